This is an optimization exercise on Yosys and OpenROAD, whose aim is small area, not a production implementation. Where RTL was checked, it was by simulation tests only, not by an equivalence proof against the original. Runs are listed by start time; runs that overlapped did not see each other's results, and the first one shown may already differ from the original design. Some runs may be left out. An edit can pass the tests and still lose a function that they never use. The RTL of runs 1, 2, 4 and 5 was laid out without a check of its function. The clock port is modelled as an ideal driver; clocking choices that lean on that would not hold on a real chip. No activity file was given, so power comes from the tool's default toggle rates.

==> design/flow/design.v <==
module spaceinvaders(
    input            CLOCK_50,       
    input            resetn,         
    input    [9:0]   SW,             
    output   [6:0]   HEX0,           
    output   [8:0]   VGA_X,          
    output   [8:0]   VGA_Y,          
    output   [2:0]   VGA_COLOUR,     
    output           VGA_PLOT        
    );
    wire [2:0] colour;
    wire [8:0] x;
    wire [8:0] y;
    wire writeEn;
    wire ld_player, ld_enemy, ld_enemy1, ld_enemy2, ld_enemy3, ld_enemy4, draw, draw_enemy, erase, move_l, move_r, init_bullet, shooting, ld_bullet, move_b, move_e, check;
	 wire endgame;
	 wire draw_board;
	 wire [2:0] score_out;
	 wire dead, dead1, dead2, dead3, dead4;
    assign VGA_X = x;
    assign VGA_Y = y;
    assign VGA_COLOUR = colour;
    assign VGA_PLOT = writeEn;
	 decoder hex(
					.VALUE(score_out),
					.HEX0(HEX0)
	);
    datapath d0(
            .clk(CLOCK_50),
            .resetn(resetn),
            .pos(SW[6:0]),
            .ld_player(ld_player),
            .ld_enemy(ld_enemy),
				.ld_enemy1(ld_enemy1),
				.ld_enemy2(ld_enemy2),
				.ld_enemy3(ld_enemy3),
				.ld_enemy4(ld_enemy4),
            .draw(draw),
				.draw_enemy(draw_enemy),
            .erase(erase),
				.init_bullet(init_bullet),
				.ld_bullet(ld_bullet),
            .out_x(x),
            .out_y(y),
            .out_color(colour),
				.move_l(move_l),
				.move_r(move_r),
				.move_b(move_b),
				.move_e(move_e),
				.check(check),
				.dead(dead),
				.dead1(dead1),
				.dead2(dead2),
				.dead3(dead3),
				.dead4(dead4),
				.endgame(endgame),
				.score_out(score_out),
				.draw_board(draw_board)
    );
    control c0(
        .clk(CLOCK_50),
        .resetn(resetn),
        .move_left(SW[1]),
        .move_right(SW[0]),
			.enable(SW[9]),
			.shoot(SW[2]),
        .ld_player(ld_player),
        .ld_enemy(ld_enemy),
		  .ld_enemy1(ld_enemy1),
		  .ld_enemy2(ld_enemy2),
		  .ld_enemy3(ld_enemy3),
		  .ld_enemy4(ld_enemy4),
        .draw(draw),
        .erase(erase),
        .writeEn(writeEn),
		  .move_l(move_l),
		  .move_r(move_r),
		  .init_bullet(init_bullet),
		  .ld_bullet(ld_bullet),
		  .move_b(move_b),
		  .move_e(move_e),
		  .check(check),
		  .draw_enemy(draw_enemy),
		  .endgame(endgame),
		  .dead(dead),
		  .dead1(dead1),
		  .dead2(dead2),
		  .dead3(dead3),
		  .dead4(dead4),
		  .draw_board(draw_board)
    );
endmodule
module datapath(
    input clk,
    input resetn,
    input [6:0] pos,
    input ld_player, ld_enemy,ld_enemy1, ld_enemy2, ld_enemy3, ld_enemy4, draw, draw_enemy, erase,move_l, move_r, init_bullet, ld_bullet, move_b, move_e, check,
	 input draw_board,
    output [8:0] out_x,
    output [8:0] out_y,
    output [2:0] out_color,
	 output shooting,
	 output dead, dead1, dead2, dead3, dead4,
	 output endgame,
	 output [2:0] score_out
     );
    reg [8:0] reg_x;
    reg [8:0] reg_y;
    reg [2:0] reg_color;
	 reg[8:0] player_x;
	 reg[8:0] player_y;
	 reg[2:0] player_color;
	 reg[8:0] enemy_x;
	 reg[8:0] enemy_y;
	 reg[2:0] enemy_color;
	 reg[1:0] enemy_direction;  
	 reg enemy_hit;
	 reg enemy_hit1;
	 reg enemy_hit2;
	 reg enemy_hit3;
	 reg enemy_hit4;
	 reg[8:0] bullet_x;
	 reg[8:0] bullet_y;
	 reg[2:0] bullet_color;
	 reg bullet_shooting;
	 reg[8:0] enemy_bullet_x;
	 reg[8:0] enemy_bullet_y;
	 reg[2:0] enemy_bullet_color;
	 reg enemy_bullet_shooting;
	 reg[7:0] board_counter_x;
	 reg[7:0] board_counter_y;
    reg [1:0] counter;  
	 reg [4:0] enemy_draw_counter;
    always @ (posedge clk) begin  
        if (!resetn) begin
            reg_x <= 8'd80;
            reg_y <= 8'b01110110;
            reg_color <= 3'b011;
				player_x <= 8'd80;
				player_y <= 8'b01110110;
				player_color <= 3'b011;
				enemy_x <= 8'd10;
				enemy_y <= 8'd10;
				enemy_color <= 3'b100;
				enemy_direction <= 2'b00;
				bullet_x <= 8'd80;
				bullet_y <= 8'b01110110;
				bullet_color <= 3'b111;
				bullet_shooting <= 1'b0;
				enemy_hit <= 1'b0;
				enemy_hit1 <= 1'b0;
				enemy_hit2 <= 1'b0;
				enemy_hit3 <= 1'b0;
				enemy_hit4 <= 1'b0;
				counter <= 2'b00;
				enemy_draw_counter <= 5'b00000;
				enemy_bullet_x <= 8'd0;
				enemy_bullet_y <= 8'd0;
				enemy_bullet_color <= 3'b100;
				enemy_bullet_shooting <= 1'b0;
				board_counter_x <= 8'd0;
				board_counter_y <= 8'd0;
				end
		  else begin
				if (ld_player) begin  
						reg_x <= player_x;
						reg_y <= player_y;
						reg_color <= player_color;
						end
				else begin
					if(ld_bullet && (bullet_shooting == 1'b1)) begin
						reg_x <= bullet_x;
						reg_y <= bullet_y;
						reg_color <= bullet_color;
						end
					else begin
						if(ld_enemy4) begin
							reg_x <= enemy_x+ 8'd120;
							reg_y <= enemy_y;
							reg_color <= enemy_color;
							end
						if(ld_enemy3) begin
							reg_x <= enemy_x+ 8'd90;
							reg_y <= enemy_y;
							reg_color <= enemy_color;
							end
						if(ld_enemy2) begin
							reg_x <= enemy_x+ 8'd60;
							reg_y <= enemy_y;
							reg_color <= enemy_color;
							end
						if(ld_enemy1) begin
							reg_x <= enemy_x + 8'd30;
							reg_y <= enemy_y;
							reg_color <= enemy_color;
							end
						if(ld_enemy) begin
							reg_x <= enemy_x;
							reg_y <= enemy_y;
							reg_color <= enemy_color;
							end
						end
					end
				if(init_bullet && (bullet_shooting == 1'b0)) begin  
						bullet_x <= player_x;
						bullet_y <= player_y - 2'b1;
						bullet_shooting <= 1'b1;
				end
					if(move_l && (player_x > 8'd9)) begin
						player_x <= player_x - 8'd3;
						end
					if(move_r && (player_x < 8'd151)) begin
						player_x <= player_x + 8'd3;
						end
					if((move_b && (bullet_y > 8'd0)) && (bullet_shooting == 1'b1)) begin
						bullet_y <= bullet_y - 8'd4;
					end
					if((move_b && (bullet_y <= 8'd10)) && (bullet_shooting == 1'b1)) begin
						bullet_shooting <= 1'b0;
						bullet_x <= player_x;
						bullet_y <= player_y;
					end
					if(move_e && (enemy_x == 8'd30) && (enemy_direction == 2'b00)) begin
						enemy_y <= enemy_y + 8'd2;
						enemy_direction <= 2'b01;
						end
					else begin
					if(move_e && ((enemy_x == 8'd10) && (enemy_direction == 2'b01))) begin
						enemy_y <= enemy_y + 1'b1;
						enemy_direction <= 2'b00;
					end
					else begin
						if(move_e && (enemy_direction == 2'b00)) begin
							enemy_x <= enemy_x + 1'b1;
							end
						else begin
							if(move_e && (enemy_direction == 2'b01))begin
								enemy_x <= enemy_x - 1'b1;
							end
							end
						end
					end
					if(draw) begin  
						if(counter == 2'b00) begin
						reg_x <= reg_x - 1'b1;
						reg_y <= reg_y + 1'b1;
						counter <= counter+1'b1;
						end
						else begin
						if(counter == 2'b11) begin
						reg_x <= reg_x + 1'b1;
						reg_y <= reg_y;
						counter <= 2'b00;
						end
						else begin
						reg_x<= reg_x +1'b1;
						counter<= counter+1'b1;
						end
						end
					end
					if(draw_enemy) begin
						if( (5'b01110 > enemy_draw_counter) &&   (enemy_draw_counter != 5'b00010) && (enemy_draw_counter != 5'b00111))begin
							reg_x <= reg_x +1'b1;
							enemy_draw_counter <= enemy_draw_counter + 1'b1;
						end
						else begin
							if(enemy_draw_counter == 5'b00010) begin
								reg_y <= reg_y + 1'b1;
								reg_x<= reg_x - 8'd3;
								enemy_draw_counter <= enemy_draw_counter + 1'b1;
							end
							if(enemy_draw_counter == 5'b00111) begin
								reg_y <= reg_y + 1'b1;
								reg_x <= reg_x - 8'd5;
								enemy_draw_counter <= enemy_draw_counter + 1'b1;
							end
							if(enemy_draw_counter == 5'b10000) begin
								reg_x <= reg_x - 8'd3;
								reg_y <= reg_y - 8'd3;
								enemy_draw_counter <= 5'b00000;
							end
							if(enemy_draw_counter == 5'b01111) begin
								reg_x <= reg_x + 8'd4;
								enemy_draw_counter <= enemy_draw_counter + 1'b1;
							end
							if(enemy_draw_counter == 5'b01110) begin
								reg_y <= reg_y + 1'b1;
								reg_x <= reg_x - 8'd5;
								enemy_draw_counter <= enemy_draw_counter + 1'b1;
							end
						end
					end
		if(check && (bullet_shooting == 1'b1)) begin
			if((bullet_x >= enemy_x - 8'd2) && (enemy_x + 8'd4 >= bullet_x) && (bullet_y >= enemy_y) && (enemy_y + 8'd3 >= bullet_y) && (enemy_hit == 1'b0)) begin
					enemy_hit <= 1'b1;
					bullet_shooting <= 1'b0;
			end
			if((bullet_x >= enemy_x + 8'd28) && (enemy_x + 8'd34 >= bullet_x) && (bullet_y >= enemy_y) && (enemy_y + 8'd3 >= bullet_y) && (enemy_hit1 == 1'b0)) begin
					enemy_hit1 <= 1'b1;
					bullet_shooting <= 1'b0;
			end
			if((bullet_x >= enemy_x + 8'd58) && (enemy_x + 8'd64 >= bullet_x) && (bullet_y >= enemy_y) && (enemy_y + 8'd3 >= bullet_y) && (enemy_hit2 == 1'b0)) begin
					enemy_hit2 <= 1'b1;
					bullet_shooting <= 1'b0;
			end
			if((bullet_x >= enemy_x + 8'd88) && (enemy_x + 8'd94 >= bullet_x) && (bullet_y >= enemy_y) && (enemy_y + 8'd3 >= bullet_y) && (enemy_hit3 == 1'b0)) begin
					enemy_hit3 <= 1'b1;
					bullet_shooting <= 1'b0;
			end
			if((bullet_x >= enemy_x + 8'd118) && (enemy_x + 8'd124 >= bullet_x) && (bullet_y >= enemy_y) && (enemy_y + 8'd3 >= bullet_y) && (enemy_hit4 == 1'b0)) begin
					enemy_hit4 <= 1'b1;
					bullet_shooting <= 1'b0;
			end
		end
		if(draw_board) begin
			if(8'd160 > board_counter_x) begin
				reg_x <= reg_x +1'b1;
				board_counter_x <= board_counter_x + 1'b1;
			end
			else begin
				reg_x <= 8'd0;
				reg_y <= reg_y + 1'b1;
				board_counter_x <= 8'd0;
			end
		end
		if (erase)
				reg_color <= 3'b000;
		end
		end
	 assign score_out = enemy_hit + enemy_hit1 + enemy_hit2 + enemy_hit3 + enemy_hit4;
	 assign dead = enemy_hit;
	 assign dead1 = enemy_hit1;
	 assign dead2 = enemy_hit2;
	 assign dead3 = enemy_hit3;
	 assign dead4 = enemy_hit4;
	 assign endgame = (enemy_hit && enemy_hit1 && enemy_hit2 && enemy_hit3 && enemy_hit4);
	 assign shooting = bullet_shooting;
    assign out_x = reg_x;
    assign out_y = reg_y;
    assign out_color = reg_color;
endmodule
module control(
		input clk,
		input resetn,
		input move_left,
		input move_right,
		input enable,
		input shoot,
		input shooting,
		input dead,
		input dead1,
		input dead2,
		input dead3,
		input dead4,
		input endgame,
		output reg ld_player, ld_enemy, ld_enemy1, ld_enemy2, ld_enemy3, ld_enemy4, draw, draw_enemy, erase, writeEn, move_l, move_r, init_bullet, ld_bullet, move_b, move_e, check,
		output reg draw_board
    );
	reg start_frame;
	reg reset_enemy, enable_enemy;
	reg enable_board;
	wire delay_out, frame_out, next, start;
	frame_counter f0(delay_out, clk, resetn, enable);
	enemy_counter e0(next, clk, reset_enemy, enable_enemy);
	board_counter b0(start, clk, resetn, enable_board);
    reg [6:0] current_state, next_state;
    localparam ERASE_BOARD = 7'd79,
					S_LOAD_INIT = 7'd0,
               S_DRAW_INIT = 7'd1,
					S_LOAD_ENEMY = 7'd24,
					S_DRAW_ENEMY = 7'd25,
					S_LOAD_ENEMY1 = 7'd34,
					S_DRAW_ENEMY1 = 7'd35,
					S_LOAD_ENEMY2 = 7'd36,
					S_DRAW_ENEMY2 = 7'd37,
					S_LOAD_ENEMY3 = 7'd38,
					S_DRAW_ENEMY3 = 7'd39,
					S_LOAD_ENEMY4 = 7'd40,
					S_DRAW_ENEMY4 = 7'd41,
					WAIT = 7'd2,   
					MOVE_L = 7'd3,
					MOVE_R = 7'd4,
					ERASE = 7'd5,
					DRAW_ERASE = 7'd6,
					LOAD_PLAYER = 7'd7,
					DRAW_PLAYER = 7'd8,
					S_DRAW_INIT1 = 7'd9,
					S_DRAW_INIT2 = 7'd10,
					S_DRAW_INIT3 = 7'd11,
					DRAW_ERASE1 = 7'd12,
					DRAW_ERASE2 = 7'd13,
					DRAW_ERASE3 = 7'd14,
					DRAW_PLAYER1 = 7'd15,
					DRAW_PLAYER2 = 7'd16,
					DRAW_PLAYER3 = 7'd17,
					INIT_BULLET = 7'd18,
					LOAD_BULLET = 7'd19,
					DRAW_BULLET = 7'd20,
					ERASE_BULLET = 7'd21,
					DRAW_ERASE_BULLET = 7'd22,
					MOVE_BULLET = 7'd23,
					ERASE_ENEMY = 7'd26,
					DRAW_ERASE_ENEMY = 7'd27,
					ERASE_ENEMY1 = 7'd42,
					DRAW_ERASE_ENEMY1 = 7'd43,
					ERASE_ENEMY2 = 7'd44,
					DRAW_ERASE_ENEMY2 = 7'd45,
					ERASE_ENEMY3 = 7'd46,
					DRAW_ERASE_ENEMY3 = 7'd47,
					ERASE_ENEMY4 = 7'd48,
					DRAW_ERASE_ENEMY4 = 6'd49,
					MOVE_ENEMY = 7'd28,
					LOAD_ENEMY = 7'd29,
					DRAW_ENEMY = 7'd30,
					LOAD_ENEMY1 = 7'd50,
					DRAW_ENEMY1 = 7'd51,
					LOAD_ENEMY2 = 7'd52,
					DRAW_ENEMY2 = 7'd53,
					LOAD_ENEMY3 = 7'd54,
					DRAW_ENEMY3 = 7'd55,
					LOAD_ENEMY4 = 7'd56,
					DRAW_ENEMY4 = 7'd57,
					CHECK = 7'd31,
					START = 7'd32,
					LOAD_ERASE_BULLET = 7'd33,
					ENDGAME = 7'd58,
					ERASE_ENEMY_BULLET = 7'd59,
					ERASE_DRAW_ENEMY_BULLET = 7'd60,
					ERASE_ENEMY_BULLET1 = 7'd61,
					ERASE_DRAW_ENEMY_BULLET1 = 7'd62,
					ERASE_ENEMY_BULLET2 = 7'd63,
					ERASE_DRAW_ENEMY_BULLET2 = 7'd64,
					ERASE_ENEMY_BULLET3 = 7'd65,
					ERASE_DRAW_ENEMY_BULLET3 = 7'd66,
					ERASE_ENEMY_BULLET4 = 7'd67,
					ERASE_DRAW_ENEMY_BULLET4 = 7'd68,
					LOAD_ENEMY_BULLET = 7'd69,
					DRAW_ENEMY_BULLET = 7'd70,
					LOAD_ENEMY_BULLET1 = 7'd71,
					DRAW_ENEMY_BULLET1 = 7'd72,
					LOAD_ENEMY_BULLET2 = 7'd73,
					DRAW_ENEMY_BULLET2 = 7'd74,
					LOAD_ENEMY_BULLET3 = 7'd75,
					DRAW_ENEMY_BULLET3 = 7'd76,
					LOAD_ENEMY_BULLET4 = 7'd77,
					DRAW_ENEMY_BULLET4 = 7'd78;
    always@(*)
    begin: state_table
            case (current_state)
				ERASE_BOARD: next_state = (start)?S_LOAD_INIT : ERASE_BOARD;
				START: next_state = S_LOAD_INIT;
				S_LOAD_INIT: next_state = S_DRAW_INIT;
				S_DRAW_INIT: next_state = S_DRAW_INIT1;
				S_DRAW_INIT1: next_state = S_DRAW_INIT2;
				S_DRAW_INIT2: next_state = S_DRAW_INIT3;
				S_DRAW_INIT3: next_state = S_LOAD_ENEMY;
				S_LOAD_ENEMY: next_state = S_DRAW_ENEMY;
				S_DRAW_ENEMY: next_state = (next)?S_LOAD_ENEMY1 : S_DRAW_ENEMY;
				S_LOAD_ENEMY1: next_state = S_DRAW_ENEMY1;
				S_DRAW_ENEMY1: next_state = (next)?S_LOAD_ENEMY2 : S_DRAW_ENEMY1;
				S_LOAD_ENEMY2: next_state = S_DRAW_ENEMY2;
				S_DRAW_ENEMY2: next_state = (next)?S_LOAD_ENEMY3: S_DRAW_ENEMY2;
				S_LOAD_ENEMY3: next_state = S_DRAW_ENEMY3;
				S_DRAW_ENEMY3: next_state = (next)?S_LOAD_ENEMY4 : S_DRAW_ENEMY3;
				S_LOAD_ENEMY4: next_state = S_DRAW_ENEMY4;
				S_DRAW_ENEMY4: next_state = (next)?WAIT: S_DRAW_ENEMY4;
				WAIT:next_state = ERASE;
				ERASE: next_state = (delay_out)? DRAW_ERASE : ERASE;
				DRAW_ERASE: next_state = DRAW_ERASE1;
				DRAW_ERASE1: next_state = DRAW_ERASE2;
				DRAW_ERASE2: next_state = DRAW_ERASE3;
				DRAW_ERASE3: begin
					next_state = LOAD_PLAYER;
					if(move_left)
						next_state = MOVE_L;
					else if(move_right)
						next_state = MOVE_R;
					else if(shoot)
						next_state = INIT_BULLET;
					end
				INIT_BULLET: next_state = LOAD_PLAYER;
				MOVE_L: next_state = LOAD_PLAYER;
				MOVE_R: next_state = LOAD_PLAYER;
				LOAD_PLAYER : next_state = DRAW_PLAYER;
				DRAW_PLAYER : next_state = DRAW_PLAYER1;
				DRAW_PLAYER1 : next_state = DRAW_PLAYER2;
				DRAW_PLAYER2 : next_state = DRAW_PLAYER3;
				DRAW_PLAYER3 : next_state = LOAD_ERASE_BULLET;
				LOAD_ERASE_BULLET : next_state = ERASE_BULLET;
				ERASE_BULLET:  next_state = DRAW_ERASE_BULLET;
				DRAW_ERASE_BULLET: next_state = MOVE_BULLET;
				MOVE_BULLET: next_state = LOAD_BULLET;
				LOAD_BULLET: next_state = DRAW_BULLET;
				DRAW_BULLET: next_state = ERASE_ENEMY;
				ERASE_ENEMY: next_state = DRAW_ERASE_ENEMY;
				DRAW_ERASE_ENEMY: next_state = (next)?ERASE_ENEMY1 : DRAW_ERASE_ENEMY;
				ERASE_ENEMY1: next_state = DRAW_ERASE_ENEMY1;
				DRAW_ERASE_ENEMY1: next_state = (next)?ERASE_ENEMY2 : DRAW_ERASE_ENEMY1;
				ERASE_ENEMY2: next_state = DRAW_ERASE_ENEMY2;
				DRAW_ERASE_ENEMY2: next_state = (next)?ERASE_ENEMY3 : DRAW_ERASE_ENEMY2;
				ERASE_ENEMY3: next_state = DRAW_ERASE_ENEMY3;
				DRAW_ERASE_ENEMY3: next_state = (next)?ERASE_ENEMY4 : DRAW_ERASE_ENEMY3;
				ERASE_ENEMY4: next_state = DRAW_ERASE_ENEMY4;
				DRAW_ERASE_ENEMY4: next_state = (next)?MOVE_ENEMY : DRAW_ERASE_ENEMY4;
				MOVE_ENEMY: next_state = LOAD_ENEMY;
				LOAD_ENEMY: next_state = (dead != 1'b1)?DRAW_ENEMY: LOAD_ENEMY1;
				DRAW_ENEMY: next_state = (next)?LOAD_ENEMY1 : DRAW_ENEMY;
				LOAD_ENEMY1: next_state = (dead1!= 1'b1)?DRAW_ENEMY1 : LOAD_ENEMY2;
				DRAW_ENEMY1: next_state = (next)?LOAD_ENEMY2 : DRAW_ENEMY1;
				LOAD_ENEMY2: next_state = (dead2 != 1'b1)?DRAW_ENEMY2 : LOAD_ENEMY3;
				DRAW_ENEMY2: next_state = (next)?LOAD_ENEMY3: DRAW_ENEMY2;
				LOAD_ENEMY3: next_state = (dead3 != 1'b1)?DRAW_ENEMY3 : LOAD_ENEMY4;
				DRAW_ENEMY3: next_state = (next)?LOAD_ENEMY4 : DRAW_ENEMY3;
				LOAD_ENEMY4: next_state = (dead4 != 1'b1)?DRAW_ENEMY4 : CHECK;
				DRAW_ENEMY4: next_state = (next)?CHECK: DRAW_ENEMY4;
				CHECK: next_state = (!endgame)?WAIT : ENDGAME;
				ENDGAME: next_state = ENDGAME;
				default: next_state = ERASE_BOARD;
				endcase
    end  
    always @(*)
    begin: enable_signals
        ld_player = 1'b0;
        ld_enemy = 1'b0;
		  ld_enemy1 = 1'b0;
		  ld_enemy2 = 1'b0;
		  ld_enemy3 = 1'b0;
		  ld_enemy4 = 1'b0;
        draw = 1'b0;  
		  draw_enemy = 1'b0;  
        erase = 1'b0;  
        writeEn  = 1'b0;  
		  move_l = 1'b0;
		  move_r = 1'b0;
		  start_frame = 1'b0;  
		  init_bullet = 1'b0;
		  ld_bullet = 1'b0;
		  move_b = 1'b0;
		  move_e = 1'b0;
		  reset_enemy = 1'b0;
		  enable_enemy = 1'b0;
		  check = 1'b0;
		  draw_board = 1'b0;
		  enable_board = 1'b0;
        case (current_state)
            S_LOAD_INIT: begin
					ld_player = 1'b1;
					end
            S_DRAW_INIT: begin
                draw = 1'b1;
                writeEn = 1'b1;
					end
				S_DRAW_INIT1: begin
                draw = 1'b1;
                writeEn = 1'b1;
					end
				S_DRAW_INIT2: begin
                draw = 1'b1;
                writeEn = 1'b1;
					end
				S_DRAW_INIT3: begin
                draw = 1'b1;
                writeEn = 1'b1;
					end
				S_LOAD_ENEMY: begin
					ld_enemy = 1'b1;
					reset_enemy = 1'b1;
					end
				S_DRAW_ENEMY: begin
					draw_enemy = 1'b1;
					writeEn = 1'b1;
					enable_enemy =1'b1;
					end
				S_LOAD_ENEMY1: begin
					ld_enemy1 = 1'b1;
					reset_enemy = 1'b1;
					end
				S_DRAW_ENEMY1: begin
					draw_enemy = 1'b1;
					writeEn = 1'b1;
					enable_enemy = 1'b1;
					end
				S_LOAD_ENEMY2: begin
					ld_enemy2 = 1'b1;
					reset_enemy = 1'b1;
					end
				S_DRAW_ENEMY2: begin
					draw_enemy = 1'b1;
					writeEn = 1'b1;
					enable_enemy = 1'b1;
					end
				S_LOAD_ENEMY3: begin
					ld_enemy3 = 1'b1;
					reset_enemy = 1'b1;
					end
				S_DRAW_ENEMY3: begin
					draw_enemy = 1'b1;
					writeEn = 1'b1;
					enable_enemy = 1'b1;
					end
				S_LOAD_ENEMY4: begin
					ld_enemy4 = 1'b1;
					reset_enemy = 1'b1;
					end
				S_DRAW_ENEMY4: begin
					draw_enemy = 1'b1;
					writeEn = 1'b1;
					enable_enemy = 1'b1;
					end
				ERASE: begin
					start_frame = 1'b1;
    				ld_player = 1'b1;
					erase = 1'b1;
					end
				DRAW_ERASE: begin
					draw = 1'b1;
					writeEn = 1'b1;
					end
				DRAW_ERASE1: begin
					draw = 1'b1;
					writeEn = 1'b1;
					end
				DRAW_ERASE2: begin
					draw = 1'b1;
					writeEn = 1'b1;
					end
				DRAW_ERASE3: begin
					draw = 1'b1;
					writeEn = 1'b1;
					end
				MOVE_L: begin
					move_l = 1'b1;
					end
				MOVE_R: begin
					move_r = 1'b1;
					end
				INIT_BULLET: begin
					init_bullet = 1'b1;
					end
				LOAD_PLAYER: begin
					ld_player = 1'b1;
					end
				DRAW_PLAYER: begin
					draw = 1'b1;
					writeEn = 1'b1;
					end
				DRAW_PLAYER1: begin
					draw = 1'b1;
					writeEn = 1'b1;
					end
				DRAW_PLAYER2: begin
					draw = 1'b1;
					writeEn = 1'b1;
					end
				DRAW_PLAYER3: begin
					draw = 1'b1;
					writeEn = 1'b1;
					end
				LOAD_ERASE_BULLET: begin
					ld_bullet = 1'b1;
					end
				ERASE_BULLET: begin
					ld_bullet = 1'b1;
					erase = 1'b1;
					end
				DRAW_ERASE_BULLET: begin
					writeEn = 1'b1;
					end
				MOVE_BULLET: begin
					move_b = 1'b1;
					end
				LOAD_BULLET: begin
					ld_bullet = 1'b1;
					end
				DRAW_BULLET: begin
					writeEn = 1'b1;
				end
				ERASE_ENEMY: begin
					ld_enemy = 1'b1;
					reset_enemy = 1'b1;
					erase = 1'b1;
					end
				DRAW_ERASE_ENEMY: begin
					writeEn = 1'b1;
					draw_enemy = 1'b1;
					enable_enemy = 1'b1;
					end
				ERASE_ENEMY1: begin
					ld_enemy1 = 1'b1;
					reset_enemy = 1'b1;
					erase = 1'b1;
					end
				DRAW_ERASE_ENEMY1: begin
					writeEn = 1'b1;
					draw_enemy = 1'b1;
					enable_enemy = 1'b1;
					end
				ERASE_ENEMY2: begin
					ld_enemy2 = 1'b1;
					reset_enemy = 1'b1;
					erase = 1'b1;
					end
				DRAW_ERASE_ENEMY2: begin
					writeEn = 1'b1;
					draw_enemy = 1'b1;
					enable_enemy = 1'b1;
					end
				ERASE_ENEMY3: begin
					ld_enemy3 = 1'b1;
					reset_enemy = 1'b1;
					erase = 1'b1;
					end
				DRAW_ERASE_ENEMY3: begin
					writeEn = 1'b1;
					draw_enemy = 1'b1;
					enable_enemy = 1'b1;
					end
				ERASE_ENEMY4: begin
					ld_enemy4 = 1'b1;
					reset_enemy = 1'b1;
					erase = 1'b1;
					end
				DRAW_ERASE_ENEMY4: begin
					writeEn = 1'b1;
					draw_enemy = 1'b1;
					enable_enemy = 1'b1;
					end
				MOVE_ENEMY: begin
					move_e = 1'b1;
					end
				LOAD_ENEMY: begin
					reset_enemy = 1'b1;
					ld_enemy = 1'b1;
					end
				DRAW_ENEMY: begin
					writeEn = 1'b1;
					draw_enemy = 1'b1;
					enable_enemy = 1'b1;
					end
				LOAD_ENEMY1: begin
					ld_enemy1 = 1'b1;
					reset_enemy = 1'b1;
					end
				DRAW_ENEMY1: begin
					draw_enemy = 1'b1;
					writeEn = 1'b1;
					enable_enemy = 1'b1;
					end
				LOAD_ENEMY2: begin
					ld_enemy2 = 1'b1;
					reset_enemy = 1'b1;
					end
				DRAW_ENEMY2: begin
					draw_enemy = 1'b1;
					writeEn = 1'b1;
					enable_enemy = 1'b1;
					end
				LOAD_ENEMY3: begin
					ld_enemy3 = 1'b1;
					reset_enemy = 1'b1;
					end
				DRAW_ENEMY3: begin
					draw_enemy = 1'b1;
					writeEn = 1'b1;
					enable_enemy = 1'b1;
					end
				LOAD_ENEMY4: begin
					ld_enemy4 = 1'b1;
					reset_enemy = 1'b1;
					end
				DRAW_ENEMY4: begin
					draw_enemy = 1'b1;
					writeEn = 1'b1;
					enable_enemy = 1'b1;
					end
				CHECK: begin
					check = 1'b1;
					end
				ERASE_BOARD: begin
					enable_board = 1'b1;
					draw_board = 1'b1;
					erase = 1'b1;
					writeEn = 1'b1;
					end
        endcase
    end  
    always@(posedge clk)
    begin: state_FFs
        if(!resetn)
            current_state <= ERASE_BOARD;
        else
            current_state <= next_state;
    end  
endmodule
module frame_counter(output out, input clk, input resetn, input enable);
 reg[22:0] q;
 always@(posedge clk)
  begin
    if(!resetn)
     q<= 23'd299;  
    else if(enable== 1'b1)
    begin
      if(q == 23'd0)
        q<= 23'd299;
      else
        q<= q-1'b1;
    end
  end
  assign out = (q== 23'b000000000000000000000000)? 1'b1 : 1'b0;
endmodule
module enemy_counter(output next, input clk, input resetn, input enable);
	reg[4:0] q;
	always @ (posedge clk) begin
		if(resetn) begin
			q<= 5'b00000;
		end
		else begin
			if(enable == 1'b1) begin
				q <= q +1'b1;
			end
		end
	end
	assign next = (q == 5'b10000)? 1'b1 : 1'b0;
endmodule
module board_counter(output start, input clk, input resetn, input enable);
	reg[14:0] q;
	always @ (posedge clk) begin
		if(!resetn) begin
			q<= 15'b0000000000000000;
		end
		else begin
			if(enable == 1'b1) begin
				q <= q +1'b1;
			end
		end
	end
	assign start = (q == 15'b110010000000000)? 1'b1 : 1'b0;
endmodule
module decoder(HEX0,VALUE);
    input [8:0] VALUE;
    output [6:0] HEX0;
    segment0 a(
    .c0(VALUE[0]),
    .c1(VALUE[1]),
    .c2(VALUE[2]),
    .c3(VALUE[3]),
    .h0(HEX0[0])
    );
    segment1 b(
    .c0(VALUE[0]),
    .c1(VALUE[1]),
    .c2(VALUE[2]),
    .c3(VALUE[3]),
    .h1(HEX0[1])
    );
    segment2 c(
    .c0(VALUE[0]),
    .c1(VALUE[1]),
    .c2(VALUE[2]),
    .c3(VALUE[3]),
    .h2(HEX0[2])
    );
    segment3 d(
    .c0(VALUE[0]),
    .c1(VALUE[1]),
    .c2(VALUE[2]),
    .c3(VALUE[3]),
    .h3(HEX0[3])
    );
    segment4 e(
    .c0(VALUE[0]),
    .c1(VALUE[1]),
    .c2(VALUE[2]),
    .c3(VALUE[3]),
    .h4(HEX0[4])
    );
    segment5 f(
    .c0(VALUE[0]),
    .c1(VALUE[1]),
    .c2(VALUE[2]),
    .c3(VALUE[3]),
    .h5(HEX0[5])
    );
    segment6 g(
    .c0(VALUE[0]),
    .c1(VALUE[1]),
    .c2(VALUE[2]),
    .c3(VALUE[3]),
    .h6(HEX0[6])
    );
endmodule
module segment0(c0, c1, c2, c3, h0);
    input c0;
    input c1;
    input c2;
    input c3;
    output h0;
    assign h0 = ~c1&c0&~c3&~c2|~c1&~c0&~c3&c2|~c1&c0&c3&c2|c1&c0&c3&~c2;
endmodule
module segment1(c0, c1, c2, c3, h1);
    input c0;
    input c1;
    input c2;
    input c3;
    output h1;
    assign h1 = ~c1&c0&~c3&c2|c1&~c0&c2|c1&c0&c3|~c0&c3&c2;
endmodule
module segment2(c0, c1, c2, c3, h2);
    input c0;
    input c1;
    input c2;
    input c3;
    output h2;
    assign h2 = c1&~c0&~c3&~c2|c1&c3&c2|~c0&c3&c2;
endmodule
module segment3(c0, c1, c2, c3, h3);
    input c0;
    input c1;
    input c2;
    input c3;
    output h3;
    assign h3 = ~c1&c0&~c2|c1&c0&c2|~c1&~c0&~c3&c2|~c0&c1&c3&~c2;
endmodule
module segment4(c0, c1, c2, c3, h4);
    input c0;
    input c1;
    input c2;
    input c3;
    output h4;
    assign h4 = ~c3&c2&~c1|~c3&c0&~c2|~c2&c0&~c1|c0&c1&~c3;
endmodule
module segment5(c0, c1, c2, c3, h5);
    input c0;
    input c1;
    input c2;
    input c3;
    output h5;
    assign h5 = c0&~c3&~c2|c1&~c3&~c2|c1&c0&~c3|c0&~c1&c3&c2;
endmodule
module segment6(c0, c1, c2, c3, h6);
    input c0;
    input c1;
    input c2;
    input c3;
    output h6;
    assign h6 = c3&c2&~c1&~c0|~c1&~c3&~c2|c1&c0&~c3&c2;
endmodule
==> design/flow/run.sh <==
#!/bin/bash
# synth_recipe.tcl (not shown) runs the flow's synth.tcl, then flattens the netlist and writes it again
# the make line also repeats each setting of config.mk as NAME=value (left out here)
make -C /OpenROAD-flow-scripts/flow DESIGN_CONFIG=/design/flow/config.mk WORK_HOME=/design/flow/orfs CLKGATE_MAP_FILE= SYNTH_SCRIPT=/design/flow/synth_recipe.tcl finish
==> design/flow/config.mk <==
export PLATFORM = sky130hd
export DESIGN_NAME = spaceinvaders
export DESIGN_NICKNAME = spaceinvaders
export VERILOG_FILES = /design/flow/design.v
export SDC_FILE = /design/flow/constraint.sdc
export NUM_CORES = 4
export LEC_CHECK = 0
export CAP_MARGIN = 20
export CORE_MARGIN = 2
export CORE_UTILIZATION = 40
export SLEW_MARGIN = 20
==> design/flow/constraint.sdc <==
create_clock -name core_clock -period 10.0 [get_ports {CLOCK_50}]
set_input_delay 2.0000 -clock core_clock [delete_from_list [all_inputs] [get_ports {CLOCK_50}]]
set_output_delay 2.0000 -clock core_clock [all_outputs]
set_load 0.01 [all_outputs]
==> reports/metrics.yaml, run 1 <==
outcome: "no timing/DRC/antenna violations"
drive_gt1_frac: 0.04424
yosysTopAreaCellShare: 0.2115
rsz0062_at_grt: "false"
max_cap_violations: 0
synth_cell_types: 87
clk_pin_slew_worst_paths_ns: 0.06
hold_start: "d0.board_counter_x[7]$_SDFFE_PN0P_"
synth_cells: 1985
ys_top_cells_by_area: "dfxtp_1 (21%), ha_1 (13%), xnor2_1 (6.0%)"
cts_resized: 0
post-route-period-util: 0.5467
drt-initial-drc-count: 1482
final_hold_viol_count: 0
hold_path.class: "register to register"
whs_path_depth: 2
fin_nets: 2098
crit_required_ns: 8.00
relSlewSlack: 0.2581
io_buffers: 34
postCtsSetupBuffers: 0
slowest_delay_ns: 0.64
fin_tns_setup_ns: 0
initial_core_util: 0.4043
cp.arrival_ns: 3.47
core_area_um2: 36520
synth_ff_type: "dfxtp_1"
dp_slack_ns: 4.856
start_kind: "register"
track_usage: 0.2320
critPathCaptureType: "primary output"
rr_startpoint: "c0.current_state[6]$_SDFF_PN1_"
synthArstFlopShare: 0
hold_end: "d0.board_counter_x[7]$_SDFFE_PN0P_"
antenna_cells: 0
clock_skew_ns: 0.02616
combPwrFrac: 0.418
intPower_mw: 1.469
via_per_inst: 6.002
yosys-top-cells-count: "nor2_1 (197), nand2_1 (173), dfxtp_1 (156), a21oi_1 (151), ha_1 (151)"
gp_congestion: 0.9289
min_period_ns: 5.467
crit_path_cell_trace: "ha_1 > inv_1 > fa_1 > inv_1 > ha_1 > fa_1 > xor2_1 > and2_1 > clkdlybuf4s50_1"
fp.dieW_um: 196.1
setup_violations: 0
fillers: 3686
syn_area_um2: 14770
finalWorstSetupSlack_ns: 4.533
r2r_cells: 9
grt_pass1_wl_um: 72520
vias: 14480
cts-htree-levels: 4
crit_type: "register to primary output"
seq_power_share: 0.304
tightest_slew_ns: 1.085
numCtsBuffers: 17
regToRegSetupSlack_ns: 5.95
yosys.cell_count.top_type: "nor2_1"
ios: 41
slew_viol_final: 0
syn_avg_cell_area_um2: 7.438
synth_nets: 2152
area_growth_pct: 7.839
drt_wl_total_um: 44960
synth-seq-cells: 156
first_pass_iters: 5
yosysSeqAreaShare: 0.2115
dp_hpwl_um: 32360
cts-root-buf: "clkbuf_16"
leakagePower_nw: 6.176
die_h_um: 196.1
cts_buffer_depth: 2
clock_latency_ns: 0.45
die_area_um2: 38470
pwr-share-clk: 0.278
synth_top_cell_by_area: "dfxtp_1"
cts_tree: "done"
grt_max_degree: 64
rows: 70
swShare: 0.4133
grt_pass1_vias: 13580
worstPathMaxFanout: 7
synth_warnings: 6
fmaxAchievable_ghz: 0.1829
post-route-util: 0.4360
r2r-end: "VGA_PLOT$_DFF_P_"
ir_drop_mv: 0.1139
cp_slowest_cell: "fa_1"
drtAntennaViolNets: 0
power_density_nw_per_um2: 157.3
grt_overflow: 0
synth_enable_flop_cells: 0
p_sw_mw: 1.035
wl_per_cell_um: 18.64
cts_hold_buf: 0
drcViolationCount: 0
antenna_found_initial: 0
cts_sinks: 156
==> layer usage <==
layer / vias up / track usage / part of all wire
met3: 95 / 0.03163 / 0.068
met5: - / 0 / 0
met2: 534 / 0.3759 / 0.45
met1: 6845 / 0.3147 / 0.45
met4: 0 / 0.08418 / 0.027
li1: 7003 / - / -
==> logic make-up after synthesis <==
logic type | after synthesis | share of synthesized area
mux | 24 | 0.01669
flops | 156 | 0.2115
xor+xnor | 161 | 0.09550
buf+inv | 240 | 0.06584
simple gates | 722 | 0.2455
fa+ha+maj | 155 | 0.1334
compound gates | 527 | 0.2316
==> worst max path at each step <==
stage                                     from                to  slack [ns]
floorplan           d0.enemy_hit1$_SDFFE_PN0P_           HEX0[1]        5.49
global placement                         SW[2]  VGA_PLOT$_DFF_P_        4.87
detailed placement                       SW[2]  VGA_PLOT$_DFF_P_        4.86
CTS                 d0.enemy_hit1$_SDFFE_PN0P_           HEX0[1]        4.50
global route        d0.enemy_hit1$_SDFFE_PN0P_           HEX0[1]        4.38
finish              d0.enemy_hit1$_SDFFE_PN0P_           HEX0[1]        4.53
==> cell usage in the layout, fill, tap and decap left out, types with 6 or more instances in the layout <==
cell type	count
nor2_1	197
nand2_1	173
dfxtp_1	156
a21oi_1	151
ha_1	151
o21ai_0	114
inv_1	106
xnor2_1	101
nand3_1	65
xor2_1	60
nor3_1	59
nand2b_1	34
clkdlybuf4s50_1	33
nor2b_1	28
a211oi_1	28
a21o_1	28
nor4_1	27
nand4_1	23
buf_4	23
or3_1	22
a31oi_1	20
mux2i_1	19
clkbuf_16	17
and2_1	16
o22ai_1	16
a2111oi_0	16
o211ai_1	16
and3_1	14
nor3b_1	13
o21a_1	13
o221ai_1	13
a22oi_1	11
o31ai_1	9
a221oi_1	9
nand3b_1	8
o21bai_1	8
a221o_1	8
nor4b_1	6
o2bb2ai_1	6
a32oi_1	6
==> sequential cells by signal, indices dropped and copies added (netlist names), 5 cells and up <==
signal	cells
c0.f0.q	23
c0.b0.q	15
d0.bullet_x	9
d0.bullet_y	9
d0.enemy_x	9
d0.enemy_y	9
d0.player_x	9
d0.reg_x	9
d0.reg_y	9
d0.board_counter_x	8
c0.current_state	7
c0.e0.q	5
d0.enemy_draw_counter	5
==> stage by stage <==
stage,total power [mW],cells,hold WS (ns),cell area [um^2]
global placement,1.790,2380,0.4435,15310
finish,2.505,2412,0.4722,15920
detailed placement,1.795,2380,0.4665,15310
CTS,2.496,2412,0.4795,15920
global route,2.644,2412,0.5048,15920
floorplan,1.526,1985,0.3931,14770
==> power groups by stage <==
stage	clock network [mW]	registers (mW)	logic, mW
2_1_floorplan	0	0.730	0.797
3_3_place_gp	0	0.773	1.02
3_5_place_dp	0	0.772	1.02
4_1_cts	0.712	0.759	1.03
5_1_grt	0.736	0.768	1.14
6_report	0.697	0.761	1.05
==> layout make-up <==
class                   instances  area (um^2)  area share
repair buffers                 57        508.0     0.03190
well taps                     468        585.6     0.03678
flip-flops and latches        156         3123      0.1961
multi-input cells            1589        10680      0.6705
inverters                     110        412.9     0.02593
clock inverters                11        156.4    0.009822
clock buffers                  21        460.4     0.02892
==> critical path, delay by kind of cell, from the launching register on <==
family | cells | cell delay (ns)
xor gates and xnor gates | 1 | 0.20
adders and majority gates | 4 | 1.68
buffers and inverters | 3 | 0.62
DFF | 1 | 0.39
and+or+nand+nor | 1 | 0.15
==> inputs of run 2 (changes only) <==
==> design/flow/design.v (replaced) <==
module spaceinvaders(
    input            CLOCK_50,
    input            resetn,
    input    [9:0]   SW,
    output   [6:0]   HEX0,
    output   [8:0]   VGA_X,
    output   [8:0]   VGA_Y,
    output   [2:0]   VGA_COLOUR,
    output           VGA_PLOT
    );
    localparam BF = 5'd0,  B0 = 5'd1,  BB = 5'd2,  PI = 5'd3,
               EI = 5'd4,  WT = 5'd5,  PE = 5'd6,  ML = 5'd7,
               MR = 5'd8,  FI = 5'd9,  PD = 5'd10, BU = 5'd11,
               EE = 5'd12, ME = 5'd13, ED = 5'd14, CK = 5'd15,
               EG = 5'd16;
    reg [4:0] st;
    reg [4:0] s;
    reg [2:0] k;
    reg [7:0] px;
    reg [8:0] ey;
    reg [4:0] ex;
    reg       dir;
    reg [7:0] bx;
    reg [4:0] byi;
    reg       shooting;
    reg       ended;
    reg [4:0] hit;
    reg [8:0] fc;
    wire [6:0] by = {byi, 2'b01};
    wire fz = (fc == 9'd0);
    wire s17 = (s == 5'd17);
    wire s4 = (s == 5'd4);
    wire k4 = (k == 3'd4);
    wire endgame = &hit;
    reg signed [3:0] dxe;
    reg [1:0] dye;
    always @(*) begin
        case (s)
            5'd1:  begin dxe = 0;  dye = 0; end
            5'd2:  begin dxe = 1;  dye = 0; end
            5'd3:  begin dxe = 2;  dye = 0; end
            5'd4:  begin dxe = -1; dye = 1; end
            5'd5:  begin dxe = 0;  dye = 1; end
            5'd6:  begin dxe = 1;  dye = 1; end
            5'd7:  begin dxe = 2;  dye = 1; end
            5'd8:  begin dxe = 3;  dye = 1; end
            5'd9:  begin dxe = -2; dye = 2; end
            5'd10: begin dxe = -1; dye = 2; end
            5'd11: begin dxe = 0;  dye = 2; end
            5'd12: begin dxe = 1;  dye = 2; end
            5'd13: begin dxe = 2;  dye = 2; end
            5'd14: begin dxe = 3;  dye = 2; end
            5'd15: begin dxe = 4;  dye = 2; end
            5'd16: begin dxe = -1; dye = 3; end
            5'd17: begin dxe = 3;  dye = 3; end
            default: begin dxe = 0; dye = 0; end
        endcase
    end
    reg [7:0] koff;
    always @(*) begin
        case (k)
            3'd0: koff = 8'd0;
            3'd1: koff = 8'd30;
            3'd2: koff = 8'd60;
            3'd3: koff = 8'd90;
            default: koff = 8'd120;
        endcase
    end
    wire [7:0] ex_k = {3'b000, ex} + koff + {{4{dxe[3]}}, dxe};
    wire [8:0] ey_k = ey + {7'd0, dye};
    reg signed [1:0] dxp;
    always @(*) begin
        case (s)
            5'd2: dxp = -1;
            5'd4: dxp = 1;
            default: dxp = 0;
        endcase
    end
    wire [7:0] px_d = px + {{6{dxp[1]}}, dxp};
    wire isP = (st == PI) || (st == PE) || (st == PD);
    wire isE = (st == EI) || (st == EE) || (st == ED);
    wire isB = (st == BF) || (st == B0) || (st == BB);
    wire bsel2 = shooting;
    wire bsel5 = shooting | ended;
    reg plot;
    reg [7:0] ox;
    reg [8:0] oy;
    reg [2:0] oc;
    always @(*) begin
        plot = 1'b0; ox = px; oy = ey; oc = 3'b000;
        if (isB) begin
            plot = 1'b1; ox = px; oy = ey; oc = (st == BF) ? 3'b011 : 3'b000;
        end else if (isP) begin
            plot = (s != 0); ox = px_d; oy = (s >= 5'd2) ? 9'd119 : 9'd118;
            oc = (st == PE) ? 3'b000 : 3'b011;
        end else if (isE) begin
            plot = (s != 0); ox = ex_k; oy = ey_k;
            oc = (st == EE) ? 3'b000 : 3'b100;
        end else if (st == BU) begin
            plot = (s == 5'd2) || (s == 5'd5);
            if ((s == 5'd2) ? bsel2 : bsel5) begin
                ox = bx; oy = {2'b00, by};
            end else begin
                ox = px + 8'd2; oy = 9'd119;
            end
            oc = (s == 5'd5 && shooting) ? 3'b111 : 3'b000;
        end
    end
    assign VGA_PLOT = plot;
    assign VGA_X = {1'b0, ox};
    assign VGA_Y = oy;
    assign VGA_COLOUR = oc;
    wire [8:0] dxb = {1'b0, bx} - {4'b0, ex};
    wire [8:0] dyb = {2'b00, by} - ey;
    wire yok = (dyb <= 9'd3);
    wire signed [9:0] dd = {dxb[8], dxb};
    wire [4:0] inwin;
    assign inwin[0] = (dd >= -2)  && (dd <= 4);
    assign inwin[1] = (dd >= 28)  && (dd <= 34);
    assign inwin[2] = (dd >= 58)  && (dd <= 64);
    assign inwin[3] = (dd >= 88)  && (dd <= 94);
    assign inwin[4] = (dd >= 118) && (dd <= 124);
    wire [4:0] newhit = inwin & ~hit & {5{yok}};
    always @(posedge CLOCK_50) begin
        if (!resetn) begin
            st <= BF; s <= 0; k <= 0;
            px <= 8'd80; ey <= 9'd118; ex <= 5'd10; dir <= 1'b0;
            bx <= 8'd0; byi <= 5'd0; shooting <= 1'b0; ended <= 1'b0;
            hit <= 5'd0;
        end else begin
            case (st)
                BF: begin px <= px + 1'b1; st <= B0; end
                B0: begin
                    if (px == 8'd240) begin px <= 8'd0; ey <= ey + 1'b1; st <= BB; end
                    else px <= px + 1'b1;
                end
                BB: begin
                    if (px == 8'd160) begin px <= 8'd0; ey <= ey + 1'b1; end
                    else if (px == 8'd1 && ey == 9'd277) begin
                        px <= 8'd80; ey <= 9'd10; st <= PI; s <= 0;
                    end else px <= px + 1'b1;
                end
                PI, PD: begin
                    if (s4) begin s <= 0; k <= 0; st <= (st == PI) ? EI : BU; end
                    else s <= s + 1'b1;
                end
                PE: begin
                    if (s == 0) begin if (fz) s <= 1; end
                    else if (s4) begin
                        s <= 0;
                        if (SW[1]) st <= ML;
                        else if (SW[0]) st <= MR;
                        else if (SW[2]) st <= FI;
                        else st <= PD;
                    end else s <= s + 1'b1;
                end
                ML: begin if (px > 8'd9) px <= px - 8'd3; st <= PD; end
                MR: begin if (px < 8'd151) px <= px + 8'd3; st <= PD; end
                FI: begin
                    if (!shooting) begin bx <= px; byi <= 5'd29; shooting <= 1'b1; end
                    st <= PD;
                end
                BU: begin
                    if (s == 5'd3) begin
                        ended <= shooting && (byi == 5'd2);
                        if (shooting) begin
                            if (byi == 5'd2) shooting <= 1'b0;
                            else byi <= byi - 1'b1;
                        end
                    end
                    if (s == 5'd5) begin s <= 0; k <= 0; st <= EE; end
                    else s <= s + 1'b1;
                end
                EI, EE, ED: begin
                    if (s == 0 && st == ED && hit[k]) begin
                        if (k4) st <= CK; else k <= k + 1'b1;
                    end else if (s17) begin
                        s <= 0;
                        if (k4) begin
                            k <= 0;
                            st <= (st == EI) ? WT : (st == EE) ? ME : CK;
                        end else k <= k + 1'b1;
                    end else s <= s + 1'b1;
                end
                WT: begin st <= PE; s <= 0; end
                ME: begin
                    if (!dir && ex == 5'd30) begin ey <= ey + 9'd2; dir <= 1'b1; end
                    else if (dir && ex == 5'd10) begin ey <= ey + 9'd1; dir <= 1'b0; end
                    else if (!dir) ex <= ex + 1'b1;
                    else ex <= ex - 1'b1;
                    st <= ED; s <= 0; k <= 0;
                end
                CK: begin
                    if (shooting && (newhit != 5'd0)) begin
                        hit <= hit | newhit;
                        shooting <= 1'b0;
                    end
                    st <= endgame ? EG : WT;
                end
                default: st <= EG;
            endcase
        end
    end
    always @(posedge CLOCK_50) begin
        if (!resetn) fc <= 9'd299;
        else if (SW[9]) fc <= fz ? 9'd299 : fc - 1'b1;
    end
    wire [2:0] score = hit[0] + hit[1] + hit[2] + hit[3] + hit[4];
    reg [6:0] hx;
    always @(*) begin
        case (score)
            3'd0: hx = 7'b1000000;
            3'd1: hx = 7'b1111001;
            3'd2: hx = 7'b0100100;
            3'd3: hx = 7'b0110000;
            3'd4: hx = 7'b0011001;
            3'd5: hx = 7'b0010010;
            3'd6: hx = 7'b0000010;
            default: hx = 7'b1111000;
        endcase
    end
    assign HEX0 = hx;
endmodule
==> run 2 against run 1 <==
Still clean on timing, DRC and antenna; routed wire length shrank 54%; cell area fell by 50%; clock skew fell by 0.019 ns; sequential share of layout area decreased by 1.8 points; count of clock-buffer cells in the layout shrank 8; first-iteration DRC count is 72% lower; cell count down 50%; die area down 50%; largest cell class unchanged; largest power group unchanged.
==> reports/metrics.yaml, run 2 <==
stdcell_count: 1195
tightest_slew_ns: 1.128
synth_warnings: 1
hold_start: "fc[2]$_SDFFE_PN0P_"
setup_violations: 0
vias: 6923
core_area_um2: 17900
synth_nets: 1058
grt_max_degree: 70
grt_pass1_vias: 6324
gp_congestion: 0.8749
cts_resized: 0
synth_compound_area_frac: 0.2579
cts_sinks: 71
synth-seq-cells: 71
swShare: 0.4062
cts_buffer_depth: 2
rows: 49
final_hold_viol_count: 0
postCtsSetupBuffers: 0
seq_power_share: 0.312
yosys.cell_count.top_type: "nand2_1"
dp_hpwl_um: 15530
drt_wl_total_um: 20480
via_per_inst: 5.793
intPower_mw: 0.7186
muxShareOfSynthArea: 0.01137
synth_enable_flop_cells: 0
synth_ff_type: "dfxtp_1"
clk_pin_slew_worst_paths_ns: 0.06
drcViolationCount: 0
ios: 41
critPathCaptureType: "primary output"
die_area_um2: 19250
max_cap_violations: 0
hold_path.class: "register to register"
fp.dieW_um: 138.8
power_density_nw_per_um2: 151.9
yosys-top-cells-count: "nand2_1 (85), nor2_1 (75), dfxtp_1 (71), ha_1 (66), o21ai_0 (61)"
cp.arrival_ns: 4.40
first_pass_iters: 6
io_buffers: 33
finalPower_mw: 1.210
track_usage: 0.2124
outcome: "no timing/DRC/antenna violations"
cts_tree: "done"
numCtsBuffers: 9
yosysSeqAreaShare: 0.1957
ys_top_cells_by_area: "dfxtp_1 (20%), ha_1 (11%), nand2_1 (4.4%)"
dp_cells: 1179
min_period_ns: 6.404
fin_nets: 1051
drive_gt1_frac: 0.04658
drt-initial-drc-count: 416
crit_required_ns: 8.00
wl_per_cell_um: 17.13
cts-root-buf: "clkbuf_16"
grt_overflow: 0
cts-htree-levels: 3
p_sw_mw: 0.4916
synth-simple-area-share: 0.2696
synth_cells: 968
pwr-share-clk: 0.273
rr_startpoint: "st[2]$_SDFFE_PN0P_"
relSlewSlack: 0.2479
crit_type: "register to primary output"
combPwrFrac: 0.415
slew_viol_final: 0
antenna_cells: 0
clock_latency_ns: 0.35
largest_registers: "ey (9), fc (9)"
post-route-period-util: 0.6404
area_growth_pct: 9.664
layout_common_cells: "nand2_1 (85), nor2_1 (75), dfxtp_1 (71), ha_1 (66), o21ai_0 (61)"
leakagePower_nw: 3.236
antenna_found_initial: 0
initial_core_util: 0.4057
yosysTopAreaCellShare: 0.1957
synth_top_family_by_area: "simple AND/OR/NAND/NOR gates"
die_h_um: 138.8
synthArstFlopShare: 0
syn_area_um2: 7263
rsz0062_at_grt: "false"
worstPathMaxFanout: 9
fin_tns_setup_ns: 0
synth_cell_types: 84
syn_avg_cell_area_um2: 7.503
synth-adder-area-share: 0.1481
synth_xor_area_frac: 0.05426
final_common_cell: "nand2_1"
drtAntennaViolNets: 0
synth_top_cell_by_area: "dfxtp_1"
grt_pass1_wl_um: 33270
crit_start: "k[2]$_SDFFE_PN0P_"
clock_skew_ns: 0.007142
cts_hold_buf: 0
start_kind: "register"
ir_drop_mv: 0.1199
fmaxAchievable_ghz: 0.1562
fillers: 1854
## run 2: final cells by class
cell class / instances / area (um^2) / share of cell area
multi-input cells: 783 / 5388 / 0.6764
repair buffers: 37 / 355.3 / 0.04461
clock buffers: 13 / 250.2 / 0.03142
inverters: 59 / 221.5 / 0.02780
flip-flops and latches: 71 / 1421 / 0.1784
well taps: 229 / 286.5 / 0.03597
clock inverters: 3 / 42.54 / 0.005341
## run 2: stage by stage
step	cell area (um^2)	hold slack, ns	utilization	setup slack [ns]
global route	7965	0.5070	0.4449	3.354
CTS	7965	0.4807	0.4449	3.593
floorplan	7263	0.4524	-	4.688
detailed placement	7672	0.4747	0.4286	3.980
global placement	7672	0.4746	0.4286	4.019
finish	7965	0.4797	0.4449	3.596
## run 2: kinds of logic after synthesis
kind of cell / count (synthesis)
AO/OA/AOI/OAI: 278
XOR/XNOR: 45
adder cells (fa/ha/maj): 79
buffers and inverters: 114
flip-flops: 71
multiplexers: 7
other: 1
AND/OR/NAND/NOR: 373
## run 2: worst paths after layout
kind | depth (start not counted) | endpoint | slack, ns
worst min-delay path | 2 | fc[2]$_SDFFE_PN0P_ | 0.48
worst min register to register | 2 | fc[2]$_SDFFE_PN0P_ | 0.48
worst max-delay path | 14 | VGA_X[7] | 3.60
worst max register to register | 13 | dxe[1]$_DFF_P_ | 5.71
## run 2: critical path, stage by stage (launching register included)
cell,delay [ns]
dfxtp_1,0.54
inv_1,0.14
ha_1,0.23
a21o_1,0.19
or3b_2,0.49
fa_1,0.45
ha_1,0.34
a21o_1,0.17
a21oi_1,0.22
o21bai_1,0.09
a21oi_1,0.17
xnor2_1,0.21
o211ai_1,0.13
o211ai_1,0.11
clkdlybuf4s50_1,0.56
## run 2: layer usage
metal | track usage | part of all wire
met3 | 0.02486 | 0.039
met5 | 0 | 0
met4 | 0.07283 | 0.024
met2 | 0.3369 | 0.45
met1 | 0.3002 | 0.49
## run 2: power by group through the flow
stage	logic, mW	registers (mW)	clock network (mW)
after floorplan	0.389	0.330	0
after global placement	0.493	0.382	0
after detailed placement	0.498	0.382	0
after CTS	0.500	0.376	0.335
after global routing	0.556	0.385	0.347
final	0.502	0.378	0.330
==> inputs of run 3 (changes only) <==
==> design/flow/design.v (replaced) <==
module spaceinvaders(
    input            CLOCK_50,
    input            resetn,
    input    [9:0]   SW,
    output   [6:0]   HEX0,
    output   [8:0]   VGA_X,
    output   [8:0]   VGA_Y,
    output   [2:0]   VGA_COLOUR,
    output           VGA_PLOT
    );
    localparam BD = 4'd0,  BU = 4'd1,  EG = 4'd3,
               PI = 4'd4,  PD = 4'd5,  PE = 4'd6,
               EI = 4'd8,  ED = 4'd9,  EE = 4'd10;
    reg [3:0] st;
    reg [4:0] s;
    reg [2:0] k;
    reg [7:0] px;
    reg [8:0] ey;
    reg [4:0] ex;
    reg       dir;
    reg [7:0] bx;
    reg [4:0] byi;
    reg       shooting;
    reg [4:0] hit;
    reg [8:0] fc;
    wire isP = (st[3:2] == 2'b01);
    wire isE = (st[3:2] == 2'b10);
    wire isB = (st == BD);
    wire isU = (st == BU);
    wire ers = st[1];
    wire s31 = (s == 5'd31);
    wire s30 = (s == 5'd30);
    wire ck  = (st == PE) && s30;
    wire sel = shooting || (s == 5'd7);
    reg [7:0] xa;
    reg [7:0] xb;
    reg signed [3:0] dxe;
    reg [1:0] dye;
    always @(*) begin
        case (s)
            5'd1:  begin dxe = 0;  dye = 0; end
            5'd2:  begin dxe = 1;  dye = 0; end
            5'd3:  begin dxe = 2;  dye = 0; end
            5'd4:  begin dxe = -1; dye = 1; end
            5'd5:  begin dxe = 0;  dye = 1; end
            5'd6:  begin dxe = 1;  dye = 1; end
            5'd7:  begin dxe = 2;  dye = 1; end
            5'd8:  begin dxe = 3;  dye = 1; end
            5'd9:  begin dxe = -2; dye = 2; end
            5'd10: begin dxe = -1; dye = 2; end
            5'd11: begin dxe = 0;  dye = 2; end
            5'd12: begin dxe = 1;  dye = 2; end
            5'd13: begin dxe = 2;  dye = 2; end
            5'd14: begin dxe = 3;  dye = 2; end
            5'd15: begin dxe = 4;  dye = 2; end
            5'd16: begin dxe = -1; dye = 3; end
            5'd17: begin dxe = 3;  dye = 3; end
            default: begin dxe = 0; dye = 0; end
        endcase
    end
    reg [7:0] koff;
    always @(*) begin
        case (k)
            3'd0: koff = 8'd0;
            3'd1: koff = 8'd30;
            3'd2: koff = 8'd60;
            3'd3: koff = 8'd90;
            default: koff = 8'd120;
        endcase
    end
    always @(*) begin
        xa = px; xb = 8'd0;
        if (isB) begin
            xb = 8'd1;
        end else if (isP) begin
            if (ck) begin
                xa = bx; xb = {3'b111, ~ex};
            end else if (s31) xb = (k == 3'd1) ? -8'd3 : 8'd3;
            else if (s == 5'd2) xb = -8'd1;
            else if (s == 5'd4) xb = 8'd1;
        end else if (isU) begin
            if (sel) xa = bx; else xb = 8'd2;
        end else begin
            xa = {3'b000, ex};
            if (s31) xb = dir ? -8'd1 : 8'd1;
            else xb = koff + {{4{dxe[3]}}, dxe};
        end
    end
    wire [7:0] X = xa + xb;
    reg [1:0] yb;
    always @(*) begin
        if (isB) yb = 2'd1;
        else if (isE) yb = s31 ? (dir ? 2'd1 : 2'd2) : dye;
        else yb = 2'd2;
    end
    wire [8:0] Y = ey + {7'd0, yb};
    reg plot;
    reg [8:0] oy;
    reg [2:0] oc;
    always @(*) begin
        plot = 1'b0; oy = Y; oc = 3'b000;
        if (isB) begin
            plot = 1'b1; oc = (s == 5'd0) ? 3'b011 : 3'b000;
        end else if (isP) begin
            plot = (s != 5'd0) && (s <= 5'd4);
            oy = {8'b00111011, s >= 5'd2};
            oc = ers ? 3'b000 : 3'b011;
        end else if (isE) begin
            plot = (s != 5'd0) && (s <= 5'd17);
            oc = ers ? 3'b000 : 3'b100;
        end else if (isU) begin
            plot = (s == 5'd2) || (s == 5'd5) || (s == 5'd7);
            oy = sel ? {2'b00, byi, 2'b01} : 9'd119;
            oc = (s == 5'd5 && shooting) ? 3'b111 : 3'b000;
        end
    end
    assign VGA_PLOT = plot;
    assign VGA_X = {1'b0, X};
    assign VGA_Y = oy;
    assign VGA_COLOUR = oc;
    wire [4:0] win;
    assign win[0] = (X >= 8'd253) || (X <= 8'd3);
    assign win[1] = (X >= 8'd27)  && (X <= 8'd33);
    assign win[2] = (X >= 8'd57)  && (X <= 8'd63);
    assign win[3] = (X >= 8'd87)  && (X <= 8'd93);
    assign win[4] = (X >= 8'd117) && (X <= 8'd123);
    wire yok = (Y[8:2] == {2'b00, byi});
    wire [4:0] newhit = win & ~hit & {5{yok}};
    wire fz = (fc == 9'd0);
    wire k4 = (k == 3'd4);
    always @(posedge CLOCK_50) begin
        if (!resetn) begin
            st <= BD; s <= 5'd0; k <= 3'd0;
            px <= 8'd79; ey <= 9'd117; ex <= 5'd10; dir <= 1'b0;
            shooting <= 1'b0; hit <= 5'd0;
        end else begin
            case (st)
                BD: begin
                    if (s == 5'd0) begin px <= X; s <= 5'd1; end
                    else if (s == 5'd1) begin
                        if (X == 8'd240) begin px <= 8'd255; ey <= Y; s <= 5'd2; end
                        else px <= X;
                    end else begin
                        if (X == 8'd160) begin px <= 8'd255; ey <= Y; end
                        else if (X == 8'd1 && Y == 9'd277) begin
                            px <= 8'd80; ey <= 9'd10; st <= PI; s <= 5'd0;
                        end else px <= X;
                    end
                end
                PI: begin
                    if (s == 5'd4) begin st <= EI; s <= 5'd0; k <= 3'd0; end
                    else s <= s + 1'b1;
                end
                PE: begin
                    if (s30) begin
                        if (shooting && (newhit != 5'd0)) begin
                            hit <= hit | newhit;
                            shooting <= 1'b0;
                        end
                        if (&hit) st <= EG; else s <= 5'd31;
                    end else if (s == 5'd0) begin
                        if (fz) s <= 5'd1;
                    end else if (s == 5'd4) begin
                        st <= PD;
                        if (SW[1]) begin s <= 5'd31; k <= 3'd1; end
                        else if (SW[0]) begin s <= 5'd31; k <= 3'd2; end
                        else if (SW[2]) begin s <= 5'd31; k <= 3'd3; end
                        else s <= 5'd0;
                    end else s <= s + 1'b1;
                end
                PD: begin
                    if (s31) begin
                        if (k == 3'd1) begin if (px != 8'd8) px <= X; end
                        else if (k == 3'd2) begin if (px != 8'd152) px <= X; end
                        else if (!shooting) begin bx <= px; byi <= 5'd29; shooting <= 1'b1; end
                        s <= 5'd0;
                    end else if (s == 5'd4) begin st <= BU; s <= 5'd0; end
                    else s <= s + 1'b1;
                end
                BU: begin
                    if (s == 5'd3) begin
                        if (shooting && byi == 5'd2) begin shooting <= 1'b0; s <= 5'd6; end
                        else begin
                            if (shooting) byi <= byi - 1'b1;
                            s <= 5'd4;
                        end
                    end else if (s == 5'd5 || s == 5'd7) begin st <= EE; s <= 5'd0; k <= 3'd0; end
                    else s <= s + 1'b1;
                end
                EI, EE, ED: begin
                    if (s31) begin
                        if (!dir && ex == 5'd30) begin ey <= Y; dir <= 1'b1; end
                        else if (dir && ex == 5'd10) begin ey <= Y; dir <= 1'b0; end
                        else ex <= X[4:0];
                        s <= 5'd0;
                    end else if (s == 5'd0 && st == ED && hit[k]) begin
                        if (k4) begin st <= PE; s <= 5'd30; k <= 3'd0; end
                        else k <= k + 1'b1;
                    end else if (s == 5'd17) begin
                        s <= 5'd0;
                        if (k4) begin
                            k <= 3'd0;
                            if (st == EI) begin st <= PE; s <= 5'd31; end
                            else if (st == EE) begin st <= ED; s <= 5'd31; end
                            else begin st <= PE; s <= 5'd30; end
                        end else k <= k + 1'b1;
                    end else s <= s + 1'b1;
                end
                default: st <= EG;
            endcase
        end
    end
    always @(posedge CLOCK_50) begin
        if (!resetn) fc <= 9'd299;
        else if (SW[9]) fc <= fz ? 9'd299 : fc - 1'b1;
    end
    wire [2:0] score = hit[0] + hit[1] + hit[2] + hit[3] + hit[4];
    reg [6:0] hx;
    always @(*) begin
        case (score)
            3'd0: hx = 7'b1000000;
            3'd1: hx = 7'b1111001;
            3'd2: hx = 7'b0100100;
            3'd3: hx = 7'b0110000;
            3'd4: hx = 7'b0011001;
            3'd5: hx = 7'b0010010;
            3'd6: hx = 7'b0000010;
            default: hx = 7'b1111000;
        endcase
    end
    assign HEX0 = hx;
endmodule
==> run 3 against run 2 <==
Flip-flop and latch count shrank 2; clock skew is essentially flat; critical endpoint unchanged; highest routed layer unchanged; largest cell class unchanged; global-route usage grew 3.2 points; clock power grew 6.7%; largest power group unchanged; routed wire length shrank 5.7%; non-clock buffer count grew 3; sequential power shrank 3%.
==> reports/metrics.yaml, run 3 <==
critPathCaptureType: "primary output"
dp_cells: 953
cts_hold_buf: 0
layout_common_cells: "nand2_1 (82), nor2_1 (79), a21oi_1 (60), dfxtp_1 (56), o21ai_0 (42)"
synth_ff_type: "dfxtp_1"
rsz0062_at_grt: "false"
cts-root-buf: "clkbuf_16"
crit_required_ns: 8.00
gp_congestion: 0.9648
synth-adder-area-share: 0.09352
synth_nets: 824
syn_area_um2: 5967
yosysSeqAreaShare: 0.2533
core_area_um2: 14530
rr_startpoint: "st[1]$_SDFFE_PN0P_"
first_pass_iters: 7
synth_enable_flop_cells: 13
fin_tns_setup_ns: 0
hold_path.class: "register to register"
fillers: 1484
numCtsBuffers: 9
grt_pass1_wl_um: 30730
syn_avg_cell_area_um2: 7.739
path_depth: 20
regArea_um2: 1511
antenna_cells: 0
clock_latency_ns: 0.35
cts_sinks: 69
slew_viol_final: 0
drtAntennaViolNets: 0
synth_top_family_by_area: "compound AO/OA/AOI/OAI gates"
synth_warnings: 1
stdcell_area_um2: 6740
cts_tree: "done"
wl_per_cell_um: 19.92
synth-simple-area-share: 0.2548
initial_core_util: 0.4106
vias: 6073
r2r-end: "dxe[1]$_DFF_P_"
worstPathMaxFanout: 13
stdcell_count: 969
final_common_cell: "nand2_1"
fin_nets: 833
synth_xor_area_frac: 0.05053
area_growth_pct: 12.96
crit_type: "register to primary output"
drt_wl_total_um: 19310
cp_slowest_cell: "xnor3_1"
postCtsSetupBuffers: 0
outcome: "no timing/DRC/antenna violations"
slowest_delay_ns: 0.81
synthArstFlopShare: 0
cts-htree-levels: 3
crit_start: "k[0]$_SDFFE_PN0P_"
io_buffers: 33
grt_pass1_vias: 5687
synth_top_cell_by_area: "dfxtp_1"
post-route-period-util: 0.7982
clk_pin_slew_worst_paths_ns: 0.06
yosys.cell_count.top_type: "nand2_1"
synth_compound_area_frac: 0.2745
largest_registers: "ey (9), fc (9)"
start_kind: "register"
crit_family: "compound AO/OA/AOI/OAI gates"
finalPower_mw: 1.385
drt-initial-drc-count: 679
clock_skew_ns: 0.007239
multi_input_comb_area_um2: 4154
tightest_slew_ns: 1.002
cts_buffer_depth: 2
ios: 41
final_hold_viol_count: 0
fmaxAchievable_ghz: 0.1253
power_density_nw_per_um2: 205.5
setup_violations: 0
muxShareOfSynthArea: 0.01908
synth-seq-cells: 69
drive_gt1_frac: 0.06624
drcViolationCount: 0
critPathCapture: "VGA_X[7]"
cp.arrival_ns: 5.98
leakagePower_nw: 2.574
max_cap_violations: 0
rows: 44
crit_path_cell_trace: "inv_1 > ha_1 > o21ai_0 > inv_1 > or3_1 > ha_1 > a21oi_1 > nand2_1 > a21oi_1 > xor2_1 > o21ai_0 > a21oi_1 > nor3_1 > ha_1 > o21a_1 > o31a_1 > nor2_1 > xnor3_1 > inv_1 > clkdlybuf4s50_1"
yosysTopAreaCellShare: 0.1879
regToRegSetupSlack_ns: 2.39
die_area_um2: 15910
post-route-util: 0.4638
grt_overflow: 0
track_usage: 0.2442
yosys-top-cells-count: "nand2_1 (82), nor2_1 (79), a21oi_1 (60), dfxtp_1 (56), o21ai_0 (42)"
via_per_inst: 6.267
min_period_ns: 7.982
synth_cell_types: 88
r2r_cells: 19
dp_hpwl_um: 14320
path_buf_inv: 4
cts_resized: 0
antenna_found_initial: 0
ys_top_cells_by_area: "dfxtp_1 (19%), ha_1 (7.3%), edfxtp_1 (6.5%)"
ir_drop_mv: 0.1145
relSlewSlack: 0.3226
detailed_place.area_um2: 6405
synth_cells: 771
die_h_um: 126.1
grt_max_degree: 27
fp.dieW_um: 126.1
## run 3: cell families (layout without fill, tap and decap cells)
family,after synthesis,in the layout
buffers and inverters,79,93
multiplexers,10,10
XOR/XNOR,32,32
other,1,1
AND/OR/NAND/NOR,300,300
AO/OA/AOI/OAI,239,239
adder cells (fa/ha/maj),41,41
flip-flops,69,69
## run 3: how the worst min path moves through the flow
stage                  startpoint         endpoint  slack (ns)  cells past startpoint
6_report       px[2]$_SDFFE_PN1P_  bx[2]$_DFFE_PP_        0.46                      0
4_1_cts        px[2]$_SDFFE_PN1P_  bx[2]$_DFFE_PP_        0.46                      0
2_1_floorplan  px[2]$_SDFFE_PN1P_  bx[2]$_DFFE_PP_        0.43                      0
3_5_place_dp   px[2]$_SDFFE_PN1P_  bx[2]$_DFFE_PP_        0.44                      0
3_3_place_gp   px[2]$_SDFFE_PN1P_  bx[2]$_DFFE_PP_        0.46                      0
5_1_grt        px[2]$_SDFFE_PN1P_  bx[2]$_DFFE_PP_        0.48                      0
## run 3: metrics by stage
stage                     worst slack [ns]  hold slack (ns)
after floorplan                      3.970           0.4305
after global placement               2.581           0.4586
after detailed placement             2.429           0.4425
after CTS                            2.049           0.4567
after global routing                 1.644           0.4839
final                                2.018           0.4559
## run 3: metal layers
metal	global-route usage	share of wire	routed length (um)
met5	0	0	0
met4	0.1015	0.035	667
met3	0.05098	0.069	1328
met2	0.3798	0.45	8682
met1	0.3299	0.45	8626
## run 3: final cells by class
type | count | share of cell area
inverters | 37 | 0.02061
clock buffers | 9 | 0.03341
well taps | 184 | 0.03416
clock inverters | 7 | 0.01448
repair buffers | 40 | 0.05680
flip-flops and latches | 69 | 0.2242
multi-input cells | 623 | 0.6163
## run 3: power breakdown
part,leakage (nW),switching (mW),total (mW),internal [mW]
clock,0.152,0.133,0.352,0.219
sequential,0.561,0.0473,0.367,0.320
combinational,1.86,0.399,0.666,0.267
total,2.57,0.579,1.39,0.806
==> inputs of run 4 (changes only) <==
==> design/flow/design.v (replaced) <==
module spaceinvaders(
    input            CLOCK_50,
    input            resetn,
    input    [9:0]   SW,
    output   [6:0]   HEX0,
    output   [8:0]   VGA_X,
    output   [8:0]   VGA_Y,
    output   [2:0]   VGA_COLOUR,
    output           VGA_PLOT
    );
    localparam BF = 4'd0,  B0 = 4'd1,  BB = 4'd2,  BU = 4'd3,
               PI = 4'd4,  PD = 4'd5,  PE = 4'd6,  CK = 4'd7,
               EI = 4'd8,  ED = 4'd9,  EE = 4'd10, ME = 4'd11,
               EG = 4'd12;
    reg [3:0] st;
    reg [1:0] dy;      
    reg [2:0] dx;      
    reg [2:0] k;       
    reg [7:0] px;
    reg [8:0] ey;
    reg [4:0] ex;
    reg       dir;
    reg [7:0] bx;
    reg [4:0] byi;
    reg       shooting;
    reg [4:0] hit;
    reg [8:0] fc;
    wire isP = (st == PI) || (st == PD) || (st == PE);
    wire isE = (st == EI) || (st == ED) || (st == EE);
    wire isB = (st == BF) || (st == B0) || (st == BB);
    wire isU = (st == BU);
    wire ld  = (dy == 2'd0) && (dx == 3'd1);
    wire sel = isU && (shooting || (k == 3'd7));
    reg [7:0] xa;
    reg [8:0] ya;
    always @(*) begin
        if (isE || st == ME) xa = {k, ex};
        else if (st == CK || sel) xa = bx;
        else xa = px;
        if (isP || (isU && !sel)) ya = 9'd118;
        else if (sel) ya = {2'b00, byi, 2'b01};
        else ya = ey;
    end
    wire [2:0] kk = isE ? k : ((st == PD && k == 3'd1) ? 3'd1 : 3'd0);
    wire [5:0] toff = {3'b000, dx} - 6'd2 - {2'b00, kk, 1'b0};
    wire [7:0] xb = (st == CK) ? {3'b111, ~ex} : sel ? 8'd0 : {{2{toff[5]}}, toff};
    wire [1:0] yb = sel ? 2'd0 : dy;
    wire [7:0] X = xa + xb;
    wire [8:0] Y = ya + {7'd0, yb};
    reg plot;
    reg [2:0] oc;
    always @(*) begin
        plot = 1'b0; oc = 3'b000;
        if (isB) begin
            plot = 1'b1; oc = (st == BF) ? 3'b011 : 3'b000;
        end else if (isP) begin
            plot = !ld && (dx[2] == 1'b0) && !(dy == 2'd0 && dx == 3'd0) && (k == 3'd0);
            oc = (st == PE) ? 3'b000 : 3'b011;
        end else if (isE) begin
            plot = !ld;
            oc = (st == EE) ? 3'b000 : 3'b100;
        end else if (isU) begin
            plot = (k == 3'd2) || (k == 3'd5) || (k == 3'd7);
            oc = (k == 3'd5 && shooting) ? 3'b111 : 3'b000;
        end
    end
    assign VGA_PLOT = plot;
    assign VGA_X = {1'b0, X};
    assign VGA_Y = Y;
    assign VGA_COLOUR = oc;
    reg [4:0] win;
    always @(*) begin
        case (X)
            8'd253, 8'd254, 8'd255, 8'd0, 8'd1, 8'd2, 8'd3: win = 5'b00001;
            8'd27, 8'd28, 8'd29, 8'd30, 8'd31, 8'd32, 8'd33: win = 5'b00010;
            8'd57, 8'd58, 8'd59, 8'd60, 8'd61, 8'd62, 8'd63: win = 5'b00100;
            8'd87, 8'd88, 8'd89, 8'd90, 8'd91, 8'd92, 8'd93: win = 5'b01000;
            8'd117, 8'd118, 8'd119, 8'd120, 8'd121, 8'd122, 8'd123: win = 5'b10000;
            default: win = 5'b00000;
        endcase
    end
    wire yok = (Y[8:2] == {2'b00, byi});
    wire [4:0] newhit = win & ~hit & {5{yok}};
    wire fz = (fc == 9'd0);
    wire k4 = (k == 3'd4);
    always @(posedge CLOCK_50) begin
        if (!resetn) begin
            st <= BF; dy <= 2'd1; dx <= 3'd3; k <= 3'd0;
            px <= 8'd79; ey <= 9'd117; ex <= 5'd10; dir <= 1'b0;
            shooting <= 1'b0; hit <= 5'd0;
        end else begin
            case (st)
                BF: begin px <= X; st <= B0; end
                B0: begin
                    if (X == 8'd240) begin px <= 8'd255; ey <= Y; st <= BB; end
                    else px <= X;
                end
                BB: begin
                    if (X == 8'd160) begin px <= 8'd255; ey <= Y; end
                    else if (X == 8'd1 && Y == 9'd277) begin
                        px <= 8'd80; ey <= 9'd10; st <= PI; dy <= 2'd0; dx <= 3'd1;
                    end else px <= X;
                end
                PI, PD, PE: begin
                    if (st == PD && k != 3'd0) begin
                        if (k == 3'd1) begin if (px != 8'd8) px <= X; end
                        else if (!shooting) begin bx <= px; byi <= 5'd29; shooting <= 1'b1; end
                        k <= 3'd0; dx <= 3'd1;
                    end else if (st == PD && dx == 3'd5) begin
                        if (px != 8'd152) px <= X;
                        dx <= 3'd1;
                    end else if (ld && st == PE && !fz) begin
                    end else if (dy == 2'd0 && dx == 3'd2) begin
                        dy <= 2'd1; dx <= 3'd1;
                    end else if (dy == 2'd1 && dx == 3'd3) begin
                        dy <= 2'd0; dx <= 3'd1;
                        if (st == PI) begin st <= EI; k <= 3'd0; end
                        else if (st == PD) begin st <= BU; k <= 3'd0; dy <= 2'd1; dx <= 3'd4; end
                        else begin
                            st <= PD;
                            if (SW[1]) k <= 3'd1;
                            else if (SW[0]) dx <= 3'd5;
                            else if (SW[2]) k <= 3'd2;
                        end
                    end else dx <= dx + 1'b1;
                end
                BU: begin
                    if (k == 3'd3) begin
                        if (shooting && byi == 5'd2) begin shooting <= 1'b0; k <= 3'd6; end
                        else begin
                            if (shooting) byi <= byi - 1'b1;
                            k <= 3'd4;
                        end
                    end else if (k == 3'd5 || k == 3'd7) begin
                        st <= EE; k <= 3'd0; dy <= 2'd0; dx <= 3'd1;
                    end else k <= k + 1'b1;
                end
                EI, EE, ED: begin
                    if (ld && st == ED && hit[k]) begin
                        if (k4) begin st <= CK; k <= 3'd0; dy <= 2'd2; end
                        else k <= k + 1'b1;
                    end else if (dy == 2'd3 && dx == 3'd5) begin
                        dy <= 2'd0; dx <= 3'd1;
                        if (k4) begin
                            k <= 3'd0;
                            if (st == EI) begin st <= PE; dx <= 3'd0; end
                            else if (st == EE) begin
                                st <= ME;
                                if (dir) begin dy <= 2'd1; dx <= 3'd1; end
                                else begin dy <= 2'd2; dx <= 3'd3; end
                            end else begin st <= CK; dy <= 2'd2; end
                        end else k <= k + 1'b1;
                    end else if (dy == 2'd3 && dx == 3'd1) begin
                        dx <= 3'd5;
                    end else if (dx == {1'b1, dy}) begin
                        dy <= dy + 1'b1; dx <= {2'b00, ~dy[0]};
                    end else dx <= dx + 1'b1;
                end
                ME: begin
                    if (!dir && ex == 5'd30) begin ey <= Y; dir <= 1'b1; end
                    else if (dir && ex == 5'd10) begin ey <= Y; dir <= 1'b0; end
                    else ex <= X[4:0];
                    st <= ED; dy <= 2'd0; dx <= 3'd1;
                end
                CK: begin
                    if (shooting && (newhit != 5'd0)) begin
                        hit <= hit | newhit;
                        shooting <= 1'b0;
                    end
                    if (&hit) st <= EG; else begin st <= PE; dy <= 2'd0; dx <= 3'd0; end
                end
                default: st <= EG;
            endcase
        end
    end
    always @(posedge CLOCK_50) begin
        if (!resetn) fc <= 9'd299;
        else if (SW[9]) fc <= fz ? 9'd299 : fc - 1'b1;
    end
    wire s1 = hit[0] ^ hit[1] ^ hit[2];
    wire c1 = (hit[0] & hit[1]) | (hit[2] & (hit[0] ^ hit[1]));
    wire p0 = s1 ^ hit[3] ^ hit[4];
    wire c2 = (hit[3] & hit[4]) | (s1 & (hit[3] ^ hit[4]));
    wire p1 = c1 ^ c2;
    wire p2 = c1 & c2;
    wire [6:0] hx;
    assign hx[6] = ~p2 & ~p1;
    assign hx[5] = ~p2 & (p1 | p0);
    assign hx[4] = p2 | p0;
    assign hx[3] = ~p1 & (p0 ^ p2);
    assign hx[2] = p1 & ~p0;
    assign hx[1] = p2 & p0;
    assign hx[0] = ~p1 & (p0 ^ p2);
    assign HEX0 = hx;
endmodule
==> design/flow/flow/run.sh (new file) <==
#!/bin/bash
# Own layout flow: the standard synthesis, then an area-oriented re-mapping
# of the combinational logic (registers kept as synthesized), then the standard flow's
# standard layout steps. Each tool's output goes to a log file in this folder.
set -euo pipefail
R=orfs/results/$FLOW_PLATFORM/spaceinvaders/base
bash standard.sh synth > 1_synth.log 2>&1
cp $R/1_2_yosys.v $R/1_2_yosys_std.v
RS_LIB=$FLOW_HOME/platforms/$FLOW_PLATFORM/lib/sky130_fd_sc_hd__tt_025C_1v80.lib \
RS_IN=$R/1_2_yosys_std.v RS_OUT=$R/1_2_yosys.v RS_ABC=$PWD/flow/area.abc \
  yosys -c flow/resynth.tcl > 2_resynth.log 2>&1
EXTRA=()
if [[ -f flow/extra.args ]]; then mapfile -t EXTRA < flow/extra.args; fi
bash standard.sh "${EXTRA[@]}" finish > 3_layout.log 2>&1
==> design/flow/flow/area.abc (new file) <==
strash
balance -l
resub -K 6 -l
rewrite -l
resub -K 6 -N 2 -l
refactor -l
resub -K 8 -l
balance -l
resub -K 8 -N 2 -l
rewrite -l
resub -K 10 -l
rewrite -z -l
resub -K 10 -N 2 -l
balance -l
resub -K 12 -l
refactor -z -l
resub -K 12 -N 2 -l
rewrite -z -l
balance -l
balance -l
resub -K 6 -l
rewrite -l
resub -K 6 -N 2 -l
refactor -l
resub -K 8 -l
balance -l
resub -K 8 -N 2 -l
rewrite -l
resub -K 10 -l
rewrite -z -l
resub -K 10 -N 2 -l
balance -l
resub -K 12 -l
refactor -z -l
resub -K 12 -N 2 -l
rewrite -z -l
balance -l
dch -f
map -a
mfs2
strash
dch -f
map -a
topo
==> design/flow/flow/resynth.tcl (new file) <==
# Re-map the combinational logic of the standard synthesis netlist for area.
# Registers (and their instance names and cell types) are kept as they are.
yosys -import
set lib $::env(RS_LIB)
set in  $::env(RS_IN)
set out $::env(RS_OUT)
set script $::env(RS_ABC)
read_liberty -ignore_miss_func $lib
read_verilog $in
hierarchy -top spaceinvaders
set seq {}
foreach c [list dfxtp_1 dfxtp_2 dfxtp_4 edfxtp_1 dfrtp_1 dfstp_1 dfbbp_1 dfrbp_1 dfsbp_1 dfxbp_1 edfxbp_1 sdfxtp_1 conb_1 dlxtp_1] {
  lappend seq sky130_fd_sc_hd__$c
}
foreach m $seq { catch { setattr -mod -set keep_hierarchy 1 $m } }
flatten
opt -purge
set du {}
foreach p {*probe* *lpflow* *clkdly* *dlygate* *dlymetal* *clkbuf* *clkinv* *buf_16 *buf_12 *buf_8 *buf_6 *inv_16 *inv_12 *inv_8 *inv_6 *bufinv* *bufbuf* *conb*} { lappend du -dont_use $p }
abc -liberty $lib {*}$du -script $script
opt_clean -purge
hilomap -singleton -hicell sky130_fd_sc_hd__conb_1 HI -locell sky130_fd_sc_hd__conb_1 LO
foreach m $seq { catch { blackbox $m } }
# left out here: clear keep_hierarchy, clean up
stat -liberty $lib
write_verilog -noattr -nohex -nodec $out
==> design/flow/standard.sh (new file) <==
#!/bin/bash
# synth_recipe.tcl (not shown) runs the flow's synth.tcl, then flattens the netlist and writes it again
# the make line also repeats each setting of config.mk as NAME=value (left out here)
make -C /OpenROAD-flow-scripts/flow DESIGN_CONFIG=/design/flow/config.mk WORK_HOME=/design/flow/orfs CLKGATE_MAP_FILE= SYNTH_SCRIPT=/design/flow/synth_recipe.tcl "${@:-finish}"
removed: design/flow/run.sh
==> run 4 against run 3 <==
Still clean on timing, DRC and antenna; die area down 27%; routed wire length down 29%; area after synthesis down 28%; sequential power down 5%; non-clock buffer count down 6; critical endpoint unchanged.
==> reports/metrics.yaml, run 4 <==
setup_violations: 0
relSlewSlack: 0.3760
met2_usage: 0.3958
drt-initial-drc-count: 436
cts_resized: 0
busiest_layer: "met2"
cts-htree-levels: 3
rsz0062_at_grt: "false"
dp_hpwl_um: 10590
crit_required_ns: 8.00
synth_nets: 691
fin_tns_setup_ns: 0
clock_skew_ns: 0.007979
area_growth_pct: 16.41
cpMostUsedCell: "nor2_1"
layout_common_cells: "nor2_1 (132), inv_1 (118), nand2_1 (105), a21oi_1 (71), dfxtp_1 (50)"
via_per_inst: 5.568
ir_drop_mv: 0.1959
cts_sinks: 63
grt_overflow: 0
drtAntennaViolNets: 0
ios: 41
fmaxAchievable_ghz: 0.1205
met3_usage: 0.04116
syn_avg_cell_area_um2: 6.322
clock_latency_ns: 0.35
worstPathMaxFanout: 15
antenna_cells: 0
rows: 37
fillers: 1084
fp.dieW_um: 107.6
grt_pass1_wl_um: 22250
multi_input_comb_area_um2: 2464
vias: 4816
post-route-period-util: 0.8300
regArea_um2: 1391
fin_nets: 736
final_hold_viol_count: 0
cts_buffer_depth: 2
wl_per_cell_um: 15.89
hold_path.class: "register to register"
cts_hold_buf: 0
final_common_cell: "nor2_1"
synth_cells: 679
synth_warnings: 1
grt_pass1_vias: 4484
track_usage: 0.2468
tightest_slew_ns: 0.9310
antenna_found_initial: 0
slowest_delay_ns: 0.52
clk_pin_slew_worst_paths_ns: 0.07
core_area_um2: 10370
die_h_um: 107.6
cp.arrival_ns: 6.30
min_period_ns: 8.300
initial_core_util: 0.4140
slew_viol_final: 0
cts_tree: "done"
first_pass_iters: 8
largest_registers: "ey (9), fc (9)"
numCtsBuffers: 9
drive_gt1_frac: 0.05075
critPathCaptureType: "primary output"
gp_congestion: 0.9389
start_kind: "register"
max_cap_violations: 0
io_buffers: 33
power_density_nw_per_um2: 326.7
cts-root-buf: "clkbuf_8"
leakagePower_nw: 2.056
detailed_place.area_um2: 4806
outcome: "no timing/DRC/antenna violations"
die_area_um2: 11580
stdcell_area_um2: 4997
crit_type: "register to primary output"
cp_slowest_cell: "nor2_1"
syn_area_um2: 4293
drcViolationCount: 0
grt_max_degree: 26
postCtsSetupBuffers: 0
drt_wl_total_um: 13750
grt.met1_usage: 0.3326
==> run 4: cell count changes in the layout (fill, tap and decap cells not counted), sizes merged, moves of 8 or more <==
cell    delta
nor2      +53
ha        -35
a211oi    -12
xnor2     -13
a21oi     +11
mux2i      -8
and3      -10
o21a      -10
nand2     +23
nor3      -12
inv       +81
nor2b      -8
nand2b    -14
==> run 4: path summary, 6_finish.rpt <==
kind	cells past startpoint	start	to	slack, ns
worst max-delay path	25	st[1]$_SDFFE_PN0P_	VGA_X[7]	1.70
worst min-delay path	0	px[2]$_SDFFE_PN1P_	bx[2]$_DFFE_PP_	0.43
worst max register to register	32	st[1]$_SDFFE_PN0P_	ey[2]$_SDFFE_PN1P_	2.74
worst min register to register	0	px[2]$_SDFFE_PN1P_	bx[2]$_DFFE_PP_	0.43
==> run 4: where the power goes <==
part	switching [mW]	leakage, nW	total (mW)	internal (mW)
Clock	0.105	0.101	0.215	0.110
Sequential	0.0503	0.521	0.349	0.299
Combinational	0.676	1.43	1.07	0.392
Total	0.831	2.06	1.63	0.801
==> run 4: per-layer routing <==
layer / up-vias / share of wire
li1: 2389 / -
met1: 2198 / 0.46
met2: 201 / 0.45
met3: 28 / 0.069
met4: 0 / 0.026
met5: - / 0
==> run 4: final cells by class <==
class	count	area share
multi-input combinational	498	0.4930
sequential	63	0.2784
inverter	118	0.08863
timing repair buffer	34	0.06760
tap	136	0.03405
clock buffer	11	0.03255
clock inverter	5	0.005759
==> run 4: worst max-delay path: cells and delay by family, from the launching register on <==
family / cells / cell delay, ns
flip-flops: 1 / 0.50
buffers and inverters: 6 / 1.69
XOR/XNOR: 2 / 0.55
AND/OR/NAND/NOR: 13 / 2.23
AO/OA/AOI/OAI: 4 / 0.98
==> run 4: through the flow <==
stage	util	power, mW	setup WS (ns)	hold slack (ns)	instances
after floorplan	-	1.032	4.143	0.4082	679
after detailed placement	0.4634	1.397	2.233	0.4155	849
after CTS	0.4819	1.617	1.801	0.4334	865
after global routing	0.4819	1.761	1.172	0.4537	865
after global placement	0.4634	1.392	2.312	0.4103	849
final	0.4819	1.632	1.700	0.4345	865
==> inputs of run 5 (changes only) <==
==> design/flow/flow/extra.args (new file) <==
CTS_ARGS=-sink_clustering_enable -repair_clock_nets -dont_use_dummy_load -buf_list sky130_fd_sc_hd__clkbuf_4 -root_buf sky130_fd_sc_hd__clkbuf_4 -sink_clustering_size 16
BUFFER_PORTS_ARGS=-buffer_cell sky130_fd_sc_hd__buf_1
==> run 5 against run 4 <==
Cell count is 0.69% lower; sequential share of layout area up 1.9 points; routed wire length increased by 0.78%; clock skew grew 0.0096 ns; critical endpoint unchanged; highest routed layer unchanged.
==> reports/metrics.yaml, run 5 <==
first_pass_iters: 6
finalWorstSetupSlack_ns: 1.976
critPathCaptureType: "primary output"
rsz0062_at_grt: "false"
synth_cells: 679
antenna_found_initial: 0
p_sw_mw: 0.8204
cts-htree-levels: 3
outcome: "no timing/DRC/antenna violations"
grt_max_degree: 26
cp_slowest_cell: "dfxtp_1"
cts_buffer_depth: 2
post-route-util: 0.4508
clock_skew_ns: 0.01762
syn_area_um2: 4293
grt_pass1_vias: 4503
power_density_nw_per_um2: 311.4
setup_violations: 0
fin_hold_ws_ns: 0.4408
vias: 4839
fmaxAchievable_ghz: 0.1246
synth_nets: 691
fin_tns_setup_ns: 0
syn_avg_cell_area_um2: 6.322
drt_wl_total_um: 13850
worstPathMaxFanout: 15
clock_latency_ns: 0.44
min_period_ns: 8.024
numCtsBuffers: 9
largest_registers: "ey (9), fc (9)"
ios: 41
met2_usage: 0.3994
met3_usage: 0.04600
max_cap_violations: 0
slowest_delay_ns: 0.51
cts_tree: "done"
pwr-share-clk: 0.088
cts_sinks: 63
slew_viol_final: 0
grt.met1_usage: 0.3233
drcViolationCount: 0
combPwrFrac: 0.672
area_growth_pct: 8.889
path_buf_inv: 6
gp_congestion: 0.9471
cts_hold_buf: 0
cts-root-buf: "clkbuf_4"
via_per_inst: 5.633
tightest_slew_ns: 0.9040
crit_required_ns: 8.00
relSlewSlack: 0.3941
leakagePower_nw: 1.914
antenna_cells: 0
initial_core_util: 0.4140
cpMostUsedCell: "nor2_1"
layout_common_cells: "nor2_1 (132), inv_1 (118), nand2_1 (105), a21oi_1 (71), dfxtp_1 (50)"
io_buffers: 33
swShare: 0.5636
grt_pass1_wl_um: 22220
dp_slack_ns: 2.628
dp_hpwl_um: 10640
rows: 37
hold_path.class: "register to register"
ir_drop_mv: 0.1416
stdcell_count: 859
cts_resized: 0
cp.arrival_ns: 6.02
dp_cells: 850
postCtsSetupBuffers: 0
track_usage: 0.2463
fp.dieW_um: 107.6
start_kind: "register"
busiest_layer: "met2"
fin_nets: 737
clk_pin_slew_worst_paths_ns: 0.11
intPower_mw: 0.6352
die_area_um2: 11580
final_common_cell: "nor2_1"
crit_family: "simple AND/OR/NAND/NOR gates"
post-route-period-util: 0.8024
synth_warnings: 1
die_h_um: 107.6
seq_power_share: 0.239
grt_overflow: 0
drt-initial-drc-count: 427
wl_per_cell_um: 16.13
drtAntennaViolNets: 0
crit_type: "register to primary output"
final_hold_viol_count: 0
drive_gt1_frac: 0.04288
core_area_um2: 10370
[run 5: path summary, 6_finish.rpt]
path,start,end,slack [ns],cells after the start
setup / recovery,st[1]$_SDFFE_PN0P_,VGA_X[7],1.98,25
hold reg to reg,px[2]$_SDFFE_PN1P_,bx[2]$_DFFE_PP_,0.44,0
setup reg to reg,st[1]$_SDFFE_PN0P_,ey[2]$_SDFFE_PN1P_,2.62,32
hold / removal,px[2]$_SDFFE_PN1P_,bx[2]$_DFFE_PP_,0.44,0
[run 5: final cells by class]
cell class / count / area [um^2]
Sequential cell: 63 / 1391
Fill cell: 1111 / 5695
Clock buffer: 9 / 67.56
Multi-Input combinational cell: 498 / 2464
Tap cell: 136 / 170.2
Inverter: 118 / 442.9
Timing Repair Buffer: 35 / 138.9
[run 5: worst reg2reg max path, delay by kind of cell, from the launching register on]
kind | cells | cell delay (ns)
AO/OA/AOI/OAI | 4 | 1.14
flip-flops | 1 | 0.51
buffers and inverters | 8 | 1.41
AND/OR/NAND/NOR | 18 | 3.61
XOR/XNOR | 2 | 0.59
[run 5: metal layers]
layer | vias up | routed length, um
met5 | - | 0
met4 | 0 | 393
met3 | 37 | 856
met2 | 205 | 6276
met1 | 2225 | 6325
li1 | 2372 | -
[run 5: stage by stage]
| stage | cell area, um^2 | total power, mW |
|---|---|---|
| after detailed placement | 4607 | 1.304 |
| after CTS | 4674 | 1.434 |
| after floorplan | 4293 | 1.032 |
| final | 4674 | 1.456 |
| after global routing | 4674 | 1.576 |
| after global placement | 4607 | 1.291 |
[run 5: power by group through the flow]
stage                     Sequential (mW)  Combinational [mW]  Clock (mW)
after floorplan                     0.336               0.696           0
after global placement              0.352               0.939           0
after detailed placement            0.353               0.951           0
after CTS                           0.347               0.955       0.132
after global routing                0.355                1.08       0.143
final                               0.348               0.978       0.129
==> inputs of run 6 (changes only) <==
--- a/design/flow/design.v
+++ b/design/flow/design.v
@@ -82,5 +82,5 @@
     wire yok = (Y[8:2] == {2'b00, byi});
     wire [4:0] newhit = win & ~hit & {5{yok}};
-    wire fz = (fc == 9'd0);
+    wire fz = ~fc[8] & ~fc[7] & fc[6] & fc[2] & ~fc[1] & ~fc[0];
     wire k4 = (k == 3'd4);
     always @(posedge CLOCK_50) begin
@@ -93,10 +93,10 @@
                 BF: begin px <= X; st <= B0; end
                 B0: begin
-                    if (X == 8'd240) begin px <= 8'd255; ey <= Y; st <= BB; end
+                    if (X[7] & X[6] & X[5] & X[4]) begin px <= 8'd255; ey <= Y; st <= BB; end
                     else px <= X;
                 end
                 BB: begin
-                    if (X == 8'd160) begin px <= 8'd255; ey <= Y; end
-                    else if (X == 8'd1 && Y == 9'd277) begin
+                    if (X[7] & X[5]) begin px <= 8'd255; ey <= Y; end
+                    else if (X[0] & Y[8] & Y[4] & Y[2] & Y[0]) begin
                         px <= 8'd80; ey <= 9'd10; st <= PI; dy <= 2'd0; dx <= 3'd1;
                     end else px <= X;
@@ -175,6 +175,6 @@
     end
     always @(posedge CLOCK_50) begin
-        if (!resetn) fc <= 9'd299;
-        else if (SW[9]) fc <= fz ? 9'd299 : fc - 1'b1;
+        if (!resetn) fc <= 9'd1;
+        else if (SW[9]) fc <= fz ? 9'd1 : {fc[7:0], fc[8] ^ fc[4]};
     end
     wire s1 = hit[0] ^ hit[1] ^ hit[2];
==> design/flow/flow/run.sh (replaced) <==
#!/bin/bash
# Own layout flow:
#  1. the standard synthesis (standard.sh synth), unchanged;
#  2. the combinational logic between the registers is re-mapped for area by
#     ABC with a few scripts (flow/*.abc); the smallest netlist is kept. The
#     registers keep their instances, names and cell types;
#  3. the standard layout (standard.sh finish) with one-size port buffers
#     and a clock tree of clkbuf_4 without dummy loads.
# Each tool writes its full output to a log file in this folder.
set -euo pipefail
R=orfs/results/$FLOW_PLATFORM/spaceinvaders/base
LIB=$FLOW_HOME/platforms/$FLOW_PLATFORM/lib/sky130_fd_sc_hd__tt_025C_1v80.lib
bash standard.sh synth > 1_synth.log 2>&1
cp $R/1_2_yosys.v $R/1_2_yosys_std.v
best=""; bestA=""
for s in flow/*.abc; do
  n=$(basename $s .abc)
  RS_LIB=$LIB RS_IN=$R/1_2_yosys_std.v RS_OUT=$R/rs_$n.v RS_ABC=$PWD/$s \
    yosys -c flow/resynth.tcl > 2_resynth_$n.log 2>&1 &
done
wait
for s in flow/*.abc; do
  n=$(basename $s .abc)
  a=$(grep "Chip area" 2_resynth_$n.log | tail -1 | awk '{print $NF}')
  echo "$n $a" >> 2_resynth_areas.log
  if [[ -n "$a" ]] && { [[ -z "$bestA" ]] || awk "BEGIN{exit !($a < $bestA)}"; }; then best=$n; bestA=$a; fi
done
echo "best $best $bestA" >> 2_resynth_areas.log
cp $R/rs_$best.v $R/1_2_yosys.v
bash standard.sh \
  "CTS_ARGS=-sink_clustering_enable -repair_clock_nets -dont_use_dummy_load -buf_list sky130_fd_sc_hd__clkbuf_4 -root_buf sky130_fd_sc_hd__clkbuf_4" \
  "BUFFER_PORTS_ARGS=-buffer_cell sky130_fd_sc_hd__buf_1" \
  finish > 3_layout.log 2>&1
==> design/flow/flow/c3.abc (new file) <==
strash
balance -l
resub -K 6 -l
rewrite -l
resub -K 6 -N 2 -l
refactor -l
resub -K 8 -l
balance -l
resub -K 8 -N 2 -l
rewrite -l
resub -K 10 -l
rewrite -z -l
resub -K 10 -N 2 -l
balance -l
resub -K 12 -l
refactor -z -l
resub -K 12 -N 2 -l
rewrite -z -l
balance -l
balance -l
resub -K 6 -l
rewrite -l
resub -K 6 -N 2 -l
refactor -l
resub -K 8 -l
balance -l
resub -K 8 -N 2 -l
rewrite -l
resub -K 10 -l
rewrite -z -l
resub -K 10 -N 2 -l
balance -l
resub -K 12 -l
refactor -z -l
resub -K 12 -N 2 -l
rewrite -z -l
balance -l
&get -n
&st
&dch -f
&nf -p -a -F 8 -A 4 -R 1000
&put
mfs2
strash
&get -n
&st
&dch -f
&nf -p -a -R 1000
&put
topo
==> design/flow/flow/d1.abc (new file) <==
strash
balance -l
resub -K 6 -l
rewrite -l
resub -K 6 -N 2 -l
refactor -l
resub -K 8 -l
balance -l
resub -K 8 -N 2 -l
rewrite -l
resub -K 10 -l
rewrite -z -l
resub -K 10 -N 2 -l
balance -l
resub -K 12 -l
refactor -z -l
resub -K 12 -N 2 -l
rewrite -z -l
balance -l
balance -l
resub -K 6 -l
rewrite -l
resub -K 6 -N 2 -l
refactor -l
resub -K 8 -l
balance -l
resub -K 8 -N 2 -l
rewrite -l
resub -K 10 -l
rewrite -z -l
resub -K 10 -N 2 -l
balance -l
resub -K 12 -l
refactor -z -l
resub -K 12 -N 2 -l
rewrite -z -l
balance -l
&get -n
&st
&dch -f
&nf -p -a -F 8 -A 4 -C 32 -R 1000
&put
mfs2
strash
&get -n
&st
&dch -f
&nf -p -a -F 8 -A 4 -C 32 -R 1000
&put
mfs2
strash
&get -n
&st
&dch -f
&nf -p -a -F 8 -A 4 -C 32 -R 1000
&put
topo
==> design/flow/flow/d2.abc (new file) <==
strash
balance -l
resub -K 6 -l
rewrite -l
resub -K 6 -N 2 -l
refactor -l
resub -K 8 -l
balance -l
resub -K 8 -N 2 -l
rewrite -l
resub -K 10 -l
rewrite -z -l
resub -K 10 -N 2 -l
balance -l
resub -K 12 -l
refactor -z -l
resub -K 12 -N 2 -l
rewrite -z -l
balance -l
balance -l
resub -K 6 -l
rewrite -l
resub -K 6 -N 2 -l
refactor -l
resub -K 8 -l
balance -l
resub -K 8 -N 2 -l
rewrite -l
resub -K 10 -l
rewrite -z -l
resub -K 10 -N 2 -l
balance -l
resub -K 12 -l
refactor -z -l
resub -K 12 -N 2 -l
rewrite -z -l
balance -l
&get -n
&st
&synch2
&nf -p -a -F 8 -A 4 -C 32 -R 1000
&put
mfs2
strash
&get -n
&st
&dch -f
&nf -p -a -F 8 -A 4 -C 32 -R 1000
&put
topo
==> design/flow/flow/d6.abc (new file) <==
strash
balance -l
resub -K 6 -l
rewrite -l
resub -K 6 -N 2 -l
refactor -l
resub -K 8 -l
balance -l
resub -K 8 -N 2 -l
rewrite -l
resub -K 10 -l
rewrite -z -l
resub -K 10 -N 2 -l
balance -l
resub -K 12 -l
refactor -z -l
resub -K 12 -N 2 -l
rewrite -z -l
balance -l
balance -l
resub -K 6 -l
rewrite -l
resub -K 6 -N 2 -l
refactor -l
resub -K 8 -l
balance -l
resub -K 8 -N 2 -l
rewrite -l
resub -K 10 -l
rewrite -z -l
resub -K 10 -N 2 -l
balance -l
resub -K 12 -l
refactor -z -l
resub -K 12 -N 2 -l
rewrite -z -l
balance -l
&get -n
&st
&dch -f
&nf -p -a -F 8 -A 4 -C 32 -R 1000
&put
mfs2
strash
&get -n
&st
&dch -f
&nf -p -a -F 8 -A 4 -C 32 -R 1000
&put
mfs2
strash
&get -n
&st
&dch -f
&nf -p -a -F 8 -A 4 -C 32 -R 1000
&put
mfs2
strash
&get -n
&st
&dch -f
&nf -p -a -F 8 -A 4 -C 32 -R 1000
&put
mfs2
strash
&get -n
&st
&dch -f
&nf -p -a -F 8 -A 4 -C 32 -R 1000
&put
topo
--- a/design/flow/flow/resynth.tcl
+++ b/design/flow/flow/resynth.tcl
@@ -1,4 +1,5 @@
 # Re-map the combinational logic of the standard synthesis netlist for area.
-# Registers (and their instance names and cell types) are kept as they are.
+# The registers keep their instances, names and cell types; only the logic
+# between them is re-mapped by ABC with the script named in RS_ABC.
 yosys -import
 set lib $::env(RS_LIB)
@@ -15,4 +16,5 @@
 foreach m $seq { catch { setattr -mod -set keep_hierarchy 1 $m } }
 flatten
+foreach m $seq { catch { blackbox $m } }
 opt -purge
 set du {}
@@ -21,5 +23,6 @@
 opt_clean -purge
 hilomap -singleton -hicell sky130_fd_sc_hd__conb_1 HI -locell sky130_fd_sc_hd__conb_1 LO
-foreach m $seq { catch { blackbox $m } }
+yosys rename -enumerate -pattern tie_% t:sky130_fd_sc_hd__conb_1
+yosys rename -hide w:*.*
 # left out here: clear keep_hierarchy, clean up
 stat -liberty $lib
removed: design/flow/flow/area.abc
removed: design/flow/flow/extra.args
==> run 6 against run 5 <==
Via count shrank 10%; synthesized cell count is 21% lower; critical path depth fell by 9; die area decreased by 6.5%.
==> reports/metrics.yaml, run 6 <==
syn_avg_cell_area_um2: 7.481
layout_common_cells: "nor2_1 (77), nand2_1 (64), o21ai_0 (56), a21oi_1 (56), dfxtp_1 (50)"
grt_pass1_wl_um: 20420
drcViolationCount: 0
max_cap_violations: 0
synth_cells: 535
cp.arrival_ns: 5.72
post-route-period-util: 0.7719
fin_nets: 597
fp.dieW_um: 104.0
cts_hold_buf: 0
grt_pass1_vias: 4054
cts-root-buf: "clkbuf_4"
tightest_slew_ns: 1.055
r2r_cells: 20
rsz0062_at_grt: "false"
clock_latency_ns: 0.41
cts_resized: 0
via_per_inst: 6.052
r2r-end: "ey[0]$_SDFFE_PN1P_"
io_buffers: 33
cts_tree: "done"
crit_start: "st[1]$_SDFFE_PN0P_"
start_kind: "register"
drive_gt1_frac: 0.02573
cts_buffer_depth: 2
min_period_ns: 7.719
rr_startpoint: "st[1]$_SDFFE_PN0P_"
relSlewSlack: 0.2895
postCtsSetupBuffers: 0
rows: 36
largest_registers: "ey (9), fc (9)"
worstPathMaxFanout: 21
fin_tns_setup_ns: 0
area_growth_pct: 10.00
drt-initial-drc-count: 430
fillers: 1003
cts_sinks: 63
syn_area_um2: 4003
initial_core_util: 0.4114
slew_viol_final: 0
die_area_um2: 10820
critPathCaptureType: "primary output"
ios: 41
cts-htree-levels: 3
hold_path.class: "register to register"
track_usage: 0.2338
wl_per_cell_um: 17.68
numCtsBuffers: 9
vias: 4333
grt_max_degree: 33
antenna_found_initial: 0
fmaxAchievable_ghz: 0.1295
crit_type: "register to primary output"
setup_violations: 0
die_h_um: 104.0
clk_pin_slew_worst_paths_ns: 0.09
clock_skew_ns: 0.02474
crit_required_ns: 8.00
synth_nets: 547
final_common_cell: "nor2_1"
critPathCapture: "VGA_X[7]"
dp_hpwl_um: 9021
first_pass_iters: 7
final_hold_viol_count: 0
drt_wl_total_um: 12660
grt_overflow: 0
drtAntennaViolNets: 0
regToRegSetupSlack_ns: 3.12
outcome: "no timing/DRC/antenna violations"
core_area_um2: 9729
gp_congestion: 0.9225
synth_warnings: 1
antenna_cells: 0
run 6: worst max-delay path, stage by stage (launching register included):
cell and delay [ns]:
dfxtp_1 0.79, nand2_1 0.19, nor3_1 0.54, o21ai_0 0.30, nand2_1 0.56, mux2i_1 0.25
a21oi_1 0.12, xnor2_1 0.41, a32o_1 0.28, maj3_1 0.18, or2_0 0.16, o21ai_0 0.17
a21oi_1 0.34, nor3b_1 0.31, mux2i_1 0.15, xnor2_1 0.37, buf_1 0.20
run 6: area by class of cell:
| class | instances | area (um^2) | share of cell area |
|---|---|---|---|
| multi-input combinational | 455 | 2547 | 0.5786 |
| sequential | 63 | 1391 | 0.3160 |
| timing repair buffer | 39 | 166.4 | 0.03779 |
| tap | 133 | 166.4 | 0.03779 |
| clock buffer | 9 | 67.56 | 0.01535 |
| inverter | 17 | 63.81 | 0.01449 |
run 6: per-layer routing:
metal | track usage | wire (um) | up-vias
met5 | 0 | 0 | -
met4 | 0.1081 | 392 | 0
met3 | 0.04073 | 955 | 33
met2 | 0.3600 | 5643 | 193
met1 | 0.3184 | 5666 | 2038
li1 | - | - | 2069
run 6: how the worst min path moves through the flow:
stage | startpoint | to | cells past startpoint
2_1_floorplan | ey[1]$_SDFFE_PN0P_ | ey[1]$_SDFFE_PN0P_ | 2
3_3_place_gp | ey[1]$_SDFFE_PN0P_ | ey[1]$_SDFFE_PN0P_ | 2
3_5_place_dp | fc[3]$_SDFFE_PN0P_ | fc[4]$_SDFFE_PN0P_ | 1
4_1_cts | ey[1]$_SDFFE_PN0P_ | ey[1]$_SDFFE_PN0P_ | 2
5_1_grt | px[3]$_SDFFE_PN1P_ | bx[3]$_DFFE_PP_ | 0
6_report | ey[1]$_SDFFE_PN0P_ | ey[1]$_SDFFE_PN0P_ | 2
run 6: through the flow:
step	setup WS [ns]	utilization	cell area [um^2]	hold slack, ns	instances
6_report	2.281	0.4525	4403	0.4660	716
5_1_grt	1.727	0.4525	4403	0.4952	716
4_1_cts	1.975	0.4520	4398	0.4706	715
3_5_place_dp	2.436	0.4451	4330	0.4517	706
3_3_place_gp	2.536	0.4451	4330	0.4423	706
2_1_floorplan	3.393	-	4003	0.4286	535
Power of run 6 is not shown: the default activity estimate is doubtful for this run.
==> inputs of run 7 (changes only) <==
==> design/flow/design.v (replaced) <==
module spaceinvaders(
    input            CLOCK_50,
    input            resetn,
    input    [9:0]   SW,
    output   [6:0]   HEX0,
    output   [8:0]   VGA_X,
    output   [8:0]   VGA_Y,
    output   [2:0]   VGA_COLOUR,
    output           VGA_PLOT
    );
    localparam ME = 5'd0,  BF = 5'd1,  B0 = 5'd2,  BB = 5'd3,
               PI = 5'd4,  PD = 5'd5,  PE = 5'd6,  BU = 5'd7,
               CK = 5'd13, EG = 5'd14;
    localparam [1:0] GI = 2'd1, GD = 2'd2, GE = 2'd3;
    reg [4:0] cs;
    reg [1:0] dy;      
    reg [2:0] dx;      
    reg [7:0] px;      
    reg [8:0] ey;      
    reg [4:0] ex;      
    reg       dir;
    reg [7:0] bx;      
    reg [4:0] byi;     
    reg [4:0] hit;
    reg [8:0] fc;
    wire [1:0] grp = cs[4:3];
    wire [2:0] k = cs[2:0];
    wire isE = (grp != 2'd0) && !(k[2] && (k[1] || k[0]));
    wire isP = (cs == PI) || (cs == PD) || (cs == PE);
    wire isB = (cs == BF) || (cs == B0) || (cs == BB);
    wire isU = (cs == BU);
    wire shooting = (byi != 5'd0);
    wire ld  = (dy == 2'd0) && (dx == 3'd1);
    wire sel = isU && (shooting || (dx == 3'd7));
    wire mvl = (cs == PD) && (dy == 2'd3) && (dx == 3'd1);
    reg [7:0] xa;
    reg [8:0] ya;
    always @(*) begin
        if (isE || cs == ME) xa = {k, ex};
        else if (cs == CK || sel) xa = bx;
        else xa = px;
        if (isP || (isU && !sel)) ya = 9'd118;
        else if (sel) ya = {2'b00, byi, 2'b01};
        else ya = ey;
    end
    wire [2:0] kk = isE ? k : 3'd0;
    wire [5:0] toff = {3'b000, dx} - 6'd2 - {2'b00, kk, 1'b0};
    wire [7:0] xb = (cs == CK) ? {3'b111, ~ex} : mvl ? 8'd253 : isU ? {6'd0, ~sel, 1'b0} : {{2{toff[5]}}, toff};
    wire [1:0] yb = isU ? {1'b0, ~sel} : dy;
    wire [7:0] X = xa + xb;
    wire [8:0] Y = ya + {7'd0, yb};
    reg plot;
    reg [2:0] oc;
    always @(*) begin
        plot = 1'b0; oc = 3'b000;
        if (isB) begin
            plot = 1'b1; oc = (cs == BF) ? 3'b011 : 3'b000;
        end else if (isP) begin
            plot = (dy == 2'd0 && dx == 3'd2) || (dy == 2'd1 && dx != 3'd0 && !dx[2]);
            oc = (cs == PE) ? 3'b000 : 3'b011;
        end else if (isE) begin
            plot = !ld;
            oc = (grp == GE) ? 3'b000 : 3'b100;
        end else if (isU) begin
            plot = (dx == 3'd2) || (dx == 3'd5) || (dx == 3'd7);
            oc = (dx == 3'd5 && shooting) ? 3'b111 : 3'b000;
        end
    end
    assign VGA_PLOT = plot;
    assign VGA_X = {1'b0, X};
    assign VGA_Y = Y;
    assign VGA_COLOUR = oc;
    reg [4:0] win;
    always @(*) begin
        case (X)
            8'd253, 8'd254, 8'd255, 8'd0, 8'd1, 8'd2, 8'd3: win = 5'b00001;
            8'd27, 8'd28, 8'd29, 8'd30, 8'd31, 8'd32, 8'd33: win = 5'b00010;
            8'd57, 8'd58, 8'd59, 8'd60, 8'd61, 8'd62, 8'd63: win = 5'b00100;
            8'd87, 8'd88, 8'd89, 8'd90, 8'd91, 8'd92, 8'd93: win = 5'b01000;
            8'd117, 8'd118, 8'd119, 8'd120, 8'd121, 8'd122, 8'd123: win = 5'b10000;
            default: win = 5'b00000;
        endcase
    end
    wire yok = (Y[8:2] == {2'b00, byi});
    wire [4:0] newhit = win & ~hit & {5{yok}};
    wire fz = ~fc[8] & ~fc[7] & fc[6] & fc[2] & ~fc[1] & ~fc[0];
    wire k4 = k[2];
    always @(posedge CLOCK_50) begin
        if (!resetn) begin
            cs <= BF; dy <= 2'd1; dx <= 3'd3;
            px <= 8'd79; ey <= 9'd117; ex <= 5'd10; dir <= 1'b0;
            byi <= 5'd0; hit <= 5'd0;
        end else if (isE) begin
            if (ld && grp == GD && hit[k]) begin
                if (k4) begin cs <= CK; dy <= 2'd2; end
                else cs <= cs + 1'b1;
            end else if (dy == 2'd3 && dx == 3'd5) begin
                dy <= 2'd0; dx <= 3'd1;
                if (k4) begin
                    if (grp == GI) begin cs <= PE; dx <= 3'd0; end
                    else if (grp == GE) begin
                        cs <= ME;
                        if (dir) begin dy <= 2'd1; dx <= 3'd1; end
                        else begin dy <= 2'd2; dx <= 3'd3; end
                    end else begin cs <= CK; dy <= 2'd2; end
                end else cs <= cs + 1'b1;
            end else if (dy == 2'd3 && dx == 3'd1) begin
                dx <= 3'd5;
            end else if (dx == {1'b1, dy}) begin
                dy <= dy + 1'b1; dx <= {2'b00, ~dy[0]};
            end else dx <= dx + 1'b1;
        end else begin
            case (cs)
                BF: begin px <= X; cs <= B0; end
                B0: begin
                    if (X[7] & X[6] & X[5] & X[4]) begin px <= 8'd255; ey <= Y; cs <= BB; end
                    else px <= X;
                end
                BB: begin
                    if (X[7] & X[5]) begin px <= 8'd255; ey <= Y; end
                    else if (X[0] & Y[8] & Y[4] & Y[2] & Y[0]) begin
                        px <= 8'd80; ey <= 9'd10; cs <= PI; dy <= 2'd0; dx <= 3'd1;
                    end else px <= X;
                end
                PI, PD, PE: begin
                    if (dy == 2'd3) begin
                        if (dx == 3'd1) begin if (px != 8'd8) px <= X; end
                        else if (dx == 3'd5) begin if (px != 8'd152) px <= X; end
                        else if (!shooting) begin bx <= px; byi <= 5'd29; end
                        dy <= 2'd0; dx <= 3'd1;
                    end else if (ld && cs == PE && !fz) begin
                    end else if (dy == 2'd0 && dx == 3'd2) begin
                        dy <= 2'd1; dx <= 3'd1;
                    end else if (dy == 2'd1 && dx == 3'd3) begin
                        if (cs == PI) begin cs <= {GI, 3'd0}; dy <= 2'd0; dx <= 3'd1; end
                        else if (cs == PD) begin cs <= BU; dx <= 3'd0; end
                        else begin
                            cs <= PD;
                            if (SW[1]) begin dy <= 2'd3; dx <= 3'd1; end
                            else if (SW[0]) begin dy <= 2'd3; dx <= 3'd5; end
                            else if (SW[2]) begin dy <= 2'd3; dx <= 3'd2; end
                            else begin dy <= 2'd0; dx <= 3'd1; end
                        end
                    end else dx <= dx + 1'b1;
                end
                BU: begin
                    if (dx == 3'd3) begin
                        if (byi == 5'd2) dx <= 3'd6;
                        else begin
                            if (shooting) byi <= byi - 1'b1;
                            dx <= 3'd4;
                        end
                    end else if (dx == 3'd5 || dx == 3'd7) begin
                        if (dx[1]) byi <= 5'd0;
                        cs <= {GE, 3'd0}; dy <= 2'd0; dx <= 3'd1;
                    end else dx <= dx + 1'b1;
                end
                ME: begin
                    if (!dir && ex == 5'd30) begin ey <= Y; dir <= 1'b1; end
                    else if (dir && ex == 5'd10) begin ey <= Y; dir <= 1'b0; end
                    else ex <= X[4:0];
                    cs <= {GD, 3'd0}; dy <= 2'd0; dx <= 3'd1;
                end
                CK: begin
                    if (shooting && yok) hit <= hit | win;
                    if (shooting && (newhit != 5'd0)) byi <= 5'd0;
                    if (&hit) cs <= EG; else begin cs <= PE; dy <= 2'd0; dx <= 3'd0; end
                end
                default: cs <= EG;
            endcase
        end
    end
    always @(posedge CLOCK_50) begin
        if (!resetn) fc <= 9'd1;
        else if (SW[9]) fc <= fz ? 9'd1 : {fc[7:0], fc[8] ^ fc[4]};
    end
    wire s1 = hit[0] ^ hit[1] ^ hit[2];
    wire c1 = (hit[0] & hit[1]) | (hit[2] & (hit[0] ^ hit[1]));
    wire p0 = s1 ^ hit[3] ^ hit[4];
    wire c2 = (hit[3] & hit[4]) | (s1 & (hit[3] ^ hit[4]));
    wire p1 = c1 ^ c2;
    wire p2 = c1 & c2;
    assign HEX0[6] = ~p2 & ~p1;
    assign HEX0[5] = ~p2 & (p1 | p0);
    assign HEX0[4] = p2 | p0;
    assign HEX0[3] = ~p1 & (p0 ^ p2);
    assign HEX0[2] = p1 & ~p0;
    assign HEX0[1] = p2 & p0;
    assign HEX0[0] = ~p1 & (p0 ^ p2);
endmodule
--- a/design/flow/flow/run.sh
+++ b/design/flow/flow/run.sh
@@ -31,3 +31,4 @@
   "CTS_ARGS=-sink_clustering_enable -repair_clock_nets -dont_use_dummy_load -buf_list sky130_fd_sc_hd__clkbuf_4 -root_buf sky130_fd_sc_hd__clkbuf_4" \
   "BUFFER_PORTS_ARGS=-buffer_cell sky130_fd_sc_hd__buf_1" \
+  GPL_TIMING_DRIVEN=0 \
   finish > 3_layout.log 2>&1
==> run 7 against run 6 <==
Fmax shrank 6.0%; core utilization grew 0.27 points; sequential share of layout area shrank 1.3 points; area after synthesis shrank 4.3%; synthesized cell count shrank 4.3%; critical path depth grew 3; critical path type unchanged; critical endpoint unchanged; largest cell class unchanged.
==> reports/metrics.yaml, run 7 <==
die_h_um: 101.9
multi_input_comb_area_um2: 2481
first_pass_iters: 7
fillers: 983
synth_warnings: 1
tightest_slew_ns: 1.016
cpMostUsedCell: "nand2_1"
critPathCaptureType: "primary output"
layout_common_cells: "nand2_1 (74), nor2_1 (52), dfxtp_1 (52), o21ai_0 (41), a21oi_1 (38)"
initial_core_util: 0.4128
dp_cells: 676
core_area_um2: 9284
fin_tns_setup_ns: 0
io_buffers: 33
dp_hpwl_um: 8938
syn_area_um2: 3832
area_growth_pct: 10.28
final_hold_viol_count: 0
clk_pin_slew_worst_paths_ns: 0.11
postCtsSetupBuffers: 0
via_per_inst: 6.045
rows: 35
crit_required_ns: 8.00
vias: 4141
fmaxAchievable_ghz: 0.1218
crit_type: "register to primary output"
fin_hold_ws_ns: 0.4554
final_common_cell: "nand2_1"
fin_nets: 570
synth_nets: 524
syn_avg_cell_area_um2: 7.485
drt_wl_total_um: 12030
crit_path_cell_trace: "nand2_1 > nor2_1 > o21ai_0 > nand2_1 > nor2_1 > nand2_1 > nand2_1 > and2_0 > nor2_1 > o21ai_0 > maj3_1 > maj3_1 > inv_1 > maj3_1 > nor3b_1 > mux2i_1 > xor2_1 > inv_1 > buf_1"
cts-htree-levels: 3
numCtsBuffers: 9
hold_path.class: "register to register"
die_area_um2: 10380
max_cap_violations: 0
r2r_cells: 25
min_period_ns: 8.210
gp_congestion: 0.9762
cp.arrival_ns: 6.21
setup_violations: 0
antenna_cells: 0
grt_pass1_wl_um: 19150
grt_pass1_vias: 3636
antenna_found_initial: 0
post-route-period-util: 0.8210
cts_resized: 0
relSlewSlack: 0.3173
cts_tree: "done"
wl_per_cell_um: 17.56
cts-root-buf: "clkbuf_4"
synth_cells: 512
rsz0062_at_grt: "false"
drive_gt1_frac: 0.02338
cts_hold_buf: 0
post-route-util: 0.4553
cp_slowest_cell: "dfxtp_1"
worstPathMaxFanout: 14
cts_buffer_depth: 2
grt_max_degree: 28
regArea_um2: 1281
largest_registers: "ey (9), fc (9)"
drcViolationCount: 0
track_usage: 0.2370
drt-initial-drc-count: 349
fp.dieW_um: 101.9
stdcell_count: 685
clock_skew_ns: 0.02891
whs_path_depth: 2
outcome: "no timing/DRC/antenna violations"
slowest_delay_ns: 0.65
slew_viol_final: 0
drtAntennaViolNets: 0
start_kind: "register"
clock_latency_ns: 0.42
cts_sinks: 60
ios: 41
grt_overflow: 0
==> run 7: area by class of cell <==
cell class / instances / area share
tap: 129 / 0.03819
clock buffer: 9 / 0.01599
sequential: 60 / 0.3031
timing repair buffer: 35 / 0.03789
multi-input combinational: 432 / 0.5870
inverter: 20 / 0.01776
==> run 7: final timing paths <==
check                startpoint                  to  slack [ns]
max          cs[2]$_SDFFE_PN0P_            VGA_X[7]        1.79
min          ey[3]$_SDFFE_PN0P_  ey[3]$_SDFFE_PN0P_        0.46
max reg2reg  cs[2]$_SDFFE_PN0P_  ey[0]$_SDFFE_PN1P_        2.24
min reg2reg  ey[3]$_SDFFE_PN0P_  ey[3]$_SDFFE_PN0P_        0.46
==> run 7: critical path, delay by kind of cell (launching register included) <==
family	cells	cell delay (ns)
AO/OA/AOI/OAI	2	0.66
XOR/XNOR	1	0.47
adder cells (fa/ha/maj)	3	1.00
buffers and inverters	3	0.39
flip-flops	1	0.65
multiplexers	1	0.12
AND/OR/NAND/NOR	9	2.51
==> run 7: metrics by stage <==
| step | area [um^2] | setup WS, ns |
|---|---|---|
| 5_1_grt | 4227 | 1.426 |
| 3_5_place_dp | 4159 | 2.356 |
| 6_report | 4227 | 1.790 |
| 2_1_floorplan | 3832 | 3.638 |
| 4_1_cts | 4227 | 1.897 |
| 3_3_place_gp | 4118 | 2.276 |
==> run 7: layer usage <==
layer / GRT usage / vias up / share of wire
met5: 0 / - / 0
met4: 0.06667 / 0 / 0.021
met3: 0.05062 / 22 / 0.057
met2: 0.3618 / 161 / 0.44
met1: 0.3388 / 1950 / 0.48
li1: - / 2008 / -
Power of run 7 is not shown: the default activity estimate is doubtful for this run.
==> inputs of run 8 (changes only) <==
--- a/design/flow/flow/run.sh
+++ b/design/flow/flow/run.sh
@@ -31,4 +31,3 @@
   "CTS_ARGS=-sink_clustering_enable -repair_clock_nets -dont_use_dummy_load -buf_list sky130_fd_sc_hd__clkbuf_4 -root_buf sky130_fd_sc_hd__clkbuf_4" \
   "BUFFER_PORTS_ARGS=-buffer_cell sky130_fd_sc_hd__buf_1" \
-  GPL_TIMING_DRIVEN=0 \
   finish > 3_layout.log 2>&1
==> run 8 against run 7 <==
Non-clock buffer count is 2 higher; die area stayed put; routed wire length is 0.37% lower; area after synthesis stayed put; clock skew is 0.015 ns higher; first-iteration DRC count is 31% higher; count of clock-buffer cells in the layout stayed put; hold slack better by 0.0054 ns.
==> reports/metrics.yaml, run 8 <==
slew_viol_final: 0
cts_tree: "done"
crit_required_ns: 8.00
area_growth_pct: 10.02
via_per_inst: 6.028
clock_skew_ns: 0.04352
setup_violations: 0
relSlewSlack: 0.3920
antenna_found_initial: 0
final_hold_viol_count: 0
clk_pin_slew_worst_paths_ns: 0.11
die_h_um: 101.9
cts_sinks: 60
syn_area_um2: 3832
fp.dieW_um: 101.9
fin_nets: 572
rows: 35
cp_slowest_cell: "dfxtp_1"
synth_warnings: 1
final_common_cell: "nand2_1"
vias: 4141
tightest_slew_ns: 0.9120
rsz0062_at_grt: "false"
outcome: "no timing/DRC/antenna violations"
cp.arrival_ns: 6.20
numCtsBuffers: 9
grt_max_degree: 46
hold_path.class: "register to register"
initial_core_util: 0.4128
synth_nets: 524
rr_startpoint: "byi[2]$_SDFFE_PN0P_"
crit_type: "register to primary output"
postCtsSetupBuffers: 0
track_usage: 0.2396
cts_hold_buf: 0
ios: 41
gp_congestion: 1.035
layout_common_cells: "nand2_1 (74), nor2_1 (52), dfxtp_1 (52), o21ai_0 (41), a21oi_1 (38)"
fmaxAchievable_ghz: 0.1220
cts-root-buf: "clkbuf_4"
crit_path_cell_trace: "nand2_1 > nor2_1 > o21ai_0 > nand2_1 > nor2_1 > nand2_1 > nand2_1 > and2_0 > nor2_1 > o21ai_0 > maj3_1 > maj3_1 > inv_1 > maj3_1 > nor3b_1 > mux2i_1 > xor2_1 > inv_1 > buf_1"
max_cap_violations: 0
grt_pass1_wl_um: 19200
fin_tns_setup_ns: 0
worstPathMaxFanout: 14
clock_latency_ns: 0.42
cts_resized: 0
drive_gt1_frac: 0.02509
dp_hpwl_um: 8663
wl_per_cell_um: 17.45
largest_registers: "ey (9), fc (9)"
die_area_um2: 10380
drcViolationCount: 0
antenna_cells: 0
drt_wl_total_um: 11990
cpMostUsedCell: "nand2_1"
cts-htree-levels: 3
grt_pass1_vias: 3673
critPathCaptureType: "primary output"
fillers: 967
core_area_um2: 9284
syn_avg_cell_area_um2: 7.485
post-route-period-util: 0.8199
grt_overflow: 0
start_kind: "register"
synth_cells: 512
drt-initial-drc-count: 457
post-route-util: 0.4542
hold_start: "ey[3]$_SDFFE_PN0P_"
io_buffers: 33
first_pass_iters: 5
cts_buffer_depth: 2
drtAntennaViolNets: 0
crit_start: "cs[2]$_SDFFE_PN0P_"
min_period_ns: 8.199
slowest_delay_ns: 0.65
run 8: final timing paths:
path	endpoint	depth (start not counted)	slack [ns]
setup reg to reg	ey[0]$_SDFFE_PN1P_	24	2.28
hold reg to reg	ey[3]$_SDFFE_PN0P_	2	0.46
setup / recovery	VGA_X[7]	19	1.80
hold / removal	ey[3]$_SDFFE_PN0P_	2	0.46
run 8: routing by layer:
| metal | routed length (um) | share of wire | up-vias | GRT usage |
|---|---|---|---|---|
| met5 | 0 | 0 | - | 0 |
| met2 | 5216 | 0.44 | 194 | 0.3568 |
| met4 | 295 | 0.025 | 0 | 0.08410 |
| li1 | - | - | 2006 | - |
| met3 | 1016 | 0.085 | 38 | 0.05198 |
| met1 | 5457 | 0.46 | 1903 | 0.3429 |
run 8: critical path: cells and delay by family, from the launching register on:
| family | cells | cell delay (ns) |
|---|---|---|
| adders and majority gates | 3 | 1.02 |
| muxes | 1 | 0.13 |
| AOI/OAI and AO/OA | 2 | 0.64 |
| DFF | 1 | 0.65 |
| and+or+nand+nor | 9 | 2.49 |
| buffers and inverters | 3 | 0.39 |
| xor gates and xnor gates | 1 | 0.45 |
run 8: final cells by class:
type | instances | area [um^2] | area share
multi-input combinational | 432 | 2476 | 0.5872
sequential | 60 | 1281 | 0.3039
clock buffer | 9 | 67.56 | 0.01602
tap | 129 | 161.4 | 0.03828
inverter | 20 | 75.07 | 0.01780
timing repair buffer | 37 | 155.1 | 0.03680
run 8: metrics by stage:
step | instances | hold WS, ns | instance area, um^2 | worst slack [ns]
global route | 687 | 0.4880 | 4217 | 1.399
finish | 687 | 0.4608 | 4217 | 1.801
global placement | 678 | 0.4372 | 4149 | 2.444
floorplan | 512 | 0.4233 | 3832 | 3.638
CTS | 687 | 0.4608 | 4217 | 1.847
detailed placement | 678 | 0.4449 | 4149 | 2.343
Power of run 8 is left out: the tool's default activity adds up to more than one toggle a clock period on the data nets, which glitch-free logic cannot reach.
==> inputs of run 9 (changes only) <==
--- a/design/flow/flow/run.sh
+++ b/design/flow/flow/run.sh
@@ -31,3 +31,4 @@
   "CTS_ARGS=-sink_clustering_enable -repair_clock_nets -dont_use_dummy_load -buf_list sky130_fd_sc_hd__clkbuf_4 -root_buf sky130_fd_sc_hd__clkbuf_4" \
   "BUFFER_PORTS_ARGS=-buffer_cell sky130_fd_sc_hd__buf_1" \
+  CORE_UTILIZATION=70 \
   finish > 3_layout.log 2>&1
==> run 9 against run 8 <==
Hold slack improved by 0.011 ns; clock skew fell by 0.014 ns; global-route usage rose by 14 points; still clean; cell count fell by 8.7%; non-clock buffer count fell by 1; sequential share of layout area rose by 0.61 points; register-to-register slack improved by 0.11 ns; first-iteration DRC count rose by 37%; die area fell by 41%; count of clock-buffer cells in the layout did not move; worst setup slack got worse by 0.055 ns; core utilization rose by 34 points.
==> reports/metrics.yaml, run 9 <==
fin_nets: 571
fillers: 388
crit_type: "register to primary output"
finalWorstSetupSlack_ns: 1.746
synth_cells: 512
path_buf_inv: 3
cts_sinks: 60
cts_buffer_depth: 2
syn_area_um2: 3832
drtAntennaViolNets: 0
postCtsSetupBuffers: 0
dp_hpwl_um: 8104
slew_viol_final: 0
area_growth_pct: 7.868
die_area_um2: 6082
layout_common_cells: "nand2_1 (74), nor2_1 (52), dfxtp_1 (52), o21ai_0 (41), a21oi_1 (38)"
crit_required_ns: 8.00
antenna_cells: 0
start_kind: "register"
tightest_slew_ns: 0.9042
cts-htree-levels: 3
clock_skew_ns: 0.02965
via_per_inst: 6.863
largest_registers: "ey (9), fc (9)"
fp.dieW_um: 77.99
cp.arrival_ns: 6.25
dp_slack_ns: 2.523
crit_family: "simple AND/OR/NAND/NOR gates"
worstPathMaxFanout: 10
cts_hold_buf: 0
fin_tns_setup_ns: 0
grt_overflow: 0
core_area_um2: 5205
cp_slowest_cell: "o21ai_0"
wl_per_cell_um: 17.85
synth_nets: 524
rsz0062_at_grt: "false"
cts-root-buf: "clkbuf_4"
fmaxAchievable_ghz: 0.1212
drt-initial-drc-count: 627
rows: 26
clock_latency_ns: 0.42
antenna_found_initial: 0
initial_core_util: 0.7363
synth_warnings: 1
die_h_um: 77.99
drt_wl_total_um: 11200
syn_avg_cell_area_um2: 7.485
clk_pin_slew_worst_paths_ns: 0.10
drive_gt1_frac: 0.02154
first_pass_iters: 9
drcViolationCount: 0
max_cap_violations: 0
relSlewSlack: 0.3908
io_buffers: 33
ios: 41
grt_max_degree: 46
track_usage: 0.3761
final_common_cell: "nand2_1"
regToRegSetupSlack_ns: 2.39
gp_congestion: 1.040
cts_resized: 0
final_hold_viol_count: 0
critPathCaptureType: "primary output"
min_period_ns: 8.254
hold_path.class: "register to register"
setup_violations: 0
post-route-period-util: 0.8254
cts_tree: "done"
outcome: "no timing/DRC/antenna violations"
grt_pass1_vias: 3856
slowest_delay_ns: 0.74
grt_pass1_wl_um: 18240
vias: 4303
crit_path_cell_trace: "or4_1 > nand2b_1 > o21ai_0 > nand2_1 > nor2_1 > nand2_1 > nand2_1 > and2_0 > nor2_1 > o21ai_0 > maj3_1 > maj3_1 > inv_1 > maj3_1 > nor3b_1 > mux2i_1 > xor2_1 > inv_1 > buf_1"
numCtsBuffers: 9
-- run 9: cell count changes in the layout (fill, tap and decap cells not counted), sizes merged --
cell | previous run | this run
clkbuf | 10 | 9
-- run 9: worst paths after layout --
path / endpoint / cells past startpoint / startpoint
worst min register to register: bx[6]$_DFFE_PP_ / 0 / px[6]$_SDFFE_PN1P_
worst min-delay path: bx[6]$_DFFE_PP_ / 0 / px[6]$_SDFFE_PN1P_
worst max-delay path: VGA_X[7] / 19 / byi[0]$_SDFFE_PN0P_
worst max register to register: ey[2]$_SDFFE_PN1P_ / 24 / byi[0]$_SDFFE_PN0P_
-- run 9: routing by layer --
layer | share of wire | global-route usage
met1 | 0.39 | 0.4731
met2 | 0.45 | 0.5991
met3 | 0.11 | 0.09302
met4 | 0.052 | 0.1912
met5 | 0 | 0
-- run 9: area by class of cell --
type	instances	area [um^2]	share of cell area
Multi-Input combinational cell	432	2476	0.5990
Sequential cell	60	1281	0.3099
Timing Repair Buffer	36	146.4	0.03541
Tap cell	70	87.58	0.02119
Inverter	20	75.07	0.01816
Clock buffer	9	67.56	0.01634
-- run 9: metrics by stage --
stage	hold WS [ns]	util	area (um^2)	cells
6_report	0.4721	0.7942	4134	627
5_1_grt	0.4963	0.7942	4134	627
4_1_cts	0.4691	0.7942	4134	627
3_5_place_dp	0.4682	0.7813	4066	618
3_3_place_gp	0.4360	0.7813	4066	618
2_1_floorplan	0.4233	-	3832	512
Power of run 9 is left out for the same reason.
==> inputs of run 10 (changes only) <==
--- a/design/flow/flow/run.sh
+++ b/design/flow/flow/run.sh
@@ -31,4 +31,4 @@
   "CTS_ARGS=-sink_clustering_enable -repair_clock_nets -dont_use_dummy_load -buf_list sky130_fd_sc_hd__clkbuf_4 -root_buf sky130_fd_sc_hd__clkbuf_4" \
   "BUFFER_PORTS_ARGS=-buffer_cell sky130_fd_sc_hd__buf_1" \
-  CORE_UTILIZATION=70 \
+  "PRE_CTS_TCL=$PWD/flow/pre_cts.tcl" \
   finish > 3_layout.log 2>&1
==> design/flow/flow/pre_cts.tcl (new file) <==
# Clock tree by hand, run before ORFS's CTS step: the clock port drives four
# clkbuf_8 leaf buffers, each driving the registers of one quarter of the
# placed registers (split at the median x, then the median y). ORFS's
# clock_tree_synthesis is then told to skip these nets.
set cell sky130_fd_sc_hd__clkbuf_8
set block [ord::get_db_block]
set net [$block findNet CLOCK_50]
set sinks {}
foreach it [$net getITerms] {
  if {[$it isInputSignal]} {
    set inst [$it getInst]
    set loc [$inst getLocation]
    lappend sinks [list [lindex $loc 0] [lindex $loc 1] "[$inst getName]/[[$it getMTerm] getName]"]
  }
}
proc split2 {lst idx} {
  set s [lsort -integer -index $idx $lst]
  set h [expr {[llength $s] / 2}]
  return [list [lrange $s 0 [expr {$h - 1}]] [lrange $s $h end]]
}
set groups {}
foreach half [split2 $sinks 0] {
  foreach q [split2 $half 1] { lappend groups $q }
}
set i 0
foreach g $groups {
  set pins {}; set sx 0; set sy 0
  foreach s $g {
    lappend pins [get_pins [lindex $s 2]]
    set sx [expr {$sx + [lindex $s 0]}]; set sy [expr {$sy + [lindex $s 1]}]
  }
  set n [llength $g]
  set x [expr {$sx / $n / 1000.0}]; set y [expr {$sy / $n / 1000.0}]
  insert_buffer -buffer_cell $cell -net CLOCK_50 -load_pins $pins -location [list $x $y] \
    -buffer_name clkleaf_$i -net_name clknet_leaf_$i
  incr i
}
set skip [list CLOCK_50]
foreach it [[$block findNet CLOCK_50] getITerms] {
  foreach o [[$it getInst] getITerms] {
    if {[$o isOutputSignal]} {
      [$o getNet] setSigType CLOCK
      lappend skip [[$o getNet] getName]
    }
  }
}
puts "Hand-built clock tree: [llength $groups] leaf buffers; CTS skips $skip"
set_cts_config -skip_nets $skip
==> run 10 against run 9 <==
Fmax grew 4.5%; global-route usage down 15 points; register-to-register slack worse by 0.02 ns; still clean; cell area up 1.7%; first-iteration DRC count decreased by 39%; via count decreased by 4.3%; core utilization fell by 34 points; critical endpoint unchanged; worst setup slack improved by 0.36 ns; hold slack got worse by 0.014 ns; cell count is 8.8% higher; clock skew fell by 0.017 ns.
==> reports/metrics.yaml, run 10 <==
synth_nets: 524
slew_viol_final: 0
outcome: "no timing/DRC/antenna violations"
drt-initial-drc-count: 385
cts_resized: 0
area_growth_pct: 9.696
io_buffers: 33
drt_wl_total_um: 11790
synth_cells: 512
grt_max_degree: 46
crit_required_ns: 8.00
grt_pass1_vias: 3654
whs_path_depth: 2
critPathCaptureType: "primary output"
via_per_inst: 6.037
track_usage: 0.2266
post-route-period-util: 0.7897
fin_nets: 567
fin_hold_ws_ns: 0.4582
cts_hold_buf: 0
relSlewSlack: 0.3994
start_kind: "register"
stdcell_count: 682
dp_slack_ns: 2.343
grt_pass1_wl_um: 19020
grt_overflow: 0
initial_core_util: 0.4128
crit_type: "register to primary output"
wl_per_cell_um: 17.29
vias: 4117
postCtsSetupBuffers: 0
worstPathMaxFanout: 14
final_hold_viol_count: 0
ios: 41
largest_registers: "ey (9), fc (9)"
first_pass_iters: 7
die_area_um2: 10380
syn_area_um2: 3832
fp.dieW_um: 101.9
rows: 35
fin_tns_setup_ns: 0
final_common_cell: "nand2_1"
fmaxAchievable_ghz: 0.1266
antenna_cells: 0
dp_hpwl_um: 8663
min_period_ns: 7.897
die_h_um: 101.9
tightest_slew_ns: 0.9009
drive_gt1_frac: 0.01627
clk_pin_slew_worst_paths_ns: 0.10
rsz0062_at_grt: "false"
r2r_cells: 24
synth_warnings: 1
drcViolationCount: 0
clock_skew_ns: 0.01294
clock_latency_ns: 0.16
cp.arrival_ns: 5.90
finalWorstSetupSlack_ns: 2.103
max_cap_violations: 0
drtAntennaViolNets: 0
gp_congestion: 1.035
core_area_um2: 9284
antenna_found_initial: 0
setup_violations: 0
dp_cells: 678
layout_common_cells: "nand2_1 (74), nor2_1 (52), dfxtp_1 (52), o21ai_0 (41), a21oi_1 (38)"
hold_path.class: "register to register"
syn_avg_cell_area_um2: 7.485
[run 10: per-layer routing]
layer / global-route usage / routed length (um)
met5: 0 / 0
met4: 0.04615 / 248
met3: 0.01915 / 853
met2: 0.3578 / 5267
met1: 0.3395 / 5422
[run 10: layout make-up, clock buffers not listed]
| class | instances | area, um^2 |
|---|---|---|
| well taps | 129 | 161.4 |
| repair buffers | 37 | 155.1 |
| flip-flops and latches | 60 | 1281 |
| inverters | 20 | 75.07 |
| multi-input cells | 432 | 2476 |
| fillers | 966 | 5080 |
[run 10: worst paths after layout]
path | start | to | slack, ns
max reg2reg | byi[2]$_SDFFE_PN0P_ | ey[2]$_SDFFE_PN1P_ | 2.37
max | cs[2]$_SDFFE_PN0P_ | VGA_X[7] | 2.10
min reg2reg | ey[3]$_SDFFE_PN0P_ | ey[3]$_SDFFE_PN0P_ | 0.46
min | ey[3]$_SDFFE_PN0P_ | ey[3]$_SDFFE_PN0P_ | 0.46
[run 10: worst max-delay path, cell delays in order, from the launching register on]
cell	delay, ns
dfxtp_1	0.65
nand2_1	0.39
nor2_1	0.57
o21ai_0	0.49
nand2_1	0.52
nor2_1	0.20
nand2_1	0.12
nand2_1	0.06
and2_0	0.22
nor2_1	0.10
o21ai_0	0.13
maj3_1	0.43
maj3_1	0.40
inv_1	0.09
maj3_1	0.19
nor3b_1	0.27
mux2i_1	0.13
xor2_1	0.45
inv_1	0.14
buf_1	0.16
[run 10: through the flow]
| step | util | area [um^2] |
|---|---|---|
| after floorplan | - | 3832 |
| after global placement | 0.4469 | 4149 |
| after detailed placement | 0.4469 | 4149 |
| after CTS | 0.4528 | 4204 |
| after global routing | 0.4528 | 4204 |
| final | 0.4528 | 4204 |
Power of run 10 is left out for the same reason.
==> inputs of run 11 (changes only) <==
--- a/design/flow/flow/run.sh
+++ b/design/flow/flow/run.sh
@@ -32,3 +32,4 @@
   "BUFFER_PORTS_ARGS=-buffer_cell sky130_fd_sc_hd__buf_1" \
   "PRE_CTS_TCL=$PWD/flow/pre_cts.tcl" \
+  MATCH_CELL_FOOTPRINT=0 \
   finish > 3_layout.log 2>&1
==> run 11 against run 10 <==
Still clean; via count stayed put; die area stayed put; sequential share of layout area stayed put; critical path type unchanged; largest cell class unchanged.
==> reports/metrics.yaml, run 11 <==
grt_overflow: 0
die_h_um: 101.9
drt-initial-drc-count: 385
path_buf_inv: 3
finalWorstSetupSlack_ns: 2.103
max_cap_violations: 0
drtAntennaViolNets: 0
stdcell_area_um2: 4204
ios: 41
slowest_delay_ns: 0.65
antenna_cells: 0
rows: 35
cpMostUsedCell: "nand2_1"
worstPathMaxFanout: 14
via_per_inst: 6.037
initial_core_util: 0.4128
core_area_um2: 9284
rsz0062_at_grt: "false"
hold_path.class: "register to register"
synth_nets: 524
die_area_um2: 10380
layout_common_cells: "nand2_1 (74), nor2_1 (52), dfxtp_1 (52), o21ai_0 (41), a21oi_1 (38)"
grt_max_degree: 46
drive_gt1_frac: 0.01627
fillers: 966
setup_violations: 0
final_hold_viol_count: 0
critPathCaptureType: "primary output"
crit_type: "register to primary output"
largest_registers: "ey (9), fc (9)"
syn_avg_cell_area_um2: 7.485
cp_slowest_cell: "dfxtp_1"
io_buffers: 33
wl_per_cell_um: 17.29
clock_skew_ns: 0.01294
detailed_place.area_um2: 4149
postCtsSetupBuffers: 0
fin_nets: 567
cp.arrival_ns: 5.90
clk_pin_slew_worst_paths_ns: 0.10
grt_pass1_vias: 3654
area_growth_pct: 9.696
syn_area_um2: 3832
drt_wl_total_um: 11790
crit_family: "simple AND/OR/NAND/NOR gates"
crit_required_ns: 8.00
fmaxAchievable_ghz: 0.1266
grt_pass1_wl_um: 19020
crit_path_cell_trace: "nand2_1 > nor2_1 > o21ai_0 > nand2_1 > nor2_1 > nand2_1 > nand2_1 > and2_0 > nor2_1 > o21ai_0 > maj3_1 > maj3_1 > inv_1 > maj3_1 > nor3b_1 > mux2i_1 > xor2_1 > inv_1 > buf_1"
start_kind: "register"
vias: 4117
cts_hold_buf: 0
post-route-period-util: 0.7897
final_common_cell: "nand2_1"
min_period_ns: 7.897
antenna_found_initial: 0
slew_viol_final: 0
dp_hpwl_um: 8663
fin_tns_setup_ns: 0
clock_latency_ns: 0.16
dp_slack_ns: 2.343
tightest_slew_ns: 0.9009
drcViolationCount: 0
track_usage: 0.2266
cts_resized: 0
first_pass_iters: 7
synth_warnings: 1
fp.dieW_um: 101.9
outcome: "no timing/DRC/antenna violations"
gp_congestion: 1.035
synth_cells: 512
relSlewSlack: 0.3994
-- run 11: layout make-up, clock buffers not listed --
class / count / area [um^2] / share of cell area
Sequential cell: 60 / 1281 / 0.3048
Tap cell: 129 / 161.4 / 0.03839
Inverter: 20 / 75.07 / 0.01786
Timing Repair Buffer: 37 / 155.1 / 0.03690
Multi-Input combinational cell: 432 / 2476 / 0.5890
-- run 11: routing by layer --
metal	GRT usage	vias to the layer above	wire length (um)
met3	0.01915	22	853
met5	0	-	0
met2	0.3578	197	5267
li1	-	2000	-
met1	0.3395	1898	5422
met4	0.04615	0	248
-- run 11: path summary, 6_finish.rpt --
check                       from                 end  slack, ns  cells past startpoint
max           cs[2]$_SDFFE_PN0P_            VGA_X[7]       2.10                     19
min           ey[3]$_SDFFE_PN0P_  ey[3]$_SDFFE_PN0P_       0.46                      2
max reg2reg  byi[2]$_SDFFE_PN0P_  ey[2]$_SDFFE_PN1P_       2.37                     24
min reg2reg   ey[3]$_SDFFE_PN0P_  ey[3]$_SDFFE_PN0P_       0.46                      2
-- run 11: stage by stage --
stage	util	cells	hold slack, ns
2_1_floorplan	-	512	0.4233
3_3_place_gp	0.4469	678	0.4372
3_5_place_dp	0.4469	678	0.4449
4_1_cts	0.4528	682	0.4459
5_1_grt	0.4528	682	0.4879
6_report	0.4528	682	0.4582
-- run 11: tightest hold or removal path, stage by stage (launching register included) --
cell and delay (ns):
dfxtp_1 0.33, inv_1 0.05, a21oi_1 0.05
Power of run 11 is left out for the same reason.
==> inputs of run 12 (changes only) <==
==> design/flow/flow/run.sh (replaced) <==
#!/bin/bash
# Own layout flow:
#  1. the standard synthesis (standard.sh synth), unchanged;
#  2. the combinational logic between the registers is re-mapped for area by
#     ABC (flow/resynth.tcl) with the scripts flow/*.abc; each round starts
#     from the smallest netlist so far, until a round finds nothing smaller.
#     The registers keep their instances, names and cell types;
#  3. the standard layout (standard.sh finish) with buf_1 port buffers,
#     70% core utilisation and a hand-built clock tree (flow/pre_cts.tcl):
#     the clock port drives four clkbuf_8, each driving a quarter of the
#     registers.
# Each tool writes its full output to a log file in this folder.
set -euo pipefail
R=orfs/results/$FLOW_PLATFORM/spaceinvaders/base
LIB=$FLOW_HOME/platforms/$FLOW_PLATFORM/lib/sky130_fd_sc_hd__tt_025C_1v80.lib
bash standard.sh synth > 1_synth.log 2>&1
cp $R/1_2_yosys.v $R/rs_best.v
bestA=999999999
for round in 1 2 3 4 5 6; do
  for s in flow/*.abc; do
    n=$(basename $s .abc)
    RS_LIB=$LIB RS_IN=$R/rs_best.v RS_OUT=$R/rs_${round}_$n.v RS_ABC=$PWD/$s \
      yosys -c flow/resynth.tcl > 2_resynth_${round}_$n.log 2>&1 &
  done
  wait || true
  improved=0
  for s in flow/*.abc; do
    n=$(basename $s .abc)
    a=$(grep "Chip area" 2_resynth_${round}_$n.log | tail -1 | awk '{print $NF}' || true)
    echo "round $round $n ${a:-failed}" >> 2_resynth_areas.log
    if [[ -n "$a" ]] && awk "BEGIN{exit !($a < $bestA)}"; then
      bestA=$a; cp $R/rs_${round}_$n.v $R/rs_next.v; improved=1
    fi
  done
  if [[ $improved == 1 ]]; then mv $R/rs_next.v $R/rs_best.v; else break; fi
done
echo "kept $bestA" >> 2_resynth_areas.log
cp $R/rs_best.v $R/1_2_yosys.v
bash standard.sh \
  "CTS_ARGS=-sink_clustering_enable -repair_clock_nets -dont_use_dummy_load -buf_list sky130_fd_sc_hd__clkbuf_4 -root_buf sky130_fd_sc_hd__clkbuf_4" \
  "BUFFER_PORTS_ARGS=-buffer_cell sky130_fd_sc_hd__buf_1" \
  "PRE_CTS_TCL=$PWD/flow/pre_cts.tcl" \
  CORE_UTILIZATION=70 \
  finish > 3_layout.log 2>&1
==> design/flow/flow/e3.abc (new file) <==
strash
balance -l
resub -K 6 -l
rewrite -l
resub -K 6 -N 2 -l
refactor -l
resub -K 8 -l
balance -l
resub -K 8 -N 2 -l
rewrite -l
resub -K 10 -l
rewrite -z -l
resub -K 10 -N 2 -l
balance -l
resub -K 12 -l
refactor -z -l
resub -K 12 -N 2 -l
rewrite -z -l
balance -l
balance -l
resub -K 6 -l
rewrite -l
resub -K 6 -N 2 -l
refactor -l
resub -K 8 -l
balance -l
resub -K 8 -N 2 -l
rewrite -l
resub -K 10 -l
rewrite -z -l
resub -K 10 -N 2 -l
balance -l
resub -K 12 -l
refactor -z -l
resub -K 12 -N 2 -l
rewrite -z -l
balance -l
&get -n
&st
&dch -f
&nf -p -a -F 8 -A 4 -C 32 -R 1000
&put
mfs2
strash
&get -n
&st
&dch -f
&nf -p -a -F 8 -A 4 -C 32 -R 1000
&put
mfs2
strash
&get -n
&st
&dch -f
&nf -p -a -F 8 -A 4 -C 32 -R 1000
&put
mfs2
strash
&get -n
&st
&dch -f
&nf -p -a -F 8 -A 4 -C 32 -R 1000
&put
mfs2
strash
&get -n
&st
&dch -f
&nf -p -a -F 8 -A 4 -C 32 -R 1000
&put
mfs2
strash
&get -n
&st
&dch -f
&nf -p -a -F 8 -A 4 -C 32 -R 1000
&put
mfs2
strash
&get -n
&st
&dch -f
&nf -p -a -F 8 -A 4 -C 32 -R 1000
&put
topo
removed: design/flow/flow/d2.abc
==> run 12 against run 11 <==
Via count rose by 2.9%; cell count fell by 9.4%; first-iteration DRC count rose by 52%; still clean on timing, DRC and antenna; register-to-register slack improved by 0.37 ns; critical path type unchanged; routed wire length fell by 7.3%; fmax fell by 1.2%; hold slack improved by 0.035 ns; worst setup slack got worse by 0.098 ns; die area fell by 42%; flip-flop and latch count did not move; sequential share of layout area rose by 0.80 points.
==> reports/metrics.yaml, run 12 <==
gp_congestion: 0.9738
rr_startpoint: "cs[3]$_SDFFE_PN0P_"
hold_path.class: "register to register"
fillers: 385
fmaxAchievable_ghz: 0.1251
antenna_cells: 0
outcome: "no timing/DRC/antenna violations"
rows: 26
fp.dieW_um: 77.83
drcViolationCount: 0
min_period_ns: 7.995
regToRegSetupSlack_ns: 2.74
multi_input_comb_area_um2: 2485
post-route-period-util: 0.7995
grt_max_degree: 44
clk_pin_slew_worst_paths_ns: 0.10
hold_end: "ey[4]$_SDFFE_PN1P_"
final_common_cell: "nand2_1"
cp.arrival_ns: 6.00
wl_per_cell_um: 17.70
area_growth_pct: 7.379
antenna_found_initial: 0
rsz0062_at_grt: "false"
whs_path_depth: 2
cpMostUsedCell: "nor2_1"
slew_viol_final: 0
first_pass_iters: 5
worstPathMaxFanout: 11
crit_family: "simple AND/OR/NAND/NOR gates"
die_h_um: 77.83
synth_nets: 521
die_area_um2: 6057
regArea_um2: 1281
crit_path_cell_trace: "nor2_1 > nand2_1 > nor2_1 > o21ai_0 > nand2_1 > nor2_1 > a22oi_1 > nand2_1 > nand2_1 > o21ai_0 > inv_1 > maj3_1 > nor2_1 > nor2_1 > nor2_1 > maj3_1 > nor3_1 > mux2i_1 > xnor2_1 > buf_1"
relSlewSlack: 0.2745
slowest_delay_ns: 0.68
io_buffers: 33
hold_start: "ey[4]$_SDFFE_PN1P_"
setup_violations: 0
critPathCaptureType: "primary output"
postCtsSetupBuffers: 0
ios: 41
r2r-end: "byi[0]$_SDFFE_PN0P_"
crit_required_ns: 8.00
final_hold_viol_count: 0
crit_type: "register to primary output"
cts_resized: 0
largest_registers: "ey (9), fc (9)"
layout_common_cells: "nand2_1 (81), nor2_1 (54), dfxtp_1 (52), o21ai_0 (46), a21oi_1 (35)"
core_area_um2: 5172
cts_hold_buf: 0
syn_avg_cell_area_um2: 7.495
fin_nets: 562
drt-initial-drc-count: 586
track_usage: 0.3650
clock_skew_ns: 0.01447
grt_overflow: 0
syn_area_um2: 3815
drt_wl_total_um: 10940
synth_cells: 509
start_kind: "register"
tightest_slew_ns: 1.077
drive_gt1_frac: 0.01095
max_cap_violations: 0
path_buf_inv: 2
drtAntennaViolNets: 0
initial_core_util: 0.7375
clock_latency_ns: 0.16
dp_hpwl_um: 8102
vias: 4236
cp_slowest_cell: "nor2_1"
grt_pass1_vias: 3928
synth_warnings: 1
fin_tns_setup_ns: 0
via_per_inst: 6.854
r2r_cells: 27
grt_pass1_wl_um: 18240
[run 12: final cells by class, clock buffers not listed]
cell class | count | area share
Timing Repair Buffer | 35 | 0.03390
Tap cell | 70 | 0.02138
Sequential cell | 60 | 0.3128
Inverter | 13 | 0.01191
Multi-Input combinational cell | 436 | 0.6066
[run 12: per-stage QoR]
step	hold WS (ns)	util	instance area (um^2)	cells	worst slack, ns
after global routing	0.5101	0.7920	4096	618	1.609
after CTS	0.4730	0.7920	4096	618	2.433
after floorplan	0.4428	-	3815	509	3.934
after global placement	0.4543	0.7813	4041	614	2.631
final	0.4935	0.7920	4096	618	2.005
after detailed placement	0.4616	0.7813	4041	614	2.481
[run 12: how the worst max path moves through the flow]
stage / start / to / slack, ns / cells past startpoint
after floorplan: byi[1]$_SDFFE_PN0P_ / VGA_X[7] / 3.93 / 16
after global placement: cs[3]$_SDFFE_PN0P_ / VGA_X[7] / 2.63 / 19
final: cs[3]$_SDFFE_PN0P_ / VGA_X[7] / 2.00 / 20
after global routing: cs[3]$_SDFFE_PN0P_ / VGA_X[7] / 1.61 / 20
after detailed placement: cs[3]$_SDFFE_PN0P_ / VGA_X[7] / 2.48 / 20
after CTS: cs[3]$_SDFFE_PN0P_ / VGA_X[7] / 2.43 / 20
[run 12: routing by layer]
metal | track usage | vias up | part of all wire | wire (um)
met5 | 0 | - | 0 | 0
met4 | 0.1429 | 0 | 0.044 | 484
met3 | 0.04651 | 60 | 0.10 | 1107
met2 | 0.5897 | 264 | 0.44 | 4832
met1 | 0.4963 | 1934 | 0.41 | 4512
li1 | - | 1978 | - | -
[run 12: worst min-delay path, stage by stage, from the launching register on]
cell	delay (ns)
dfxtp_1	0.35
a22oi_1	0.07
nand2_1	0.06
Power of run 12 is not shown: the default activity estimate is doubtful for this run.
==> inputs of run 13 (changes only) <==
--- a/design/flow/flow/run.sh
+++ b/design/flow/flow/run.sh
@@ -41,4 +41,4 @@
   "BUFFER_PORTS_ARGS=-buffer_cell sky130_fd_sc_hd__buf_1" \
   "PRE_CTS_TCL=$PWD/flow/pre_cts.tcl" \
-  CORE_UTILIZATION=70 \
+  CORE_UTILIZATION=70 CAP_MARGIN=5 SLEW_MARGIN=5 \
   finish > 3_layout.log 2>&1
==> run 13 against run 12 <==
Cell area stayed put; die area stayed put; register-to-register slack hardly changed; critical path depth stayed put; first-iteration DRC count stayed put; flip-flop and latch count stayed put; core utilization stayed put; highest routed layer unchanged; worst setup slack stayed put; fmax stayed put.
==> reports/metrics.yaml, run 13 <==
postCtsSetupBuffers: 0
tightest_slew_ns: 1.077
slowest_delay_ns: 0.68
track_usage: 0.3650
synth_cells: 509
start_kind: "register"
syn_avg_cell_area_um2: 7.495
dp_hpwl_um: 8102
clk_pin_slew_worst_paths_ns: 0.10
ios: 41
fp.dieW_um: 77.83
layout_common_cells: "nand2_1 (81), nor2_1 (54), dfxtp_1 (52), o21ai_0 (46), a21oi_1 (35)"
post-route-period-util: 0.7995
drive_gt1_frac: 0.01095
clock_latency_ns: 0.16
hold_path.class: "register to register"
crit_path_cell_trace: "nor2_1 > nand2_1 > nor2_1 > o21ai_0 > nand2_1 > nor2_1 > a22oi_1 > nand2_1 > nand2_1 > o21ai_0 > inv_1 > maj3_1 > nor2_1 > nor2_1 > nor2_1 > maj3_1 > nor3_1 > mux2i_1 > xnor2_1 > buf_1"
grt_max_degree: 44
antenna_found_initial: 0
stdcell_area_um2: 4096
cp_slowest_cell: "nor2_1"
cpMostUsedCell: "nor2_1"
grt_pass1_wl_um: 18240
grt_pass1_vias: 3928
fin_nets: 562
cts_resized: 0
cts_hold_buf: 0
dp_slack_ns: 2.481
clock_skew_ns: 0.01447
via_per_inst: 6.854
die_h_um: 77.83
cp.arrival_ns: 6.00
initial_core_util: 0.7375
syn_area_um2: 3815
finalWorstSetupSlack_ns: 2.005
core_area_um2: 5172
fmaxAchievable_ghz: 0.1251
first_pass_iters: 5
largest_registers: "ey (9), fc (9)"
worstPathMaxFanout: 11
fin_tns_setup_ns: 0
synth_warnings: 1
final_common_cell: "nand2_1"
drtAntennaViolNets: 0
slew_viol_final: 0
min_period_ns: 7.995
regToRegSetupSlack_ns: 2.74
antenna_cells: 0
io_buffers: 33
path_buf_inv: 2
setup_violations: 0
crit_required_ns: 8.00
drt-initial-drc-count: 586
fillers: 385
final_hold_viol_count: 0
die_area_um2: 6057
relSlewSlack: 0.2745
critPathCaptureType: "primary output"
outcome: "no timing/DRC/antenna violations"
drcViolationCount: 0
area_growth_pct: 7.379
vias: 4236
rows: 26
rsz0062_at_grt: "false"
gp_congestion: 0.9738
post-route-util: 0.7920
max_cap_violations: 0
synth_nets: 521
detailed_place.area_um2: 4041
wl_per_cell_um: 17.70
drt_wl_total_um: 10940
grt_overflow: 0
crit_type: "register to primary output"
crit_family: "simple AND/OR/NAND/NOR gates"
==> run 13: final timing paths <==
path                            cells past startpoint               start                   to
worst max-delay path                               20  cs[3]$_SDFFE_PN0P_             VGA_X[7]
worst min-delay path                                2  ey[4]$_SDFFE_PN1P_   ey[4]$_SDFFE_PN1P_
worst max register to register                     27  cs[3]$_SDFFE_PN0P_  byi[0]$_SDFFE_PN0P_
worst min register to register                      2  ey[4]$_SDFFE_PN1P_   ey[4]$_SDFFE_PN1P_
==> run 13: final cells by class, clock buffers not listed <==
| class | instances | area [um^2] | area share |
|---|---|---|---|
| multi-input cells | 436 | 2485 | 0.6066 |
| flip-flops and latches | 60 | 1281 | 0.3128 |
| repair buffers | 35 | 138.9 | 0.03390 |
| well taps | 70 | 87.58 | 0.02138 |
| inverters | 13 | 48.80 | 0.01191 |
==> run 13: tightest hold or removal path, cell delays in order (launching register included) <==
cell	delay, ns
dfxtp_1	0.35
a22oi_1	0.07
nand2_1	0.06
==> run 13: through the flow <==
step	hold slack, ns	std cells
after floorplan	0.4428	509
after global placement	0.4543	614
after detailed placement	0.4616	614
after CTS	0.4730	618
after global routing	0.5101	618
final	0.4935	618
==> run 13: routing by layer <==
layer,track usage,share of wire,vias up
li1,-,-,1978
met1,0.4963,0.41,1934
met2,0.5897,0.44,264
met3,0.04651,0.10,60
met4,0.1429,0.044,0
met5,0,0,-
Power of run 13 is not shown: the default activity estimate is doubtful for this run.
==> inputs of run 14 (changes only) <==
==> design/flow/flow/run.sh (replaced) <==
#!/bin/bash
# Own layout flow:
#  1. the standard synthesis (standard.sh synth), unchanged;
#  2. the combinational logic between the registers is re-mapped for area by
#     ABC (flow/resynth.tcl) with the scripts flow/*.abc, in rounds that start
#     from the smallest netlists so far; the smallest netlist is kept.
#     The registers keep their instances, names and cell types;
#  3. the standard layout (standard.sh finish) with buf_1 port buffers,
#     70% core utilisation and a hand-built clock tree (flow/pre_cts.tcl):
#     the clock port drives four clkbuf_8, each driving a quarter of the
#     registers.
# Each tool writes its full output to a log file in this folder.
set -euo pipefail
R=orfs/results/$FLOW_PLATFORM/spaceinvaders/base
LIB=$FLOW_HOME/platforms/$FLOW_PLATFORM/lib/sky130_fd_sc_hd__tt_025C_1v80.lib
bash standard.sh synth > 1_synth.log 2>&1
# Beam search over re-mapped netlists: each round re-maps the BEAM smallest
# netlists so far with every script; it stops when a round finds nothing
# smaller. Four re-mappings run at a time.
BEAM=3
cp $R/1_2_yosys.v $R/rs_0.v
echo "999999999 $R/rs_0.v" > 2_resynth_pool.log
best=999999999
for round in 1 2 3 4 5 6; do
  head -n $BEAM 2_resynth_pool.log | awk '{print $2}' > 2_resynth_starts.log
  i=0
  while read -r start; do
    for s in flow/*.abc; do
      i=$((i+1))
      n=$(basename $s .abc)
      out=$R/rs_${round}_$i.v
      log=2_resynth_${round}_${i}_$n.log
      ( RS_LIB=$LIB RS_IN=$start RS_OUT=$out RS_ABC=$PWD/$s \
          yosys -c flow/resynth.tcl > $log 2>&1 || true
        a=$(grep "Chip area" $log | tail -1 | awk '{print $NF}' || true)
        if [[ -n "$a" && -s $out ]]; then echo "$a $out" >> 2_resynth_pool.log; fi ) &
      if (( i % 4 == 0 )); then wait; fi
    done
  done < 2_resynth_starts.log
  wait
  sort -n -u 2_resynth_pool.log -o 2_resynth_pool.log
  nb=$(head -n 1 2_resynth_pool.log | awk '{print $1}')
  echo "round $round best $nb" >> 2_resynth_areas.log
  if awk "BEGIN{exit !($nb >= $best)}"; then break; fi
  best=$nb
done
cp "$(head -n 1 2_resynth_pool.log | awk '{print $2}')" $R/rs_best.v
echo "kept $(head -n 1 2_resynth_pool.log)" >> 2_resynth_areas.log
cp $R/rs_best.v $R/1_2_yosys.v
bash standard.sh \
  "CTS_ARGS=-sink_clustering_enable -repair_clock_nets -dont_use_dummy_load -buf_list sky130_fd_sc_hd__clkbuf_4 -root_buf sky130_fd_sc_hd__clkbuf_4" \
  "BUFFER_PORTS_ARGS=-buffer_cell sky130_fd_sc_hd__buf_1" \
  "PRE_CTS_TCL=$PWD/flow/pre_cts.tcl" \
  CORE_UTILIZATION=70 \
  finish > 3_layout.log 2>&1
==> run 14 against run 13 <==
Sequential share of layout area unchanged; fmax unchanged; die area unchanged; via count unchanged; area after synthesis unchanged; hold slack unchanged; critical path type unchanged; worst setup slack unchanged; clock skew unchanged; synthesized cell count unchanged; critical path depth unchanged; global-route usage unchanged.
==> reports/metrics.yaml, run 14 <==
initial_core_util: 0.7375
fin_tns_setup_ns: 0
rsz0062_at_grt: "false"
slew_viol_final: 0
post-route-period-util: 0.7995
io_buffers: 33
layout_common_cells: "nand2_1 (81), nor2_1 (54), dfxtp_1 (52), o21ai_0 (46), a21oi_1 (35)"
cts_hold_buf: 0
postCtsSetupBuffers: 0
cp.arrival_ns: 6.00
max_cap_violations: 0
drtAntennaViolNets: 0
final_common_cell: "nand2_1"
start_kind: "register"
tightest_slew_ns: 1.077
drcViolationCount: 0
cts_resized: 0
grt_pass1_vias: 3928
fp.dieW_um: 77.83
hold_path.class: "register to register"
synth_cells: 509
ios: 41
fmaxAchievable_ghz: 0.1251
track_usage: 0.3650
clk_pin_slew_worst_paths_ns: 0.10
rows: 26
core_area_um2: 5172
drt_wl_total_um: 10940
crit_required_ns: 8.00
relSlewSlack: 0.2745
vias: 4236
grt_pass1_wl_um: 18240
drt-initial-drc-count: 586
fillers: 385
first_pass_iters: 5
syn_area_um2: 3815
drive_gt1_frac: 0.01095
synth_warnings: 1
critPathCaptureType: "primary output"
area_growth_pct: 7.379
final_hold_viol_count: 0
min_period_ns: 7.995
clock_skew_ns: 0.01447
worstPathMaxFanout: 11
die_area_um2: 6057
die_h_um: 77.83
syn_avg_cell_area_um2: 7.495
largest_registers: "ey (9), fc (9)"
crit_type: "register to primary output"
gp_congestion: 0.9738
clock_latency_ns: 0.16
setup_violations: 0
dp_hpwl_um: 8102
antenna_found_initial: 0
outcome: "no timing/DRC/antenna violations"
grt_max_degree: 44
grt_overflow: 0
synth_nets: 521
via_per_inst: 6.854
antenna_cells: 0
fin_nets: 562
wl_per_cell_um: 17.70
[run 14: critical path, stage by stage, from the launching register on]
cell	delay [ns]
dfxtp_1	0.42
nor2_1	0.27
nand2_1	0.33
nor2_1	0.68
o21ai_0	0.61
nand2_1	0.54
nor2_1	0.18
a22oi_1	0.23
nand2_1	0.13
nand2_1	0.11
o21ai_0	0.14
inv_1	0.11
maj3_1	0.19
nor2_1	0.06
nor2_1	0.11
nor2_1	0.08
maj3_1	0.39
nor3_1	0.24
mux2i_1	0.12
xnor2_1	0.68
buf_1	0.22
[run 14: per-stage QoR]
stage	cell area, um^2	std cells	setup slack, ns	hold WS, ns	utilization
after floorplan	3815	509	3.934	0.4428	-
after global placement	4041	614	2.631	0.4543	0.7813
after detailed placement	4041	614	2.481	0.4616	0.7813
after CTS	4096	618	2.433	0.4730	0.7920
after global routing	4096	618	1.609	0.5101	0.7920
final	4096	618	2.005	0.4935	0.7920
[run 14: layer usage]
layer  track usage  vias to the layer above  share of wire
li1              -                     1978              -
met1        0.4963                     1934           0.41
met2        0.5897                      264           0.44
met3       0.04651                       60           0.10
met4        0.1429                        0          0.044
met5             0                        -              0
[run 14: layout make-up, clock buffers not listed]
class	instances	area, um^2	area share
inverters	13	48.80	0.01191
multi-input cells	436	2485	0.6066
flip-flops and latches	60	1281	0.3128
well taps	70	87.58	0.02138
repair buffers	35	138.9	0.03390
[run 14: worst paths after layout]
check,start,end,slack (ns),cells past startpoint
worst max-delay path,cs[3]$_SDFFE_PN0P_,VGA_X[7],2.00,20
worst min-delay path,ey[4]$_SDFFE_PN1P_,ey[4]$_SDFFE_PN1P_,0.49,2
worst max register to register,cs[3]$_SDFFE_PN0P_,byi[0]$_SDFFE_PN0P_,2.74,27
worst min register to register,ey[4]$_SDFFE_PN1P_,ey[4]$_SDFFE_PN1P_,0.49,2
Power of run 14 is not shown: the default activity estimate is doubtful for this run.
==> inputs of run 15 (changes only) <==
--- a/design/flow/design.v
+++ b/design/flow/design.v
@@ -45,5 +45,5 @@
     end
     wire [2:0] kk = isE ? k : 3'd0;
-    wire [5:0] toff = {3'b000, dx} - 6'd2 - {2'b00, kk, 1'b0};
+    wire [5:0] toff = {3'b000, dx} + {2'b11, ~kk, 1'b0};    
     wire [7:0] xb = (cs == CK) ? {3'b111, ~ex} : mvl ? 8'd253 : isU ? {6'd0, ~sel, 1'b0} : {{2{toff[5]}}, toff};
     wire [1:0] yb = isU ? {1'b0, ~sel} : dy;
--- a/design/flow/flow/run.sh
+++ b/design/flow/flow/run.sh
@@ -16,12 +16,14 @@
 bash standard.sh synth > 1_synth.log 2>&1
 # Beam search over re-mapped netlists: each round re-maps the BEAM smallest
-# netlists so far with every script; it stops when a round finds nothing
-# smaller. Four re-mappings run at a time.
-BEAM=3
+# netlists so far with every script (after a round without progress, the
+# next-best ones); it stops after two rounds in a row find nothing smaller. Four re-mappings run at a time.
+BEAM=4
+STALL=0
 cp $R/1_2_yosys.v $R/rs_0.v
 echo "999999999 $R/rs_0.v" > 2_resynth_pool.log
 best=999999999
-for round in 1 2 3 4 5 6; do
-  head -n $BEAM 2_resynth_pool.log | awk '{print $2}' > 2_resynth_starts.log
+for round in 1 2 3 4 5 6 7 8 9 10 11 12; do
+  # after a round without progress, start from the next-best netlists instead
+  tail -n +$((STALL * BEAM + 1)) 2_resynth_pool.log | head -n $BEAM | awk '{print $2}' > 2_resynth_starts.log
   i=0
   while read -r start; do
@@ -42,6 +44,9 @@
   nb=$(head -n 1 2_resynth_pool.log | awk '{print $1}')
   echo "round $round best $nb" >> 2_resynth_areas.log
-  if awk "BEGIN{exit !($nb >= $best)}"; then break; fi
-  best=$nb
+  if awk "BEGIN{exit !($nb >= $best)}"; then
+    STALL=$((STALL+1)); if (( STALL >= 2 )); then break; fi
+  else
+    STALL=0; best=$nb
+  fi
 done
 cp "$(head -n 1 2_resynth_pool.log | awk '{print $2}')" $R/rs_best.v
==> design/flow/flow/b1.abc (new file) <==
strash
balance -l
resub -K 6 -l
rewrite -l
resub -K 6 -N 2 -l
refactor -l
resub -K 8 -l
balance -l
resub -K 8 -N 2 -l
rewrite -l
resub -K 10 -l
rewrite -z -l
resub -K 10 -N 2 -l
balance -l
resub -K 12 -l
refactor -z -l
resub -K 12 -N 2 -l
rewrite -z -l
balance -l
balance -l
resub -K 6 -l
rewrite -l
resub -K 6 -N 2 -l
refactor -l
resub -K 8 -l
balance -l
resub -K 8 -N 2 -l
rewrite -l
resub -K 10 -l
rewrite -z -l
resub -K 10 -N 2 -l
balance -l
resub -K 12 -l
refactor -z -l
resub -K 12 -N 2 -l
rewrite -z -l
balance -l
dch -f
map -a
mfs2
strash
dch -f
map -a
topo
==> design/flow/flow/d2.abc (new file) <==
strash
balance -l
resub -K 6 -l
rewrite -l
resub -K 6 -N 2 -l
refactor -l
resub -K 8 -l
balance -l
resub -K 8 -N 2 -l
rewrite -l
resub -K 10 -l
rewrite -z -l
resub -K 10 -N 2 -l
balance -l
resub -K 12 -l
refactor -z -l
resub -K 12 -N 2 -l
rewrite -z -l
balance -l
balance -l
resub -K 6 -l
rewrite -l
resub -K 6 -N 2 -l
refactor -l
resub -K 8 -l
balance -l
resub -K 8 -N 2 -l
rewrite -l
resub -K 10 -l
rewrite -z -l
resub -K 10 -N 2 -l
balance -l
resub -K 12 -l
refactor -z -l
resub -K 12 -N 2 -l
rewrite -z -l
balance -l
&get -n
&st
&synch2
&nf -p -a -F 8 -A 4 -C 32 -R 1000
&put
mfs2
strash
&get -n
&st
&dch -f
&nf -p -a -F 8 -A 4 -C 32 -R 1000
&put
topo
==> design/flow/flow/e4.abc (new file) <==
strash
balance -l
resub -K 6 -l
rewrite -l
resub -K 6 -N 2 -l
refactor -l
resub -K 8 -l
balance -l
resub -K 8 -N 2 -l
rewrite -l
resub -K 10 -l
rewrite -z -l
resub -K 10 -N 2 -l
balance -l
resub -K 12 -l
refactor -z -l
resub -K 12 -N 2 -l
rewrite -z -l
balance -l
balance -l
resub -K 6 -l
rewrite -l
resub -K 6 -N 2 -l
refactor -l
resub -K 8 -l
balance -l
resub -K 8 -N 2 -l
rewrite -l
resub -K 10 -l
rewrite -z -l
resub -K 10 -N 2 -l
balance -l
resub -K 12 -l
refactor -z -l
resub -K 12 -N 2 -l
rewrite -z -l
balance -l
&get -n
&st
&synch2
&nf -p -a -F 8 -A 4 -C 32 -R 1000
&put
mfs2
strash
&get -n
&st
&synch2
&nf -p -a -F 8 -A 4 -C 32 -R 1000
&put
mfs2
strash
&get -n
&st
&dch -f
&nf -p -a -F 8 -A 4 -C 32 -R 1000
&put
topo
==> design/flow/flow/f2.abc (new file) <==
strash
balance -l
resub -K 6 -l
rewrite -l
resub -K 6 -N 2 -l
refactor -l
resub -K 8 -l
balance -l
resub -K 8 -N 2 -l
rewrite -l
resub -K 10 -l
rewrite -z -l
resub -K 10 -N 2 -l
balance -l
resub -K 12 -l
refactor -z -l
resub -K 12 -N 2 -l
rewrite -z -l
balance -l
balance -l
resub -K 6 -l
rewrite -l
resub -K 6 -N 2 -l
refactor -l
resub -K 8 -l
balance -l
resub -K 8 -N 2 -l
rewrite -l
resub -K 10 -l
rewrite -z -l
resub -K 10 -N 2 -l
balance -l
resub -K 12 -l
refactor -z -l
resub -K 12 -N 2 -l
rewrite -z -l
balance -l
dc2
&get -n
&st
&dc2
&put
&get -n
&st
&dch -f
&nf -p -a -F 8 -A 4 -C 32 -R 1000
&put
mfs2
strash
&get -n
&st
&dch -f
&nf -p -a -F 8 -A 4 -C 32 -R 1000
&put
topo
==> run 15 against run 14 <==
Critical endpoint unchanged; area after synthesis is 3.0% lower; worst setup slack better by 0.12 ns; critical path depth is 1 higher; via count is 1.3% higher; hold slack worse by 0.013 ns; critical path type unchanged; flip-flop and latch count stayed put; routed wire length is 2.3% higher; fmax is 1.5% higher; synthesized cell count is 0.79% lower.
==> reports/metrics.yaml, run 15 <==
outcome: "no timing/DRC/antenna violations"
post-route-util: 0.7837
first_pass_iters: 5
clock_skew_ns: 0.02065
track_usage: 0.3671
fp.dieW_um: 76.70
regArea_um2: 1281
dp_hpwl_um: 8098
fin_nets: 561
fillers: 386
tightest_slew_ns: 0.8935
grt_max_degree: 26
postCtsSetupBuffers: 0
die_area_um2: 5883
syn_area_um2: 3700
cp.arrival_ns: 5.88
drt-initial-drc-count: 597
via_per_inst: 6.951
drtAntennaViolNets: 0
die_h_um: 76.70
grt_overflow: 0
max_cap_violations: 0
setup_violations: 0
grt_pass1_vias: 3786
clk_pin_slew_worst_paths_ns: 0.11
gp_congestion: 1.042
dp_cells: 612
antenna_found_initial: 0
post-route-period-util: 0.7876
hold_path.class: "register to register"
core_area_um2: 5107
rsz0062_at_grt: "false"
syn_avg_cell_area_um2: 7.326
rows: 26
critPathCaptureType: "primary output"
crit_type: "register to primary output"
clock_latency_ns: 0.16
grt_pass1_wl_um: 18000
synth_nets: 517
antenna_cells: 0
slew_viol_final: 0
fmaxAchievable_ghz: 0.1270
cpMostUsedCell: "nor2_1"
area_growth_pct: 8.184
synth_warnings: 1
final_hold_viol_count: 0
initial_core_util: 0.7244
crit_required_ns: 8.00
cts_hold_buf: 0
drive_gt1_frac: 0.01645
multi_input_comb_area_um2: 2349
ios: 41
start_kind: "register"
cts_resized: 0
stdcell_count: 617
slowest_delay_ns: 0.54
fin_tns_setup_ns: 0
vias: 4289
synth_cells: 505
min_period_ns: 7.876
crit_path_cell_trace: "inv_1 > nor3_1 > buf_4 > and3_1 > nand2_1 > nand2_1 > nor2_1 > a22oi_1 > a21oi_1 > maj3_1 > nor2_1 > nor2_1 > a21oi_1 > nor2_1 > o21ai_0 > mux2i_1 > mux2i_1 > xnor2_1 > xor2_1 > inv_1 > buf_1"
layout_common_cells: "nand2_1 (75), nor2_1 (66), o21ai_0 (52), dfxtp_1 (52), a21oi_1 (44)"
io_buffers: 33
largest_registers: "ey (9), fc (9)"
fin_hold_ws_ns: 0.4806
final_common_cell: "nand2_1"
worstPathMaxFanout: 12
wl_per_cell_um: 18.14
cp_slowest_cell: "dfxtp_1"
drcViolationCount: 0
drt_wl_total_um: 11190
relSlewSlack: 0.3981
run 15: final timing paths:
kind	depth (start not counted)	to	slack, ns	start
hold / removal	1	fc[6]$_SDFFE_PN0P_	0.48	fc[5]$_SDFFE_PN0P_
setup / recovery	21	VGA_X[7]	2.12	cs[2]$_SDFFE_PN0P_
hold reg to reg	1	fc[6]$_SDFFE_PN0P_	0.48	fc[5]$_SDFFE_PN0P_
setup reg to reg	32	byi[4]$_SDFFE_PN0P_	2.40	cs[2]$_SDFFE_PN0P_
run 15: final cells by class, clock buffers not listed:
| type | instances | area share |
|---|---|---|
| Multi-Input combinational cell | 426 | 0.5867 |
| Sequential cell | 60 | 0.3201 |
| Timing Repair Buffer | 38 | 0.03970 |
| Tap cell | 70 | 0.02188 |
| Inverter | 19 | 0.01782 |
run 15: critical path: cells and delay by family, from the launching register on:
family | cells | cell delay (ns)
adders and majority gates | 1 | 0.40
and+or+nand+nor | 8 | 1.89
buffers and inverters | 4 | 0.66
xor gates and xnor gates | 2 | 0.62
DFF | 1 | 0.54
AOI/OAI and AO/OA | 4 | 0.97
muxes | 2 | 0.63
run 15: stage by stage:
step                instance area (um^2)  worst slack (ns)
global placement                    3941             2.795
finish                              4003             2.124
detailed placement                  3941             2.576
floorplan                           3700             3.546
CTS                                 3996             2.565
global route                        4003             1.754
run 15: metal layers:
layer	GRT usage	vias up	wire length, um
met3	0.02941	63	1278
li1	-	1947	-
met2	0.6211	347	5125
met5	0	-	0
met1	0.4864	1932	4259
met4	0.1491	0	529
Power of run 15 is not shown: the default activity estimate is doubtful for this run.
==> inputs of run 16 (changes only) <==
--- a/design/flow/flow/run.sh
+++ b/design/flow/flow/run.sh
@@ -7,5 +7,5 @@
 #     The registers keep their instances, names and cell types;
 #  3. the standard layout (standard.sh finish) with buf_1 port buffers,
-#     70% core utilisation and a hand-built clock tree (flow/pre_cts.tcl):
+#     85% core utilisation and a hand-built clock tree (flow/pre_cts.tcl):
 #     the clock port drives four clkbuf_8, each driving a quarter of the
 #     registers.
@@ -57,4 +57,4 @@
   "BUFFER_PORTS_ARGS=-buffer_cell sky130_fd_sc_hd__buf_1" \
   "PRE_CTS_TCL=$PWD/flow/pre_cts.tcl" \
-  CORE_UTILIZATION=70 \
+  CORE_UTILIZATION=85 \
   finish > 3_layout.log 2>&1
==> run 16 against run 15 <==
Synthesized cell count is the same; the run now fails in global placement without I/O (3_1_place_gp_skip_io); area after synthesis is the same.
==> reports/metrics.yaml, run 16 <==
initial_core_util: 0.9054
synth_nets: 517
rows: 23
error: "[ERROR GPL-0301] Utilization 106.474 % exceeds 100%."
outcome: "aborted with a tool error"
synth_warnings: 1
syn_avg_cell_area_um2: 7.326
synth_cells: 505
syn_area_um2: 3700
fp.dieW_um: 69.98
die_h_um: 69.98
haltStage: "global placement without I/O (3_1_place_gp_skip_io)"
==> inputs of run 17 (changes only) <==
--- a/design/flow/flow/run.sh
+++ b/design/flow/flow/run.sh
@@ -5,7 +5,8 @@
 #     ABC (flow/resynth.tcl) with the scripts flow/*.abc, in rounds that start
 #     from the smallest netlists so far; the smallest netlist is kept.
-#     The registers keep their instances, names and cell types;
+#     The registers keep their instances, names and cell types; weak gates
+#     driving six or more loads get a stronger cell (flow/upsize.py);
 #  3. the standard layout (standard.sh finish) with buf_1 port buffers,
-#     85% core utilisation and a hand-built clock tree (flow/pre_cts.tcl):
+#     70% core utilisation and a hand-built clock tree (flow/pre_cts.tcl):
 #     the clock port drives four clkbuf_8, each driving a quarter of the
 #     registers.
@@ -52,9 +53,9 @@
 cp "$(head -n 1 2_resynth_pool.log | awk '{print $2}')" $R/rs_best.v
 echo "kept $(head -n 1 2_resynth_pool.log)" >> 2_resynth_areas.log
-cp $R/rs_best.v $R/1_2_yosys.v
+python3 flow/upsize.py $R/rs_best.v $R/1_2_yosys.v > 2_upsize.log 2>&1
 bash standard.sh \
   "CTS_ARGS=-sink_clustering_enable -repair_clock_nets -dont_use_dummy_load -buf_list sky130_fd_sc_hd__clkbuf_4 -root_buf sky130_fd_sc_hd__clkbuf_4" \
   "BUFFER_PORTS_ARGS=-buffer_cell sky130_fd_sc_hd__buf_1" \
   "PRE_CTS_TCL=$PWD/flow/pre_cts.tcl" \
-  CORE_UTILIZATION=85 \
+  CORE_UTILIZATION=70 \
   finish > 3_layout.log 2>&1
==> design/flow/flow/upsize.py (new file) <==
#!/usr/bin/env python3
"""Give weak gates that drive many loads a stronger cell of the same function.

Reads a gate-level Verilog netlist (argv[1]) and writes it to argv[2] with
the cell type of every instance whose output net has at least MIN_FANOUT
loads changed by SWAP (registers and other cells are left as they are).
"""
import re, sys, collections

MIN_FANOUT = 6
SWAP = {
    'sky130_fd_sc_hd__o21ai_0': 'sky130_fd_sc_hd__o21ai_1',
    'sky130_fd_sc_hd__a2111oi_0': 'sky130_fd_sc_hd__a2111oi_1',
    'sky130_fd_sc_hd__o311ai_0': 'sky130_fd_sc_hd__o311ai_1',
    'sky130_fd_sc_hd__nor3_1': 'sky130_fd_sc_hd__nor3_2',
    'sky130_fd_sc_hd__nor4_1': 'sky130_fd_sc_hd__nor4_2',
}
OUT_PINS = {'X', 'Y', 'Q', 'Q_N', 'HI', 'LO', 'SUM', 'COUT'}

text = open(sys.argv[1]).read()
inst_re = re.compile(r'^(\s*)(sky130_fd_sc_hd__\w+)(\s+\S+\s*\()(.*?)\);', re.S | re.M)
pin_re = re.compile(r'\.(\w+)\(([^()]*)\)')
fanout = collections.Counter()
for m in inst_re.finditer(text):
    for pin, net in pin_re.findall(m.group(4)):
        if pin not in OUT_PINS:
            fanout[net.strip()] += 1
# output ports count as loads too
for m in re.finditer(r'^\s*assign\s+\S+\s*=\s*([^;]+);', text, re.M):
    fanout[m.group(1).strip()] += 1
swapped = 0
def repl(m):
    global swapped
    cell = m.group(2)
    if cell in SWAP:
        outs = [net.strip() for pin, net in pin_re.findall(m.group(4)) if pin in OUT_PINS]
        if outs and fanout[outs[0]] >= MIN_FANOUT:
            swapped += 1
            return m.group(1) + SWAP[cell] + m.group(3) + m.group(4) + ');'
    return m.group(0)
text = inst_re.sub(repl, text)
open(sys.argv[2], 'w').write(text)
print('upsized %d cells' % swapped)
==> run 17 against run 16 <==
The run now finishes clean; area after synthesis up 0.27%; synthesized cell count unchanged.
==> reports/metrics.yaml, run 17 <==
syn_avg_cell_area_um2: 7.346
wl_met1_um: 4404
wl_per_cell_um: 17.81
rr_startpoint: "cs[2]$_SDFFE_PN0P_"
clock_latency_ns: 0.17
vias: 4139
antenna_cells: 0
fmaxAchievable_ghz: 0.1276
die_h_um: 76.80
outcome: "no timing/DRC/antenna violations"
fp.dieW_um: 76.80
synth_cells: 505
hold_start: "fc[5]$_SDFFE_PN0P_"
grt_max_degree: 26
final_hold_viol_count: 0
rows: 26
max_cap_violations: 0
worstPathMaxFanout: 12
synth_nets: 517
tightest_slew_ns: 0.8591
dp_hpwl_um: 8059
largest_registers: "ey (9), fc (9)"
drt-initial-drc-count: 401
layout_common_cells: "nand2_1 (75), nor2_1 (66), dfxtp_1 (52), o21ai_0 (50), a21oi_1 (44)"
cts_hold_buf: 0
crit_required_ns: 8.00
setup_violations: 0
slew_viol_final: 0
wl_met2_um: 5016
ios: 41
top_layer: "met4"
r2r_cells: 30
core_area_um2: 5107
whs_path_depth: 1
relSlewSlack: 0.4246
drtAntennaViolNets: 0
crit_type: "register to primary output"
hold_end: "fc[6]$_SDFFE_PN0P_"
cp.arrival_ns: 5.84
drt_wl_total_um: 10940
first_pass_iters: 6
regToRegSetupSlack_ns: 2.38
via_per_inst: 6.741
hold_path.class: "register to register"
postCtsSetupBuffers: 0
fin_tns_setup_ns: 0
grt_pass1_vias: 3811
clock_skew_ns: 0.02313
clk_pin_slew_worst_paths_ns: 0.11
io_buffers: 33
fin_nets: 558
crit_path_cell_trace: "inv_1 > nor3_2 > and3_1 > nand2_1 > nand2_1 > nor2_1 > a22oi_1 > a21oi_1 > maj3_1 > nor2_1 > nor2_1 > a21oi_1 > nor2_1 > o21ai_0 > mux2i_1 > mux2i_1 > xnor2_1 > xor2_1 > inv_1 > buf_1"
wl_met3_um: 1117
cpMostUsedCell: "nor2_1"
start_kind: "register"
post-route-period-util: 0.7837
min_period_ns: 7.837
final_common_cell: "nand2_1"
drive_gt1_frac: 0.01471
cts_resized: 0
initial_core_util: 0.7264
antenna_found_initial: 0
r2r-end: "byi[4]$_SDFFE_PN0P_"
grt_pass1_wl_um: 17860
crit_family: "simple AND/OR/NAND/NOR gates"
critPathCaptureType: "primary output"
syn_area_um2: 3710
area_growth_pct: 7.622
synth_warnings: 1
grt_overflow: 0
gp_congestion: 1.016
track_usage: 0.3648
rsz0062_at_grt: "false"
die_area_um2: 5898
drcViolationCount: 0
slowest_delay_ns: 0.56
path_buf_inv: 3
cp_slowest_cell: "and3_1"
run 17: metrics by stage:
| step | util | worst slack (ns) | std cells | hold WS (ns) | cell area [um^2] |
|---|---|---|---|---|---|
| floorplan | - | 3.677 | 505 | 0.4393 | 3710 |
| finish | 0.7817 | 2.163 | 614 | 0.4835 | 3993 |
| CTS | 0.7815 | 2.535 | 614 | 0.4664 | 3991 |
| global placement | 0.7707 | 2.638 | 610 | 0.4527 | 3936 |
| global route | 0.7817 | 1.544 | 614 | 0.5082 | 3993 |
| detailed placement | 0.7707 | 2.546 | 610 | 0.4616 | 3936 |
run 17: area by class of cell, clock buffers not listed:
| cell class | count | area [um^2] |
|---|---|---|
| inverter | 19 | 71.32 |
| fill | 444 | 1115 |
| multi-input combinational | 426 | 2359 |
| sequential | 60 | 1281 |
| timing repair buffer | 35 | 138.9 |
| tap | 70 | 87.58 |
run 17: how the worst max path moves through the flow:
stage	cells past startpoint	from	end
floorplan	19	cs[2]$_SDFFE_PN0P_	VGA_X[7]
global placement	20	cs[2]$_SDFFE_PN0P_	VGA_X[7]
detailed placement	20	cs[2]$_SDFFE_PN0P_	VGA_X[7]
CTS	20	cs[2]$_SDFFE_PN0P_	VGA_X[7]
global route	20	cs[2]$_SDFFE_PN0P_	VGA_X[7]
finish	20	cs[2]$_SDFFE_PN0P_	VGA_X[7]
run 17: per-layer routing:
metal,up-vias,GRT usage
met3,45,0.06235
met4,0,0.1091
met5,-,0
li1,1945,-
met2,270,0.6202
met1,1879,0.4746
Power of run 17 is not shown: the default activity estimate is doubtful for this run.

what the ideal ports hide:
How much do the figures lean on ideal ports? The routed layouts below were timed once more, with nothing changed but the port constraints. Step 1, drivers: a clkbuf_16 drives CLOCK_50 and a buf_2 each remaining input, both assumed. Step 2 also shifts input and output timing later by t, the mid clock arrival at the registers, as if the neighbouring blocks saw the same clock. a / b / c = no drivers / after step 1 / after step 2; a / b = the first two.
run | shift t [ns] | slack for setup (ns) | hold WS [ns]
run 1 | 0.487 | 4.533 / 4.482 / 4.761 | 0.472 / 0.472 / 0.472
run 2 | 0.393 | 3.596 / 3.551 / 3.944 | 0.480 / 0.480 / 0.480
run 3 | 0.389 | 2.018 / 1.976 / 2.364 | 0.456 / 0.456 / 0.456
run 4 | 0.385 | 1.700 / 1.666 / 2.051 | 0.434 / 0.434 / 0.434
run 5 | 0.458 | 1.976 / 1.944 / 2.402 | 0.441 / 0.441 / 0.441
run 6 | 0.430 | 2.281 / 2.249 / 2.680 | 0.466 / 0.466 / 0.466
run 7 | 0.432 | 1.790 / 1.760 / 2.192 | 0.455 / 0.455 / 0.455
run 8 | 0.431 | 1.801 / 1.770 / 2.201 | 0.461 / 0.461 / 0.461
run 9 | 0.435 | 1.746 / 1.717 / 2.153 | 0.472 / 0.472 / 0.472
run 10 | 0.218 | 2.103 / 2.039 / 2.257 | 0.458 / 0.458 / 0.458
run 11 | 0.218 | 2.103 / 2.039 / 2.257 | 0.458 / 0.458 / 0.458
run 12 | 0.221 | 2.005 / 1.937 / 2.158 | 0.493 / 0.493 / 0.493
run 13 | 0.221 | 2.005 / 1.937 / 2.158 | 0.493 / 0.493 / 0.493
run 14 | 0.221 | 2.005 / 1.937 / 2.158 | 0.493 / 0.493 / 0.493
run 15 | 0.220 | 2.124 / 2.058 / 2.278 | 0.481 / 0.481 / 0.481
run 17 | 0.221 | 2.163 / 2.098 / 2.319 | 0.484 / 0.484 / 0.484
After both steps every run listed still meets setup and hold.
